Source: an optimization exercise on an open RTL-to-GDS flow (aim: small area). Production flows keep margins and buffers that such runs may drop.
At most, simulation tests tie the RTL to the original design; equivalence was not proved.
Order is by start time. A run may have started before the one above it ended, and the first run may already hold edits.
The series may have gaps, and a smaller design here may also do less where the tests do not look.
No functional check of the RTL was part of runs 1, 2, 4 and 14.
Power and IR drop assume default switching activity.

==> design/flow/design.v <==
module mc_cneg (
    input  logic [31:0] v,
    input  logic        n,
    output logic [31:0] o
);
    logic [32:0] c;
    assign c[0] = n;
    for (genvar i = 0; i < 32; i++) begin : g
        wire t = v[i] ^ n;
        assign o[i]   = t ^ c[i];
        assign c[i+1] = t & c[i];
    end
endmodule
module mc_add #(parameter W = 32) (
    input  logic [W-1:0] a, b,
    input  logic         ci,
    output logic [W-1:0] s,
    output logic         co
);
    logic [W:0] c;
    assign c[0] = ci;
    for (genvar i = 0; i < W; i++) begin : g
        assign s[i]   = a[i] ^ b[i] ^ c[i];
        assign c[i+1] = (a[i] & b[i]) | (c[i] & (a[i] | b[i]));
    end
    assign co = c[W];
endmodule
module mc_div (
    input  logic [31:0] x, y,
    input  logic        isdiv,    
    output logic [31:0] res
);
    wire sa = x[31], sb = y[31];
    logic [31:0] ua, ub;
    mc_cneg na (.v(x), .n(sa), .o(ua));
    mc_cneg nb (.v(y), .n(sb), .o(ub));
    logic [32:0] hz;
    assign hz[32] = 1'b1;
    for (genvar g = 31; g >= 0; g--) begin : ghz
        assign hz[g] = hz[g+1] & ~ub[g];
    end
    logic [31:0] R [0:31];
    logic [31:0] q;
    for (genvar k = 31; k >= 0; k--) begin : row
        localparam int W = 32 - k;
        logic [W-1:0] rp, d;
        logic [W:0]   c;
        if (W == 1) begin : g1
            assign rp = ua[k];
        end else begin : gn
            assign rp = {R[k+1][W-2:0], ua[k]};
        end
        assign c[0] = 1'b1;
        for (genvar i = 0; i < W; i++) begin : bit_
            wire nb_ = ~ub[i];
            assign d[i]   = rp[i] ^ nb_ ^ c[i];
            assign c[i+1] = (rp[i] & nb_) | (c[i] & (rp[i] | nb_));
        end
        assign q[k] = c[W] & hz[W];
        if (W < 32) begin : gpad
            assign R[k] = {{(32-W){1'b0}}, (q[k] ? d : rp)};
        end else begin : gfull
            assign R[k] = q[k] ? d : rp;
        end
    end
    wire bz = hz[0];
    wire [31:0] sel = isdiv ? q : R[0];
    wire n = isdiv ? ((sa ^ sb) & ~bz) : sa;
    mc_cneg no (.v(sel), .n(n), .o(res));
endmodule
module mc_mul (
    input  logic        clk,
    input  logic [31:0] a, b,
    input  logic        s,
    input  logic        ph1,
    output logic [63:0] p
);
    logic [48:0] mr;    
    logic [32:0] acc [0:15];
    logic [15:0] lsb;
    for (genvar r = 0; r < 16; r++) begin : row
        wire bs = ph1 ? b[r] : b[r+16];
        logic [31:0] pp, A;
        for (genvar i = 0; i < 32; i++) begin : gpp
            if (r < 15) begin : gl
                if (i == 31) begin : gi
                    assign pp[i] = (a[i] & bs) ^ s;
                end else begin : gn
                    assign pp[i] = a[i] & bs;
                end
            end else begin : gl15
                if (i == 31) begin : gi
                    assign pp[i] = (a[i] & bs) ^ (s & ph1);
                end else begin : gn
                    assign pp[i] = (a[i] & bs) ^ (s & ~ph1);
                end
            end
        end
        if (r == 0) begin : ga0
            assign A = ph1 ? 32'b0 : mr[48:17];
        end else if (r == 1) begin : ga1
            assign A = {acc[0][32] | (s & ph1), acc[0][31:1]};
        end else begin : gan
            assign A = acc[r-1][32:1];
        end
        logic [31:0] sum;
        logic        co;
        mc_add #(32) add (.a(A), .b(pp), .ci(1'b0), .s(sum), .co(co));
        assign acc[r] = {co, sum};
        assign lsb[r] = sum[0];
    end
    always_ff @(negedge clk) mr <= {acc[15], lsb};
    assign p = {acc[15][32] ^ s, acc[15][31:1], lsb, mr[15:0]};
endmodule
module CPU (
    input  logic        clk, rst_n,
    output logic [13:0] imem_addr,
    input  logic [31:0] imem_rdata,
    output logic [13:0] dmem_addr,
    output logic [31:0] dmem_wdata,
    output logic        dmem_we,
    input  logic [31:0] dmem_rdata,
    input  logic [7:0]  switches1, switches2, switches3,
    input  logic        bt1, bt2, bt3, bt4, bt5,
    input  logic [4:0]  kb_idx,
    output logic [7:0]  led1_out, led2_out,
    output logic [31:0] seg1_out
);
    wire rst = ~rst_n;
    function automatic [31:0] immgen(input [31:0] i);
        case (i[6:0])
            7'b0010011, 7'b0000011, 7'b1100111: immgen = {{20{i[31]}}, i[31:20]};
            7'b0100011: immgen = {{20{i[31]}}, i[31:25], i[11:7]};
            7'b1100011: immgen = {{19{i[31]}}, i[31], i[7], i[30:25], i[11:8], 1'b0};
            7'b0110111, 7'b0010111: immgen = {i[31:12], 12'b0};
            7'b1101111: immgen = {{11{i[31]}}, i[31], i[19:12], i[20], i[30:21], 1'b0};
            default: immgen = 32'b0;
        endcase
    endfunction
    function automatic [31:0] rom(input [15:0] a);
        case (a)
            16'h0000: rom = 32'hff810113;
            16'h0004: rom = 32'h00512223;
            16'h0008: rom = 32'h00612023;
            16'h000c: rom = 32'h00a00293;
            16'h0010: rom = 32'h02588c63;
            16'h0014: rom = 32'h00100293;
            16'h0018: rom = 32'h04588663;
            16'h001c: rom = 32'h00200293;
            16'h0020: rom = 32'h04588663;
            16'h0024: rom = 32'h00300293;
            16'h0028: rom = 32'h04588663;
            16'h002c: rom = 32'h00500293;
            16'h0030: rom = 32'h00588e63;
            16'h0034: rom = 32'h00600293;
            16'h0038: rom = 32'h00588e63;
            16'h003c: rom = 32'h00700293;
            16'h0040: rom = 32'h00588e63;
            16'h0044: rom = 32'h0380006f;
            16'h0048: rom = 32'h0000006f;
            16'h004c: rom = 32'h0001a503;
            16'h0050: rom = 32'h02c0006f;
            16'h0054: rom = 32'h0041a503;
            16'h0058: rom = 32'h0240006f;
            16'h005c: rom = 32'h0081a503;
            16'h0060: rom = 32'h01c0006f;
            16'h0064: rom = 32'h00a1a623;
            16'h0068: rom = 32'h0140006f;
            16'h006c: rom = 32'h00a1a823;
            16'h0070: rom = 32'h00c0006f;
            16'h0074: rom = 32'h02a1a423;
            16'h0078: rom = 32'h0040006f;
            16'h007c: rom = 32'h00012303;
            16'h0080: rom = 32'h00412283;
            16'h0084: rom = 32'h00810113;
            16'h0088: rom = 32'h10200073;
            default:  rom = 32'h00000000;
        endcase
    endfunction
    function automatic [31:0] rstval(input [4:0] r);
        rstval = (r == 5'd2) ? 32'h00007ffc : (r == 5'd3) ? 32'hffffff00 : 32'h0;
    endfunction
    logic [31:0] pc;
    logic [31:0] d_inst, d_pc, d_ppc;      
    logic        d_pred;
    logic [31:0] e_inst, e_pc, e_d1, e_d2, e_ppc;   
    logic        e_pred;
    logic [31:0] m_alu, m_d2;              
    logic [4:0]  m_rd;
    logic [2:0]  m_op;
    logic        m_we, m_re, m_rw;
    logic [31:0] w_data;                   
    logic [4:0]  w_rd;
    logic        w_rw;
    logic icache_stall, dcache_stall, hz_stall, predict_fail;
    logic [31:0] old_pc;
    logic        old_branch, old_actual;
    logic ph_p, ph_n;
    always_ff @(posedge clk) ph_p <= ~ph_p;
    always_ff @(negedge clk) ph_n <= ph_p;
    wire ph1 = ph_p ^ ph_n;
    logic [15:0] ic_v;
    logic [15:0][9:0]  ic_tag;
    logic [15:0][31:0] ic_dat;
    logic [1:0]  ic_rs;
    wire [3:0] ic_off = pc[5:2];
    wire [9:0] ic_t   = pc[15:6];
    wire unc_i = pc[31:16] == 16'h1c09;
    wire ic_lv = ic_v[ic_off];
    wire ic_hit = ic_lv && ic_tag[ic_off] == ic_t;
    wire [31:0] mem_inst = unc_i ? rom(pc[15:0]) : imem_rdata;
    wire [31:0] inst = (ic_rs == 2'd2 || unc_i) ? mem_inst : (ic_lv ? ic_dat[ic_off] : 32'b0);
    assign icache_stall = !unc_i && !predict_fail && !ic_hit && ic_rs != 2'd3;
    assign imem_addr = pc[15:2];
    always_ff @(negedge clk) ic_rs <= (rst || !icache_stall) ? 2'd0 : ic_rs + 2'd1;
    always_ff @(posedge clk) begin
        if (rst) ic_v <= 16'b0;
        else if (ic_rs == 2'd2) ic_v[ic_off] <= 1'b1;
    end
    always_ff @(posedge clk)
        for (int i = 0; i < 16; i++)
            if (ic_rs == 2'd2 && ic_off == i) begin
                ic_tag[i] <= ic_t;
                ic_dat[i] <= mem_inst;
            end
    logic [31:0] sepc;
    logic        start_flag;
    logic [15:0][1:0]  bht;
    logic [15:0][31:0] ras;
    logic [3:0]  ras_top;
    wire [6:0] opc_i = inst[6:0];
    wire jal_i  = opc_i == 7'b1101111;
    wire jalr_i = opc_i == 7'b1100111;
    wire br_i   = opc_i == 7'b1100011;
    wire jump_i = jal_i | jalr_i;
    wire excp   = opc_i == 7'b1110011;
    wire sret   = excp && inst[31:25] == 7'b0001000;
    wire rs1_is1 = !jal_i && inst[19:15] == 5'd1;
    wire rd_is1  = inst[11:7] == 5'd1;
    wire [31:0] imm_i = immgen(inst);
    wire [31:0] pc4, pcimm;
    wire c_unused0, c_unused1;
    mc_add #(30) inc4 (.a(pc[31:2]), .b(30'd1), .ci(1'b0), .s(pc4[31:2]), .co(c_unused0));
    assign pc4[1:0] = pc[1:0];
    mc_add #(32) addi (.a(pc), .b(imm_i), .ci(1'b0), .s(pcimm), .co(c_unused1));
    wire [1:0] bht_cur = bht[pc[5:2]];
    wire taken_i = bht_cur[1];
    logic        pred_res;
    logic [31:0] tgt0;
    always_comb begin
        if (!start_flag) begin
            pred_res = 1'b0; tgt0 = 32'b0;
        end else if (predict_fail) begin
            pred_res = 1'b0; tgt0 = old_pc;
        end else if (jump_i) begin
            pred_res = 1'b1; tgt0 = rs1_is1 ? ras[ras_top] : pcimm;
        end else if (br_i) begin
            pred_res = taken_i; tgt0 = taken_i ? pcimm : pc4;
        end else begin
            pred_res = 1'b0; tgt0 = pc4;
        end
    end
    wire [31:0] target = excp ? (sret ? sepc : 32'h1c090000) : tgt0;
    wire bp_stall = icache_stall || dcache_stall || hz_stall;
    always_ff @(posedge clk) begin
        if (rst) sepc <= 32'b0;
        else if (excp && !sret) sepc <= pc4;
    end
    always_ff @(posedge clk) start_flag <= !rst;
    wire [3:0] upd = e_pc[5:2];
    always_ff @(posedge clk)
        for (int i = 0; i < 16; i++) begin
            if (rst) bht[i] <= 2'b01;
            else if (old_branch && !bp_stall && upd == i) begin
                if (old_actual) begin
                    if (bht[i] != 2'b11) bht[i] <= bht[i] + 2'b01;
                end else begin
                    if (bht[i] != 2'b00) bht[i] <= bht[i] - 2'b01;
                end
            end
        end
    wire ras_op = start_flag && jump_i && !bp_stall && !predict_fail;
    wire [3:0] ras_up = ras_top + 4'd1;
    always_ff @(posedge clk) begin
        if (rst || !start_flag) ras_top <= 4'd0;
        else if (ras_op) begin
            if (rd_is1) ras_top <= ras_up;
            else if (rs1_is1) ras_top <= ras_top - 4'd1;
        end
    end
    always_ff @(posedge clk)
        for (int i = 0; i < 16; i++) begin
            if (rst) ras[i] <= 32'b0;
            else if (ras_op && rd_is1 && ras_up == i) ras[i] <= pc4;
        end
    always_ff @(posedge clk) begin
        if (rst) pc <= 32'b0;
        else if (!(hz_stall || icache_stall || dcache_stall)) pc <= target;
    end
    always_ff @(posedge clk) begin
        if (rst || (icache_stall && !dcache_stall && !hz_stall) || predict_fail) begin
            d_inst <= 32'b0; d_pc <= 32'b0; d_pred <= 1'b0; d_ppc <= 32'b0;
        end else if (!(dcache_stall || hz_stall)) begin
            d_inst <= inst; d_pc <= pc; d_pred <= pred_res; d_ppc <= target;
        end
    end
    wire [4:0] d_rs1 = d_inst[19:15];
    wire [4:0] d_rs2 = d_inst[24:20];
    wire [4:0] e_rd  = e_inst[11:7];
    wire e_load = e_inst[6:0] == 7'b0000011;
    assign hz_stall = e_load && (e_rd == d_rs1 || e_rd == d_rs2);
    logic rst_neg;                 
    always_ff @(negedge clk) rst_neg <= rst;
    logic [31:1][31:0] rf;
    wire w_wr = w_rw && w_rd != 5'd0;
    always_ff @(posedge clk)
        for (int i = 1; i < 32; i++) begin
            if (rst_neg) rf[i] <= rstval(i[4:0]);
            else if (w_wr && w_rd == i) rf[i] <= w_data;
        end
    wire [31:0][31:0] regs = {rf, 32'b0};
    wire [4:0]  raddr = ph1 ? d_rs1 : d_rs2;
    wire [31:0] rport = regs[raddr];
    wire [31:0] rval  = (w_wr && w_rd == raddr) ? w_data : rport;
    logic [31:0] r1tmp;
    always_ff @(negedge clk) r1tmp <= rst ? rstval(d_rs1) : rval;
    wire [31:0] r2val = rst_neg ? rstval(d_rs2) : rval;
    always_ff @(posedge clk) begin
        if (rst || ((hz_stall || predict_fail) && !dcache_stall)) begin
            e_inst <= 32'b0; e_pc <= 32'b0; e_d1 <= 32'b0; e_d2 <= 32'b0;
            e_pred <= 1'b0; e_ppc <= 32'b0;
        end else if (!dcache_stall) begin
            e_inst <= d_inst; e_pc <= d_pc; e_d1 <= r1tmp; e_d2 <= r2val;
            e_pred <= d_pred; e_ppc <= d_ppc;
        end
    end
    logic [3:0] aluop;
    logic [2:0] bruop, memop;
    logic [1:0] alusrc;
    logic jalr_e, memwrite, memread, regwrite;
    wire [6:0] opc = e_inst[6:0];
    wire [2:0] f3  = e_inst[14:12];
    wire [6:0] f7  = e_inst[31:25];
    always_comb begin
        aluop = 4'd3; bruop = 3'd0; memop = 3'd0; alusrc = 2'd0;
        jalr_e = 1'b0; memwrite = 1'b0; memread = 1'b0; regwrite = 1'b0;
        case (opc)
            7'b0110011: begin
                regwrite = 1'b1;
                if (f7 == 7'h01) begin
                    case (f3)
                        3'd0: aluop = 4'd10;
                        3'd1: aluop = 4'd11;
                        3'd2: aluop = 4'd12;
                        3'd3: aluop = 4'd13;
                        3'd4: aluop = 4'd14;
                        3'd6: aluop = 4'd15;
                        default: aluop = 4'd0;
                    endcase
                end else begin
                    case (f3)
                        3'd0: aluop = (f7 == 7'h20) ? 4'd4 : 4'd3;
                        3'd1: aluop = 4'd5;
                        3'd2: aluop = 4'd8;
                        3'd3: aluop = 4'd9;
                        3'd4: aluop = 4'd2;
                        3'd5: aluop = (f7 == 7'h20) ? 4'd7 : 4'd6;
                        3'd6: aluop = 4'd1;
                        default: aluop = 4'd0;
                    endcase
                end
            end
            7'b0010011: begin
                regwrite = 1'b1; alusrc = 2'd1;
                case (f3)
                    3'd0: aluop = 4'd3;
                    3'd1: aluop = 4'd5;
                    3'd2: aluop = 4'd8;
                    3'd3: aluop = 4'd9;
                    3'd4: aluop = 4'd2;
                    3'd5: aluop = (f7 == 7'h20) ? 4'd7 : 4'd6;
                    3'd6: aluop = 4'd1;
                    default: aluop = 4'd0;
                endcase
            end
            7'b0000011: begin
                alusrc = 2'd1; memread = 1'b1; regwrite = 1'b1;
                case (f3)
                    3'd0: memop = 3'd0;
                    3'd1: memop = 3'd1;
                    3'd2: memop = 3'd2;
                    3'd4: memop = 3'd3;
                    3'd5: memop = 3'd4;
                    default: memop = 3'd0;
                endcase
            end
            7'b0100011: begin
                alusrc = 2'd1; memwrite = 1'b1;
                case (f3)
                    3'd0: memop = 3'd5;
                    3'd1: memop = 3'd6;
                    3'd2: memop = 3'd7;
                    default: memop = 3'd0;
                endcase
            end
            7'b1100011: begin
                case (f3)
                    3'd0: bruop = 3'd1;
                    3'd1: bruop = 3'd2;
                    3'd4: bruop = 3'd3;
                    3'd5: bruop = 3'd4;
                    3'd6: bruop = 3'd5;
                    3'd7: bruop = 3'd6;
                    default: bruop = 3'd0;
                endcase
            end
            7'b1100111: begin bruop = 3'd7; jalr_e = 1'b1; alusrc = 2'd1; regwrite = 1'b1; end
            7'b1101111: begin bruop = 3'd7; alusrc = 2'd2; regwrite = 1'b1; end
            7'b0110111: begin alusrc = 2'd1; regwrite = 1'b1; end
            7'b0010111: begin alusrc = 2'd3; regwrite = 1'b1; end
            7'b1110011: begin end
            default: aluop = 4'd0;
        endcase
    end
    wire [31:0] imm = immgen(e_inst);
    wire [4:0] e_rs1 = e_inst[19:15];
    wire [4:0] e_rs2 = e_inst[24:20];
    logic [31:0] mem_addr;
    wire fa_m = m_rw && m_rd != 5'd0 && m_rd == e_rs1;
    wire fa_w = !fa_m && w_wr && w_rd == e_rs1;
    wire fb_m = m_rw && m_rd != 5'd0 && m_rd == e_rs2;
    wire fb_w = !fb_m && w_wr && w_rd == e_rs2;
    wire [31:0] s1r = fa_m ? mem_addr : fa_w ? w_data : e_d1;
    wire [31:0] s2r = fb_m ? mem_addr : fb_w ? w_data : e_d2;
    wire [31:0] s1c = fa_m ? m_alu : fa_w ? w_data : e_d1;
    wire [31:0] s2c = fb_m ? m_alu : fb_w ? w_data : e_d2;
    wire [31:0] bx = s1r ^ s2r;
    wire beq = bx == 32'b0;
    logic [31:0] bd;
    logic bco;
    mc_add #(32) bcmp (.a(s1r), .b(~s2r), .ci(1'b1), .s(bd), .co(bco));
    wire bltu = !bco;
    wire blt  = (s1r[31] ^ s2r[31]) ? s1r[31] : bd[31];
    always_comb begin
        case (bruop)
            3'd1: old_actual = beq;
            3'd2: old_actual = !beq;
            3'd3: old_actual = blt;
            3'd4: old_actual = !blt;
            3'd5: old_actual = bltu;
            3'd6: old_actual = !bltu;
            3'd7: old_actual = 1'b1;
            default: old_actual = 1'b0;
        endcase
    end
    assign old_branch = bruop != 3'd0;
    wire [31:0] ta = (old_actual && jalr_e) ? s1r : e_pc;
    wire [31:0] tb = old_actual ? imm : 32'd4;
    wire c_unused2;
    mc_add #(32) tadd (.a(ta), .b(tb), .ci(1'b0), .s(old_pc), .co(c_unused2));
    assign predict_fail = (old_actual != e_pred) || (old_branch && e_ppc != old_pc);
    wire [31:0] x = alusrc[1] ? e_pc : s1c;
    logic [31:0] y;
    always_comb begin
        case (alusrc)
            2'd0: y = s2c;
            2'd2: y = 32'd4;
            default: y = imm;
        endcase
    end
    wire is_sub = aluop == 4'd4 || aluop == 4'd8 || aluop == 4'd9;
    logic [31:0] asum;
    logic aco;
    mc_add #(32) aadd (.a(x), .b(y ^ {32{is_sub}}), .ci(is_sub), .s(asum), .co(aco));
    wire slt  = (x[31] ^ y[31]) ? x[31] : asum[31];
    wire sltu = !aco;
    wire sh_left = aluop == 4'd5;
    logic [31:0] xr, shr;
    for (genvar i = 0; i < 32; i++) begin : grev
        assign xr[i] = x[31-i];
    end
    wire [31:0] shin = sh_left ? xr : x;
    wire shfill = (aluop == 4'd7) & x[31];
    wire [32:0] shr33 = $signed({shfill, shin}) >>> y[4:0];
    assign shr = shr33[31:0];
    logic [31:0] shl;
    for (genvar i = 0; i < 32; i++) begin : grev2
        assign shl[i] = shr[31-i];
    end
    logic [63:0] prod;
    mc_mul mul (.clk(clk), .a(s1c), .b(s2c), .s(aluop == 4'd11), .ph1(ph1), .p(prod));
    logic [31:0] dres;
    mc_div div (.x(s1c), .y(s2c), .isdiv(aluop == 4'd14), .res(dres));
    logic [31:0] alu_res;
    always_comb begin
        case (aluop)
            4'd0:  alu_res = x & y;
            4'd1:  alu_res = x | y;
            4'd2:  alu_res = x ^ y;
            4'd3, 4'd4: alu_res = asum;
            4'd5:  alu_res = shl;
            4'd6, 4'd7: alu_res = shr;
            4'd8:  alu_res = {31'b0, slt};
            4'd9:  alu_res = {31'b0, sltu};
            4'd10: alu_res = prod[31:0];
            4'd11, 4'd12, 4'd13: alu_res = prod[63:32];
            default: alu_res = dres;
        endcase
    end
    always_ff @(posedge clk) begin
        if (rst) begin
            m_alu <= 32'b0; m_d2 <= 32'b0; m_rd <= 5'b0; m_op <= 3'b0;
            m_we <= 1'b0; m_re <= 1'b0; m_rw <= 1'b0;
        end else if (!dcache_stall) begin
            m_alu <= alu_res; m_d2 <= s2c; m_rd <= e_rd; m_op <= memop;
            m_we <= memwrite; m_re <= memread; m_rw <= regwrite;
        end
    end
    logic [15:0] dc_v, dc_dt;
    logic [15:0][9:0]  dc_tag;
    logic [15:0][31:0] dc_dat;
    logic [2:0]  cs;             
    logic        od;             
    logic [9:0]  otag;
    logic [31:0] odata;
    wire [3:0] off = m_alu[5:2];
    wire [9:0] tg  = m_alu[15:6];
    wire unc = m_alu[19:16] == 4'hf;
    wire lv = dc_v[off];
    wire [9:0] ltag = dc_tag[off];
    wire [31:0] ldat = dc_dat[off];
    wire hit = lv && ltag == tg;
    wire wbn = od && otag != tg;
    wire acc_ = m_re || m_we;
    assign dcache_stall = !unc && acc_ && (cs != (wbn ? 3'd4 : 3'd2)) && (!hit || wbn);
    wire cs2 = cs == 3'd2;
    wire io = m_alu[31:16] == 16'hffff;
    logic [31:0] io_data;
    always_comb begin
        case (m_alu)
            32'hffffff00: io_data = {24'b0, switches1};
            32'hffffff04: io_data = {24'b0, switches2};
            32'hffffff08: io_data = {24'b0, switches3};
            32'hffffff14: io_data = {31'b0, bt1};
            32'hffffff18: io_data = {31'b0, bt2};
            32'hffffff1c: io_data = {31'b0, bt3};
            32'hffffff20: io_data = {31'b0, bt4};
            32'hffffff24: io_data = {31'b0, bt5};
            32'hffffff2c: io_data = {31'b0, kb_idx[4]};
            32'hffffff30: io_data = {28'b0, kb_idx[3:0]};
            default:      io_data = 32'b0;
        endcase
    end
    wire [31:0] mem_data = io ? io_data : dmem_rdata;
    wire [31:0] rin = (cs2 || unc) ? mem_data : ldat;
    logic [31:0] rout;
    always_comb begin
        case (m_op)
            3'd2: rout = rin;
            3'd1: rout = m_alu[1] ? {{16{rin[31]}}, rin[31:16]} : {{16{rin[15]}}, rin[15:0]};
            3'd4: rout = {16'b0, m_alu[1] ? rin[31:16] : rin[15:0]};
            3'd3: case (m_alu[1:0])
                      2'd0: rout = {24'b0, rin[7:0]};
                      2'd1: rout = {24'b0, rin[15:8]};
                      2'd2: rout = {24'b0, rin[23:16]};
                      default: rout = {24'b0, rin[31:24]};
                  endcase
            3'd0: case (m_alu[1:0])
                      2'd0: rout = {{24{rin[7]}}, rin[7:0]};
                      2'd1: rout = {{24{rin[15]}}, rin[15:8]};
                      2'd2: rout = {{24{rin[23]}}, rin[23:16]};
                      default: rout = {{24{rin[31]}}, rin[31:24]};
                  endcase
            3'd7: rout = m_d2;
            3'd6: rout = m_alu[1] ? {m_d2[15:0], rin[15:0]} : {rin[31:16], m_d2[15:0]};
            default: case (m_alu[1:0])
                      2'd0: rout = {rin[31:8], m_d2[7:0]};
                      2'd1: rout = {rin[31:16], m_d2[7:0], rin[7:0]};
                      2'd2: rout = {rin[31:24], m_d2[7:0], rin[15:0]};
                      default: rout = {m_d2[7:0], rin[23:0]};
                  endcase
        endcase
    end
    wire cweb = (acc_ && cs2) || (m_we && hit && cs == 3'd0);
    wire [31:0] cwdata = (m_re && cs2) ? mem_data : rout;
    always_ff @(negedge clk) begin
        if (rst || !dcache_stall) begin
            cs <= 3'd0; od <= 1'b0;
        end else begin
            cs <= cs + 3'd1;
            if (cs == 3'd0) od <= lv & dc_dt[off];
        end
        if (cs == 3'd0) begin
            otag  <= lv ? ltag : 10'b0;
            odata <= ldat;
        end
    end
    always_ff @(posedge clk) begin
        if (rst) dc_v <= 16'b0;
        else if (cweb) dc_v[off] <= 1'b1;
    end
    always_ff @(posedge clk)
        for (int i = 0; i < 16; i++)
            if (cweb && off == i) begin
                dc_dt[i]  <= m_we;
                dc_tag[i] <= tg;
                dc_dat[i] <= cwdata;
            end
    always_comb begin
        case (cs)
            3'd0, 3'd1: mem_addr = m_alu;
            3'd2, 3'd3: mem_addr = {16'b0, otag, m_alu[5:0]};
            default:    mem_addr = 32'b0;
        endcase
    end
    assign dmem_addr  = mem_addr[15:2];
    assign dmem_we    = (cs2 && wbn) || cs == 3'd3;
    assign dmem_wdata = odata;
    logic [7:0]  led1, led2;
    logic [31:0] seg1;
    always_ff @(posedge clk) begin
        if (rst) begin
            led1 <= 8'b0; led2 <= 8'b0; seg1 <= 32'b0;
        end else begin
            if (m_alu == 32'hffffff0c) led1 <= m_d2[7:0];
            if (m_alu == 32'hffffff10) led2 <= m_d2[7:0];
            if (m_alu == 32'hffffff28) seg1 <= m_d2;
        end
    end
    assign led1_out = led1;
    assign led2_out = led2;
    assign seg1_out = seg1;
    always_ff @(posedge clk) begin
        if (rst) begin
            w_data <= 32'b0; w_rd <= 5'b0; w_rw <= 1'b0;
        end else if (!dcache_stall) begin
            w_data <= m_re ? rout : m_alu; w_rd <= m_rd; w_rw <= m_rw;
        end
    end
endmodule
==> design/flow/run.sh <==
#!/bin/bash
# synth_recipe.tcl (not shown) runs the flow's synth.tcl, then flattens the netlist and writes it again
# the make line also repeats each setting of config.mk as NAME=value (left out here)
make -C /OpenROAD-flow-scripts/flow DESIGN_CONFIG=/design/flow/config.mk WORK_HOME=/design/flow/orfs CLKGATE_MAP_FILE= SYNTH_SCRIPT=/design/flow/synth_recipe.tcl finish
==> design/flow/config.mk <==
export PLATFORM = sky130hd
export DESIGN_NAME = CPU
export DESIGN_NICKNAME = CPU
export VERILOG_FILES = /design/flow/design.v
export SDC_FILE = /design/flow/constraint.sdc
export NUM_CORES = 8
export LEC_CHECK = 0
export ABC_AREA = 1
export CAP_MARGIN = 20
export CORE_MARGIN = 2
export CORE_UTILIZATION = 30
export SLEW_MARGIN = 20
==> design/flow/constraint.sdc <==
create_clock -name core_clock -period 200.0 [get_ports {clk}]
set_input_delay 40.0000 -clock core_clock [delete_from_list [all_inputs] [get_ports {clk}]]
set_output_delay 40.0000 -clock core_clock [all_outputs]
set_load 0.01 [all_outputs]
==> results of run 1 <==
## synthesized netlist by cell type, types with 20 or more instances
cell and number:
nand3_2 22, o21ai_2 23, or2_2 109, a31oi_2 42, a22o_1 23, nor2_1 2967
nand4_1 136, nand2_1 2902, clkbuf_1 1593, clkbuf_8 57, o22ai_1 589, o211ai_1 134
xnor2_1 51, nor4_1 33, o21ai_0 3597, nor3_1 53, nand3_1 752, a2111oi_0 29
clkinv_1 35, dfxtp_1 2145, ha_1 350, mux2i_1 37, fa_1 1055, o21ai_1 90
edfxtp_1 1402, xor2_1 215, nand2_2 52, a211oi_1 55, o2111ai_1 85, o221ai_1 111
o21bai_1 32, a221oi_1 39, inv_1 2105, a21oi_1 2001, inv_2 20, buf_1 137
a22oi_1 25, a31oi_1 248
## stage by stage
stage | util | instance area (um^2) | worst slack (ns) | hold slack, ns
2_1_floorplan | - | 199000 | -0.472 | 0.370
3_3_place_gp | 0.328 | 216000 | -3.10 | 0.379
3_5_place_dp | 0.328 | 216000 | -4.65 | 0.387
4_1_cts | 0.348 | 229000 | -3.97 | 0.402
5_1_grt | 0.350 | 230000 | -7.58 | 0.414
6_report | 0.350 | 230000 | -0.959 | 0.402
## layout make-up
type / count / share of cell area
Clock buffer: 526 / 0.0468
Sequential cell: 3547 / 0.369
Tap cell: 8700 / 0.0473
Clock inverter: 292 / 0.00925
Inverter: 2159 / 0.0356
Multi-Input combinational cell: 16000 / 0.437
Antenna cell: 32 / 0.000348
Timing Repair Buffer: 1545 / 0.0544
## cells by family (layout without fill, tap and decap cells)
kind of cell / after synthesis / count (layout) / share of synthesized area
flops: 3547 / 3547 / 0.431
xor+xnor: 266 / 266 / 0.0118
fa+ha+maj: 1405 / 1405 / 0.129
other cells: 0 / 32 / 0
buf+inv: 3979 / 4522 / 0.0794
compound gates: 7195 / 7195 / 0.201
mux: 38 / 38 / 0.00199
simple gates: 7089 / 7089 / 0.147
## registers in the layout, summed over array words and instances, names as in the netlist, 48 cells and up
register	count
rf	992
dc_dat	512
ic_dat	512
ras	512
dc_tag	160
ic_tag	160
mul.mr	48
## what timing repair did
item                       CTS  global route
setup endpoints to repair   32            32
resized for setup           44           228
gates cloned                 1             0
pin swaps                   19           150
buffers inserted             6            41
## metal layers
metal | part of all wire | vias to the layer above | wire, um | global-route usage
li1 | - | 79700 | - | -
met1 | 0.42 | 86100 | 330000 | 0.308
met2 | 0.44 | 7846 | 347000 | 0.351
met3 | 0.091 | 1452 | 71800 | 0.0454
met4 | 0.052 | 32 | 41200 | 0.103
met5 | 0.00025 | - | 195 | 0
==> run notes, run 1 <==
* Critical path's top delay family: adder cells
* Die area at 0.665 mm^2
* Avg Cell Area, Syn at between 8 and 9 um^2
* Post-Layout Cell Count at ~33000
* I/O Pins at 209
* Cell variety after synth at 75
* Die Ht at about 800 um
* Fin Clk Skew at 0.160 ns
* Initial Utilization at 0.300
* Post-DP HPWL at approximately 530 mm
* Hold Path Class: flop to flop
* Fin. Hold Viols at 0
* CP Depth at a little over 900
* Cell taking the most area after synthesis: dfxtp_1
* Clock slew at reported path FFs at ~0.060 ns
* CTS tree: done
* Synthesis-to-finish area growth at 16.6%
* H-tree depth at 5
* Commonest non-fill, non-tap cell in the layout: o21ai_0
* Vias per cell at between 5 and 6
* CTS Sinks at 3547
* Crit share post-route at 1.00
* Kind of critical path: flop to flop
* Die width at roughly 820 um
* Clk buf depth at 4
* Core ar. at 0.657 mm^2
* Fail Reasons: negative setup slack
* Fmax at between 4 and 5 MHz
* Fill cells at between 60000 and 70000
* R2R Setup Slk at -0.96 ns
* Drt wl/cell at around 24 um
* Final ANT Viol Nets at 0
* Pin count of the biggest net entering global routing at roughly 240
* Hold Path Depth at 1
* Worst slew pin tran at 1.25 ns
* Reg2reg start: e_inst[21]
* Nets at between 20000 and 30000
* Sequential area share after synthesis at 0.431
* Fin. max-slew vios at 0
* Final WS setup at -0.959 ns
* Syn_nets at 25000
* Clock latency (worst-skew pair) at roughly 1.1 ns
* Run status: failed layout checks
* Cts bufs inserted at about 370
* Startpoint types: flop
* Highest cell delay on the worst timing path at around 0.4 ns
* Worst Setup SP: e_inst[21]
* Detailed-route DRC error count at 0
* Dominant synthesized flop cell: dfxtp_1
* Post-Syn Instances at around 24000
* Cell mode on critical path: fa_2
* RR Endpoint: m_alu[31]
* FF+latch area at 0.0851 mm^2
* Number of synthesized flops with an enable pin at 1402
* Fraction of registers with async set/reset at 0
* Slowest stage cell, crit path: fa_2
* FP Rows at slightly below 300
* Worst slew margin at 0.161
* IO Port Bufs at around 210
* Largest cells by area after synthesis: dfxtp_1 (22%), edfxtp_1 (21%), fa_1 (11%), o21ai_0 (9.1%), nor2_1 (5.6%)
* Crit path to: m_alu[31]
* Worst endpoint required time at ~200 ns
* CP bufs+invs at roughly 130
* DRT Pass-1 Iters at 8
* All-Layer GR Usage at 0.228
* Initial drt markers at between 20000 and 25000
* Critical Path Fanout Max at 7
* Gp weighted congestion at around 1
* Cts hold-fix bufs at 0
* Final min period at between 200 and 250 ns
* Yosys warns at 5
* Synth Cell Area at 0.197 mm^2
* Total Neg Setup Slack at -3.27 ns
* Vias in the first global route at approximately 170k
* CTS root buf: clkbuf_16
* Number of cells on the worst reg-to-reg path at 791
* WL final at roughly 790 mm
* RSZ-0062 raised after global routing: true
* Max cap viols at 0
* Placed cells at between 30000 and 40000
* Finish-stage setup viols at 6
* Hold Crit Start: ph_p
* Register bit count reported by yosys at around 3500
* Area of the multi-input gates at approximately 0.10 mm^2
* Worst Setup End Kind: flop
* Initial antenna violation count at 67
* Synth top area share at 0.217
* First-pass GRT wire length at about 1100 mm
* Via count at around 180k
* Grt total ovfl at 0
* WHS Endpoint: ph_p
* Most frequent cells in the layout: o21ai_0 (3504), nor2_1 (2889), nand2_1 (2860)
* Layout cells sized above 1 at 0.133
* CP Data Arrival Time at 201.80 ns
Power of run 1 is not shown: the default activity estimate is doubtful for this run.
==> run 2: changes to the inputs <==
--- a/design/flow/design.v
+++ b/design/flow/design.v
@@ -27,2 +27,50 @@
 endmodule
+module mc_sub #(parameter int W = 8, parameter int FB = 8, parameter int B = 8) (
+    input  logic [W-1:0] a, b,
+    output logic [W-1:0] d,
+    output logic         co
+);
+    if (W <= FB) begin : grip
+        logic [W:0] c;
+        assign c[0] = 1'b1;
+        for (genvar i = 0; i < W; i++) begin : g
+            wire nb = ~b[i];
+            assign d[i]   = a[i] ^ nb ^ c[i];
+            assign c[i+1] = (a[i] & nb) | (c[i] & (a[i] | nb));
+        end
+        assign co = c[W];
+    end else begin : gblk
+        localparam int NB = (W - FB + B - 1) / B;     
+        logic [NB:0] cb;                              
+        logic [FB:0] c;
+        assign c[0] = 1'b1;
+        for (genvar i = 0; i < FB; i++) begin : g0
+            wire nb = ~b[i];
+            assign d[i]   = a[i] ^ nb ^ c[i];
+            assign c[i+1] = (a[i] & nb) | (c[i] & (a[i] | nb));
+        end
+        assign cb[0] = c[FB];
+        for (genvar k = 0; k < NB; k++) begin : gb
+            localparam int LO = FB + k * B;
+            localparam int HI = (LO + B < W) ? LO + B : W;
+            localparam int N  = HI - LO;
+            logic [N:0] cc;
+            logic [N-1:0] s0;
+            logic [N:0] ic;
+            assign cc[0] = 1'b0;
+            for (genvar i = 0; i < N; i++) begin : g
+                wire nb = ~b[LO+i];
+                assign s0[i]   = a[LO+i] ^ nb ^ cc[i];
+                assign cc[i+1] = (a[LO+i] & nb) | (cc[i] & (a[LO+i] | nb));
+            end
+            assign ic[0] = cb[k];
+            for (genvar i = 0; i < N; i++) begin : gi
+                assign d[LO+i]  = s0[i] ^ ic[i];
+                assign ic[i+1] = s0[i] & ic[i];
+            end
+            assign cb[k+1] = cc[N] | (cb[k] & (&s0));
+        end
+        assign co = cb[NB];
+    end
+endmodule
 module mc_div (
@@ -34,3 +82,9 @@
     logic [31:0] ua, ub;
-    mc_cneg na (.v(x), .n(sa), .o(ua));
+    for (genvar i = 0; i < 32; i++) begin : gabs
+        if (i == 0) begin : g0
+            assign ua[i] = x[i];
+        end else begin : gn
+            assign ua[i] = x[i] ^ (sa & (|x[i-1:0]));
+        end
+    end
     mc_cneg nb (.v(y), .n(sb), .o(ub));
@@ -38,7 +92,9 @@
     assign hz[32] = 1'b1;
-    for (genvar g = 31; g >= 0; g--) begin : ghz
-        assign hz[g] = hz[g+1] & ~ub[g];
+    for (genvar w = 1; w < 32; w++) begin : ghz
+        assign hz[w] = sb ? ((&y[31:w]) & (|y[w-1:0])) : ~(|y[31:w]);
     end
+    assign hz[0] = ~(|y);
     logic [31:0] R [0:31];
     logic [31:0] q;
+    logic [31:0] rp0, d0;      
     for (genvar k = 31; k >= 0; k--) begin : row
@@ -46,3 +102,2 @@
         logic [W-1:0] rp, d;
-        logic [W:0]   c;
         if (W == 1) begin : g1
@@ -52,9 +107,5 @@
         end
-        assign c[0] = 1'b1;
-        for (genvar i = 0; i < W; i++) begin : bit_
-            wire nb_ = ~ub[i];
-            assign d[i]   = rp[i] ^ nb_ ^ c[i];
-            assign c[i+1] = (rp[i] & nb_) | (c[i] & (rp[i] | nb_));
-        end
-        assign q[k] = c[W] & hz[W];
+        logic co;
+        mc_sub #(.W(W), .FB(22), .B(10)) sub (.a(rp), .b(ub[W-1:0]), .d(d), .co(co));
+        assign q[k] = co & hz[W];
         if (W < 32) begin : gpad
@@ -63,8 +114,19 @@
             assign R[k] = q[k] ? d : rp;
+            assign rp0 = rp;
+            assign d0  = d;
+        end
+    end
+    wire negq = (sa ^ sb) & ~hz[0];
+    logic [31:0] qr, rr;
+    for (genvar i = 0; i < 32; i++) begin : gout
+        if (i == 0) begin : g0
+            assign qr[i] = q[i];
+            assign rr[i] = R[0][i];
+        end else begin : gn
+            wire t = q[0] ? (|d0[i-1:0]) : (|rp0[i-1:0]);
+            assign qr[i] = q[i] ^ (negq & (|q[i-1:0]));
+            assign rr[i] = R[0][i] ^ (sa & t);
         end
     end
-    wire bz = hz[0];
-    wire [31:0] sel = isdiv ? q : R[0];
-    wire n = isdiv ? ((sa ^ sb) & ~bz) : sa;
-    mc_cneg no (.v(sel), .n(n), .o(res));
+    assign res = isdiv ? qr : rr;
 endmodule
@@ -215,6 +277,5 @@
     always_ff @(negedge clk) ic_rs <= (rst || !icache_stall) ? 2'd0 : ic_rs + 2'd1;
-    always_ff @(posedge clk) begin
-        if (rst) ic_v <= 16'b0;
-        else if (ic_rs == 2'd2) ic_v[ic_off] <= 1'b1;
-    end
+    always_ff @(posedge clk)
+        for (int i = 0; i < 16; i++)
+            if (rst || (ic_rs == 2'd2 && ic_off == i)) ic_v[i] <= !rst;
     always_ff @(posedge clk)
@@ -264,19 +325,13 @@
     wire bp_stall = icache_stall || dcache_stall || hz_stall;
-    always_ff @(posedge clk) begin
-        if (rst) sepc <= 32'b0;
-        else if (excp && !sret) sepc <= pc4;
-    end
+    always_ff @(posedge clk)
+        if (rst || (excp && !sret)) sepc <= rst ? 32'b0 : pc4;
     always_ff @(posedge clk) start_flag <= !rst;
     wire [3:0] upd = e_pc[5:2];
+    wire [1:0] bht_old = bht[upd];
+    wire [1:0] bht_new = old_actual ? ((bht_old == 2'b11) ? 2'b11 : bht_old + 2'b01)
+                                    : ((bht_old == 2'b00) ? 2'b00 : bht_old - 2'b01);
+    wire bht_we = old_branch && !bp_stall;
     always_ff @(posedge clk)
-        for (int i = 0; i < 16; i++) begin
-            if (rst) bht[i] <= 2'b01;
-            else if (old_branch && !bp_stall && upd == i) begin
-                if (old_actual) begin
-                    if (bht[i] != 2'b11) bht[i] <= bht[i] + 2'b01;
-                end else begin
-                    if (bht[i] != 2'b00) bht[i] <= bht[i] - 2'b01;
-                end
-            end
-        end
+        for (int i = 0; i < 16; i++)
+            if (rst || (bht_we && upd == i)) bht[i] <= rst ? 2'b01 : bht_new;
     wire ras_op = start_flag && jump_i && !bp_stall && !predict_fail;
@@ -290,16 +345,17 @@
     end
+    wire [31:0] ras_d = rst ? 32'b0 : pc4;
     always_ff @(posedge clk)
-        for (int i = 0; i < 16; i++) begin
-            if (rst) ras[i] <= 32'b0;
-            else if (ras_op && rd_is1 && ras_up == i) ras[i] <= pc4;
-        end
-    always_ff @(posedge clk) begin
-        if (rst) pc <= 32'b0;
-        else if (!(hz_stall || icache_stall || dcache_stall)) pc <= target;
-    end
+        for (int i = 0; i < 16; i++)
+            if (rst || (ras_op && rd_is1 && ras_up == i)) ras[i] <= ras_d;
+    always_ff @(posedge clk)
+        if (rst || !(hz_stall || icache_stall || dcache_stall)) pc <= rst ? 32'b0 : target;
+    wire d_clr = rst || (icache_stall && !dcache_stall && !hz_stall) || predict_fail;
+    wire d_ld  = !(dcache_stall || hz_stall);
     always_ff @(posedge clk) begin
-        if (rst || (icache_stall && !dcache_stall && !hz_stall) || predict_fail) begin
-            d_inst <= 32'b0; d_pc <= 32'b0; d_pred <= 1'b0; d_ppc <= 32'b0;
-        end else if (!(dcache_stall || hz_stall)) begin
-            d_inst <= inst; d_pc <= pc; d_pred <= pred_res; d_ppc <= target;
+        if (d_clr || d_ld) begin
+            d_inst <= d_clr ? 32'b0 : inst;
+            d_pred <= d_clr ? 1'b0 : pred_res;
+        end
+        if (d_ld) begin
+            d_pc <= pc; d_ppc <= target;
         end
@@ -315,7 +371,7 @@
     wire w_wr = w_rw && w_rd != 5'd0;
+    wire [31:0] rf_d = rst_neg ? 32'b0 : w_data;
     always_ff @(posedge clk)
-        for (int i = 1; i < 32; i++) begin
-            if (rst_neg) rf[i] <= rstval(i[4:0]);
-            else if (w_wr && w_rd == i) rf[i] <= w_data;
-        end
+        for (int i = 1; i < 32; i++)
+            if (rst_neg || (w_wr && w_rd == i))
+                rf[i] <= (i == 2 || i == 3) ? (rst_neg ? rstval(i[4:0]) : w_data) : rf_d;
     wire [31:0][31:0] regs = {rf, 32'b0};
@@ -327,9 +383,12 @@
     wire [31:0] r2val = rst_neg ? rstval(d_rs2) : rval;
+    wire e_clr = rst || ((hz_stall || predict_fail) && !dcache_stall);
+    wire e_ld  = !dcache_stall;
     always_ff @(posedge clk) begin
-        if (rst || ((hz_stall || predict_fail) && !dcache_stall)) begin
-            e_inst <= 32'b0; e_pc <= 32'b0; e_d1 <= 32'b0; e_d2 <= 32'b0;
-            e_pred <= 1'b0; e_ppc <= 32'b0;
-        end else if (!dcache_stall) begin
-            e_inst <= d_inst; e_pc <= d_pc; e_d1 <= r1tmp; e_d2 <= r2val;
-            e_pred <= d_pred; e_ppc <= d_ppc;
+        if (e_clr || e_ld) begin
+            e_inst <= e_clr ? 32'b0 : d_inst;
+            e_pred <= e_clr ? 1'b0 : d_pred;
+            e_d1   <= e_clr ? 32'b0 : r1tmp;
+        end
+        if (e_ld) begin
+            e_pc <= d_pc; e_d2 <= r2val; e_ppc <= d_ppc;
         end
@@ -510,8 +569,8 @@
     always_ff @(posedge clk) begin
-        if (rst) begin
-            m_alu <= 32'b0; m_d2 <= 32'b0; m_rd <= 5'b0; m_op <= 3'b0;
-            m_we <= 1'b0; m_re <= 1'b0; m_rw <= 1'b0;
-        end else if (!dcache_stall) begin
-            m_alu <= alu_res; m_d2 <= s2c; m_rd <= e_rd; m_op <= memop;
-            m_we <= memwrite; m_re <= memread; m_rw <= regwrite;
+        if (rst || !dcache_stall) begin
+            m_alu <= rst ? 32'b0 : alu_res;
+            m_we <= !rst && memwrite; m_re <= !rst && memread; m_rw <= !rst && regwrite;
+        end
+        if (!dcache_stall) begin
+            m_d2 <= s2c; m_rd <= e_rd; m_op <= memop;
         end
@@ -597,6 +656,5 @@
     end
-    always_ff @(posedge clk) begin
-        if (rst) dc_v <= 16'b0;
-        else if (cweb) dc_v[off] <= 1'b1;
-    end
+    always_ff @(posedge clk)
+        for (int i = 0; i < 16; i++)
+            if (rst || (cweb && off == i)) dc_v[i] <= !rst;
     always_ff @(posedge clk)
@@ -620,10 +678,7 @@
     logic [31:0] seg1;
+    wire [31:0] io_wd = rst ? 32'b0 : m_d2;
     always_ff @(posedge clk) begin
-        if (rst) begin
-            led1 <= 8'b0; led2 <= 8'b0; seg1 <= 32'b0;
-        end else begin
-            if (m_alu == 32'hffffff0c) led1 <= m_d2[7:0];
-            if (m_alu == 32'hffffff10) led2 <= m_d2[7:0];
-            if (m_alu == 32'hffffff28) seg1 <= m_d2;
-        end
+        if (rst || m_alu == 32'hffffff0c) led1 <= io_wd[7:0];
+        if (rst || m_alu == 32'hffffff10) led2 <= io_wd[7:0];
+        if (rst || m_alu == 32'hffffff28) seg1 <= io_wd;
     end
@@ -633,6 +688,5 @@
     always_ff @(posedge clk) begin
-        if (rst) begin
-            w_data <= 32'b0; w_rd <= 5'b0; w_rw <= 1'b0;
-        end else if (!dcache_stall) begin
-            w_data <= m_re ? rout : m_alu; w_rd <= m_rd; w_rw <= m_rw;
+        if (rst || !dcache_stall) w_rw <= !rst && m_rw;
+        if (!dcache_stall) begin
+            w_data <= m_re ? rout : m_alu; w_rd <= m_rd;
         end
--- a/design/flow/config.mk
+++ b/design/flow/config.mk
@@ -10,3 +10,5 @@
 export CORE_MARGIN = 2
-export CORE_UTILIZATION = 30
+export CORE_UTILIZATION = 55
+export CTS_BUF_LIST = sky130_fd_sc_hd__clkbuf_4 sky130_fd_sc_hd__clkbuf_8
+export PLACE_DENSITY = 0.65
 export SLEW_MARGIN = 20
==> run 2 against run 1 <==
The run now finishes clean; global-route usage is 16 points higher; first-iteration DRC count is 4.1% lower; critical path depth is 13 higher; final cell count is 24% lower; synthesized area is 1.9% lower; routed wire length is 12% lower; cell area is 2.4% lower; worst setup slack better by 8.9 ns; fmax is 4.6% higher; synthesized cell count is 23% lower; register-to-register slack better by 8.9 ns; critical endpoint is now m_alu[31]; highest routed layer unchanged.
==> run notes, run 2 <==
* Run status: complete, no violations
* Clock latency (worst-skew pair) at between 1 and 1.5 ns
* Startpoint types: flop
* Gp weighted congestion at approximately 1.1
* Fin. max-slew vios at 0
* Commonest cells post-synth: edfxtp_1 (3453), nand2_1 (2522), nor2_1 (2418)
* Grt total ovfl at 0
* Initial drt markers at 19700
* Drt wl/cell at approximately 28 um
* Synth Cell Area at 0.194 mm^2
* RR Endpoint: m_alu[31]
* CP bufs+invs at between 100 and 150
* Commonest non-fill, non-tap cell in the layout: edfxtp_1
* Hold Crit Start: d_ppc[14]
* Finish-stage setup viols at 0
* Post-Layout Cell Count at 24800
* Register bit count reported by yosys at roughly 3500
* Worst Setup SP: w_rd[2]
* Most frequent cells in the layout: edfxtp_1 (3453), nand2_1 (2506), nor2_1 (2329)
* Cell mode on critical path: fa_2
* Met1 usage at 0.551
* CTS root buf: clkbuf_8
* Die Ht at 597 um
* Slowest stage cell, crit path: fa_1
* Kind of critical path: flop to flop
* Cell taking the most area after synthesis: edfxtp_1
* Fin Clk Skew at approximately 0.25 ns
* Post-DP HPWL at 482 mm
* Global route hottest layer: met2
* Clock slew at reported path FFs at about 0.060 ns
* Hold Path Depth at 0
* Most numerous cell in the Yosys netlist: edfxtp_1
* Worst endpoint required time at between 200 and 250 ns
* Largest cells by area after synthesis: edfxtp_1 (54%), fa_1 (11%), o21ai_0 (5.3%), nand2_1 (4.9%), nor2_1 (4.7%)
* Synth top area share at 0.535
* Hold Path Class: flop to flop
* Final min period at approximately 190 ns
* Highest cell delay on the worst timing path at 0.46 ns
* First-pass GRT wire length at between 1000 and 1500 mm
* Fmax at ~5.2 MHz
* Dominant synthesized flop cell: edfxtp_1
* CP Depth at about 950
* Most flops, register: rf
* DRT Pass-1 Iters at 8
* Number of synthesized flops with an enable pin at 3453
* IO Port Bufs at ~210
* Vias per cell at 6.08
* Reg2reg start: w_rd[2]
* All-Layer GR Usage at 0.386
* Detailed-route DRC error count at 0
* Avg Cell Area, Syn at ~11 um^2
* Die area at roughly 0.36 mm^2
* CP Data Arrival Time at 192.96 ns
* Crit share post-route at 0.960
* Placed cells at approximately 24000
* Number of cells on the worst reg-to-reg path at roughly 740
* R2R Setup Slk at around 8 ns
* Sequential area share after synthesis at 0.545
* Clk buf depth at 4
* FP Rows at ~220
* Worst Setup End Kind: flop
* Final ANT Viol Nets at 0
* Largest register FFs at around 990
* Nets at about 21000
* Yosys warns at 5
* Initial Utilization at 0.553
* Cts bufs inserted at between 500 and 600
* Critical Path Fanout Max at 12
* Worst slew pin tran at 1.30 ns
* H-tree depth at 6
* Layout cells sized above 1 at 0.175
* Fraction of registers with async set/reset at 0
* Via count at 151000
* WL final at 697 mm
* Post-Syn Instances at between 15000 and 20000
* Synthesis-to-finish area growth at 16.0%
* Hold WS at between 0.3 and 0.4 ns
* GR Util met2 at 0.576
* Met3 Usage GRT at 0.0815
* Syn_nets at 19700
* I/O Pins at roughly 210
* Pin count of the biggest net entering global routing at 194
* Fin. Hold Viols at 0
* Vias in the first global route at roughly 150k
* CTS tree: done
* Cts hold-fix bufs at 0
* Core ar. at between 0.3 and 0.4 mm^2
* Crit path to: m_alu[31]
* Die width at around 600 um
* CTS Sinks at about 3500
* Worst slew margin at 0.127
* Final core utilization at 0.642
* WHS Endpoint: e_ppc[14]
* Initial antenna violation count at 42
* Cell variety after synth at 77
* Max cap viols at 0
* Critical path's top delay family: adder cells
run 2: what timing repair did:
action / 4_1_cts / 5_1_grt
gates cloned: 0 / 2
pin swaps: 4 / 16
setup buffers: 3 / 1
gates resized for setup: 123 / 156
endpoints found under the setup margin: 32 / 32
hold endpoints to repair: 0 / 0
run 2: cell families after synthesis:
family | after synthesis | synth area share
compound gates | 3962 | 0.119
xor+xnor | 280 | 0.0127
fa+ha+maj | 1383 | 0.130
buf+inv | 2534 | 0.0506
flops | 3547 | 0.545
mux | 24 | 0.00125
simple gates | 6479 | 0.141
run 2: per-layer routing:
layer,vias to the layer above,routed length (um)
met4,22,33300
met2,8422,306000
met1,74400,284000
met3,1412,74400
li1,66600,-
met5,-,175
run 2: layout make-up:
cell class	instances	area, um^2
Tap cell	4599	5750
Multi-Input combinational cell	12100	80600
Inverter	1502	5680
Timing Repair Buffer	1893	15200
Clock buffer	772	9450
Fill cell	28200	125000
Clock inverter	373	2430
Sequential cell	3547	106000
Antenna cell	12	30.0
run 2: through the flow:
| stage | cell area [um^2] | setup TNS (ns) | setup slack [ns] |
|---|---|---|---|
| 3_5_place_dp | 212000 | -183.00 | -6.98 |
| 2_1_floorplan | 194000 | 0 | 0.0177 |
| 5_1_grt | 225000 | -0.0243 | -0.0243 |
| 4_1_cts | 224000 | 0 | 0.0614 |
| 6_report | 225000 | 0 | 7.93 |
| 3_3_place_gp | 212000 | -126.63 | -5.20 |
Power of run 2 is not shown: the default activity estimate is doubtful for this run.
==> run 3: changes to the inputs <==
--- a/design/flow/design.v
+++ b/design/flow/design.v
@@ -76,4 +76,6 @@
 module mc_div (
+    input  logic        clk,
     input  logic [31:0] x, y,
     input  logic        isdiv,    
+    input  logic        ph1,
     output logic [31:0] res
@@ -96,20 +98,22 @@
     assign hz[0] = ~(|y);
-    logic [31:0] R [0:31];
-    logic [31:0] q;
+    logic [31:0] dr;           
+    logic [31:0] R [0:15];
+    logic [15:0] q;
     logic [31:0] rp0, d0;      
-    for (genvar k = 31; k >= 0; k--) begin : row
-        localparam int W = 32 - k;
+    for (genvar r = 0; r < 16; r++) begin : row
+        localparam int W = r + 17;
         logic [W-1:0] rp, d;
-        if (W == 1) begin : g1
-            assign rp = ua[k];
+        wire nbit = ph1 ? ua[31-r] : ua[15-r];
+        if (r == 0) begin : g0
+            assign rp = {(ph1 ? 16'b0 : dr[31:16]), nbit};
         end else begin : gn
-            assign rp = {R[k+1][W-2:0], ua[k]};
+            assign rp = {R[r-1][W-2:0], nbit};
         end
         logic co;
-        mc_sub #(.W(W), .FB(22), .B(10)) sub (.a(rp), .b(ub[W-1:0]), .d(d), .co(co));
-        assign q[k] = co & hz[W];
+        mc_sub #(.W(W), .FB(11), .B(8)) sub (.a(rp), .b(ub[W-1:0]), .d(d), .co(co));
+        assign q[15-r] = co & hz[W];
         if (W < 32) begin : gpad
-            assign R[k] = {{(32-W){1'b0}}, (q[k] ? d : rp)};
+            assign R[r] = {{(32-W){1'b0}}, (q[15-r] ? d : rp)};
         end else begin : gfull
-            assign R[k] = q[k] ? d : rp;
+            assign R[r] = q[15-r] ? d : rp;
             assign rp0 = rp;
@@ -118,2 +122,4 @@
     end
+    always_ff @(negedge clk) dr <= {R[15][15:0], q};
+    wire [31:0] qa = {dr[15:0], q};
     wire negq = (sa ^ sb) & ~hz[0];
@@ -122,8 +128,8 @@
         if (i == 0) begin : g0
-            assign qr[i] = q[i];
-            assign rr[i] = R[0][i];
+            assign qr[i] = qa[i];
+            assign rr[i] = R[15][i];
         end else begin : gn
-            wire t = q[0] ? (|d0[i-1:0]) : (|rp0[i-1:0]);
-            assign qr[i] = q[i] ^ (negq & (|q[i-1:0]));
-            assign rr[i] = R[0][i] ^ (sa & t);
+            wire t = qa[0] ? (|d0[i-1:0]) : (|rp0[i-1:0]);
+            assign qr[i] = qa[i] ^ (negq & (|qa[i-1:0]));
+            assign rr[i] = R[15][i] ^ (sa & t);
         end
@@ -551,3 +557,3 @@
     logic [31:0] dres;
-    mc_div div (.x(s1c), .y(s2c), .isdiv(aluop == 4'd14), .res(dres));
+    mc_div div (.clk(clk), .x(s1c), .y(s2c), .isdiv(aluop == 4'd14), .ph1(ph1), .res(dres));
     logic [31:0] alu_res;
==> run 3 against run 2 <==
Cell area down 5.5%; count of clock-buffer cells in the layout grew 30; sequential share of layout area rose by 3.0 points; highest routed layer unchanged; non-clock buffer count fell by 1209; via count is 3.2% lower; still clean; critical path depth is 585 lower; first-iteration DRC count fell by 0.87%; core utilization down 2.9 points.
==> run notes, run 3 <==
* Vias per cell at between 6 and 7
* RSZ-0062 raised after global routing: false
* CTS tree: done
* Layout cells sized above 1 at 0.102
* Cell variety after synth at 76
* Max cap viols at 0
* WL final at around 680 mm
* CP bufs+invs at 56
* Initial drt markers at 19600
* Gp weighted congestion at roughly 1.1
* Hold WS at 0.319 ns
* Commonest non-fill, non-tap cell in the layout: edfxtp_1
* Finish-stage setup viols at 0
* Yosys warns at 5
* Die Ht at approximately 600 um
* Commonest cells post-synth: edfxtp_1 (3453), nand2_1 (2455), nor2_1 (2308)
* Initial antenna violation count at 38
* Die width at 594 um
* Startpoint types: flop
* Worst slew margin at 0.0859
* Cts bufs inserted at 589
* Cts hold-fix bufs at 0
* Nets at around 20000
* Worst endpoint required time at roughly 100 ns
* Die area at between 0.3 and 0.4 mm^2
* Synth top area share at 0.542
* I/O Pins at 209
* Largest cells by area after synthesis: edfxtp_1 (54%), fa_1 (9.6%), o21ai_0 (5.4%), nand2_1 (4.8%), nor2_1 (4.5%)
* Fraction of registers with async set/reset at 0
* Cell mode on critical path: fa_1
* Clock latency (worst-skew pair) at around 1.3 ns
* Most numerous cell in the Yosys netlist: edfxtp_1
* Fin Clk Skew at around 0.24 ns
* Avg Cell Area, Syn at 10.7 um^2
* Clock slew at reported path FFs at roughly 0.06 ns
* Initial Utilization at 0.552
* CTS Sinks at 3579
* Register bit count reported by yosys at ~3600
* Final WS setup at approximately 5.4 ns
* Largest register FFs at 992
* Final ANT Viol Nets at 0
* Post-Syn Instances at around 18000
* Reg2reg start: w_rd[3]
* Highest cell delay on the worst timing path at ~0.5 ns
* RR Endpoint: div.dr[23]
* Cell taking the most area after synthesis: edfxtp_1
* Syn_nets at ~19000
* DRT Pass-1 Iters at 6
* Synth Cell Area at around 0.19 mm^2
* Dominant synthesized flop cell: edfxtp_1
* Clk buf depth at 4
* H-tree depth at 6
* Worst slew pin tran at approximately 1.4 ns
* Detailed-route DRC error count at 0
* Number of synthesized flops with an enable pin at roughly 3500
* CP Depth at about 360
* IO Port Bufs at ~210
* Post-DP HPWL at about 460 mm
* GR Util met2 at 0.560
* Global route hottest layer: met2
* Via count at 146000
* Grt total ovfl at 0
* Crit path to: div.dr[23]
* Worst Setup End Kind: flop
* Synthesis-to-finish area growth at 11.1%
* Sequential area share after synthesis at 0.555
* Worst Setup SP: w_rd[3]
* Most frequent cells in the layout: edfxtp_1 (3453), nand2_1 (2446), nor2_1 (2247)
* Core ar. at between 0.3 and 0.4 mm^2
* Number of cells on the worst reg-to-reg path at between 300 and 400
* Slowest stage cell, crit path: edfxtp_1
* Met1 usage at 0.518
* Critical Path Fanout Max at 59
* Kind of critical path: flop to flop
* Place WS at 4.64 ns
* FP Rows at 216
* First-pass GRT wire length at a little under 1000 mm
* CTS root buf: clkbuf_8
* Most flops, register: rf
* Hold Path Class: flop to flop
* Fin. max-slew vios at 0
* Fin. Hold Viols at 0
* Vias in the first global route at ~140k
* Pin count of the biggest net entering global routing at slightly above 200
* Critical path's top delay family: adder cells
* CP Data Arrival Time at 95.60 ns
* Met3 Usage GRT at 0.0929
* R2R Setup Slk at about 5.4 ns
* Total Neg Setup Slack at 0 ns
* All-Layer GR Usage at 0.378
* Drt wl/cell at just under 30 um
* Run status: complete, no violations
-- run 3: cell types whose count changed after synthesis, moves of 32 or more --
cell	previous run	this run
nor2_1	2418	2308
clkbuf_1	834	868
dfxtp_1	94	126
a21oi_1	392	431
nand3_1	780	650
inv_1	1437	1339
xor2_1	221	178
ha_1	337	465
nand2_1	2522	2455
fa_1	1046	919
or2_2	267	180
-- run 3: kinds of logic after synthesis --
logic type | share of synthesized area
AOI/OAI and AO/OA | 0.125
xor gates and xnor gates | 0.0111
adders and majority gates | 0.127
buffers and inverters | 0.0487
DFF | 0.555
muxes | 0.000582
and+or+nand+nor | 0.133
-- run 3: worst min-delay path by stage --
stage	from	slack, ns	endpoint	cells after the start
6_report	d_ppc[18]	0.32	e_ppc[18]	0
5_1_grt	d_ppc[18]	0.32	e_ppc[18]	0
4_1_cts	d_ppc[18]	0.30	e_ppc[18]	0
3_5_place_dp	ph_p	0.39	ph_p	1
3_3_place_gp	ph_p	0.39	ph_p	1
2_1_floorplan	ph_p	0.37	ph_p	1
-- run 3: repair_timing --
action | CTS | global route
setup buffers | 0 | 1
endpoints found under the setup margin | 0 | 17
gates resized for setup | 0 | 8
-- run 3: final cells by class --
type,instances,area [um^2]
tap,4578,5730
antenna,26,65.1
sequential,3579,106000
timing repair buffer,684,5740
clock inverter,402,2530
fill,28600,134000
multi-input combinational,11800,77100
inverter,1377,5210
clock buffer,802,9810
-- run 3: worst register-to-register path: cells and delay by family (launching register included) --
family / cells / cell delay [ns]
simple gates: 99 / 12.05
buf+inv: 56 / 8.24
fa+ha+maj: 160 / 65.22
compound gates: 46 / 8.58
flops: 1 / 0.50
-- run 3: through the flow --
stage | instances | area [um^2] | util
final | 23200 | 212000 | 0.613
after global routing | 23200 | 212000 | 0.613
after CTS | 23200 | 212000 | 0.613
after detailed placement | 22000 | 200000 | 0.577
after global placement | 22000 | 200000 | 0.577
after floorplan | 17800 | 191000 | -
-- run 3: metal layers --
layer,part of all wire,up-vias
met4,0.060,26
met5,0.00057,-
met3,0.12,1791
met1,0.39,72000
li1,-,63300
met2,0.44,8951
Power of run 3 is not shown: default switching activity piles up to over one toggle a cycle in this logic, so the estimate is an artifact.
==> run 4: changes to the inputs <==
--- a/design/flow/design.v
+++ b/design/flow/design.v
@@ -75,108 +75,130 @@
 endmodule
-module mc_div (
-    input  logic        clk,
-    input  logic [31:0] x, y,
-    input  logic        isdiv,    
-    input  logic        ph1,
-    output logic [31:0] res
+module mc_row #(parameter int W = 17, parameter int FB = 9, parameter int B = 7) (
+    input  logic [31:0] a, b,
+    input  logic        ci,
+    output logic [31:0] s,
+    output logic        cw, c32
 );
-    wire sa = x[31], sb = y[31];
-    logic [31:0] ua, ub;
-    for (genvar i = 0; i < 32; i++) begin : gabs
-        if (i == 0) begin : g0
-            assign ua[i] = x[i];
-        end else begin : gn
-            assign ua[i] = x[i] ^ (sa & (|x[i-1:0]));
-        end
-    end
-    mc_cneg nb (.v(y), .n(sb), .o(ub));
-    logic [32:0] hz;
-    assign hz[32] = 1'b1;
-    for (genvar w = 1; w < 32; w++) begin : ghz
-        assign hz[w] = sb ? ((&y[31:w]) & (|y[w-1:0])) : ~(|y[31:w]);
-    end
-    assign hz[0] = ~(|y);
-    logic [31:0] dr;           
-    logic [31:0] R [0:15];
-    logic [15:0] q;
-    logic [31:0] rp0, d0;      
-    for (genvar r = 0; r < 16; r++) begin : row
-        localparam int W = r + 17;
-        logic [W-1:0] rp, d;
-        wire nbit = ph1 ? ua[31-r] : ua[15-r];
-        if (r == 0) begin : g0
-            assign rp = {(ph1 ? 16'b0 : dr[31:16]), nbit};
-        end else begin : gn
-            assign rp = {R[r-1][W-2:0], nbit};
-        end
-        logic co;
-        mc_sub #(.W(W), .FB(11), .B(8)) sub (.a(rp), .b(ub[W-1:0]), .d(d), .co(co));
-        assign q[15-r] = co & hz[W];
-        if (W < 32) begin : gpad
-            assign R[r] = {{(32-W){1'b0}}, (q[15-r] ? d : rp)};
-        end else begin : gfull
-            assign R[r] = q[15-r] ? d : rp;
-            assign rp0 = rp;
-            assign d0  = d;
-        end
-    end
-    always_ff @(negedge clk) dr <= {R[15][15:0], q};
-    wire [31:0] qa = {dr[15:0], q};
-    wire negq = (sa ^ sb) & ~hz[0];
-    logic [31:0] qr, rr;
-    for (genvar i = 0; i < 32; i++) begin : gout
-        if (i == 0) begin : g0
-            assign qr[i] = qa[i];
-            assign rr[i] = R[15][i];
-        end else begin : gn
-            wire t = qa[0] ? (|d0[i-1:0]) : (|rp0[i-1:0]);
-            assign qr[i] = qa[i] ^ (negq & (|qa[i-1:0]));
-            assign rr[i] = R[15][i] ^ (sa & t);
-        end
+    localparam int NB = (W - FB + B - 1) / B;
+    logic [NB:0] cb;
+    logic [FB:0] c;
+    assign c[0] = ci;
+    for (genvar i = 0; i < FB; i++) begin : g0
+        assign s[i]   = a[i] ^ b[i] ^ c[i];
+        assign c[i+1] = (a[i] & b[i]) | (c[i] & (a[i] | b[i]));
+    end
+    assign cb[0] = c[FB];
+    for (genvar k = 0; k < NB; k++) begin : gb
+        localparam int LO = FB + k * B;
+        localparam int HI = (LO + B < W) ? LO + B : W;
+        localparam int N  = HI - LO;
+        logic [N:0] cc, ic;
+        logic [N-1:0] s0;
+        assign cc[0] = 1'b0;
+        for (genvar i = 0; i < N; i++) begin : g
+            assign s0[i]   = a[LO+i] ^ b[LO+i] ^ cc[i];
+            assign cc[i+1] = (a[LO+i] & b[LO+i]) | (cc[i] & (a[LO+i] | b[LO+i]));
+        end
+        assign ic[0] = cb[k];
+        for (genvar i = 0; i < N; i++) begin : gi
+            assign s[LO+i] = s0[i] ^ ic[i];
+            assign ic[i+1] = s0[i] & ic[i];
+        end
+        assign cb[k+1] = cc[N] | (cb[k] & (&s0));
+    end
+    assign cw = cb[NB];
+    logic [32-W:0] ct;
+    assign ct[0] = cw;
+    for (genvar i = W; i < 32; i++) begin : gt
+        assign s[i]       = a[i] ^ b[i] ^ ct[i-W];
+        assign ct[i-W+1]  = (a[i] & b[i]) | (ct[i-W] & (a[i] | b[i]));
     end
-    assign res = isdiv ? qr : rr;
+    assign c32 = ct[32-W];
 endmodule
-module mc_mul (
+module mc_md (
     input  logic        clk,
     input  logic [31:0] a, b,
-    input  logic        s,
-    input  logic        ph1,
-    output logic [63:0] p
+    input  logic        s, div, isq, ph1,
+    output logic [63:0] p,
+    output logic [31:0] dres
 );
-    logic [48:0] mr;    
-    logic [32:0] acc [0:15];
-    logic [15:0] lsb;
+    wire sa = a[31], sb = b[31];
+    logic [31:0] ua, ub;
+    mc_cneg na (.v(a), .n(sa), .o(ua));
+    mc_cneg nb (.v(b), .n(sb), .o(ub));
+    logic [32:17] hz;
+    assign hz[32] = 1'b1;
+    for (genvar w = 17; w < 32; w++) begin : ghz
+        assign hz[w] = sb ? ((&b[31:w]) & (|b[w-1:0])) : ~(|b[31:w]);
+    end
+    wire bz = ~(|b);
+    logic [48:0] mr;      
+    logic [31:0] O [0:15];
+    logic [15:0] co, lsb, q;
     for (genvar r = 0; r < 16; r++) begin : row
+        localparam int W = r + 17;
         wire bs = ph1 ? b[r] : b[r+16];
-        logic [31:0] pp, A;
+        wire nbit = ph1 ? ua[31-r] : ua[15-r];
+        logic [31:0] A, B, S;
         for (genvar i = 0; i < 32; i++) begin : gpp
+            wire inv;
             if (r < 15) begin : gl
-                if (i == 31) begin : gi
-                    assign pp[i] = (a[i] & bs) ^ s;
-                end else begin : gn
-                    assign pp[i] = a[i] & bs;
-                end
+                assign inv = (i == 31) ? s : 1'b0;
             end else begin : gl15
-                if (i == 31) begin : gi
-                    assign pp[i] = (a[i] & bs) ^ (s & ph1);
-                end else begin : gn
-                    assign pp[i] = (a[i] & bs) ^ (s & ~ph1);
+                assign inv = (i == 31) ? (s & ph1) : (s & ~ph1);
+            end
+            assign B[i] = div ? ~ub[i] : ((a[i] & bs) ^ inv);
+        end
+        for (genvar i = 0; i < 32; i++) begin : ga
+            wire am, ad;    
+            if (r == 0) begin : g0
+                if (i < 31) begin : gm
+                    assign am = ph1 ? 1'b0 : mr[17+i];
+                end else begin : gm31
+                    assign am = ph1 ? 1'b0 : mr[48];
+                end
+                if (i == 0) begin : gd0
+                    assign ad = nbit;
+                end else if (i <= 16) begin : gd
+                    assign ad = ph1 ? 1'b0 : mr[16+i-1];
+                end else begin : gdx
+                    assign ad = 1'b0;
+                end
+            end else begin : gn
+                if (r == 1 && i == 31) begin : gm1
+                    assign am = co[0] | (s & ph1);     
+                end else if (i == 31) begin : gm31
+                    assign am = co[r-1];
+                end else begin : gm
+                    assign am = O[r-1][i+1];
+                end
+                if (i == 0) begin : gd0
+                    assign ad = nbit;
+                end else if (i < W) begin : gd
+                    assign ad = O[r-1][i-1];
+                end else begin : gdx
+                    assign ad = 1'b0;
                 end
             end
+            assign A[i] = div ? ad : am;
+        end
+        logic cw, c32;
+        mc_row #(.W(W), .FB(9), .B(7)) add (.a(A), .b(B), .ci(div), .s(S), .cw(cw), .c32(c32));
+        assign q[15-r] = cw & hz[W];
+        assign co[r] = c32;
+        assign lsb[r] = S[0];
+        wire keep = div & ~q[15-r];     
+        for (genvar i = 0; i < 32; i++) begin : go
+            if (i < W) begin : gk
+                assign O[r][i] = keep ? A[i] : S[i];
+            end else begin : gs
+                assign O[r][i] = S[i];
+            end
         end
-        if (r == 0) begin : ga0
-            assign A = ph1 ? 32'b0 : mr[48:17];
-        end else if (r == 1) begin : ga1
-            assign A = {acc[0][32] | (s & ph1), acc[0][31:1]};
-        end else begin : gan
-            assign A = acc[r-1][32:1];
-        end
-        logic [31:0] sum;
-        logic        co;
-        mc_add #(32) add (.a(A), .b(pp), .ci(1'b0), .s(sum), .co(co));
-        assign acc[r] = {co, sum};
-        assign lsb[r] = sum[0];
     end
-    always_ff @(negedge clk) mr <= {acc[15], lsb};
-    assign p = {acc[15][32] ^ s, acc[15][31:1], lsb, mr[15:0]};
+    always_ff @(negedge clk) mr <= {co[15], O[15], (div ? q : lsb)};
+    assign p = {co[15] ^ s, O[15][31:1], lsb, mr[15:0]};
+    wire negq = (sa ^ sb) & ~bz;
+    wire [31:0] sel = isq ? {mr[15:0], q} : O[15];
+    mc_cneg no (.v(sel), .n(isq ? negq : sa), .o(dres));
 endmodule
@@ -207,42 +229,2 @@
     endfunction
-    function automatic [31:0] rom(input [15:0] a);
-        case (a)
-            16'h0000: rom = 32'hff810113;
-            16'h0004: rom = 32'h00512223;
-            16'h0008: rom = 32'h00612023;
-            16'h000c: rom = 32'h00a00293;
-            16'h0010: rom = 32'h02588c63;
-            16'h0014: rom = 32'h00100293;
-            16'h0018: rom = 32'h04588663;
-            16'h001c: rom = 32'h00200293;
-            16'h0020: rom = 32'h04588663;
-            16'h0024: rom = 32'h00300293;
-            16'h0028: rom = 32'h04588663;
-            16'h002c: rom = 32'h00500293;
-            16'h0030: rom = 32'h00588e63;
-            16'h0034: rom = 32'h00600293;
-            16'h0038: rom = 32'h00588e63;
-            16'h003c: rom = 32'h00700293;
-            16'h0040: rom = 32'h00588e63;
-            16'h0044: rom = 32'h0380006f;
-            16'h0048: rom = 32'h0000006f;
-            16'h004c: rom = 32'h0001a503;
-            16'h0050: rom = 32'h02c0006f;
-            16'h0054: rom = 32'h0041a503;
-            16'h0058: rom = 32'h0240006f;
-            16'h005c: rom = 32'h0081a503;
-            16'h0060: rom = 32'h01c0006f;
-            16'h0064: rom = 32'h00a1a623;
-            16'h0068: rom = 32'h0140006f;
-            16'h006c: rom = 32'h00a1a823;
-            16'h0070: rom = 32'h00c0006f;
-            16'h0074: rom = 32'h02a1a423;
-            16'h0078: rom = 32'h0040006f;
-            16'h007c: rom = 32'h00012303;
-            16'h0080: rom = 32'h00412283;
-            16'h0084: rom = 32'h00810113;
-            16'h0088: rom = 32'h10200073;
-            default:  rom = 32'h00000000;
-        endcase
-    endfunction
     function automatic [31:0] rstval(input [4:0] r);
@@ -276,6 +258,62 @@
     wire unc_i = pc[31:16] == 16'h1c09;
-    wire ic_lv = ic_v[ic_off];
-    wire ic_hit = ic_lv && ic_tag[ic_off] == ic_t;
-    wire [31:0] mem_inst = unc_i ? rom(pc[15:0]) : imem_rdata;
-    wire [31:0] inst = (ic_rs == 2'd2 || unc_i) ? mem_inst : (ic_lv ? ic_dat[ic_off] : 32'b0);
+    logic [15:0] ic_sel;
+    for (genvar i = 0; i < 16; i++) begin : gics
+        assign ic_sel[i] = ic_off == i;
+    end
+    logic ic_lv;
+    logic [9:0]  ic_tag_r;
+    logic [31:0] ic_dat_r;    
+    always_comb begin
+        ic_lv = 1'b0; ic_tag_r = 10'b0; ic_dat_r = 32'b0;
+        for (int i = 0; i < 16; i++) begin
+            ic_lv    = ic_lv | (ic_sel[i] & ic_v[i]);
+            ic_tag_r = ic_tag_r | (ic_tag[i] & {10{ic_sel[i]}});
+            ic_dat_r = ic_dat_r | (ic_dat[i] & {32{ic_sel[i] & ic_v[i]}});
+        end
+    end
+    wire ic_hit = ic_lv && ic_tag_r == ic_t;
+    logic [31:0] rom_w;
+    always_comb begin
+        case (pc[7:2])
+        6'd0: rom_w = 32'hff810113;
+        6'd1: rom_w = 32'h00512223;
+        6'd2: rom_w = 32'h00612023;
+        6'd3: rom_w = 32'h00a00293;
+        6'd4: rom_w = 32'h02588c63;
+        6'd5: rom_w = 32'h00100293;
+        6'd6: rom_w = 32'h04588663;
+        6'd7: rom_w = 32'h00200293;
+        6'd8: rom_w = 32'h04588663;
+        6'd9: rom_w = 32'h00300293;
+        6'd10: rom_w = 32'h04588663;
+        6'd11: rom_w = 32'h00500293;
+        6'd12: rom_w = 32'h00588e63;
+        6'd13: rom_w = 32'h00600293;
+        6'd14: rom_w = 32'h00588e63;
+        6'd15: rom_w = 32'h00700293;
+        6'd16: rom_w = 32'h00588e63;
+        6'd17: rom_w = 32'h0380006f;
+        6'd18: rom_w = 32'h0000006f;
+        6'd19: rom_w = 32'h0001a503;
+        6'd20: rom_w = 32'h02c0006f;
+        6'd21: rom_w = 32'h0041a503;
+        6'd22: rom_w = 32'h0240006f;
+        6'd23: rom_w = 32'h0081a503;
+        6'd24: rom_w = 32'h01c0006f;
+        6'd25: rom_w = 32'h00a1a623;
+        6'd26: rom_w = 32'h0140006f;
+        6'd27: rom_w = 32'h00a1a823;
+        6'd28: rom_w = 32'h00c0006f;
+        6'd29: rom_w = 32'h02a1a423;
+        6'd30: rom_w = 32'h0040006f;
+        6'd31: rom_w = 32'h00012303;
+        6'd32: rom_w = 32'h00412283;
+        6'd33: rom_w = 32'h00810113;
+        6'd34: rom_w = 32'h10200073;
+        default: rom_w = 32'h00000000;
+        endcase
+    end
+    wire [31:0] rom_out = (pc[15:8] == 8'b0 && pc[1:0] == 2'b0) ? rom_w : 32'h00000000;
+    wire [31:0] mem_inst = unc_i ? rom_out : imem_rdata;
+    wire [31:0] inst = (ic_rs == 2'd2 || unc_i) ? mem_inst : ic_dat_r;
     assign icache_stall = !unc_i && !predict_fail && !ic_hit && ic_rs != 2'd3;
@@ -297,2 +335,7 @@
     logic [3:0]  ras_top;
+    logic [31:0] ras_r;
+    always_comb begin
+        ras_r = 32'b0;
+        for (int i = 0; i < 16; i++) ras_r = ras_r | (ras[i] & {32{ras_top == i}});
+    end
     wire [6:0] opc_i = inst[6:0];
@@ -312,3 +355,7 @@
     mc_add #(32) addi (.a(pc), .b(imm_i), .ci(1'b0), .s(pcimm), .co(c_unused1));
-    wire [1:0] bht_cur = bht[pc[5:2]];
+    logic [1:0] bht_cur;
+    always_comb begin
+        bht_cur = 2'b0;
+        for (int i = 0; i < 16; i++) bht_cur = bht_cur | (bht[i] & {2{ic_sel[i]}});
+    end
     wire taken_i = bht_cur[1];
@@ -322,3 +369,3 @@
         end else if (jump_i) begin
-            pred_res = 1'b1; tgt0 = rs1_is1 ? ras[ras_top] : pcimm;
+            pred_res = 1'b1; tgt0 = rs1_is1 ? ras_r : pcimm;
         end else if (br_i) begin
@@ -335,3 +382,7 @@
     wire [3:0] upd = e_pc[5:2];
-    wire [1:0] bht_old = bht[upd];
+    logic [1:0] bht_old;
+    always_comb begin
+        bht_old = 2'b0;
+        for (int i = 0; i < 16; i++) bht_old = bht_old | (bht[i] & {2{upd == i}});
+    end
     wire [1:0] bht_new = old_actual ? ((bht_old == 2'b11) ? 2'b11 : bht_old + 2'b01)
@@ -384,3 +435,7 @@
     wire [4:0]  raddr = ph1 ? d_rs1 : d_rs2;
-    wire [31:0] rport = regs[raddr];
+    logic [31:0] rport;
+    always_comb begin
+        rport = 32'b0;
+        for (int i = 1; i < 32; i++) rport = rport | (rf[i] & {32{raddr == i}});
+    end
     wire [31:0] rval  = (w_wr && w_rd == raddr) ? w_data : rport;
@@ -541,19 +596,14 @@
     wire sltu = !aco;
-    wire sh_left = aluop == 4'd5;
-    logic [31:0] xr, shr;
-    for (genvar i = 0; i < 32; i++) begin : grev
-        assign xr[i] = x[31-i];
-    end
-    wire [31:0] shin = sh_left ? xr : x;
-    wire shfill = (aluop == 4'd7) & x[31];
-    wire [32:0] shr33 = $signed({shfill, shin}) >>> y[4:0];
-    assign shr = shr33[31:0];
-    logic [31:0] shl;
-    for (genvar i = 0; i < 32; i++) begin : grev2
-        assign shl[i] = shr[31-i];
+    wire is_sh = aluop == 4'd5 || aluop == 4'd6 || aluop == 4'd7;
+    wire [4:0] sh = y[4:0];
+    wire [4:0] shk = (aluop == 4'd5) ? sh : (5'd0 - sh);
+    logic [31:0] shb, shmask;
+    for (genvar i = 0; i < 32; i++) begin : gsh
+        assign shb[i] = is_sh ? (shk == i) : s2c[i];
+        assign shmask[i] = (i > 31 - sh);      
     end
     logic [63:0] prod;
-    mc_mul mul (.clk(clk), .a(s1c), .b(s2c), .s(aluop == 4'd11), .ph1(ph1), .p(prod));
     logic [31:0] dres;
-    mc_div div (.clk(clk), .x(s1c), .y(s2c), .isdiv(aluop == 4'd14), .ph1(ph1), .res(dres));
+    mc_md md (.clk(clk), .a(s1c), .b(shb), .s(aluop == 4'd11), .div(aluop == 4'd14 || aluop == 4'd15),
+              .isq(aluop == 4'd14), .ph1(ph1), .p(prod), .dres(dres));
     logic [31:0] alu_res;
@@ -565,4 +615,5 @@
             4'd3, 4'd4: alu_res = asum;
-            4'd5:  alu_res = shl;
-            4'd6, 4'd7: alu_res = shr;
+            4'd5:  alu_res = prod[31:0];
+            4'd6:  alu_res = (sh == 5'd0) ? prod[31:0] : prod[63:32];
+            4'd7:  alu_res = ((sh == 5'd0) ? prod[31:0] : prod[63:32]) | (shmask & {32{x[31]}});
             4'd8:  alu_res = {31'b0, slt};
@@ -593,5 +644,18 @@
     wire unc = m_alu[19:16] == 4'hf;
-    wire lv = dc_v[off];
-    wire [9:0] ltag = dc_tag[off];
-    wire [31:0] ldat = dc_dat[off];
+    logic [15:0] dc_sel;
+    for (genvar i = 0; i < 16; i++) begin : gdcs
+        assign dc_sel[i] = off == i;
+    end
+    logic lv, ldt;
+    logic [9:0]  ltag;
+    logic [31:0] ldat;
+    always_comb begin
+        lv = 1'b0; ldt = 1'b0; ltag = 10'b0; ldat = 32'b0;
+        for (int i = 0; i < 16; i++) begin
+            lv   = lv | (dc_sel[i] & dc_v[i]);
+            ldt  = ldt | (dc_sel[i] & dc_dt[i]);
+            ltag = ltag | (dc_tag[i] & {10{dc_sel[i]}});
+            ldat = ldat | (dc_dat[i] & {32{dc_sel[i]}});
+        end
+    end
     wire hit = lv && ltag == tg;
@@ -655,3 +719,3 @@
             cs <= cs + 3'd1;
-            if (cs == 3'd0) od <= lv & dc_dt[off];
+            if (cs == 3'd0) od <= lv & ldt;
         end
--- a/design/flow/config.mk
+++ b/design/flow/config.mk
@@ -10,5 +10,7 @@
 export CORE_MARGIN = 2
-export CORE_UTILIZATION = 55
-export CTS_BUF_LIST = sky130_fd_sc_hd__clkbuf_4 sky130_fd_sc_hd__clkbuf_8
-export PLACE_DENSITY = 0.65
+export CORE_UTILIZATION = 70
+export CTS_BUF_LIST = sky130_fd_sc_hd__clkbuf_8
+export CTS_CLUSTER_DIAMETER = 60
+export CTS_CLUSTER_SIZE = 16
+export PLACE_DENSITY = 0.78
 export SLEW_MARGIN = 20
==> run 4 against run 3 <==
Clock skew decreased by 0.096 ns; global-route usage increased by 12 points; first-iteration DRC count increased by 39%; core utilization increased by 14 points; sequential share of layout area increased by 3.8 points; still clean; synthesized area decreased by 4.0%; critical path depth decreased by 12; highest routed layer unchanged; final cell count decreased by 10%.
==> run notes, run 4 <==
* Worst Setup SP: w_rd[4]
* CP Data Arrival Time at around 90 ns
* Final ANT Viol Nets at 0
* Most flops, register: rf
* Post-Syn Instances at ~17000
* Cell mode on critical path: fa_1
* Worst Setup End Kind: flop
* Total Neg Setup Slack at 0 ns
* Sw Share at 0.348
* Worst slew pin tran at 1.29 ns
* Placed cells at between 20000 and 25000
* Register bit count reported by yosys at between 3000 and 4000
* Fin. max-slew vios at 0
* Most frequent cells in the layout: nand2_1 (4329), edfxtp_1 (3453), inv_1 (1683)
* Syn_nets at 18200
* Psw at 0.641 mW
* FF+latch area at ~0.11 mm^2
* Fill cells at about 17000
* Number of synthesized flops with an enable pin at between 3000 and 4000
* Cell area after layout at a little under 0.2 mm^2
* Final WS setup at between 10 and 15 ns
* Number of cells on the worst reg-to-reg path at around 350
* Commonest cells post-synth: nand2_1 (4339), edfxtp_1 (3453), inv_1 (1524)
* VDD IR max at between 0.00001 and 0.000015 V
* Largest family of logic cells by synthesized area: simple AND/OR/NAND/NOR gates
* Critical Path Fanout Max at 27
* Multiplexer share of the synthesized area at 0.000600
* Clk buf depth at 4
* Xor and xnor area share after synthesis at 0.0119
* WL final at 666 mm
* Fin Clk Skew at between 0.1 and 0.15 ns
* Initial antenna violation count at 50
* Sequential area share after synthesis at 0.578
* Reg2reg start: w_rd[4]
* Initial drt markers at approximately 27000
* CTS root buf: clkbuf_8
* Clock slew at reported path FFs at 0.10 ns
* Worst slew margin at 0.137
* Grt total ovfl at 0
* Cts hold-fix bufs at 0
* Most numerous cell in the Yosys netlist: nand2_1
* Sequential share of power at 0.522
* All-Layer GR Usage at 0.495
* Power share of the clock group at 0.219
* Final Power at roughly 1.8 mW
* H-tree depth at 5
* Startpoint types: flop
* Yosys warns at 3
* Hold WS at between 0.3 and 0.4 ns
* Post-CTS resize count at 0
* Gp weighted congestion at 1.11
* Drt wl/cell at 31.9 um
* Run status: complete, no violations
* Largest cells by area after synthesis: edfxtp_1 (56%), nand2_1 (8.9%), fa_1 (6.2%), ha_1 (3.7%), inv_1 (3.1%)
* Final core utilization at 0.758
* Cts bufs inserted at 280
* Hold Path Class: flop to flop
* Via count at ~150k
* Cell variety after synth at slightly above 80
* Internal power at roughly 1.2 mW
* Combinational power share at 0.259
* Pin count of the biggest net entering global routing at 98
* Max cap viols at 0
* Synth top area share at 0.565
* Vias per cell at ~7.0
* Slowest stage cell, crit path: nor2_1
* Avg Cell Area, Syn at 10.8 um^2
* CTS Sinks at 3571
* RSZ-0062 raised after global routing: false
* Pwr dens at 9.34 mW/mm^2
* Initial Utilization at 0.705
* Finish-stage setup viols at 0
* Detailed-route DRC error count at 0
* Clock latency (worst-skew pair) at approximately 1.1 ns
* IO Port Bufs at ~210
* Post-Layout Cell Count at ~21000
* RR Endpoint: md.mr[47]
* Core ar. at approximately 0.26 mm^2
* Synth Cell Area at 0.184 mm^2
* Fin. Hold Viols at 0
* CTS tree: done
* Die Ht at a little over 500 um
* Kind of critical path: flop to flop
* Synth Area in Adders at 0.0990
* I/O Pins at ~210
* Post-synthesis simple-gate area fraction at 0.146
* Cell taking the most area after synthesis: edfxtp_1
* Dominant synthesized flop cell: edfxtp_1
* Highest cell delay on the worst timing path at roughly 0.78 ns
* Layout cells sized above 1 at 0.0794
* Area of the multi-input gates at around 0.07 mm^2
* First-pass GRT wire length at 944 mm
* Nets at approximately 18000
* Fraction of registers with async set/reset at 0
* Worst endpoint required time at a little over 100 ns
* Post-CTS setup buffers at 0
* Place WS at between 10 and 15 ns
* Die width at 516 um
* Static Leak at between 70 and 80 nW
* FP Rows at ~190
* Complex-gate fraction of the synthesized area at 0.113
* DRT Pass-1 Iters at 10
* Commonest non-fill, non-tap cell in the layout: nand2_1
* Crit path to: md.mr[47]
* R2R Setup Slk at 11.34 ns
* Die area at about 0.27 mm^2
* Synthesis-to-finish area growth at 7.41%
* Post-DP HPWL at around 450 mm
* Vias in the first global route at 138000
* Post-DP Area at ~0.19 mm^2
* Largest register FFs at about 990
[run 4: cell count changes in the layout (fill, tap and decap cells not counted), moves of 109 or more]
cell,before,now
o21ai_0,2000,842
inv_1,1487,1683
a22o_1,18,222
nand2_1,2446,4329
a221oi_1,38,534
clkinv_1,136,27
a21oi_1,429,744
nor2_1,2247,653
nand4_1,129,349
o22ai_1,584,80
clkbuf_4,199,1
a22oi_1,411,87
fa_1,919,565
clkbuf_8,606,288
[run 4: worst min path at each step]
stage	start	end	slack (ns)	cells past startpoint
floorplan	ph_p	ph_p	0.38	1
CTS	d_ppc[12]	e_ppc[12]	0.40	0
global placement	ph_p	ph_p	0.40	1
detailed placement	ph_p	ph_p	0.40	1
finish	d_ppc[11]	e_ppc[11]	0.38	0
global route	d_ppc[11]	e_ppc[11]	0.40	0
[run 4: area by class of cell]
| class | instances | share of cell area |
|---|---|---|
| Antenna cell | 29 | 0.000368 |
| Timing Repair Buffer | 704 | 0.0296 |
| Clock inverter | 242 | 0.00789 |
| Inverter | 1583 | 0.0302 |
| Multi-Input combinational cell | 10900 | 0.352 |
| Sequential cell | 3571 | 0.538 |
| Clock buffer | 288 | 0.0201 |
| Tap cell | 3496 | 0.0222 |
[run 4: power groups by stage]
| stage | clock network (mW) | logic, mW | registers, mW |
|---|---|---|---|
| 3_5_place_dp | 0.00396 | 0.443 | 0.972 |
| 2_1_floorplan | 0.00397 | 0.246 | 0.956 |
| 6_report | 0.404 | 0.477 | 0.960 |
| 3_3_place_gp | 0.00396 | 0.438 | 0.968 |
| 5_1_grt | 0.423 | 0.492 | 0.962 |
| 4_1_cts | 0.400 | 0.447 | 0.956 |
[run 4: critical path: cells and delay by family (launching register included)]
kind | cells | cell delay, ns
compound gates | 63 | 13.85
flops | 1 | 0.34
buf+inv | 47 | 8.50
xor+xnor | 1 | 0.14
fa+ha+maj | 150 | 49.97
simple gates | 88 | 15.39
[run 4: cells by family (layout without fill, tap and decap cells)]
kind of cell | count (synthesis) | count (layout)
DFF | 3571 | 3571
adders and majority gates | 1113 | 1113
buffers and inverters | 2473 | 2817
other | 0 | 29
muxes | 11 | 11
AOI/OAI and AO/OA | 3179 | 3179
and+or+nand+nor | 6388 | 6388
xor gates and xnor gates | 250 | 250
[run 4: layer usage]
metal	wire length, um	track usage
met4	52300	0.304
met5	254	0
met1	221000	0.656
met2	277000	0.700
met3	115000	0.177
==> run 5: changes to the inputs <==
--- a/design/flow/design.v
+++ b/design/flow/design.v
@@ -125,5 +125,6 @@
     wire sa = a[31], sb = b[31];
-    logic [31:0] ua, ub;
+    logic [31:0] ua;
     mc_cneg na (.v(a), .n(sa), .o(ua));
-    mc_cneg nb (.v(b), .n(sb), .o(ub));
+    wire [31:0] m = div ? (b ^ {32{~sb}}) : a;
+    wire sm = s & ~div;     
     logic [32:17] hz;
@@ -139,3 +140,3 @@
         localparam int W = r + 17;
-        wire bs = ph1 ? b[r] : b[r+16];
+        wire bs = div | (ph1 ? b[r] : b[r+16]);
         wire nbit = ph1 ? ua[31-r] : ua[15-r];
@@ -145,7 +146,7 @@
             if (r < 15) begin : gl
-                assign inv = (i == 31) ? s : 1'b0;
+                assign inv = (i == 31) ? sm : 1'b0;
             end else begin : gl15
-                assign inv = (i == 31) ? (s & ph1) : (s & ~ph1);
+                assign inv = (i == 31) ? (sm & ph1) : (sm & ~ph1);
             end
-            assign B[i] = div ? ~ub[i] : ((a[i] & bs) ^ inv);
+            assign B[i] = (m[i] & bs) ^ inv;
         end
@@ -185,3 +186,3 @@
         logic cw, c32;
-        mc_row #(.W(W), .FB(9), .B(7)) add (.a(A), .b(B), .ci(div), .s(S), .cw(cw), .c32(c32));
+        mc_row #(.W(W), .FB(7), .B(6)) add (.a(A), .b(B), .ci(div & ~sb), .s(S), .cw(cw), .c32(c32));
         assign q[15-r] = cw & hz[W];
@@ -558,7 +559,10 @@
     wire beq = bx == 32'b0;
-    logic [31:0] bd;
-    logic bco;
-    mc_add #(32) bcmp (.a(s1r), .b(~s2r), .ci(1'b1), .s(bd), .co(bco));
-    wire bltu = !bco;
-    wire blt  = (s1r[31] ^ s2r[31]) ? s1r[31] : bd[31];
+    logic [31:0] blc;
+    assign blc[0] = 1'b0;
+    for (genvar i = 0; i < 31; i++) begin : gblc
+        assign blc[i+1] = (~s1r[i] & s2r[i]) | (~s1r[i] & blc[i]) | (s2r[i] & blc[i]);
+    end
+    wire bsd  = s1r[31] ^ s2r[31];
+    wire bltu = bsd ? s2r[31] : blc[31];
+    wire blt  = bsd ? s1r[31] : blc[31];
     always_comb begin
==> design/flow/flow/run.sh (new file) <==
#!/bin/bash
# Layout flow: the standard ORFS flow (standard.sh), with two changes:
#  - synthesis maps the combinational logic with ABC's area-oriented "&nf"
#    mapper (flow/abc_area.script) instead of "map"; registers are mapped by
#    the unchanged synthesis script before ABC runs, so they are the standard
#    synthesis's, with the same names and cells;
#  - the port buffers are sky130_fd_sc_hd__buf_1 cells.
# Every other step runs ORFS's own scripts unchanged. Each tool's full output
# goes to a log file in this folder (make.log, write_def.log) and ORFS's
# per-step logs under orfs/logs/.
set -euo pipefail
W=$(pwd)
rm -rf "$W/scripts_mod"
cp -r "$FLOW_HOME/scripts" "$W/scripts_mod"
cp "$W/flow/abc_area.script" "$W/scripts_mod/abc_area.script"
# standard.sh's make call, with the copied scripts and the port-buffer cell
sed -e "s#CLKGATE_MAP_FILE= #CLKGATE_MAP_FILE= SCRIPTS_DIR=$W/scripts_mod 'BUFFER_PORTS_ARGS=-buffer_cell sky130_fd_sc_hd__buf_1' #" \
    -e "s#^  openroad -no_init -exit \(.*\)\$#  openroad -no_init -exit \1 > $W/write_def.log 2>\&1#" \
    standard.sh > "$W/own_standard.sh"
grep -q "SCRIPTS_DIR=$W/scripts_mod" "$W/own_standard.sh"
bash "$W/own_standard.sh" > "$W/make.log" 2>&1
test -s "$W/out/final.def"
==> design/flow/flow/abc_area.script (new file) <==
strash
&get -n
&dch -f
&nf -p -R 1000
&put
topo
stime -c
dnsize -c
==> design/flow/standard.sh (new file) <==
#!/bin/bash
# synth_recipe.tcl (not shown) runs the flow's synth.tcl, then flattens the netlist and writes it again
# the make line also repeats each setting of config.mk as NAME=value (left out here)
make -C /OpenROAD-flow-scripts/flow DESIGN_CONFIG=/design/flow/config.mk WORK_HOME=/design/flow/orfs CLKGATE_MAP_FILE= SYNTH_SCRIPT=/design/flow/synth_recipe.tcl "${@:-finish}"
--- a/design/flow/config.mk
+++ b/design/flow/config.mk
@@ -13,3 +13,3 @@
 export CTS_CLUSTER_DIAMETER = 60
-export CTS_CLUSTER_SIZE = 16
+export CTS_CLUSTER_SIZE = 14
 export PLACE_DENSITY = 0.78
removed: design/flow/run.sh
==> run 5 against run 4 <==
The run now fails in global routing (5_1_grt); synthesized cell count fell by 24%; synthesized area shrank 6.8%.
==> run notes, run 5 <==
* Run status: stopped before the end
* Halt Stage: global routing (5_1_grt)
* Log Error: [ERROR GRT-0232] Routing congestion too high. Check the congestion heatmap in the GUI.
* Post-DP HPWL at 442 mm
* Initial Utilization at 0.704
* Clk buf depth at 4
* I/O Pins at roughly 210
* Gp weighted congestion at approximately 1.1
* Sequential area share after synthesis at 0.620
* Synth top area share at 0.606
* Avg Cell Area, Syn at 13.3 um^2
* CTS Sinks at about 3600
* Yosys warns at 3
* Register bit count reported by yosys at between 3000 and 4000
* Die Ht at 498 um
* Post-CTS setup buffers at 0
* Pin count of the biggest net entering global routing at 121
* Cell variety after synth at roughly 70
* Number of synthesized flops with an enable pin at about 3500
* Synth Cell Area at approximately 0.17 mm^2
* Cts hold-fix bufs at 0
* H-tree depth at 5
* Commonest cells post-synth: edfxtp_1 (3453), nor2_1 (1440), nand2_1 (1124)
* Cell taking the most area after synthesis: edfxtp_1
* FP Rows at about 180
* CTS root buf: clkbuf_8
* Die width at approximately 500 um
* Cts bufs inserted at 320
* Initial antenna violation count at about 130
* Post-Syn Instances at roughly 13000
* Fraction of registers with async set/reset at 0
* All-Layer GR Usage at 0.698
* Dominant synthesized flop cell: edfxtp_1
* Grt total ovfl at 11
* IO Port Bufs at 208
* Post-CTS resize count at 0
* Largest cells by area after synthesis: edfxtp_1 (61%), fa_1 (6.5%), ha_1 (3.8%), nor2_1 (3.2%), a222oi_1 (2.9%)
* Most numerous cell in the Yosys netlist: edfxtp_1
* Syn_nets at roughly 14000
[run 5: cell types whose count changed after synthesis, moves of 207 or more]
cell and delta:
o21ai_0 -240, clkinv_1 +339, nand3_1 -328, inv_1 -1524
nor2_1 +668, a22oi_1 +207, clkbuf_1 -711, a221oi_1 -374
nand2_1 -3215, a222oi_1 +492
[run 5: how the worst max path moves through the flow]
stage / endpoint / cells past startpoint
2_1_floorplan: md.mr[18] / 249
3_3_place_gp: md.mr[21] / 294
3_5_place_dp: md.mr[21] / 292
4_1_cts: md.mr[21] / 292
[run 5: logic make-up after synthesis]
logic type,after synthesis,share of synthesized area
and+or+nand+nor,3993,0.106
DFF,3571,0.620
AOI/OAI and AO/OA,3303,0.134
adders and majority gates,1074,0.103
buffers and inverters,376,0.00856
xor gates and xnor gates,301,0.0154
muxes,211,0.0125
[run 5: per-layer routing]
metal / GRT overflow / track usage
met4: 7 / 0.617
met5: 0 / 0.364
met3: 0 / 0.538
met1: 0 / 0.737
met2: 4 / 0.848
[run 5: stage by stage]
step | hold slack [ns] | cells | cell area [um^2] | util | worst slack (ns)
after CTS | 0.374 | 17200 | 187000 | 0.768 | 15.42
after detailed placement | 0.405 | 16700 | 181000 | 0.743 | 15.86
after global placement | 0.401 | 16700 | 181000 | 0.743 | 18.89
after floorplan | 0.393 | 12800 | 171000 | - | 6.24
==> run 6: changes to the inputs <==
--- a/design/flow/config.mk
+++ b/design/flow/config.mk
@@ -10,3 +10,3 @@
 export CORE_MARGIN = 2
-export CORE_UTILIZATION = 70
+export CORE_UTILIZATION = 60
 export CTS_BUF_LIST = sky130_fd_sc_hd__clkbuf_8
@@ -14,3 +14,3 @@
 export CTS_CLUSTER_SIZE = 14
-export PLACE_DENSITY = 0.78
+export PLACE_DENSITY = 0.7
 export SLEW_MARGIN = 20
==> run 6 against run 5 <==
Now clean on timing, DRC and antenna; synthesized cell count did not move; synthesized area did not move.
==> run notes, run 6 <==
* Run status: complete, no violations
* Commonest non-fill, non-tap cell in the layout: edfxtp_1
* Worst Setup End Kind: flop
* Die width at around 540 um
* DRT Pass-1 Iters at 8
* Detailed-route DRC error count at 0
* CTS root buf: clkbuf_8
* Via count at about 130k
* Nets at about 15000
* Drt wl/cell at ~35 um
* Slowest stage cell, crit path: nor2_2
* Worst slew pin tran at between 1 and 1.5 ns
* Sequential area share after synthesis at 0.620
* Fin. Hold Viols at 0
* Cts bufs inserted at ~310
* Largest cells by area after synthesis: edfxtp_1 (61%), fa_1 (6.5%), ha_1 (3.8%), nor2_1 (3.2%), a222oi_1 (2.9%)
* WL final at 616 mm
* Hold Path Class: flop to flop
* Synth top area share at 0.606
* Yosys warns at 3
* Layout cells sized above 1 at 0.0806
* Post-CTS resize count at 0
* Post-DP HPWL at between 400 and 500 mm
* Highest cell delay on the worst timing path at between 0.7 and 0.8 ns
* Uppermost layer routed: met5
* Worst endpoint required time at 100.83 ns
* Pwr dens at 12.0 mW/mm^2
* Met1 Wirelength at approximately 220 mm
* Final core utilization at 0.664
* Initial antenna violation count at 35
* FP Rows at 195
* Most frequent cells in the layout: edfxtp_1 (3453), nor2_1 (1396), nand2_1 (1115)
* Clock latency (worst-skew pair) at around 1.2 ns
* Hold WS at 0.357 ns
* Final ANT Viol Nets at 0
* Most numerous cell in the Yosys netlist: edfxtp_1
* Syn_nets at between 10000 and 15000
* Synth Cell Area at about 0.17 mm^2
* CTS Sinks at 3571
* Worst slew margin at 0.0937
* Post-Syn Instances at roughly 13000
* Clock slew at reported path FFs at ~0.10 ns
* Cts hold-fix bufs at 0
* Dominant synthesized flop cell: edfxtp_1
* Cell taking the most area after synthesis: edfxtp_1
* Total Neg Setup Slack at 0 ns
* IO Port Bufs at about 210
* Pin count of the biggest net entering global routing at between 100 and 150
* CP Data Arrival Time at approximately 86 ns
* Number of synthesized flops with an enable pin at about 3500
* Initial drt markers at approximately 23000
* All-Layer GR Usage at 0.420
* I/O Pins at 209
* Vias per cell at ~7.1
* VDD IR max at approximately 0.000014 V
* Largest register FFs at a little under 1000
* Fraction of registers with async set/reset at 0
* Routed length on met2 at between 200 and 300 mm
* Static Leak at approximately 68 nW
* Grt total ovfl at 0
* Avg Cell Area, Syn at about 13 um^2
* Cell mode on critical path: fa_1
* Core ar. at ~0.28 mm^2
* Synthesis-to-finish area growth at 9.85%
* Clk buf depth at 4
* Max cap viols at 0
* Initial Utilization at 0.605
* Startpoint types: flop
* Gp weighted congestion at roughly 1.1
* Metal3 WL at 96.7 mm
* RSZ-0062 raised after global routing: false
* Vias in the first global route at 121000
* Critical Path Fanout Max at 60
* Die area at 0.289 mm^2
* H-tree depth at 5
* Finish-stage setup viols at 0
* Kind of critical path: flop to flop
* Fin. max-slew vios at 0
* Register bit count reported by yosys at ~3600
* Fin Clk Skew at between 0.2 and 0.3 ns
* Commonest cells post-synth: edfxtp_1 (3453), nor2_1 (1440), nand2_1 (1124)
* Die Ht at approximately 540 um
* Post-CTS setup buffers at 0
* Most flops, register: rf
* First-pass GRT wire length at between 800 and 900 mm
* CTS tree: done
* Cell variety after synth at 69
run 6: cell counts after synthesis:
Identical to the previous run, type by type.
run 6: cells by family (layout without fill, tap and decap cells):
family,after synthesis,after routing,share of synthesized area
XOR/XNOR,301,301,0.0154
flip-flops,3571,3571,0.620
AO/OA/AOI/OAI,3303,3303,0.134
buffers and inverters,376,1614,0.00856
adder cells (fa/ha/maj),1074,1074,0.103
other,0,19,0
multiplexers,211,211,0.0125
AND/OR/NAND/NOR,3993,3993,0.106
run 6: layer usage:
layer	global-route usage	vias up
met3	0.135	1540
met1	0.586	62600
met4	0.182	24
met2	0.607	10600
met5	0.00444	-
li1	-	52400
run 6: worst paths after layout:
check | from | to | slack (ns) | cells after the start
max | m_rd[4] | md.mr[33] | 15.03 | 299
min | d_ppc[12] | e_ppc[12] | 0.36 | 0
max reg2reg | m_rd[4] | md.mr[33] | 15.03 | 299
min reg2reg | d_ppc[12] | e_ppc[12] | 0.36 | 0
run 6: through the flow:
stage	cells	setup WS, ns	instance area, um^2	total power [mW]
2_1_floorplan	12800	6.24	171000	1.45
3_3_place_gp	17200	17.85	181000	1.79
3_5_place_dp	17200	16.21	181000	1.81
4_1_cts	17800	15.86	188000	2.22
5_1_grt	17800	10.44	188000	2.32
6_report	17800	15.03	188000	2.26
run 6: final cells by class:
class,instances,area [um^2]
diodes,19,47.5
clock buffers,329,4530
clock inverters,238,1560
fillers,20200,95000
inverters,361,1360
multi-input cells,8882,65200
flip-flops and latches,3571,106000
well taps,3743,4680
repair buffers,686,4410
run 6: worst max-delay path: cells and delay by family, from the launching register on:
kind | cells | cell delay [ns]
AO/OA/AOI/OAI | 83 | 20.69
flip-flops | 1 | 0.46
adder cells (fa/ha/maj) | 129 | 42.87
AND/OR/NAND/NOR | 59 | 15.11
buffers and inverters | 21 | 3.49
multiplexers | 7 | 1.84
run 6: power by group:
| part | leakage, nW | total (mW) | internal, mW | switching (mW) |
|---|---|---|---|---|
| registers | 35.4 | 1.08 | 1.00 | 0.0787 |
| logic | 29.0 | 0.750 | 0.208 | 0.541 |
| clock network | 3.24 | 0.427 | 0.175 | 0.252 |
| total | 67.7 | 2.26 | 1.39 | 0.872 |
==> run 7: changes to the inputs <==
--- a/design/flow/flow/run.sh
+++ b/design/flow/flow/run.sh
@@ -2,3 +2,4 @@
 # Layout flow: the standard ORFS flow (standard.sh), with two changes:
-#  - synthesis maps the combinational logic with ABC's area-oriented "&nf"
+#  - synthesis optimises the combinational logic with ABC's &deepsyn and maps
+#    it with the area-oriented "&nf"
 #    mapper (flow/abc_area.script) instead of "map"; registers are mapped by
==> design/flow/flow/abc_area.script (replaced) <==
strash
&get -n
&deepsyn -T 60
&put
&get -n
&dch -f
&nf -p -R 1000
&put
topo
stime -c
dnsize -c
==> run 7 against run 6 <==
Die area down 2.1%; routed wire length up 2.5%; critical path type unchanged; critical path depth up 2; first-iteration DRC count up 2.5%; non-clock buffer count down 19; sequential cell count unchanged; core utilization up 0.098 points; worst setup slack better by 1.4 ns; critical endpoint is now md.mr[26]; clock power up 5.2%.
==> run notes, run 7 <==
* Run status: complete, no violations
* H-tree depth at 5
* CTS tree: done
* Clock slew at reported path FFs at ~0.10 ns
* CP Data Arrival Time at 84.40 ns
* DRT Pass-1 Iters at 13
* Pin count of the biggest net entering global routing at around 110
* CTS root buf: clkbuf_8
* Number of cells on the worst reg-to-reg path at about 300
* Internal power at roughly 1.3 mW
* Fill cells at just over 20000
* Synthesis-to-finish area growth at 10.0%
* Largest cells by area after synthesis: edfxtp_1 (62%), fa_1 (6.6%), ha_1 (3.9%), a222oi_1 (3.4%), a22oi_1 (2.7%)
* Fin Clk Skew at between 0.15 and 0.2 ns
* Post-CTS resize count at 0
* Most frequent cells in the layout: edfxtp_1 (3453), nor2_1 (1094), nand2_1 (1054)
* Startpoint types: flop
* Post-DP HPWL at 408 mm
* Nets at 14300
* Critical Path Fanout Max at 34
* RSZ-0062 raised after global routing: false
* Fraction of registers with async set/reset at 0
* Yosys warns at 3
* Highest cell delay on the worst timing path at 0.75 ns
* Commonest cells post-synth: edfxtp_1 (3453), nor2_1 (1162), nand2_1 (1055)
* Initial drt markers at 23900
* Finish-stage setup viols at 0
* Kind of critical path: flop to flop
* Fin. Hold Viols at 0
* Number of synthesized flops with an enable pin at 3453
* Clock latency (worst-skew pair) at 1.13 ns
* Gp weighted congestion at roughly 1.1
* Worst Setup End Kind: flop
* Cts hold-fix bufs at 0
* Final core utilization at 0.665
* Fin. max-slew vios at 0
* Initial antenna violation count at 34
* All-Layer GR Usage at 0.437
* Dominant synthesized flop cell: edfxtp_1
* Cts bufs inserted at 310
* Die width at between 500 and 600 um
* Initial Utilization at 0.604
* Syn_nets at ~13000
* Most flops, register: rf
* Avg Cell Area, Syn at about 14 um^2
* CP bufs+invs at 26
* WL final at around 630 mm
* Grt total ovfl at 0
* Commonest non-fill, non-tap cell in the layout: edfxtp_1
* Die area at around 0.28 mm^2
* CP Depth at ~300
* Sw Share at 0.365
* Detailed-route DRC error count at 0
* Post-CTS setup buffers at 0
* Hold Path Depth at 0
* IO Port Bufs at approximately 210
* Vias in the first global route at ~120k
* Cell mode on critical path: fa_1
* I/O Pins at roughly 210
* Final ANT Viol Nets at 0
* FP Rows at between 150 and 200
* Most numerous cell in the Yosys netlist: edfxtp_1
* Register bit count reported by yosys at 3571
* Worst endpoint required time at 100.84 ns
* CTS Sinks at roughly 3600
* First-pass GRT wire length at ~880 mm
* Psw at 0.764 mW
* Critical path's top delay family: adder cells
* Die Ht at between 500 and 600 um
* Sequential area share after synthesis at 0.633
* Post-Syn Instances at between 10000 and 15000
* Via count at roughly 120k
* Power share of the clock group at 0.215
* Cell taking the most area after synthesis: edfxtp_1
* Core ar. at 0.277 mm^2
* Pwr dens at ~11 mW/mm^2
* Combinational power share at 0.288
* Clk buf depth at 4
* Drt wl/cell at roughly 37 um
* Static Leak at around 67 nW
* Slowest stage cell, crit path: edfxtp_1
* Vias per cell at roughly 7.3
* Worst slew margin at 0.0546
* VDD IR max at between 0.00001 and 0.000015 V
* Worst slew pin tran at ~1.4 ns
* Cell variety after synth at 67
* Max cap viols at 0
* Total Neg Setup Slack at 0 ns
* Hold Path Class: flop to flop
* Layout cells sized above 1 at 0.0831
* Synth top area share at 0.619
* Sequential share of power at 0.497
* Synth Cell Area at 0.167 mm^2
* Largest register FFs at a little under 1000
## run 7: metrics by stage
stage	worst slack, ns	total power, mW	hold slack, ns	area [um^2]	instances
after floorplan	8.50	1.31	0.393	167000	12000
after CTS	17.89	2.06	0.419	184000	16900
after global routing	12.55	2.14	0.421	184000	17000
after detailed placement	18.04	1.62	0.405	178000	16400
final	16.44	2.09	0.417	184000	17000
after global placement	20.34	1.62	0.403	178000	16400
## run 7: worst paths after layout
check	startpoint	end	slack [ns]
worst min register to register	d_pc[22]	e_pc[22]	0.42
worst min-delay path	d_pc[22]	e_pc[22]	0.42
worst max register to register	w_rd[2]	md.mr[26]	16.44
worst max-delay path	w_rd[2]	md.mr[26]	16.44
## run 7: cell type report
class                      instances  area (um^2)  area share
timing repair buffer             667         4230      0.0230
sequential                      3571       106000       0.576
multi-input combinational       8035        61200       0.332
tap                             3705         4640      0.0252
clock buffer                     324         4460      0.0242
clock inverter                   268         2080      0.0113
inverter                         378         1420     0.00773
antenna                           49          123    0.000666
## run 7: power by group through the flow
| stage | registers (mW) | clock network, mW | logic [mW] |
|---|---|---|---|
| floorplan | 1.02 | 0.00399 | 0.295 |
| global placement | 1.05 | 0.00399 | 0.565 |
| detailed placement | 1.05 | 0.00399 | 0.570 |
| CTS | 1.03 | 0.449 | 0.574 |
| global route | 1.04 | 0.476 | 0.623 |
| finish | 1.04 | 0.449 | 0.603 |
## run 7: cell families after synthesis
| kind of cell | Yosys count | share of synthesized area |
|---|---|---|
| xor+xnor | 200 | 0.0105 |
| buf+inv | 393 | 0.00912 |
| fa+ha+maj | 1073 | 0.105 |
| simple gates | 3554 | 0.0987 |
| compound gates | 3082 | 0.136 |
| mux | 126 | 0.00763 |
| flops | 3571 | 0.633 |
## run 7: metal layers
metal | wire length, um | track usage | share of wire
met2 | 275000 | 0.647 | 0.44
met1 | 221000 | 0.590 | 0.35
met3 | 96100 | 0.131 | 0.15
met5 | 235 | 0 | 0.00037
met4 | 38800 | 0.218 | 0.061
==> run 8: changes to the inputs <==
--- a/design/flow/design.v
+++ b/design/flow/design.v
@@ -186,3 +186,3 @@
         logic cw, c32;
-        mc_row #(.W(W), .FB(7), .B(6)) add (.a(A), .b(B), .ci(div & ~sb), .s(S), .cw(cw), .c32(c32));
+        mc_row #(.W(W), .FB(9), .B(7)) add (.a(A), .b(B), .ci(div & ~sb), .s(S), .cw(cw), .c32(c32));
         assign q[15-r] = cw & hz[W];
==> design/flow/run.sh (new file) <==
#!/bin/bash
# synth_recipe.tcl (not shown) runs the flow's synth.tcl, then flattens the netlist and writes it again
# the make line also repeats each setting of config.mk as NAME=value (left out here)
make -C /OpenROAD-flow-scripts/flow DESIGN_CONFIG=/design/flow/config.mk WORK_HOME=/design/flow/orfs CLKGATE_MAP_FILE= SYNTH_SCRIPT=/design/flow/synth_recipe.tcl finish
--- a/design/flow/config.mk
+++ b/design/flow/config.mk
@@ -8,5 +8,5 @@
 export ABC_AREA = 1
-export CAP_MARGIN = 20
+export CAP_MARGIN = 30
 export CORE_MARGIN = 2
-export CORE_UTILIZATION = 60
+export CORE_UTILIZATION = 63
 export CTS_BUF_LIST = sky130_fd_sc_hd__clkbuf_8
@@ -14,3 +14,3 @@
 export CTS_CLUSTER_SIZE = 14
-export PLACE_DENSITY = 0.7
-export SLEW_MARGIN = 20
+export PLACE_DENSITY = 0.72
+export SLEW_MARGIN = 30
removed: design/flow/flow/run.sh
removed: design/flow/flow/abc_area.script
removed: design/flow/standard.sh
==> run 8 against run 7 <==
Core utilization increased by 1.9 points; non-clock buffer count unchanged; clock power decreased by 8.2%; synthesized cell count increased by 32%; global-route usage decreased by 2.2 points; sequential cell count unchanged; via count increased by 6.3%; synthesized area increased by 6.7%; sequential power about the same; routed wire length decreased by 4.4%.
==> run notes, run 8 <==
* Run status: complete, no violations
* Die width at between 500 and 600 um
* I/O Pins at roughly 210
* H-tree depth at 5
* Nets at approximately 17000
* RSZ-0062 raised after global routing: false
* Synth top area share at 0.580
* Gp weighted congestion at between 1 and 1.5
* Initial drt markers at between 20000 and 25000
* Most flops, register: rf
* Pin count of the biggest net entering global routing at between 100 and 150
* Sequential area share after synthesis at 0.593
* Post-CTS setup buffers at 0
* Vias per cell at 6.62
* FF+latch area at between 0.1 and 0.15 mm^2
* Post-CTS resize count at 0
* Largest register FFs at slightly below 1000
* Worst slew pin tran at 1.20 ns
* Commonest non-fill, non-tap cell in the layout: edfxtp_1
* Fin Clk Skew at ~0.17 ns
* Post-DP HPWL at approximately 410 mm
* All-Layer GR Usage at 0.415
* DRT Pass-1 Iters at 7
* Reg2reg start: w_rd[3]
* FP Rows at roughly 200
* Synth Cell Area at around 0.18 mm^2
* Die area at ~0.29 mm^2
* Clock latency (worst-skew pair) at between 1 and 1.5 ns
* Number of cells on the worst reg-to-reg path at roughly 340
* Die Ht at approximately 540 um
* Final ANT Viol Nets at 0
* Post-Layout Cell Count at ~20000
* Core ar. at ~0.28 mm^2
* Register bit count reported by yosys at 3571
* R2R Setup Slk at 12.90 ns
* Kind of critical path: flop to flop
* CTS Sinks at between 3000 and 4000
* Hold Crit Start: d_ppc[14]
* Pwr dens at ~11 mW/mm^2
* Via count at 133000
* Static Leak at 76.3 nW
* Detailed-route DRC error count at 0
* Finish-stage setup viols at 0
* VDD IR max at roughly 0.0000081 V
* RR Endpoint: md.mr[23]
* Hold Path Class: flop to flop
* Clock slew at reported path FFs at roughly 0.09 ns
* Synthesis-to-finish area growth at 8.07%
* Post-Syn Instances at roughly 16000
* CP Data Arrival Time at approximately 88 ns
* Cts bufs inserted at ~310
* Total Neg Setup Slack at 0 ns
* Max cap viols at 0
* Grt total ovfl at 0
* Vias in the first global route at 124000
* IO Port Bufs at 208
* Drt wl/cell at 30.1 um
* Fraction of registers with async set/reset at 0
* Area of the multi-input gates at roughly 0.065 mm^2
* Most frequent cells in the layout: edfxtp_1 (3453), nand2_1 (3089), inv_1 (1612)
* Slowest stage cell, crit path: clkinv_1
* Dominant synthesized flop cell: edfxtp_1
* Commonest cells post-synth: edfxtp_1 (3453), nand2_1 (3099), inv_1 (1425)
* WL final at roughly 600 mm
* Clk buf depth at 4
* Largest cells by area after synthesis: edfxtp_1 (58%), nand2_1 (6.5%), fa_1 (6.3%), ha_1 (3.4%), inv_1 (3.0%)
* Avg Cell Area, Syn at between 10 and 15 um^2
* CTS root buf: clkbuf_8
* Cell taking the most area after synthesis: edfxtp_1
* Cell variety after synth at 88
* Cts hold-fix bufs at 0
* Placed cells at 19500
* Hold Path Depth at 0
* Worst Setup End Kind: flop
* CTS tree: done
* Worst slew margin at 0.202
* Critical Path Fanout Max at 46
* Fill cells at 20900
* Most numerous cell in the Yosys netlist: edfxtp_1
* Initial Utilization at 0.633
* WHS Endpoint: e_ppc[14]
* Layout cells sized above 1 at 0.0830
* Fin. Hold Viols at 0
* Initial antenna violation count at 34
* Yosys warns at 3
* Number of synthesized flops with an enable pin at roughly 3500
* Fin. max-slew vios at 0
* Cell mode on critical path: fa_1
* Startpoint types: flop
* Worst endpoint required time at approximately 100 ns
* First-pass GRT wire length at 864 mm
* Highest cell delay on the worst timing path at around 0.67 ns
* Syn_nets at 17000
-- run 8: cell count changes in the layout (fill, tap and decap cells not counted), moves of 334 or more --
cell,change
a222oi_1,-569
clkinv_1,-487
a22oi_1,-529
o21ai_0,+334
a221oi_1,+392
nand2_1,+2035
inv_1,+1582
-- run 8: kinds of logic (layout without fill, tap and decap cells) --
| kind of cell | after synthesis | in the layout | synth area share |
|---|---|---|---|
| AND/OR/NAND/NOR | 5462 | 5462 | 0.127 |
| flip-flops | 3571 | 3571 | 0.593 |
| AO/OA/AOI/OAI | 3142 | 3142 | 0.118 |
| buffers and inverters | 2306 | 2764 | 0.0498 |
| adder cells (fa/ha/maj) | 1052 | 1052 | 0.0973 |
| XOR/XNOR | 256 | 256 | 0.0125 |
| multiplexers | 46 | 46 | 0.00258 |
| other | 0 | 19 | 0 |
-- run 8: per-stage QoR --
stage                     hold slack (ns)  setup slack [ns]   util  cell area, um^2  total power [mW]
after detailed placement            0.405             13.86  0.663           187000              1.77
after global routing                0.422              8.55  0.684           193000              2.28
final                               0.391             12.90  0.684           193000              2.20
after CTS                           0.405             14.13  0.684           193000              2.17
after global placement              0.401             15.91  0.663           187000              1.77
after floorplan                     0.370             22.78      -           179000              1.43
-- run 8: worst max path at each step --
| stage | startpoint | to | slack, ns | depth (start not counted) |
|---|---|---|---|---|
| floorplan | ph_n | m_alu[31] | 22.78 | 349 |
| global placement | ph_n | m_alu[31] | 15.91 | 338 |
| detailed placement | ph_n | m_alu[31] | 13.86 | 336 |
| CTS | w_rd[3] | md.mr[23] | 14.13 | 336 |
| global route | w_rd[3] | md.mr[23] | 8.55 | 334 |
| finish | w_rd[3] | md.mr[23] | 12.90 | 335 |
-- run 8: where the power goes --
part / internal, mW / switching (mW) / leakage [nW]
sequential: 0.962 / 0.0489 / 35.4
combinational: 0.211 / 0.570 / 37.3
clock: 0.158 / 0.254 / 3.64
total: 1.33 / 0.874 / 76.3
-- run 8: area by class of cell --
| type | count | share of cell area |
|---|---|---|
| Antenna cell | 19 | 0.000246 |
| Inverter | 1523 | 0.0297 |
| Clock buffer | 317 | 0.0226 |
| Clock inverter | 257 | 0.00756 |
| Timing Repair Buffer | 667 | 0.0288 |
| Tap cell | 3743 | 0.0242 |
| Sequential cell | 3571 | 0.549 |
| Multi-Input combinational cell | 9958 | 0.338 |
-- run 8: worst max-delay path: cells and delay by family (launching register included) --
| kind | cells | cell delay, ns |
|---|---|---|
| buffers and inverters | 36 | 7.01 |
| adders and majority gates | 153 | 53.59 |
| muxes | 6 | 1.63 |
| xor gates and xnor gates | 1 | 0.28 |
| AOI/OAI and AO/OA | 70 | 13.35 |
| and+or+nand+nor | 69 | 10.39 |
| DFF | 1 | 0.54 |
-- run 8: per-layer routing --
layer	global-route usage	up-vias	wire, um
li1	-	56800	-
met1	0.593	64600	227000
met2	0.604	9745	260000
met3	0.113	1545	86300
met4	0.176	18	30700
met5	0	-	122
==> run 9: changes to the inputs <==
==> design/flow/flow/run.sh (new file) <==
#!/bin/bash
# Layout flow: the standard ORFS flow (standard.sh), with two changes:
#  - synthesis runs ORFS's own ABC area script without its last buffering and
#    upsizing commands (flow/abc_area.script), which size gates for a 200 ps
#    target that this design's 200 ns clock does not need; registers are
#    mapped by the unchanged synthesis script before ABC runs, so they are
#    the standard synthesis's, with the same names and cells;
#  - the port buffers are sky130_fd_sc_hd__buf_1 cells.
# Every other step runs ORFS's own scripts unchanged. Each tool's full output
# goes to a log file in this folder (make.log, write_def.log) and ORFS's
# per-step logs under orfs/logs/.
set -euo pipefail
W=$(pwd)
rm -rf "$W/scripts_mod"
cp -r "$FLOW_HOME/scripts" "$W/scripts_mod"
cp "$W/flow/abc_area.script" "$W/scripts_mod/abc_area.script"
# standard.sh's make call, with the copied scripts and the port-buffer cell
sed -e "s#CLKGATE_MAP_FILE= #CLKGATE_MAP_FILE= SCRIPTS_DIR=$W/scripts_mod 'BUFFER_PORTS_ARGS=-buffer_cell sky130_fd_sc_hd__buf_1' #" \
    -e "s#^  openroad -no_init -exit \(.*\)\$#  openroad -no_init -exit \1 > $W/write_def.log 2>\&1#" \
    standard.sh > "$W/own_standard.sh"
grep -q "SCRIPTS_DIR=$W/scripts_mod" "$W/own_standard.sh"
bash "$W/own_standard.sh" > "$W/make.log" 2>&1
test -s "$W/out/final.def"
==> design/flow/flow/abc_area.script (new file) <==
strash
dch
map -B 0.9
topo
stime -c
dnsize -c
==> design/flow/standard.sh (new file) <==
#!/bin/bash
# synth_recipe.tcl (not shown) runs the flow's synth.tcl, then flattens the netlist and writes it again
# the make line also repeats each setting of config.mk as NAME=value (left out here)
make -C /OpenROAD-flow-scripts/flow DESIGN_CONFIG=/design/flow/config.mk WORK_HOME=/design/flow/orfs CLKGATE_MAP_FILE= SYNTH_SCRIPT=/design/flow/synth_recipe.tcl "${@:-finish}"
removed: design/flow/run.sh
==> run 9 against run 8 <==
Still clean; sequential share of layout area increased by 0.40 points; combinational power decreased by 0.9%; non-clock buffer count increased by 35; count of clock-buffer cells in the layout increased by 6; clock skew increased by 0.036 ns; via count increased by 0.19%; synthesized area decreased by 2.1%; power increased by 0.23%; first-iteration DRC count increased by 0.38%; routed wire length decreased by 0.33%; register-to-register slack got worse by 4.9 ns; die area decreased by 2.1%; critical endpoint is now md.mr[30].
==> run notes, run 9 <==
* Reg2reg start: w_rd[3]
* Initial drt markers at around 21000
* Syn_nets at roughly 16000
* Final ANT Viol Nets at 0
* Most numerous cell in the Yosys netlist: edfxtp_1
* Startpoint types: flop
* Die area at roughly 0.28 mm^2
* FP Rows at between 150 and 200
* Sequential area share after synthesis at 0.606
* Largest register FFs at about 990
* Most frequent cells in the layout: edfxtp_1 (3453), nand2_1 (3135), clkinv_1 (1655)
* Final core utilization at 0.693
* Synthesis-to-finish area growth at 9.58%
* Gp weighted congestion at between 1 and 1.5
* Vias per cell at 6.63
* Place WS at about 9.7 ns
* Die width at roughly 530 um
* Dominant synthesized flop cell: edfxtp_1
* Kind of critical path: flop to flop
* CP Data Arrival Time at 92.79 ns
* Cts bufs inserted at between 300 and 400
* Critical path's top delay family: adder cells
* Cell variety after synth at 55
* Cts hold-fix bufs at 0
* Synth Cell Area at ~0.17 mm^2
* Hold Crit Start: ph_p
* Pwr dens at roughly 12 mW/mm^2
* Avg Cell Area, Syn at 11.6 um^2
* Critical Path Fanout Max at between 60 and 70
* Static Leak at 70.2 nW
* Detailed-route DRC error count at 0
* Initial antenna violation count at 30
* Worst slew margin at 0.202
* Post-DP HPWL at between 400 and 500 mm
* Hold WS at ~0.4 ns
* Max cap viols at 0
* Final WS setup at 8.01 ns
* Hold Path Class: flop to flop
* All-Layer GR Usage at 0.422
* Cell mode on critical path: fa_1
* Vias in the first global route at about 120k
* Pin count of the biggest net entering global routing at 155
* Fin. max-slew vios at 0
* IO Port Bufs at 208
* Fraction of registers with async set/reset at 0
* Die Ht at approximately 530 um
* Largest cells by area after synthesis: edfxtp_1 (59%), nand2_1 (6.7%), fa_1 (6.4%), ha_1 (3.5%), clkinv_1 (3.3%)
* WL final at approximately 600 mm
* Worst Setup SP: w_rd[3]
* R2R Setup Slk at approximately 8 ns
* H-tree depth at 5
* Commonest non-fill, non-tap cell in the layout: edfxtp_1
* Met1 Wirelength at ~230 mm
* CTS tree: done
* Yosys warns at 3
* Post-Syn Instances at between 15000 and 20000
* Clock latency (worst-skew pair) at approximately 1.1 ns
* VDD IR max at 0.00000860 V
* Layout cells sized above 1 at 0.0735
* Core ar. at approximately 0.28 mm^2
* CP bufs+invs at 45
* Uppermost layer routed: met5
* Fin. Hold Viols at 0
* Clk buf depth at 4
* DRT Pass-1 Iters at 9
* Number of synthesized flops with an enable pin at 3453
* Run status: complete, no violations
* Via count at about 130k
* Commonest cells post-synth: edfxtp_1 (3453), nand2_1 (3145), clkinv_1 (1524)
* Initial Utilization at 0.633
* First-pass GRT wire length at ~860 mm
* Fin Clk Skew at between 0.2 and 0.25 ns
* Metal3 WL at about 85 mm
* I/O Pins at ~210
* Grt total ovfl at 0
* Most flops, register: rf
* CTS Sinks at about 3600
* Cell taking the most area after synthesis: edfxtp_1
* Worst Setup End Kind: flop
* Clock slew at reported path FFs at approximately 0.11 ns
* RSZ-0062 raised after global routing: false
* Drt wl/cell at 30.0 um
* Finish-stage setup viols at 0
* Nets at 17400
* Worst slew pin tran at 1.18 ns
* CTS root buf: clkbuf_8
* Worst endpoint required time at a little over 100 ns
* Synth top area share at 0.593
* Routed length on met2 at 259 mm
* Highest cell delay on the worst timing path at approximately 0.74 ns
* Post-CTS setup buffers at 0
* Total Neg Setup Slack at 0 ns
* Post-CTS resize count at 0
* Slowest stage cell, crit path: clkinv_1
* Register bit count reported by yosys at about 3600
## run 9: changes by cell type after synthesis, sizes merged
| cell | change |
|---|---|
| clkbuf | -599 |
| clkinv | +1502 |
| inv | -1502 |
| buf | -169 |
## run 9: power breakdown
part	internal, mW	switching (mW)
Sequential	0.962	0.0487
Combinational	0.203	0.571
Clock	0.167	0.258
Total	1.33	0.878
## run 9: path summary, 6_finish.rpt
path                to  depth (start not counted)
max          md.mr[30]                        339
min               ph_p                          1
max reg2reg  md.mr[30]                        339
min reg2reg       ph_p                          1
## run 9: cells by family after synthesis
logic type / Yosys count / share of synthesized area
fa+ha+maj: 1052 / 0.0994
mux: 46 / 0.00263
buf+inv: 1538 / 0.0333
xor+xnor: 256 / 0.0128
flops: 3571 / 0.606
simple gates: 5462 / 0.127
compound gates: 3142 / 0.119
## run 9: final cells by class
cell class,instances,area (um^2)
sequential,3571,106000
fill,20300,84800
multi-input combinational,9958,64600
inverter,1523,5730
tap,3705,4640
timing repair buffer,702,4630
clock buffer,323,4450
clock inverter,260,1630
antenna,19,47.5
## run 9: layer usage
layer | vias up | global-route usage
li1 | 56900 | -
met1 | 64600 | 0.604
met2 | 9872 | 0.618
met3 | 1529 | 0.108
met4 | 16 | 0.181
met5 | - | 0
## run 9: worst register-to-register path: cells and delay by family, from the launching register on
family / cells / cell delay [ns]
adders and majority gates: 151 / 52.41
DFF: 1 / 0.55
muxes: 4 / 0.81
and+or+nand+nor: 69 / 12.58
buffers and inverters: 45 / 11.37
AOI/OAI and AO/OA: 69 / 13.77
xor gates and xnor gates: 1 / 0.22
## run 9: through the flow
stage	cell area, um^2	power [mW]	cells
4_1_cts	192000	2.17	20000
5_1_grt	192000	2.28	20000
6_report	192000	2.21	20100
3_3_place_gp	185000	1.76	19500
3_5_place_dp	185000	1.76	19500
2_1_floorplan	175000	1.42	15100
==> run 10: changes to the inputs <==
--- a/design/flow/design.v
+++ b/design/flow/design.v
@@ -249,3 +249,3 @@
     logic ph_p, ph_n;
-    always_ff @(posedge clk) ph_p <= ~ph_p;
+    always_ff @(posedge clk) ph_p <= !rst && !ph_p;
     always_ff @(negedge clk) ph_n <= ph_p;
==> design/flow/run.sh (new file) <==
#!/bin/bash
# synth_recipe.tcl (not shown) runs the flow's synth.tcl, then flattens the netlist and writes it again
# the make line also repeats each setting of config.mk as NAME=value (left out here)
make -C /OpenROAD-flow-scripts/flow DESIGN_CONFIG=/design/flow/config.mk WORK_HOME=/design/flow/orfs CLKGATE_MAP_FILE= SYNTH_SCRIPT=/design/flow/synth_recipe.tcl finish
removed: design/flow/flow/run.sh
removed: design/flow/flow/abc_area.script
removed: design/flow/standard.sh
==> run 10 against run 9 <==
Still clean on timing, DRC and antenna; routed wire length is 1.0% higher; worst hold slack worse by 0.027 ns; clock skew down 0.058 ns; critical path depth down 5; critical endpoint is now m_alu[31].
==> run notes, run 10 <==
* Run status: complete, no violations
* Final ANT Viol Nets at 0
* I/O Pins at approximately 210
* Drt wl/cell at 30.2 um
* Worst slew margin at 0.158
* All-Layer GR Usage at 0.418
* FP Rows at just under 200
* Worst Setup End Kind: flop
* Layout cells sized above 1 at 0.0824
* Clk buf depth at 4
* Post-CTS setup buffers at 0
* Post-CTS resize count at 0
* Pwr dens at between 10 and 15 mW/mm^2
* Die width at 536 um
* CTS tree: done
* Cell mode on critical path: fa_1
* Slowest stage cell, crit path: inv_1
* Initial Utilization at 0.633
* Cell taking the most area after synthesis: edfxtp_1
* Post-Syn Instances at ~16000
* Reg2reg start: ph_n
* Dominant synthesized flop cell: edfxtp_1
* Fin. max-slew vios at 0
* Critical Path Fanout Max at 64
* Post-Layout Cell Count at between 20000 and 25000
* Final Power at around 2.5 mW
* VDD IR max at 0.00000942 V
* Most numerous cell in the Yosys netlist: edfxtp_1
* First-pass GRT wire length at around 870 mm
* CTS Sinks at 3571
* Most frequent cells in the layout: edfxtp_1 (3453), nand2_1 (3169), inv_1 (1669)
* Worst slew pin tran at 1.25 ns
* Initial drt markers at between 20000 and 25000
* DRT Pass-1 Iters at 7
* Sequential area share after synthesis at 0.594
* Startpoint types: flop
* Static Leak at about 77 nW
* Kind of critical path: flop to flop
* Fin. Hold Viols at 0
* Yosys warns at 3
* Cell variety after synth at 95
* Total Neg Setup Slack at 0 ns
* Core ar. at approximately 0.28 mm^2
* CTS root buf: clkbuf_8
* CP Data Arrival Time at ~190 ns
* Worst Setup SP: ph_n
* Cts bufs inserted at slightly above 300
* Nets at between 15000 and 20000
* WL final at between 600 and 700 mm
* Initial antenna violation count at 34
* Worst endpoint required time at approximately 200 ns
* Die area at about 0.29 mm^2
* Largest register FFs at between 900 and 1000
* Vias per cell at around 6.6
* Crit path to: m_alu[31]
* Highest cell delay on the worst timing path at about 0.70 ns
* Commonest non-fill, non-tap cell in the layout: edfxtp_1
* H-tree depth at 5
* Number of cells on the worst reg-to-reg path at 334
* Largest cells by area after synthesis: edfxtp_1 (58%), nand2_1 (6.7%), fa_1 (6.3%), ha_1 (3.4%), inv_1 (3.1%)
* Number of synthesized flops with an enable pin at roughly 3500
* Post-DP HPWL at slightly above 400 mm
* Synth top area share at 0.581
* Pin count of the biggest net entering global routing at 131
* Via count at roughly 130k
* Clock slew at reported path FFs at roughly 0.090 ns
* Syn_nets at around 17000
* Cts hold-fix bufs at 0
* Die Ht at between 500 and 600 um
* RSZ-0062 raised after global routing: false
* Fraction of registers with async set/reset at 0
* Detailed-route DRC error count at 0
* Synthesis-to-finish area growth at 8.18%
* R2R Setup Slk at around 9.9 ns
* Most flops, register: rf
* Vias in the first global route at 125000
* IO Port Bufs at between 200 and 250
* Placed cells at 19500
* Register bit count reported by yosys at approximately 3600
* Commonest cells post-synth: edfxtp_1 (3453), nand2_1 (3175), inv_1 (1476)
* Hold Path Class: flop to flop
* Fin Clk Skew at 0.150 ns
* Max cap viols at 0
* Synth Cell Area at around 0.18 mm^2
* Grt total ovfl at 0
* Clock latency (worst-skew pair) at between 1 and 1.5 ns
* Finish-stage setup viols at 0
* Avg Cell Area, Syn at 11.3 um^2
* Hold WS at 0.383 ns
* RR Endpoint: m_alu[31]
* Gp weighted congestion at approximately 1.0
## run 10: cell types whose count changed after synthesis, sizes merged, moves of 24 or more
| cell | delta |
|---|---|
| a32oi | -24 |
| inv | +1536 |
| o21ai | -68 |
| nand2 | +75 |
| nor2 | -62 |
| clkbuf | +615 |
| clkinv | -1507 |
| a21oi | +35 |
| buf | +159 |
| nand3 | +46 |
| a22oi | +26 |
## run 10: layer usage
layer  track usage  vias up  routed length, um
met2         0.605     9721             259000
met4         0.189       20              33700
li1              -    56800                  -
met3         0.109     1615              86100
met5             0        -                126
met1         0.597    64600             229000
## run 10: stage by stage
stage / util / setup WS, ns / cell area, um^2
finish: 0.685 / 9.89 / 193000
global placement: 0.663 / 12.44 / 187000
CTS: 0.684 / 10.57 / 193000
detailed placement: 0.664 / 10.43 / 187000
global route: 0.685 / 5.21 / 193000
floorplan: - / 21.11 / 179000
## run 10: area by class of cell
type	instances	area [um^2]
clock inverters	270	1520
repair buffers	692	5840
diodes	23	57.6
flip-flops and latches	3571	106000
inverters	1552	5840
clock buffers	313	4310
well taps	3743	4680
fillers	20800	88800
multi-input cells	9954	64900
## run 10: critical path: cells and delay by family, from the launching register on
kind,cells,cell delay (ns)
buffers and inverters,38,8.35
flip-flops,1,0.30
AND/OR/NAND/NOR,65,12.05
AO/OA/AOI/OAI,70,12.78
XOR/XNOR,3,0.47
adder cells (fa/ha/maj),154,55.09
multiplexers,4,0.70
## run 10: cell families (layout without fill, tap and decap cells)
logic type,Yosys count,count (layout),synth area share
compound gates,3067,3067,0.115
xor+xnor,247,247,0.0122
fa+ha+maj,1052,1052,0.0974
buf+inv,2341,2827,0.0502
flops,3571,3571,0.594
mux,44,44,0.00247
other cells,0,23,0
simple gates,5544,5544,0.129
## run 10: worst min-delay path by stage
stage                         start         to  slack (ns)  cells after the start
after floorplan             d_pc[0]    e_pc[0]        0.40                      0
after global routing      d_ppc[20]  e_ppc[20]        0.41                      0
after detailed placement   d_pc[24]   e_pc[24]        0.40                      0
after global placement     d_ppc[9]   e_ppc[9]        0.40                      0
after CTS                 d_ppc[20]  e_ppc[20]        0.36                      0
final                     d_ppc[20]  e_ppc[20]        0.38                      0
## run 10: report_power, final
| part | leakage [nW] | switching, mW | internal [mW] |
|---|---|---|---|
| combinational | 37.6 | 0.776 | 0.325 |
| sequential | 35.3 | 0.0461 | 0.973 |
| clock | 3.68 | 0.251 | 0.159 |
==> run 11: changes to the inputs <==
--- a/design/flow/design.v
+++ b/design/flow/design.v
@@ -186,3 +186,3 @@
         logic cw, c32;
-        mc_row #(.W(W), .FB(9), .B(7)) add (.a(A), .b(B), .ci(div & ~sb), .s(S), .cw(cw), .c32(c32));
+        mc_row #(.W(W), .FB(7), .B(6)) add (.a(A), .b(B), .ci(div & ~sb), .s(S), .cw(cw), .c32(c32));
         assign q[15-r] = cw & hz[W];
==> design/flow/flow/run.sh (new file) <==
#!/bin/bash
# Layout flow: the standard ORFS flow (standard.sh), with two changes:
#  - synthesis optimises the combinational logic with ABC's &deepsyn and maps
#    it with the area-oriented "&nf"
#    mapper (flow/abc_area.script) instead of "map"; registers are mapped by
#    the unchanged synthesis script before ABC runs, so they are the standard
#    synthesis's, with the same names and cells;
#  - the port buffers are sky130_fd_sc_hd__buf_1 cells.
# Every other step runs ORFS's own scripts unchanged. Each tool's full output
# goes to a log file in this folder (make.log, write_def.log) and ORFS's
# per-step logs under orfs/logs/.
set -euo pipefail
W=$(pwd)
rm -rf "$W/scripts_mod"
cp -r "$FLOW_HOME/scripts" "$W/scripts_mod"
cp "$W/flow/abc_area.script" "$W/scripts_mod/abc_area.script"
# standard.sh's make call, with the copied scripts and the port-buffer cell
sed -e "s#CLKGATE_MAP_FILE= #CLKGATE_MAP_FILE= SCRIPTS_DIR=$W/scripts_mod 'BUFFER_PORTS_ARGS=-buffer_cell sky130_fd_sc_hd__buf_1' #" \
    -e "s#^  openroad -no_init -exit \(.*\)\$#  openroad -no_init -exit \1 > $W/write_def.log 2>\&1#" \
    standard.sh > "$W/own_standard.sh"
grep -q "SCRIPTS_DIR=$W/scripts_mod" "$W/own_standard.sh"
bash "$W/own_standard.sh" > "$W/make.log" 2>&1
test -s "$W/out/final.def"
==> design/flow/flow/abc_area.script (new file) <==
strash
&get -n
&deepsyn -T 60
&put
&get -n
&dch -f
&nf -p -R 1000
&put
topo
stime -c
dnsize -c
==> design/flow/standard.sh (new file) <==
#!/bin/bash
# synth_recipe.tcl (not shown) runs the flow's synth.tcl, then flattens the netlist and writes it again
# the make line also repeats each setting of config.mk as NAME=value (left out here)
make -C /OpenROAD-flow-scripts/flow DESIGN_CONFIG=/design/flow/config.mk WORK_HOME=/design/flow/orfs CLKGATE_MAP_FILE= SYNTH_SCRIPT=/design/flow/synth_recipe.tcl "${@:-finish}"
--- a/design/flow/config.mk
+++ b/design/flow/config.mk
@@ -8,5 +8,5 @@
 export ABC_AREA = 1
-export CAP_MARGIN = 30
+export CAP_MARGIN = 20
 export CORE_MARGIN = 2
-export CORE_UTILIZATION = 63
+export CORE_UTILIZATION = 60
 export CTS_BUF_LIST = sky130_fd_sc_hd__clkbuf_8
@@ -14,3 +14,3 @@
 export CTS_CLUSTER_SIZE = 14
-export PLACE_DENSITY = 0.72
-export SLEW_MARGIN = 30
+export PLACE_DENSITY = 0.7
+export SLEW_MARGIN = 20
removed: design/flow/run.sh
==> run 11 against run 10 <==
Synthesized area decreased by 5.9%; sequential power about the same; count of clock-buffer cells in the layout increased by 2; still clean on timing, DRC and antenna; clock skew increased by 0.029 ns; largest cell class unchanged; critical endpoint is now md.mr[47]; sequential cell count unchanged; sequential share of layout area increased by 2.7 points; worst hold slack got worse by 0.016 ns; cell area decreased by 4.6%; synthesized cell count decreased by 24%; via count decreased by 5.9%; critical path depth decreased by 39; die area decreased by 1.2%.
==> run notes, run 11 <==
* Gp weighted congestion at about 1.1
* Most numerous cell in the Yosys netlist: edfxtp_1
* Synthesis-to-finish area growth at 9.64%
* Power share of the clock group at 0.147
* Layout cells sized above 1 at 0.0807
* RSZ-0062 raised after global routing: false
* Vias in the first global route at 121000
* First-pass GRT wire length at 892 mm
* Total Neg Setup Slack at 0 ns
* Vias per cell at ~7.3
* Register bit count reported by yosys at between 3000 and 4000
* Cell mode on critical path: fa_1
* Static Leak at approximately 67 nW
* Initial drt markers at between 20000 and 25000
* Post-CTS setup buffers at 0
* Die area at about 0.28 mm^2
* Worst endpoint required time at between 100 and 150 ns
* Die Ht at between 500 and 600 um
* Psw at around 1.3 mW
* Sw Share at 0.448
* Initial antenna violation count at 52
* Most flops, register: rf
* Sequential area share after synthesis at 0.631
* Largest family of logic cells by synthesized area: compound AO/OA/AOI/OAI gates
* Clk buf depth at 4
* Clock latency (worst-skew pair) at around 1.1 ns
* Fin. max-slew vios at 0
* Number of synthesized flops with an enable pin at between 3000 and 4000
* Post-DP Area at 0.178 mm^2
* Fin Clk Skew at about 0.18 ns
* Final ANT Viol Nets at 0
* Number of cells on the worst reg-to-reg path at just under 300
* Dominant synthesized flop cell: edfxtp_1
* Post-synthesis simple-gate area fraction at 0.100
* Finish-stage setup viols at 0
* CP Data Arrival Time at a little over 80 ns
* Syn_nets at around 13000
* Cell area after layout at 0.184 mm^2
* FP Rows at around 190
* Post-Layout Cell Count at 17100
* DRT Pass-1 Iters at 11
* Cts bufs inserted at 308
* Kind of critical path: flop to flop
* Clock slew at reported path FFs at 0.09 ns
* Startpoint types: flop
* Highest cell delay on the worst timing path at 0.84 ns
* Initial Utilization at 0.602
* Run status: complete, no violations
* VDD IR max at ~0.000013 V
* Placed cells at 16500
* IO Port Bufs at 208
* Slowest stage cell, crit path: and2_0
* Fin. Hold Viols at 0
* Post-CTS resize count at 0
* Commonest non-fill, non-tap cell in the layout: edfxtp_1
* RR Endpoint: md.mr[47]
* Synth Area in Adders at 0.105
* Hold Path Class: flop to flop
* Largest register FFs at between 900 and 1000
* Critical Path Fanout Max at 37
* Fraction of registers with async set/reset at 0
* Nets at approximately 14000
* Cell taking the most area after synthesis: edfxtp_1
* H-tree depth at 5
* Drt wl/cell at approximately 37 um
* Internal power at 1.59 mW
* Combinational power share at 0.491
* Max cap viols at 0
* Xor and xnor area share after synthesis at 0.0105
* Detailed-route DRC error count at 0
* Die width at ~530 um
* Commonest cells post-synth: edfxtp_1 (3453), nor2_1 (1119), nand2_1 (1118)
* Hold WS at around 0.37 ns
* Largest cells by area after synthesis: edfxtp_1 (62%), fa_1 (6.6%), ha_1 (3.9%), a222oi_1 (3.4%), nor2_1 (2.5%)
* Post-DP HPWL at between 400 and 500 mm
* Multiplexer share of the synthesized area at 0.00940
* Crit path to: md.mr[47]
* Pwr dens at approximately 16 mW/mm^2
* CTS root buf: clkbuf_8
* Most frequent cells in the layout: edfxtp_1 (3453), nand2_1 (1116), nor2_1 (1057)
* Via count at between 100k and 150k
* Grt total ovfl at 0
* WL final at approximately 640 mm
* Pin count of the biggest net entering global routing at 76
* Final Power at between 2 and 3 mW
* Worst slew pin tran at approximately 1.3 ns
* Reg2reg start: w_rd[0]
* Sequential share of power at 0.361
* Synth top area share at 0.617
* Synth Cell Area at about 0.17 mm^2
* Yosys warns at 3
* Post-Syn Instances at 12100
* Cell variety after synth at 70
* All-Layer GR Usage at 0.441
* Avg Cell Area, Syn at 13.9 um^2
* Cts hold-fix bufs at 0
* CTS tree: done
* Complex-gate fraction of the synthesized area at 0.135
* I/O Pins at between 200 and 250
* Core ar. at 0.279 mm^2
* R2R Setup Slk at 18.79 ns
* CTS Sinks at around 3600
* Worst Setup SP: w_rd[0]
* Worst slew margin at 0.117
* Worst Setup End Kind: flop
* Fill cells at around 20000
==> run 11: cell types whose count changed in the layout (fill, tap and decap cells not counted), sizes merged, moves of 195 or more <==
cell           change
nand2           -2102
inv             -1695
a222oi           +571
clkinv           +489
a22oi            +441
o21ai            -423
a221oi           -378
nand3            -275
and2             +209
clkdlybuf4s50    -207
nor2             -195
==> run 11: per-layer routing <==
layer,GRT usage,up-vias,part of all wire
met5,0.00217,-,0.00053
met4,0.227,50,0.064
met3,0.136,2165,0.16
met2,0.649,11500,0.43
met1,0.596,61100,0.35
li1,-,50100,-
==> run 11: cell type report <==
cell class	instances	area (um^2)	area share
Inverter	379	1430	0.00775
Clock buffer	315	4340	0.0235
Timing Repair Buffer	662	4190	0.0227
Tap cell	3724	4660	0.0253
Clock inverter	258	1680	0.00913
Multi-Input combinational cell	8155	61800	0.335
Antenna cell	38	95.1	0.000516
Sequential cell	3571	106000	0.576
==> run 11: power groups by stage <==
| stage | Combinational, mW | Sequential (mW) | Clock (mW) |
|---|---|---|---|
| final | 1.41 | 1.04 | 0.424 |
| after global routing | 1.49 | 1.04 | 0.450 |
| after CTS | 1.36 | 1.03 | 0.422 |
| after detailed placement | 1.36 | 1.05 | 0.00399 |
| after global placement | 1.37 | 1.04 | 0.00399 |
| after floorplan | 0.790 | 1.01 | 0.00399 |
==> run 11: metrics by stage <==
stage	setup slack, ns	utilization
floorplan	11.40	-
global placement	22.13	0.638
detailed placement	20.12	0.638
CTS	19.87	0.660
global route	14.65	0.660
finish	18.79	0.661
==> run 11: worst min path at each step <==
stage | start | to | slack, ns | depth (start not counted)
after floorplan | d_pc[0] | e_pc[0] | 0.40 | 0
after global placement | d_ppc[24] | e_ppc[24] | 0.40 | 0
after detailed placement | d_pc[23] | e_pc[23] | 0.40 | 0
after CTS | d_pc[19] | e_pc[19] | 0.35 | 0
after global routing | d_pc[19] | e_pc[19] | 0.38 | 0
final | d_pc[19] | e_pc[19] | 0.37 | 0
==> run 11: critical path, delay by kind of cell (launching register included) <==
family	cells	cell delay [ns]
flops	1	0.75
compound gates	86	20.87
xor+xnor	1	0.14
fa+ha+maj	126	41.70
buf+inv	26	4.39
mux	3	1.29
simple gates	53	11.69
==> run 11: logic make-up (layout without fill, tap and decap cells) <==
logic type                 Yosys count  after routing
and+or+nand+nor                   3616           3616
adders and majority gates         1074           1074
xor gates and xnor gates           202            202
AOI/OAI and AO/OA                 3108           3108
buffers and inverters              394           1614
DFF                               3571           3571
other                                0             38
muxes                              155            155
==> run 12: changes to the inputs <==
--- a/design/flow/design.v
+++ b/design/flow/design.v
@@ -186,3 +186,3 @@
         logic cw, c32;
-        mc_row #(.W(W), .FB(7), .B(6)) add (.a(A), .b(B), .ci(div & ~sb), .s(S), .cw(cw), .c32(c32));
+        mc_row #(.W(W), .FB(9), .B(7)) add (.a(A), .b(B), .ci(div & ~sb), .s(S), .cw(cw), .c32(c32));
         assign q[15-r] = cw & hz[W];
==> design/flow/run.sh (new file) <==
#!/bin/bash
# synth_recipe.tcl (not shown) runs the flow's synth.tcl, then flattens the netlist and writes it again
# the make line also repeats each setting of config.mk as NAME=value (left out here)
make -C /OpenROAD-flow-scripts/flow DESIGN_CONFIG=/design/flow/config.mk WORK_HOME=/design/flow/orfs CLKGATE_MAP_FILE= SYNTH_SCRIPT=/design/flow/synth_recipe.tcl finish
==> design/flow/config.mk (replaced) <==
export PLATFORM = sky130hd
export DESIGN_NAME = CPU
export DESIGN_NICKNAME = CPU
export VERILOG_FILES = /design/flow/design.v
export SDC_FILE = /design/flow/constraint.sdc
export NUM_CORES = 8
export LEC_CHECK = 0
export ABC_AREA = 1
export CAP_MARGIN = 30
export CORE_MARGIN = 2
export CORE_UTILIZATION = 67
export CTS_BUF_LIST = sky130_fd_sc_hd__clkbuf_8
export CTS_CLUSTER_DIAMETER = 60
export CTS_CLUSTER_SIZE = 15
export PLACE_DENSITY = 0.76
export SLEW_MARGIN = 30
removed: design/flow/flow/run.sh
removed: design/flow/flow/abc_area.script
removed: design/flow/standard.sh
==> run 12 against run 11 <==
Register-to-register slack got worse by 9.8 ns; final cell count rose by 16%; critical path type unchanged; sequential power barely moved; clock skew fell by 0.018 ns; sequential cell count did not move; global-route usage fell by 0.41 points; largest power group unchanged; combinational power fell by 22%; via count rose by 7.1%; clock power fell by 3%; routed wire length fell by 6.1%.
==> run notes, run 12 <==
* Drt wl/cell at about 30 um
* Most flops, register: rf
* Fill cells at around 18000
* Die area at 0.271 mm^2
* Synthesis-to-finish area growth at 8.00%
* Most frequent cells in the layout: edfxtp_1 (3453), nand2_1 (3166), inv_1 (1646)
* Worst endpoint required time at 200.76 ns
* H-tree depth at 5
* Final core utilization at 0.728
* Worst slew margin at 0.183
* Worst Setup End Kind: flop
* Post-CTS setup buffers at 0
* All-Layer GR Usage at 0.437
* Crit path to: m_alu[31]
* Cell mode on critical path: fa_1
* Fin Clk Skew at around 0.16 ns
* RSZ-0062 raised after global routing: false
* Die Ht at 520 um
* Via count at ~130k
* Layout cells sized above 1 at 0.0822
* CTS root buf: clkbuf_8
* Post-Syn Instances at approximately 16000
* First-pass GRT wire length at about 860 mm
* CP Data Arrival Time at about 190 ns
* Gp weighted congestion at approximately 1.1
* VDD IR max at between 0.000008 and 0.000009 V
* CTS Sinks at between 3000 and 4000
* Fin. max-slew vios at 0
* Initial antenna violation count at 28
* Hold Path Class: flop to flop
* Worst Setup SP: ph_n
* Post-DP HPWL at 409 mm
* Clk buf depth at 4
* I/O Pins at 209
* Pwr dens at 13.1 mW/mm^2
* Sequential area share after synthesis at 0.594
* FF+latch area at approximately 0.11 mm^2
* Clock latency (worst-skew pair) at about 1.1 ns
* FP Rows at 189
* Post-CTS resize count at 0
* Clock slew at reported path FFs at roughly 0.090 ns
* Kind of critical path: flop to flop
* Vias per cell at between 6 and 7
* Slowest stage cell, crit path: inv_1
* Number of synthesized flops with an enable pin at about 3500
* RR Endpoint: m_alu[31]
* Grt total ovfl at 0
* Most numerous cell in the Yosys netlist: edfxtp_1
* Pin count of the biggest net entering global routing at around 120
* Avg Cell Area, Syn at between 10 and 15 um^2
* WL final at 600 mm
* Register bit count reported by yosys at around 3600
* IO Port Bufs at between 200 and 250
* Final ANT Viol Nets at 0
* R2R Setup Slk at 9.02 ns
* Commonest cells post-synth: edfxtp_1 (3453), nand2_1 (3175), inv_1 (1476)
* Area of the multi-input gates at 0.0649 mm^2
* Highest cell delay on the worst timing path at about 0.7 ns
* Critical Path Fanout Max at 57
* Synth top area share at 0.581
* Worst slew pin tran at 1.22 ns
* Max cap viols at 0
* Initial Utilization at 0.674
* Die width at 520 um
* CTS tree: done
* DRT Pass-1 Iters at 10
* Nets at 17300
* Total Neg Setup Slack at 0 ns
* Static Leak at about 77 nW
* Detailed-route DRC error count at 0
* Reg2reg start: ph_n
* Run status: complete, no violations
* Cts bufs inserted at approximately 300
* Synth Cell Area at approximately 0.18 mm^2
* Yosys warns at 3
* Cell variety after synth at 95
* Initial drt markers at roughly 22000
* Startpoint types: flop
* Largest register FFs at roughly 990
* Fraction of registers with async set/reset at 0
* Largest cells by area after synthesis: edfxtp_1 (58%), nand2_1 (6.7%), fa_1 (6.3%), ha_1 (3.4%), inv_1 (3.1%)
* Cell taking the most area after synthesis: edfxtp_1
* Vias in the first global route at 126000
* Cts hold-fix bufs at 0
* Core ar. at about 0.27 mm^2
* Number of cells on the worst reg-to-reg path at 333
* Fin. Hold Viols at 0
* Finish-stage setup viols at 0
* Dominant synthesized flop cell: edfxtp_1
* Commonest non-fill, non-tap cell in the layout: edfxtp_1
* Syn_nets at around 17000
==> run 12: routing by layer <==
layer	GRT usage	wire length, um
met5	0	143
met4	0.213	36000
met3	0.128	91300
met2	0.635	257000
met1	0.610	215000
==> run 12: cell type report <==
type                       instances  area share
clock inverter                   256     0.00825
antenna                           20    0.000259
inverter                        1552      0.0303
tap                             3533      0.0229
sequential                      3571       0.550
clock buffer                     309      0.0220
multi-input combinational       9954       0.336
timing repair buffer             681      0.0300
==> run 12: kinds of logic (layout without fill, tap and decap cells) <==
family                   Yosys count  after routing  synth area share
AND/OR/NAND/NOR                 5544           5544             0.129
flip-flops                      3571           3571             0.594
AO/OA/AOI/OAI                   3067           3067             0.115
buffers and inverters           2341           2798            0.0502
adder cells (fa/ha/maj)         1052           1052            0.0974
XOR/XNOR                         247            247            0.0122
multiplexers                      44             44           0.00247
other                              0             20                 0
==> run 12: how the worst min path moves through the flow <==
stage / start / end / slack, ns / cells past startpoint
finish: d_pc[19] / e_pc[19] / 0.42 / 0
global route: d_pc[10] / e_pc[10] / 0.41 / 0
CTS: d_ppc[27] / e_ppc[27] / 0.40 / 0
detailed placement: d_pc[0] / e_pc[0] / 0.40 / 0
global placement: d_ppc[1] / e_ppc[1] / 0.40 / 0
floorplan: d_pc[0] / e_pc[0] / 0.40 / 0
==> run 12: critical path: cells and delay by family (launching register included) <==
| kind | cells | cell delay, ns |
|---|---|---|
| xor+xnor | 3 | 0.48 |
| buf+inv | 37 | 8.45 |
| mux | 3 | 0.52 |
| compound gates | 70 | 13.10 |
| simple gates | 67 | 12.45 |
| fa+ha+maj | 153 | 55.30 |
| flops | 1 | 0.30 |
==> run 12: stage by stage <==
stage / area [um^2] / power [mW] / instances / setup slack (ns) / hold WS (ns)
finish: 193000 / 2.53 / 19900 / 9.02 / 0.420
global route: 193000 / 2.63 / 19900 / 4.85 / 0.413
CTS: 193000 / 2.48 / 19900 / 10.65 / 0.402
detailed placement: 187000 / 2.08 / 19300 / 10.42 / 0.405
global placement: 187000 / 2.08 / 19300 / 12.42 / 0.401
floorplan: 179000 / 1.63 / 15900 / 21.11 / 0.400
==> run 12: report_power, final <==
group	total (mW)	switching, mW	internal [mW]
clock network	0.412	0.248	0.164
logic	1.10	0.775	0.325
registers	1.02	0.0472	0.973
==> run 13: changes to the inputs <==
==> design/flow/flow/run.sh (new file) <==
#!/bin/bash
# Layout flow: the standard ORFS flow (standard.sh) with one change: the
# port buffers are sky130_fd_sc_hd__buf_1 cells instead of the 10 um2 buffer
# ORFS picks. Synthesis and every other step run ORFS's scripts unchanged.
# Each tool's full output goes to a log file in this folder (make.log,
# write_def.log) and ORFS's per-step logs under orfs/logs/.
set -euo pipefail
W=$(pwd)
sed -e "s#CLKGATE_MAP_FILE= #CLKGATE_MAP_FILE= 'BUFFER_PORTS_ARGS=-buffer_cell sky130_fd_sc_hd__buf_1' #" \
    -e "s#^  openroad -no_init -exit \(.*\)\$#  openroad -no_init -exit \1 > $W/write_def.log 2>\&1#" \
    standard.sh > "$W/own_standard.sh"
grep -q "BUFFER_PORTS_ARGS=-buffer_cell" "$W/own_standard.sh"
bash "$W/own_standard.sh" > "$W/make.log" 2>&1
test -s "$W/out/final.def"
==> design/flow/standard.sh (new file) <==
#!/bin/bash
# synth_recipe.tcl (not shown) runs the flow's synth.tcl, then flattens the netlist and writes it again
# the make line also repeats each setting of config.mk as NAME=value (left out here)
make -C /OpenROAD-flow-scripts/flow DESIGN_CONFIG=/design/flow/config.mk WORK_HOME=/design/flow/orfs CLKGATE_MAP_FILE= SYNTH_SCRIPT=/design/flow/synth_recipe.tcl "${@:-finish}"
--- a/design/flow/config.mk
+++ b/design/flow/config.mk
@@ -10,7 +10,7 @@
 export CORE_MARGIN = 2
-export CORE_UTILIZATION = 67
+export CORE_UTILIZATION = 63
 export CTS_BUF_LIST = sky130_fd_sc_hd__clkbuf_8
 export CTS_CLUSTER_DIAMETER = 60
-export CTS_CLUSTER_SIZE = 15
-export PLACE_DENSITY = 0.76
+export CTS_CLUSTER_SIZE = 14
+export PLACE_DENSITY = 0.72
 export SLEW_MARGIN = 30
removed: design/flow/run.sh
==> run 13 against run 12 <==
Still clean; worst setup slack improved by 1.6 ns; power fell by 0.32%; sequential cell count did not move; critical endpoint unchanged; largest cell class unchanged; largest power group unchanged; highest routed layer unchanged.
==> run notes, run 13 <==
* Run status: complete, no violations
* Total Neg Setup Slack at 0 ns
* GR Util met2 at 0.614
* Clock latency (worst-skew pair) at between 1 and 1.5 ns
* Die Ht at about 540 um
* First-pass GRT wire length at 871 mm
* Power share of the clock group at 0.165
* Vias in the first global route at approximately 120k
* Synth top area share at 0.581
* Avg Cell Area, Syn at 11.3 um^2
* Finish-stage setup viols at 0
* Worst Setup SP: ph_n
* Worst slew margin at 0.211
* Initial drt markers at 20700
* Most frequent cells in the layout: edfxtp_1 (3453), nand2_1 (3168), inv_1 (1697)
* Post-CTS resize count at 0
* Crit path to: m_alu[31]
* H-tree depth at 5
* Fin. max-slew vios at 0
* Post-DP HPWL at 416 mm
* Via count at about 130k
* Sequential share of power at 0.404
* Number of synthesized flops with an enable pin at about 3500
* Fin Clk Skew at a little over 0.2 ns
* Initial antenna violation count at 37
* Dominant synthesized flop cell: edfxtp_1
* Worst Setup End Kind: flop
* Cts bufs inserted at 313
* Gp weighted congestion at about 1.0
* Drt wl/cell at a little over 30 um
* Hold WS at 0.354 ns
* Met3 Usage GRT at 0.106
* Combinational power share at 0.431
* CTS Sinks at between 3000 and 4000
* Nets at around 17000
* Final Power at 2.52 mW
* Critical Path Fanout Max at 40
* Most flops, register: rf
* Pwr dens at 13.1 mW/mm^2
* Clk buf depth at 4
* Global route hottest layer: met2
* Grt total ovfl at 0
* WL final at between 600 and 700 mm
* Slowest stage cell, crit path: inv_1
* Number of cells on the worst reg-to-reg path at between 300 and 400
* CTS root buf: clkbuf_8
* Hold Crit Start: d_pc[22]
* Cts hold-fix bufs at 0
* Internal power at 1.45 mW
* R2R Setup Slk at approximately 11 ns
* Syn_nets at around 17000
* Cell variety after synth at 95
* Static Leak at 76.2 nW
* FP Rows at a little under 200
* Worst endpoint required time at about 200 ns
* Layout cells sized above 1 at 0.0827
* Sw Share at 0.425
* Met1 usage at 0.599
* RR Endpoint: m_alu[31]
* Clock slew at reported path FFs at 0.08 ns
* Die width at ~540 um
* Post-CTS setup buffers at 0
* All-Layer GR Usage at 0.420
* Cell taking the most area after synthesis: edfxtp_1
* CTS tree: done
* FF+latch area at about 0.11 mm^2
* Fill cells at between 20000 and 25000
* Synthesis-to-finish area growth at 7.53%
* CP Data Arrival Time at between 150 and 200 ns
* Largest register FFs at ~990
* Die area at around 0.29 mm^2
* Fraction of registers with async set/reset at 0
* Area of the multi-input gates at around 0.065 mm^2
* Highest cell delay on the worst timing path at between 0.7 and 0.8 ns
* Post-DP Area at 0.186 mm^2
* Largest cells by area after synthesis: edfxtp_1 (58%), nand2_1 (6.7%), fa_1 (6.3%), ha_1 (3.4%), inv_1 (3.1%)
* Cell area after layout at between 0.15 and 0.2 mm^2
* Synth Cell Area at about 0.18 mm^2
* Sequential area share after synthesis at 0.594
* Startpoint types: flop
* Most numerous cell in the Yosys netlist: edfxtp_1
* Fin. Hold Viols at 0
* Post-Syn Instances at 15900
* IO Port Bufs at 208
* Cell mode on critical path: fa_1
* Psw at approximately 1.1 mW
* Commonest cells post-synth: edfxtp_1 (3453), nand2_1 (3175), inv_1 (1476)
* DRT Pass-1 Iters at 7
* Worst slew pin tran at about 1.2 ns
* Yosys warns at 3
* Commonest non-fill, non-tap cell in the layout: edfxtp_1
* VDD IR max at about 0.0000083 V
* I/O Pins at ~210
* Final ANT Viol Nets at 0
* Core ar. at between 0.2 and 0.3 mm^2
* Pin count of the biggest net entering global routing at 120
* Max cap viols at 0
* Vias per cell at between 6 and 7
* Kind of critical path: flop to flop
* Reg2reg start: ph_n
* Register bit count reported by yosys at roughly 3600
* Detailed-route DRC error count at 0
* Hold Path Class: flop to flop
* RSZ-0062 raised after global routing: false
* Initial Utilization at 0.633
[run 13: changes by cell type in the layout (fill, tap and decap cells not counted), moves of 4 or more]
cell,delta
buf_1,+207
clkdlybuf4s50_1,-207
inv_1,+51
clkbuf_8,+13
bufinv_8,-12
clkinvlp_4,+7
inv_6,-7
clkinv_1,-5
a21oi_2,+4
clkinv_8,-4
inv_12,+4
[run 13: cell type report]
| class | instances | area share |
|---|---|---|
| diodes | 23 | 0.000300 |
| clock buffers | 322 | 0.0231 |
| clock inverters | 293 | 0.00831 |
| inverters | 1552 | 0.0304 |
| multi-input cells | 9954 | 0.338 |
| flip-flops and latches | 3571 | 0.552 |
| well taps | 3743 | 0.0244 |
| repair buffers | 683 | 0.0232 |
[run 13: worst max-delay path: cells and delay by family (launching register included)]
family	cells	cell delay, ns
xor+xnor	3	0.47
buf+inv	39	8.70
mux	3	0.55
flops	1	0.30
simple gates	66	11.17
fa+ha+maj	152	54.56
compound gates	71	13.31
[run 13: metrics by stage]
stage / cells / setup slack [ns] / utilization
global route: 20100 / 6.15 / 0.681
detailed placement: 19500 / 11.66 / 0.659
finish: 20100 / 10.65 / 0.681
global placement: 19500 / 13.36 / 0.658
CTS: 20100 / 11.88 / 0.680
floorplan: 15900 / 21.11 / -
[run 13: cell families after synthesis]
| logic type | share of synthesized area |
|---|---|
| simple gates | 0.129 |
| flops | 0.594 |
| compound gates | 0.115 |
| buf+inv | 0.0502 |
| fa+ha+maj | 0.0974 |
| xor+xnor | 0.0122 |
| mux | 0.00247 |
[run 13: worst min path at each step]
| stage | to | slack [ns] | cells past startpoint |
|---|---|---|---|
| 2_1_floorplan | e_pc[0] | 0.40 | 0 |
| 3_3_place_gp | e_ppc[1] | 0.40 | 0 |
| 3_5_place_dp | e_pc[0] | 0.40 | 0 |
| 4_1_cts | e_pc[22] | 0.34 | 0 |
| 5_1_grt | e_pc[22] | 0.38 | 0 |
| 6_report | e_pc[22] | 0.35 | 0 |
[run 13: routing by layer]
metal / routed length (um) / vias to the layer above / share of wire
met5: 232 / - / 0.00038
met4: 31700 / 32 / 0.052
met3: 85500 / 1544 / 0.14
met2: 263000 / 9832 / 0.43
met1: 230000 / 64500 / 0.38
li1: - / 56800 / -
[run 13: power by group through the flow]
stage	Clock (mW)	Combinational, mW	Sequential [mW]
2_1_floorplan	0.00397	0.612	1.02
5_1_grt	0.445	1.16	1.03
6_report	0.417	1.09	1.02
3_5_place_dp	0.00396	1.04	1.03
3_3_place_gp	0.00396	1.04	1.03
4_1_cts	0.417	1.05	1.02
==> run 14: changes to the inputs <==
--- a/design/flow/design.v
+++ b/design/flow/design.v
@@ -186,3 +186,3 @@
         logic cw, c32;
-        mc_row #(.W(W), .FB(9), .B(7)) add (.a(A), .b(B), .ci(div & ~sb), .s(S), .cw(cw), .c32(c32));
+        mc_row #(.W(W), .FB(11), .B(8)) add (.a(A), .b(B), .ci(div & ~sb), .s(S), .cw(cw), .c32(c32));
         assign q[15-r] = cw & hz[W];
--- a/design/flow/config.mk
+++ b/design/flow/config.mk
@@ -13,3 +13,3 @@
 export CTS_CLUSTER_DIAMETER = 60
-export CTS_CLUSTER_SIZE = 14
+export CTS_CLUSTER_SIZE = 15
 export PLACE_DENSITY = 0.72
==> run 14 against run 13 <==
Critical path depth increased by 29; worst hold slack better by 0.027 ns; clock power fell by 3%; first-iteration DRC count shrank 2.5%; final cell count shrank 0.66%; worst setup slack worse by 6.3 ns; critical endpoint unchanged; core utilization about the same; power is 4.2% higher; cell area fell by 0.13%.
==> run notes, run 14 <==
* Uppermost layer routed: met5
* Clock latency (worst-skew pair) at around 1.1 ns
* FP Rows at about 200
* CTS root buf: clkbuf_8
* Cell variety after synth at 93
* Fin. max-slew vios at 0
* Most flops, register: rf
* Grt total ovfl at 0
* Hold Path Class: flop to flop
* Max cap viols at 0
* Startpoint types: flop
* Fin Clk Skew at approximately 0.14 ns
* Most frequent cells in the layout: edfxtp_1 (3453), nand2_1 (3060), inv_1 (1608)
* Commonest non-fill, non-tap cell in the layout: edfxtp_1
* Metal3 WL at about 85 mm
* Die width at about 540 um
* Fraction of registers with async set/reset at 0
* Worst slew pin tran at between 1 and 1.5 ns
* Dominant synthesized flop cell: edfxtp_1
* Synth top area share at 0.582
* Critical Path Fanout Max at 38
* Vias per cell at about 6.6
* Slowest stage cell, crit path: fa_1
* Kind of critical path: flop to flop
* Worst endpoint required time at 200.81 ns
* Number of synthesized flops with an enable pin at about 3500
* Largest register FFs at 992
* Worst slew margin at 0.244
* CTS tree: done
* H-tree depth at 5
* Most numerous cell in the Yosys netlist: edfxtp_1
* Largest cells by area after synthesis: edfxtp_1 (58%), nand2_1 (6.5%), fa_1 (6.4%), ha_1 (3.2%), inv_1 (3.0%)
* First-pass GRT wire length at ~870 mm
* Post-Syn Instances at roughly 16000
* Core ar. at approximately 0.28 mm^2
* Drt wl/cell at ~30 um
* Nets at 17200
* Hold WS at 0.381 ns
* Cell taking the most area after synthesis: edfxtp_1
* Syn_nets at ~17000
* Pin count of the biggest net entering global routing at 132
* Static Leak at 75.4 nW
* Initial Utilization at 0.633
* Sequential area share after synthesis at 0.595
* Worst Setup End Kind: flop
* Fin. Hold Viols at 0
* Cts bufs inserted at between 200 and 300
* Run status: complete, no violations
* Gp weighted congestion at between 1 and 1.5
* Post-DP HPWL at between 400 and 500 mm
* Vias in the first global route at roughly 120k
* Routed length on met2 at between 200 and 300 mm
* CP bufs+invs at 26
* Die Ht at ~540 um
* Highest cell delay on the worst timing path at about 0.54 ns
* Layout cells sized above 1 at 0.0846
* VDD IR max at roughly 0.00001 V
* Avg Cell Area, Syn at roughly 11 um^2
* Final WS setup at between 4 and 5 ns
* Met1 Wirelength at between 200 and 250 mm
* Yosys warns at 3
* Cell mode on critical path: fa_1
* CP Data Arrival Time at slightly below 200 ns
* Commonest cells post-synth: edfxtp_1 (3453), nand2_1 (3076), inv_1 (1426)
* Initial antenna violation count at 29
* Initial drt markers at 20200
* Critical path's top delay family: adder cells
* I/O Pins at about 210
* Detailed-route DRC error count at 0
* Clk buf depth at 4
* Pwr dens at 13.7 mW/mm^2
* Via count at roughly 130k
* Register bit count reported by yosys at ~3600
* IO Port Bufs at ~210
* Fill cells at ~21000
* All-Layer GR Usage at 0.419
* Die area at roughly 0.29 mm^2
* Synth Cell Area at around 0.18 mm^2
* WL final at between 600 and 700 mm
* Final ANT Viol Nets at 0
* CTS Sinks at approximately 3600
* Clock slew at reported path FFs at roughly 0.10 ns
* Finish-stage setup viols at 0
* Place WS at between 1 and 1.5 ns
* DRT Pass-1 Iters at 12
* Final Power at approximately 2.6 mW
* Synthesis-to-finish area growth at 7.56%
## run 14: cell types whose count changed after synthesis, sizes merged, moves of 16 or more
cell    before   now
nand3      500   474
o221ai      48    23
clkbuf     615   587
o31ai       26    49
a22o       213   243
nor2      1314  1366
nand2     3220  3116
a21oi      544   571
buf        173   207
nand4      322   302
o21ai      981  1025
ha         489   459
xor2       194   178
inv       1536  1473
## run 14: worst reg2reg max path: cells and delay by family, from the launching register on
| family | cells | cell delay [ns] |
|---|---|---|
| buffers and inverters | 26 | 3.93 |
| AO/OA/AOI/OAI | 62 | 11.16 |
| AND/OR/NAND/NOR | 83 | 10.50 |
| flip-flops | 1 | 0.30 |
| adder cells (fa/ha/maj) | 188 | 68.81 |
| XOR/XNOR | 2 | 0.37 |
| multiplexers | 2 | 0.47 |
## run 14: cell families (layout without fill, tap and decap cells)
family	after synthesis	after routing	share of synthesized area
AOI/OAI and AO/OA	3171	3171	0.119
xor gates and xnor gates	245	245	0.0120
adders and majority gates	1030	1030	0.0963
buffers and inverters	2292	2771	0.0496
DFF	3571	3571	0.595
muxes	42	42	0.00243
other	0	14	0
and+or+nand+nor	5422	5422	0.126
## run 14: metrics by stage
step	cells	utilization	TNS (ns)	area (um^2)
5_1_grt	20000	0.680	-0.00149	192000
3_3_place_gp	19400	0.658	0	185000
4_1_cts	20000	0.679	0	191000
3_5_place_dp	19400	0.659	0	186000
2_1_floorplan	15800	-	0	178000
6_report	20000	0.681	0	192000
## run 14: per-layer routing
metal	vias to the layer above	global-route usage
li1	56600	-
met1	64700	0.602
met2	9716	0.607
met3	1447	0.104
met4	16	0.187
met5	-	0
## run 14: repair_timing
action,CTS,global route
hold buffers,0,0
endpoints found under the setup margin,0,62
setup buffers,0,26
resized for setup,0,38
## run 14: cell type report
| cell class | instances | area [um^2] | area share |
|---|---|---|---|
| multi-input combinational | 9910 | 65000 | 0.339 |
| clock inverter | 264 | 1490 | 0.00776 |
| timing repair inverter | 2 | 10.0 | 0.0000522 |
| timing repair buffer | 700 | 4600 | 0.0240 |
| clock buffer | 308 | 4240 | 0.0221 |
| inverter | 1497 | 5670 | 0.0296 |
| tap | 3743 | 4680 | 0.0244 |
| sequential | 3571 | 106000 | 0.553 |
| antenna | 14 | 35.0 | 0.000183 |
## run 14: worst paths after layout
path | startpoint | endpoint | slack, ns | cells after the start
max | ph_n | m_alu[31] | 4.36 | 363
min | d_pc[22] | e_pc[22] | 0.38 | 0
max reg2reg | ph_n | m_alu[31] | 4.36 | 363
min reg2reg | d_pc[22] | e_pc[22] | 0.38 | 0
## run 14: power by group
group	internal [mW]	total, mW	leakage (nW)	switching [mW]
Sequential	0.976	1.03	35.3	0.0504
Combinational	0.351	1.20	36.5	0.846
Clock	0.154	0.406	3.60	0.252
Total	1.48	2.63	75.4	1.15
==> run 15: changes to the inputs <==
--- a/design/flow/design.v
+++ b/design/flow/design.v
@@ -186,3 +186,3 @@
         logic cw, c32;
-        mc_row #(.W(W), .FB(11), .B(8)) add (.a(A), .b(B), .ci(div & ~sb), .s(S), .cw(cw), .c32(c32));
+        mc_row #(.W(W), .FB(9), .B(7)) add (.a(A), .b(B), .ci(div & ~sb), .s(S), .cw(cw), .c32(c32));
         assign q[15-r] = cw & hz[W];
==> design/flow/flow/run.sh (replaced) <==
#!/bin/bash
# Layout flow: the standard ORFS flow (standard.sh) with two changes that
# leave synthesis untouched:
#  - the port buffers are sky130_fd_sc_hd__buf_1 cells;
#  - after synthesis, the steps that repair slew, capacitance and timing may
#    not use the large buffers (buf_4 and up, clkbuf_4 and clkbuf_16), so
#    they buffer with buf_1/buf_2; clkbuf_8, the clock tree's buffer, stays.
# Synthesis and every other step run ORFS's scripts unchanged. Each tool's
# full output goes to a log file in this folder (make_synth.log,
# make_layout.log, print.log, write_def.log) and ORFS's per-step logs under
# orfs/logs/.
set -euo pipefail
W=$(pwd)
sed -e "s#CLKGATE_MAP_FILE= #CLKGATE_MAP_FILE= 'BUFFER_PORTS_ARGS=-buffer_cell sky130_fd_sc_hd__buf_1' #" \
    -e "s#^  openroad -no_init -exit \(.*\)\$#  openroad -no_init -exit \1 > $W/write_def.log 2>\&1#" \
    standard.sh > "$W/own_standard.sh"
grep -q "BUFFER_PORTS_ARGS=-buffer_cell" "$W/own_standard.sh"
bash "$W/own_standard.sh" synth > "$W/make_synth.log" 2>&1
# the platform's don't-use list, plus the large buffers
PLAT=$(make -s -C "$FLOW_HOME" DESIGN_CONFIG="$W/config.mk" WORK_HOME="$W/orfs" print-DONT_USE_CELLS 2> "$W/print.log" | sed -n 's/^DONT_USE_CELLS[:=] *//p')
echo "$PLAT" >> "$W/print.log"
echo "$PLAT" | grep -q lpflow_bleeder_1
EXTRA="sky130_fd_sc_hd__buf_4 sky130_fd_sc_hd__buf_6 sky130_fd_sc_hd__buf_8 sky130_fd_sc_hd__buf_12 sky130_fd_sc_hd__buf_16 sky130_fd_sc_hd__clkbuf_4 sky130_fd_sc_hd__clkbuf_16"
sed -i -e "s#CLKGATE_MAP_FILE= #CLKGATE_MAP_FILE= 'DONT_USE_CELLS=$PLAT $EXTRA' #" "$W/own_standard.sh"
bash "$W/own_standard.sh" finish > "$W/make_layout.log" 2>&1
test -s "$W/out/final.def"
--- a/design/flow/config.mk
+++ b/design/flow/config.mk
@@ -13,3 +13,3 @@
 export CTS_CLUSTER_DIAMETER = 60
-export CTS_CLUSTER_SIZE = 15
+export CTS_CLUSTER_SIZE = 14
 export PLACE_DENSITY = 0.72
==> run 15 against run 14 <==
Still clean; register-to-register slack improved by 2.8 ns; synthesized cell count up 0.59%; final cell count increased by 0.44%; sequential share of layout area shrank 0.35 points; sequential power about the same; synthesized area rose by 0.17%; worst setup slack better by 2.8 ns; critical path type unchanged; critical endpoint unchanged; largest cell class unchanged; highest routed layer unchanged.
==> run notes, run 15 <==
* Post-synthesis simple-gate area fraction at 0.129
* Hold Path Class: flop to flop
* Cts bufs inserted at roughly 310
* Final WS setup at between 7 and 8 ns
* Fin Clk Skew at between 0.15 and 0.2 ns
* Syn_nets at 17000
* Post-CTS resize count at 0
* Hold WS at around 0.38 ns
* Largest cells by area after synthesis: edfxtp_1 (58%), nand2_1 (6.7%), fa_1 (6.3%), ha_1 (3.4%), inv_1 (3.1%)
* Post-Syn Instances at about 16000
* Most numerous cell in the Yosys netlist: edfxtp_1
* Die area at approximately 0.29 mm^2
* Startpoint types: flop
* Fin. max-slew vios at 0
* Synthesis-to-finish area growth at 8.06%
* Worst endpoint required time at 200.78 ns
* R2R Setup Slk at slightly above 7 ns
* VDD IR max at about 0.0000083 V
* Synth top area share at 0.581
* Cts hold-fix bufs at 0
* Worst slew margin at 0.146
* Number of cells on the worst reg-to-reg path at between 300 and 400
* Die Ht at 536 um
* Reg2reg start: ph_n
* Internal power at 1.45 mW
* Pwr dens at 13.1 mW/mm^2
* Largest register FFs at between 900 and 1000
* Core ar. at between 0.2 and 0.3 mm^2
* Detailed-route DRC error count at 0
* Place WS at 8.66 ns
* Drt wl/cell at about 30 um
* Worst slew pin tran at 1.27 ns
* Cell area after layout at 0.193 mm^2
* Complex-gate fraction of the synthesized area at 0.115
* Layout cells sized above 1 at 0.0691
* Cell taking the most area after synthesis: edfxtp_1
* Largest family of logic cells by synthesized area: simple AND/OR/NAND/NOR gates
* Worst Setup SP: ph_n
* Grt total ovfl at 0
* Vias per cell at 6.61
* Initial drt markers at around 21000
* Gp weighted congestion at between 1 and 1.5
* Finish-stage setup viols at 0
* Crit path to: m_alu[31]
* Final Power at between 2 and 3 mW
* Post-DP Area at 0.187 mm^2
* Power share of the clock group at 0.165
* CTS root buf: clkbuf_8
* Synth Area in Adders at 0.0974
* Max cap viols at 0
* Synth Cell Area at 0.179 mm^2
* Kind of critical path: flop to flop
* CTS Sinks at 3571
* Number of synthesized flops with an enable pin at between 3000 and 4000
* Vias in the first global route at 124000
* Critical Path Fanout Max at 40
* Placed cells at ~20000
* First-pass GRT wire length at between 800 and 900 mm
* Post-Layout Cell Count at about 20000
* Slowest stage cell, crit path: o41ai_1
* Run status: complete, no violations
* Post-DP HPWL at roughly 430 mm
* IO Port Bufs at around 210
* Cell variety after synth at 95
* I/O Pins at ~210
* WL final at between 600 and 700 mm
* Commonest non-fill, non-tap cell in the layout: edfxtp_1
* Most flops, register: rf
* Fin. Hold Viols at 0
* CTS tree: done
* Post-CTS setup buffers at 0
* Multiplexer share of the synthesized area at 0.00247
* Initial antenna violation count at 31
* Clock slew at reported path FFs at around 0.090 ns
* Worst Setup End Kind: flop
* Sequential area share after synthesis at 0.594
* Final core utilization at 0.684
* RSZ-0062 raised after global routing: false
* H-tree depth at 5
* Nets at approximately 17000
* RR Endpoint: m_alu[31]
* All-Layer GR Usage at 0.415
* Xor and xnor area share after synthesis at 0.0122
* Die width at 536 um
* DRT Pass-1 Iters at 9
* Highest cell delay on the worst timing path at 0.84 ns
* Combinational power share at 0.429
* Pin count of the biggest net entering global routing at about 140
* Static Leak at 76.8 nW
* Avg Cell Area, Syn at ~11 um^2
* Initial Utilization at 0.633
* FP Rows at approximately 200
* Sw Share at 0.425
* CP Data Arrival Time at 193.61 ns
* Clk buf depth at 4
* Final ANT Viol Nets at 0
* Dominant synthesized flop cell: edfxtp_1
* Commonest cells post-synth: edfxtp_1 (3453), nand2_1 (3175), inv_1 (1476)
* Yosys warns at 3
* Clock latency (worst-skew pair) at 1.11 ns
* Cell mode on critical path: fa_1
* Most frequent cells in the layout: edfxtp_1 (3453), nand2_1 (3169), inv_1 (1651)
* Fraction of registers with async set/reset at 0
* Register bit count reported by yosys at about 3600
* Psw at 1.07 mW
* Sequential share of power at 0.406
* Total Neg Setup Slack at 0 ns
* Via count at 133000
-- run 15: changes by cell type after synthesis, moves of 28 or more --
| cell | delta |
|---|---|
| nor2_1 | -48 |
| a22o_1 | -30 |
| nand3_1 | +28 |
| nand2_1 | +99 |
| o21ai_0 | -61 |
| clkbuf_1 | +28 |
| ha_1 | +30 |
| inv_1 | +50 |
-- run 15: logic make-up (layout without fill, tap and decap cells) --
| group | count (synthesis) | in the layout |
|---|---|---|
| fa+ha+maj | 1052 | 1052 |
| mux | 44 | 44 |
| xor+xnor | 247 | 247 |
| simple gates | 5544 | 5544 |
| flops | 3571 | 3571 |
| buf+inv | 2341 | 2817 |
| compound gates | 3067 | 3067 |
| other cells | 0 | 12 |
-- run 15: worst max-delay path: cells and delay by family, from the launching register on --
family / cells / cell delay, ns
adder cells (fa/ha/maj): 151 / 54.44
AO/OA/AOI/OAI: 69 / 13.52
AND/OR/NAND/NOR: 68 / 13.36
buffers and inverters: 37 / 9.87
multiplexers: 3 / 0.51
XOR/XNOR: 3 / 0.45
flip-flops: 1 / 0.30
-- run 15: power groups by stage --
stage	Sequential, mW	Combinational (mW)	Clock (mW)
floorplan	1.02	0.612	0.00397
global placement	1.03	1.03	0.00396
detailed placement	1.04	1.03	0.00396
CTS	1.02	1.04	0.415
global route	1.03	1.15	0.443
finish	1.02	1.08	0.415
-- run 15: cell type report --
cell class                      count  area (um^2)
Clock buffer                      319         4390
Fill cell                       20900        89000
Tap cell                         3743         4680
Clock inverter                    258         1540
Sequential cell                  3571       106000
Antenna cell                       12         30.0
Multi-Input combinational cell   9954        65000
Timing Repair Buffer              688         5490
Inverter                         1552         5840
-- run 15: worst min-delay path by stage --
stage          slack [ns]  cells after the start   endpoint       from
2_1_floorplan        0.40                      0    e_pc[0]    d_pc[0]
3_3_place_gp         0.40                      0  e_ppc[26]  d_ppc[26]
3_5_place_dp         0.40                      0   e_pc[17]   d_pc[17]
4_1_cts              0.40                      0  e_ppc[16]  d_ppc[16]
5_1_grt              0.40                      0  e_ppc[16]  d_ppc[16]
6_report             0.38                      0  e_ppc[16]  d_ppc[16]
-- run 15: per-layer routing --
layer  up-vias  track usage  wire, um
met5         -            0       369
met4        22        0.187     32500
met3      1444        0.100     79900
met2      9600        0.606    261000
met1     65000        0.595    232000
li1      56800            -         -
==> run 16: changes to the inputs <==
==> design/flow/flow/run.sh (replaced) <==
#!/bin/bash
# Layout flow: the standard ORFS flow (standard.sh) with two changes: the
# port buffers are sky130_fd_sc_hd__buf_1 cells instead of the 10 um2 buffer
# ORFS picks, and after global routing ORFS's power recovery may downsize
# cells on up to 40% of the paths with positive slack (RECOVER_POWER=40).
# Synthesis and every other step run ORFS's scripts unchanged.
# Each tool's full output goes to a log file in this folder (make.log,
# write_def.log) and ORFS's per-step logs under orfs/logs/.
set -euo pipefail
W=$(pwd)
sed -e "s#CLKGATE_MAP_FILE= #CLKGATE_MAP_FILE= 'BUFFER_PORTS_ARGS=-buffer_cell sky130_fd_sc_hd__buf_1' RECOVER_POWER=40 #" \
    -e "s#^  openroad -no_init -exit \(.*\)\$#  openroad -no_init -exit \1 > $W/write_def.log 2>\&1#" \
    standard.sh > "$W/own_standard.sh"
grep -q "BUFFER_PORTS_ARGS=-buffer_cell" "$W/own_standard.sh"
grep -q "RECOVER_POWER=40" "$W/own_standard.sh"
bash "$W/own_standard.sh" > "$W/make.log" 2>&1
test -s "$W/out/final.def"
==> run 16 against run 15 <==
The layout now fails its checks (max-capacitance violations, max-slew violations); worst hold slack worse by 0.018 ns; register-to-register slack better by 2.0 ns; count of clock-buffer cells in the layout is 3 higher.
==> run notes, run 16 <==
* Placed cells at between 15000 and 20000
* R2R Setup Slk at roughly 9.1 ns
* Final WS setup at around 9.1 ns
* Cell variety after synth at 95
* Clock slew at reported path FFs at approximately 0.090 ns
* Largest cells by area after synthesis: edfxtp_1 (58%), nand2_1 (6.7%), fa_1 (6.3%), ha_1 (3.4%), inv_1 (3.1%)
* Crit path to: md.mr[20]
* DRT Pass-1 Iters at 9
* Place WS at between 10 and 15 ns
* All-Layer GR Usage at 0.420
* Synth Cell Area at between 0.15 and 0.2 mm^2
* Pin count of the biggest net entering global routing at 120
* Initial Utilization at 0.633
* Grt total ovfl at 0
* Commonest non-fill, non-tap cell in the layout: edfxtp_1
* Drt wl/cell at roughly 30 um
* Register bit count reported by yosys at roughly 3600
* Critical path's top delay family: adder cells
* Final core utilization at 0.679
* RR Endpoint: md.mr[20]
* Post-CTS resize count at 0
* WL final at just over 600 mm
* Vias per cell at 6.59
* Vias in the first global route at around 120k
* Yosys warns at 3
* Worst slew pin tran at ~3.6 ns
* Total Neg Setup Slack at 0 ns
* RSZ-0062 raised after global routing: false
* Layout cells sized above 1 at 0.0765
* CP bufs+invs at 40
* Synthesis-to-finish area growth at 7.28%
* Dominant synthesized flop cell: edfxtp_1
* Post-CTS setup buffers at 0
* Run status: failed layout checks
* First-pass GRT wire length at 871 mm
* Worst Setup End Kind: flop
* Syn_nets at roughly 17000
* Nets at 17400
* CTS tree: done
* Post-Layout Cell Count at 20100
* Worst Setup SP: w_rd[3]
* Sequential area share after synthesis at 0.594
* Post-DP HPWL at between 400 and 500 mm
* Cell taking the most area after synthesis: edfxtp_1
* Most numerous cell in the Yosys netlist: edfxtp_1
* Avg Cell Area, Syn at 11.3 um^2
* Core ar. at 0.282 mm^2
* Fin Clk Skew at 0.187 ns
* Slowest stage cell, crit path: nand2_1
* Clock latency (worst-skew pair) at ~1.1 ns
* Worst slew margin at -1.40
* Synth top area share at 0.581
* Most frequent cells in the layout: edfxtp_1 (3453), nand2_1 (3172), inv_1 (1698)
* Hold Path Class: flop to flop
* CTS root buf: clkbuf_8
* Max cap viols at between 50 and 60
* Cell mode on critical path: fa_1
* Initial antenna violation count at 38
* Hold Path Depth at 0
* CP Depth at between 300 and 400
* Worst endpoint required time at 100.80 ns
* Cts bufs inserted at around 310
* H-tree depth at 5
* Final ANT Viol Nets at 0
* Post-Syn Instances at around 16000
* I/O Pins at about 210
* Cts hold-fix bufs at 0
* Number of cells on the worst reg-to-reg path at 308
* Fin. Hold Viols at 0
* Hold Crit Start: d_pc[22]
* Clk buf depth at 4
* Die Ht at between 500 and 600 um
* WHS Endpoint: e_pc[22]
* Commonest cells post-synth: edfxtp_1 (3453), nand2_1 (3175), inv_1 (1476)
* Largest register FFs at 992
* Fin. max-slew vios at around 1700
* Startpoint types: flop
* FP Rows at 195
* Critical Path Fanout Max at 63
* Initial drt markers at about 21000
* CP Data Arrival Time at between 90 and 100 ns
* Die width at between 500 and 600 um
* Finish-stage setup viols at 0
* Via count at ~130k
* Number of synthesized flops with an enable pin at approximately 3500
* Reg2reg start: w_rd[3]
* Gp weighted congestion at approximately 1.0
* Detailed-route DRC error count at 0
* CTS Sinks at between 3000 and 4000
* Most flops, register: rf
* Fraction of registers with async set/reset at 0
* Kind of critical path: flop to flop
* Fail Reasons: max-capacitance violations, max-slew violations
* Highest cell delay on the worst timing path at 1.60 ns
* Die area at 0.288 mm^2
* IO Port Bufs at around 210
==> run 16: worst min-delay path by stage <==
stage / to / slack [ns] / cells after the start
3_5_place_dp: e_pc[0] / 0.40 / 0
4_1_cts: e_pc[22] / 0.34 / 0
3_3_place_gp: e_ppc[1] / 0.40 / 0
2_1_floorplan: e_pc[0] / 0.40 / 0
==> run 16: through the flow <==
| stage | area, um^2 | hold slack, ns |
|---|---|---|
| 3_3_place_gp | 186000 | 0.401 |
| 5_1_grt | 192000 | 0.377 |
| 6_report | 192000 | 0.361 |
| 4_1_cts | 192000 | 0.339 |
| 2_1_floorplan | 179000 | 0.400 |
| 3_5_place_dp | 186000 | 0.405 |
==> run 16: cell type report <==
| class | count | area (um^2) |
|---|---|---|
| inverter | 1552 | 5840 |
| fill | 20900 | 90500 |
| antenna | 15 | 37.5 |
| timing repair buffer | 683 | 4210 |
| tap | 3743 | 4680 |
| sequential | 3571 | 106000 |
| multi-input combinational | 9954 | 64700 |
| clock buffer | 322 | 4430 |
| clock inverter | 293 | 1600 |
==> run 16: logic make-up (layout without fill, tap and decap cells) <==
group / after synthesis / count (layout) / share of synthesized area
AOI/OAI and AO/OA: 3067 / 3067 / 0.115
DFF: 3571 / 3571 / 0.594
buffers and inverters: 2341 / 2850 / 0.0502
adders and majority gates: 1052 / 1052 / 0.0974
other: 0 / 15 / 0
and+or+nand+nor: 5544 / 5544 / 0.129
muxes: 44 / 44 / 0.00247
xor gates and xnor gates: 247 / 247 / 0.0122
==> run 16: per-layer routing <==
layer	part of all wire	GRT usage
met1	0.38	0.599
met2	0.43	0.614
met3	0.14	0.106
met4	0.052	0.184
met5	0.00041	0
Power of run 16 is not shown: the default activity estimate is doubtful for this run.
==> run 17: changes to the inputs <==
==> design/flow/flow/run.sh (replaced) <==
#!/bin/bash
# Layout flow: the standard ORFS flow (standard.sh), with two changes:
#  - synthesis runs ORFS's own ABC area script without its last buffering and
#    upsizing commands (flow/abc_area.script), which size gates for a 200 ps
#    target that this design's 200 ns clock does not need; registers are
#    mapped by the unchanged synthesis script before ABC runs, so they are
#    the standard synthesis's, with the same names and cells;
#  - the port buffers are sky130_fd_sc_hd__buf_1 cells.
# Every other step runs ORFS's own scripts unchanged. Each tool's full output
# goes to a log file in this folder (make.log, write_def.log) and ORFS's
# per-step logs under orfs/logs/.
set -euo pipefail
W=$(pwd)
rm -rf "$W/scripts_mod"
cp -r "$FLOW_HOME/scripts" "$W/scripts_mod"
cp "$W/flow/abc_area.script" "$W/scripts_mod/abc_area.script"
# standard.sh's make call, with the copied scripts and the port-buffer cell
sed -e "s#CLKGATE_MAP_FILE= #CLKGATE_MAP_FILE= SCRIPTS_DIR=$W/scripts_mod 'BUFFER_PORTS_ARGS=-buffer_cell sky130_fd_sc_hd__buf_1' #" \
    -e "s#^  openroad -no_init -exit \(.*\)\$#  openroad -no_init -exit \1 > $W/write_def.log 2>\&1#" \
    standard.sh > "$W/own_standard.sh"
grep -q "SCRIPTS_DIR=$W/scripts_mod" "$W/own_standard.sh"
bash "$W/own_standard.sh" > "$W/make.log" 2>&1
test -s "$W/out/final.def"
==> design/flow/flow/abc_area.script (new file) <==
strash
dch
map -B 0.9
topo
stime -c
dnsize -c
==> run 17 against run 16 <==
The run now finishes clean; count of clock-buffer cells in the layout is the same; synthesized area shrank 2.1%; synthesized cell count shrank 4.9%; critical path depth grew 28; clock skew fell by 0.0069 ns; via count is 0.42% higher; cell area barely moved; worst hold slack better by 0.059 ns; core utilization is 1.4 points higher; global-route usage is 0.42 points higher.
==> run notes, run 17 <==
* Post-CTS resize count at 0
* Vias per cell at about 6.6
* Most frequent cells in the layout: edfxtp_1 (3453), nand2_1 (3212), clkinv_1 (1676)
* Static Leak at ~70 nW
* Internal power at between 1 and 1.5 mW
* Kind of critical path: flop to flop
* Die area at between 0.2 and 0.3 mm^2
* Post-Syn Instances at ~15000
* Highest cell delay on the worst timing path at about 0.77 ns
* CTS Sinks at about 3600
* Sw Share at 0.424
* Total Neg Setup Slack at 0 ns
* Reg2reg start: m_rd[3]
* Sequential area share after synthesis at 0.607
* Worst slew margin at 0.252
* Synth top area share at 0.593
* Worst Setup End Kind: flop
* Critical Path Fanout Max at 30
* Commonest cells post-synth: edfxtp_1 (3453), nand2_1 (3220), clkinv_1 (1553)
* Fin. Hold Viols at 0
* RSZ-0062 raised after global routing: false
* Avg Cell Area, Syn at roughly 12 um^2
* CTS root buf: clkbuf_8
* Commonest non-fill, non-tap cell in the layout: edfxtp_1
* Cts bufs inserted at just over 300
* I/O Pins at ~210
* Sequential share of power at 0.403
* Dominant synthesized flop cell: edfxtp_1
* Pwr dens at about 13 mW/mm^2
* Psw at between 1 and 1.5 mW
* Largest register FFs at roughly 1000
* Nets at between 15000 and 20000
* Final ANT Viol Nets at 0
* Post-DP HPWL at roughly 420 mm
* Post-DP Area at between 0.15 and 0.2 mm^2
* Number of cells on the worst reg-to-reg path at 336
* Core ar. at 0.276 mm^2
* IO Port Bufs at 208
* Initial drt markers at between 20000 and 25000
* WL final at ~600 mm
* Fraction of registers with async set/reset at 0
* Most flops, register: rf
* Synthesis-to-finish area growth at 9.53%
* CTS tree: done
* Initial Utilization at 0.633
* Slowest stage cell, crit path: nor2_1
* WHS Endpoint: e_pc[21]
* Hold Path Depth at 0
* Startpoint types: flop
* Cell taking the most area after synthesis: edfxtp_1
* R2R Setup Slk at ~6.4 ns
* VDD IR max at ~0.0000077 V
* Die Ht at about 530 um
* Largest cells by area after synthesis: edfxtp_1 (59%), nand2_1 (6.9%), fa_1 (6.4%), ha_1 (3.5%), clkinv_1 (3.3%)
* Cell mode on critical path: fa_1
* Grt total ovfl at 0
* Yosys warns at 3
* DRT Pass-1 Iters at 7
* Via count at approximately 130k
* Worst slew pin tran at 1.11 ns
* Pin count of the biggest net entering global routing at around 120
* Hold WS at around 0.42 ns
* Die width at 531 um
* Hold Crit Start: d_pc[21]
* Clock slew at reported path FFs at 0.10 ns
* Finish-stage setup viols at 0
* Layout cells sized above 1 at 0.0729
* Final core utilization at 0.693
* Combinational power share at 0.428
* Clock latency (worst-skew pair) at 1.12 ns
* Fill cells at approximately 20000
* Power share of the clock group at 0.169
* Hold Path Class: flop to flop
* Cts hold-fix bufs at 0
* RR Endpoint: md.mr[20]
* Cell variety after synth at 54
* Vias in the first global route at 125000
* Number of synthesized flops with an enable pin at 3453
* H-tree depth at 5
* Run status: complete, no violations
* Fin Clk Skew at roughly 0.18 ns
* CP Data Arrival Time at around 94 ns
* First-pass GRT wire length at 861 mm
* Max cap viols at 0
* Detailed-route DRC error count at 0
* FP Rows at around 190
* Register bit count reported by yosys at between 3000 and 4000
* Post-CTS setup buffers at 0
* Cell area after layout at between 0.15 and 0.2 mm^2
* Fin. max-slew vios at 0
* Syn_nets at around 16000
* Worst endpoint required time at 100.78 ns
* Drt wl/cell at between 30 and 40 um
* Clk buf depth at 4
* Most numerous cell in the Yosys netlist: edfxtp_1
* Synth Cell Area at 0.175 mm^2
* All-Layer GR Usage at 0.424
* Initial antenna violation count at 40
* Gp weighted congestion at 1.08
==> run 17: changes by cell type after synthesis, sizes merged <==
cell,change
clkinv,+1536
inv,-1536
clkbuf,-615
buf,-159
==> run 17: cell families after synthesis <==
family | count (synthesis) | synth area share
AOI/OAI and AO/OA | 3067 | 0.116
xor gates and xnor gates | 247 | 0.0124
adders and majority gates | 1052 | 0.0995
buffers and inverters | 1567 | 0.0339
DFF | 3571 | 0.607
muxes | 44 | 0.00253
and+or+nand+nor | 5544 | 0.130
==> run 17: how the worst max path moves through the flow <==
stage               from        end  slack, ns
2_1_floorplan  e_inst[3]  md.mr[17]       3.35
3_3_place_gp        ph_n  m_alu[31]      10.40
3_5_place_dp        ph_n  m_alu[31]       8.28
4_1_cts          m_rd[4]  md.mr[27]       8.18
5_1_grt          m_rd[4]  md.mr[20]       1.57
6_report         m_rd[3]  md.mr[20]       6.41
==> run 17: stage by stage <==
step	power (mW)	setup WS [ns]	instances
5_1_grt	2.64	1.57	20100
6_report	2.54	6.41	20100
4_1_cts	2.49	8.18	20000
3_3_place_gp	2.08	10.40	19500
3_5_place_dp	2.08	8.28	19500
2_1_floorplan	1.62	3.35	15100
==> run 17: power groups by stage <==
stage / sequential (mW) / clock (mW) / combinational [mW]
6_report: 1.02 / 0.429 / 1.09
3_5_place_dp: 1.04 / 0.00399 / 1.04
3_3_place_gp: 1.03 / 0.00399 / 1.04
5_1_grt: 1.03 / 0.456 / 1.15
2_1_floorplan: 1.02 / 0.00399 / 0.597
4_1_cts: 1.02 / 0.429 / 1.05
==> run 17: layer usage <==
metal  global-route usage  part of all wire  up-vias
li1                     -                 -    56900
met1                0.605              0.37    64700
met2                0.616              0.43     9903
met3                0.113              0.14     1588
met4                0.184             0.051       32
met5                    0           0.00034        -
==> run 17: area by class of cell <==
class | instances | area (um^2) | area share
flip-flops and latches | 3571 | 106000 | 0.554
multi-input cells | 9954 | 64200 | 0.335
inverters | 1552 | 5840 | 0.0305
well taps | 3705 | 4640 | 0.0242
repair buffers | 701 | 4630 | 0.0242
clock buffers | 322 | 4430 | 0.0231
clock inverters | 246 | 1700 | 0.00888
diodes | 25 | 62.6 | 0.000327
==> run 17: worst max-delay path: cells and delay by family, from the launching register on <==
| family | cells | cell delay (ns) |
|---|---|---|
| DFF | 1 | 0.47 |
| xor gates and xnor gates | 1 | 0.25 |
| and+or+nand+nor | 69 | 13.02 |
| adders and majority gates | 151 | 53.93 |
| AOI/OAI and AO/OA | 68 | 13.18 |
| muxes | 5 | 1.30 |
| buffers and inverters | 42 | 11.00 |
